This is an optimization exercise on Yosys and OpenROAD, whose aim is small area, not a production implementation.
At most, simulation tests tie the RTL to the original design; equivalence was not proved.
Runs are listed by start time; runs that overlapped did not see each other's results, and the first one shown may already differ from the original design.
The series may have gaps, and a smaller design here may also do less where the tests do not look.
The RTL of run 13 was laid out without a check of its function.
Power is estimated from default activity; no workload was simulated.

[design/flow/run.sh]
#!/bin/bash
# synth_recipe.tcl (not shown) runs the flow's synth.tcl, then flattens the netlist and writes it again
# the make line also repeats each setting of config.mk as NAME=value (left out here)
make -C /OpenROAD-flow-scripts/flow DESIGN_CONFIG=/design/flow/config.mk WORK_HOME=/design/flow/orfs CLKGATE_MAP_FILE= SYNTH_SCRIPT=/design/flow/synth_recipe.tcl finish
[design/flow/config.mk]
export PLATFORM = sky130hd
export DESIGN_NAME = accelerate_matrix
export DESIGN_NICKNAME = accelerate_matrix
export VERILOG_FILES = /design/flow/design.v
export SDC_FILE = /design/flow/constraint.sdc
export NUM_CORES = 4
export LEC_CHECK = 0
export ABC_AREA = 1
export CAP_MARGIN = 20
export CORE_MARGIN = 2
export CORE_UTILIZATION = 40
export PLACE_DENSITY = 0.6
export SLEW_MARGIN = 20
export SYNTH_HIERARCHICAL = 1
export SYNTH_MINIMUM_KEEP_SIZE = 0
[design/flow/constraint.sdc]
create_clock -name core_clock -period 10.0 [get_ports {clk}]
set_input_delay 2.0000 -clock core_clock [delete_from_list [all_inputs] [get_ports {clk}]]
set_output_delay 2.0000 -clock core_clock [all_outputs]
set_load 0.01 [all_outputs]
[design/flow/design.v]
`timescale 1ns/10ps
module accelerate_matrix (
    input clk,
    input rst,
    input [31:0]wmatrix,
    input [31:0]xmatrix,
    input [31:0]bias,
    output reg [15:0]out1,
    output reg [15:0]out2,
    output reg [15:0]out3,
    output reg [15:0]out4
);
    reg [3:0] p;
    always @(posedge clk or posedge rst) begin
        if (rst)
            p <= 4'd0;
        else
            p <= (p == 4'd12) ? 4'd0 : p + 4'd1;
    end
    wire ld_p  = (p == 4'd1) || (p == 4'd2);           
    wire ld_q  = (p == 4'd3) || (p == 4'd4);           
    wire sh_w  = (p >= 4'd1 && p <= 4'd4) || (p == 4'd6) || (p == 4'd8) || (p == 4'd10);
    wire ld_b  = (p == 4'd1);
    reg [31:0] xp0, xp1, xq0, xq1;
    always @(posedge clk) begin
        xp0 <= xp1;
        xp1 <= ld_p ? xmatrix : xp0;
        xq0 <= xq1;
        xq1 <= ld_q ? xmatrix : xq0;
    end
    reg [31:0] w0, w1, w2, w3;
    always @(posedge clk) begin
        if (sh_w) begin
            w0 <= w1;
            w1 <= w2;
            w2 <= w3;
            w3 <= wmatrix;
        end
    end
    reg [31:0] bq;
    always @(posedge clk) begin
        if (ld_b)
            bq <= bias;
    end
    reg [7:0] bsel;
    always @(*) begin
        case (p)
            4'd7, 4'd8:   bsel = bq[23:16];
            4'd9, 4'd10:  bsel = bq[15:8];
            4'd11, 4'd12: bsel = bq[7:0];
            default:      bsel = bq[31:24];
        endcase
    end
    wire [14:0] ya, yb;
    dot_unit ua (.w(w0), .x(xp0), .b(bsel), .y(ya));
    dot_unit ub (.w(w0), .x(xq0), .b(bsel), .y(yb));
    reg [14:0] ra0, ra1, ra2, ra3, rb0, rb1, rb2, rb3;
    always @(posedge clk) begin
        ra0 <= ya; ra1 <= ra0; ra2 <= ra1; ra3 <= ra2;
        rb0 <= yb; rb1 <= rb0; rb2 <= rb1; rb3 <= rb2;
    end
    always @(*) begin
        case (p[1:0])
            2'b01: begin
                out1 = {1'b0, ra3}; out2 = {1'b0, ra2};
                out3 = {1'b0, rb3}; out4 = {1'b0, rb2};
            end
            2'b10: begin
                out1 = {1'b0, ra2}; out2 = {1'b0, ra1};
                out3 = {1'b0, rb2}; out4 = {1'b0, rb1};
            end
            2'b11: begin
                out1 = {1'b0, ra1}; out2 = {1'b0, ra0};
                out3 = {1'b0, rb1}; out4 = {1'b0, rb0};
            end
            default: begin
                out1 = {1'b0, ra0}; out2 = {1'b0, ya};
                out3 = {1'b0, rb0}; out4 = {1'b0, yb};
            end
        endcase
    end
endmodule
module dot_unit (
    input  [31:0] w,
    input  [31:0] x,
    input  [7:0]  b,
    output [14:0] y
);
  wire t1 = ~(w[0] & x[0]);
  wire t2 = ~(w[0] & x[1]);
  wire t3 = ~(w[0] & x[2]);
  wire t4 = ~(w[0] & x[3]);
  wire t5 = ~(w[0] & x[4]);
  wire t6 = ~(w[0] & x[5]);
  wire t7 = ~(w[0] & x[6]);
  wire t8 = ~(w[0] & x[7]);
  wire t9 = ~(w[1] & x[0]);
  wire t10 = ~(w[1] & x[1]);
  wire t11 = ~(w[1] & x[2]);
  wire t12 = ~(w[1] & x[3]);
  wire t13 = ~(w[1] & x[4]);
  wire t14 = ~(w[1] & x[5]);
  wire t15 = ~(w[1] & x[6]);
  wire t16 = ~(w[1] & x[7]);
  wire t17 = ~(w[2] & x[0]);
  wire t18 = ~(w[2] & x[1]);
  wire t19 = ~(w[2] & x[2]);
  wire t20 = ~(w[2] & x[3]);
  wire t21 = ~(w[2] & x[4]);
  wire t22 = ~(w[2] & x[5]);
  wire t23 = ~(w[2] & x[6]);
  wire t24 = ~(w[2] & x[7]);
  wire t25 = ~(w[3] & x[0]);
  wire t26 = ~(w[3] & x[1]);
  wire t27 = ~(w[3] & x[2]);
  wire t28 = ~(w[3] & x[3]);
  wire t29 = ~(w[3] & x[4]);
  wire t30 = ~(w[3] & x[5]);
  wire t31 = ~(w[3] & x[6]);
  wire t32 = ~(w[3] & x[7]);
  wire t33 = ~(w[4] & x[0]);
  wire t34 = ~(w[4] & x[1]);
  wire t35 = ~(w[4] & x[2]);
  wire t36 = ~(w[4] & x[3]);
  wire t37 = ~(w[4] & x[4]);
  wire t38 = ~(w[4] & x[5]);
  wire t39 = ~(w[4] & x[6]);
  wire t40 = ~(w[4] & x[7]);
  wire t41 = ~(w[5] & x[0]);
  wire t42 = ~(w[5] & x[1]);
  wire t43 = ~(w[5] & x[2]);
  wire t44 = ~(w[5] & x[3]);
  wire t45 = ~(w[5] & x[4]);
  wire t46 = ~(w[5] & x[5]);
  wire t47 = ~(w[5] & x[6]);
  wire t48 = ~(w[5] & x[7]);
  wire t49 = ~(w[6] & x[0]);
  wire t50 = ~(w[6] & x[1]);
  wire t51 = ~(w[6] & x[2]);
  wire t52 = ~(w[6] & x[3]);
  wire t53 = ~(w[6] & x[4]);
  wire t54 = ~(w[6] & x[5]);
  wire t55 = ~(w[6] & x[6]);
  wire t56 = ~(w[6] & x[7]);
  wire t57 = ~(w[7] & x[0]);
  wire t58 = ~(w[7] & x[1]);
  wire t59 = ~(w[7] & x[2]);
  wire t60 = ~(w[7] & x[3]);
  wire t61 = ~(w[7] & x[4]);
  wire t62 = ~(w[7] & x[5]);
  wire t63 = ~(w[7] & x[6]);
  wire t64 = ~(w[7] & x[7]);
  wire t65 = ~(w[8] & x[8]);
  wire t66 = ~(w[8] & x[9]);
  wire t67 = ~(w[8] & x[10]);
  wire t68 = ~(w[8] & x[11]);
  wire t69 = ~(w[8] & x[12]);
  wire t70 = ~(w[8] & x[13]);
  wire t71 = ~(w[8] & x[14]);
  wire t72 = ~(w[8] & x[15]);
  wire t73 = ~(w[9] & x[8]);
  wire t74 = ~(w[9] & x[9]);
  wire t75 = ~(w[9] & x[10]);
  wire t76 = ~(w[9] & x[11]);
  wire t77 = ~(w[9] & x[12]);
  wire t78 = ~(w[9] & x[13]);
  wire t79 = ~(w[9] & x[14]);
  wire t80 = ~(w[9] & x[15]);
  wire t81 = ~(w[10] & x[8]);
  wire t82 = ~(w[10] & x[9]);
  wire t83 = ~(w[10] & x[10]);
  wire t84 = ~(w[10] & x[11]);
  wire t85 = ~(w[10] & x[12]);
  wire t86 = ~(w[10] & x[13]);
  wire t87 = ~(w[10] & x[14]);
  wire t88 = ~(w[10] & x[15]);
  wire t89 = ~(w[11] & x[8]);
  wire t90 = ~(w[11] & x[9]);
  wire t91 = ~(w[11] & x[10]);
  wire t92 = ~(w[11] & x[11]);
  wire t93 = ~(w[11] & x[12]);
  wire t94 = ~(w[11] & x[13]);
  wire t95 = ~(w[11] & x[14]);
  wire t96 = ~(w[11] & x[15]);
  wire t97 = ~(w[12] & x[8]);
  wire t98 = ~(w[12] & x[9]);
  wire t99 = ~(w[12] & x[10]);
  wire t100 = ~(w[12] & x[11]);
  wire t101 = ~(w[12] & x[12]);
  wire t102 = ~(w[12] & x[13]);
  wire t103 = ~(w[12] & x[14]);
  wire t104 = ~(w[12] & x[15]);
  wire t105 = ~(w[13] & x[8]);
  wire t106 = ~(w[13] & x[9]);
  wire t107 = ~(w[13] & x[10]);
  wire t108 = ~(w[13] & x[11]);
  wire t109 = ~(w[13] & x[12]);
  wire t110 = ~(w[13] & x[13]);
  wire t111 = ~(w[13] & x[14]);
  wire t112 = ~(w[13] & x[15]);
  wire t113 = ~(w[14] & x[8]);
  wire t114 = ~(w[14] & x[9]);
  wire t115 = ~(w[14] & x[10]);
  wire t116 = ~(w[14] & x[11]);
  wire t117 = ~(w[14] & x[12]);
  wire t118 = ~(w[14] & x[13]);
  wire t119 = ~(w[14] & x[14]);
  wire t120 = ~(w[14] & x[15]);
  wire t121 = ~(w[15] & x[8]);
  wire t122 = ~(w[15] & x[9]);
  wire t123 = ~(w[15] & x[10]);
  wire t124 = ~(w[15] & x[11]);
  wire t125 = ~(w[15] & x[12]);
  wire t126 = ~(w[15] & x[13]);
  wire t127 = ~(w[15] & x[14]);
  wire t128 = ~(w[15] & x[15]);
  wire t129 = ~(w[16] & x[16]);
  wire t130 = ~(w[16] & x[17]);
  wire t131 = ~(w[16] & x[18]);
  wire t132 = ~(w[16] & x[19]);
  wire t133 = ~(w[16] & x[20]);
  wire t134 = ~(w[16] & x[21]);
  wire t135 = ~(w[16] & x[22]);
  wire t136 = ~(w[16] & x[23]);
  wire t137 = ~(w[17] & x[16]);
  wire t138 = ~(w[17] & x[17]);
  wire t139 = ~(w[17] & x[18]);
  wire t140 = ~(w[17] & x[19]);
  wire t141 = ~(w[17] & x[20]);
  wire t142 = ~(w[17] & x[21]);
  wire t143 = ~(w[17] & x[22]);
  wire t144 = ~(w[17] & x[23]);
  wire t145 = ~(w[18] & x[16]);
  wire t146 = ~(w[18] & x[17]);
  wire t147 = ~(w[18] & x[18]);
  wire t148 = ~(w[18] & x[19]);
  wire t149 = ~(w[18] & x[20]);
  wire t150 = ~(w[18] & x[21]);
  wire t151 = ~(w[18] & x[22]);
  wire t152 = ~(w[18] & x[23]);
  wire t153 = ~(w[19] & x[16]);
  wire t154 = ~(w[19] & x[17]);
  wire t155 = ~(w[19] & x[18]);
  wire t156 = ~(w[19] & x[19]);
  wire t157 = ~(w[19] & x[20]);
  wire t158 = ~(w[19] & x[21]);
  wire t159 = ~(w[19] & x[22]);
  wire t160 = ~(w[19] & x[23]);
  wire t161 = ~(w[20] & x[16]);
  wire t162 = ~(w[20] & x[17]);
  wire t163 = ~(w[20] & x[18]);
  wire t164 = ~(w[20] & x[19]);
  wire t165 = ~(w[20] & x[20]);
  wire t166 = ~(w[20] & x[21]);
  wire t167 = ~(w[20] & x[22]);
  wire t168 = ~(w[20] & x[23]);
  wire t169 = ~(w[21] & x[16]);
  wire t170 = ~(w[21] & x[17]);
  wire t171 = ~(w[21] & x[18]);
  wire t172 = ~(w[21] & x[19]);
  wire t173 = ~(w[21] & x[20]);
  wire t174 = ~(w[21] & x[21]);
  wire t175 = ~(w[21] & x[22]);
  wire t176 = ~(w[21] & x[23]);
  wire t177 = ~(w[22] & x[16]);
  wire t178 = ~(w[22] & x[17]);
  wire t179 = ~(w[22] & x[18]);
  wire t180 = ~(w[22] & x[19]);
  wire t181 = ~(w[22] & x[20]);
  wire t182 = ~(w[22] & x[21]);
  wire t183 = ~(w[22] & x[22]);
  wire t184 = ~(w[22] & x[23]);
  wire t185 = ~(w[23] & x[16]);
  wire t186 = ~(w[23] & x[17]);
  wire t187 = ~(w[23] & x[18]);
  wire t188 = ~(w[23] & x[19]);
  wire t189 = ~(w[23] & x[20]);
  wire t190 = ~(w[23] & x[21]);
  wire t191 = ~(w[23] & x[22]);
  wire t192 = ~(w[23] & x[23]);
  wire t193 = ~(w[24] & x[24]);
  wire t194 = ~(w[24] & x[25]);
  wire t195 = ~(w[24] & x[26]);
  wire t196 = ~(w[24] & x[27]);
  wire t197 = ~(w[24] & x[28]);
  wire t198 = ~(w[24] & x[29]);
  wire t199 = ~(w[24] & x[30]);
  wire t200 = ~(w[24] & x[31]);
  wire t201 = ~(w[25] & x[24]);
  wire t202 = ~(w[25] & x[25]);
  wire t203 = ~(w[25] & x[26]);
  wire t204 = ~(w[25] & x[27]);
  wire t205 = ~(w[25] & x[28]);
  wire t206 = ~(w[25] & x[29]);
  wire t207 = ~(w[25] & x[30]);
  wire t208 = ~(w[25] & x[31]);
  wire t209 = ~(w[26] & x[24]);
  wire t210 = ~(w[26] & x[25]);
  wire t211 = ~(w[26] & x[26]);
  wire t212 = ~(w[26] & x[27]);
  wire t213 = ~(w[26] & x[28]);
  wire t214 = ~(w[26] & x[29]);
  wire t215 = ~(w[26] & x[30]);
  wire t216 = ~(w[26] & x[31]);
  wire t217 = ~(w[27] & x[24]);
  wire t218 = ~(w[27] & x[25]);
  wire t219 = ~(w[27] & x[26]);
  wire t220 = ~(w[27] & x[27]);
  wire t221 = ~(w[27] & x[28]);
  wire t222 = ~(w[27] & x[29]);
  wire t223 = ~(w[27] & x[30]);
  wire t224 = ~(w[27] & x[31]);
  wire t225 = ~(w[28] & x[24]);
  wire t226 = ~(w[28] & x[25]);
  wire t227 = ~(w[28] & x[26]);
  wire t228 = ~(w[28] & x[27]);
  wire t229 = ~(w[28] & x[28]);
  wire t230 = ~(w[28] & x[29]);
  wire t231 = ~(w[28] & x[30]);
  wire t232 = ~(w[28] & x[31]);
  wire t233 = ~(w[29] & x[24]);
  wire t234 = ~(w[29] & x[25]);
  wire t235 = ~(w[29] & x[26]);
  wire t236 = ~(w[29] & x[27]);
  wire t237 = ~(w[29] & x[28]);
  wire t238 = ~(w[29] & x[29]);
  wire t239 = ~(w[29] & x[30]);
  wire t240 = ~(w[29] & x[31]);
  wire t241 = ~(w[30] & x[24]);
  wire t242 = ~(w[30] & x[25]);
  wire t243 = ~(w[30] & x[26]);
  wire t244 = ~(w[30] & x[27]);
  wire t245 = ~(w[30] & x[28]);
  wire t246 = ~(w[30] & x[29]);
  wire t247 = ~(w[30] & x[30]);
  wire t248 = ~(w[30] & x[31]);
  wire t249 = ~(w[31] & x[24]);
  wire t250 = ~(w[31] & x[25]);
  wire t251 = ~(w[31] & x[26]);
  wire t252 = ~(w[31] & x[27]);
  wire t253 = ~(w[31] & x[28]);
  wire t254 = ~(w[31] & x[29]);
  wire t255 = ~(w[31] & x[30]);
  wire t256 = ~(w[31] & x[31]);
  wire t257 = ~b[0];
  wire t258 = ~b[1];
  wire t259 = ~b[2];
  wire t260 = ~b[3];
  wire t261 = ~b[4];
  wire t262 = ~b[5];
  wire t263 = ~b[6];
  wire t264 = ~b[7];
  wire t265, t266;
  FA u_t265 (.a(t7), .b(t14), .c(1'b1), .s(t265), .co(t266));
  wire t267, t268;
  FA u_t267 (.a(t8), .b(t15), .c(t22), .s(t267), .co(t268));
  wire t269, t270;
  FA u_t269 (.a(t29), .b(t36), .c(t43), .s(t269), .co(t270));
  wire t271, t272;
  FA u_t271 (.a(t50), .b(t57), .c(t72), .s(t271), .co(t272));
  wire t273, t274;
  FA u_t273 (.a(t16), .b(t23), .c(t30), .s(t273), .co(t274));
  wire t275, t276;
  FA u_t275 (.a(t37), .b(t44), .c(1'b1), .s(t275), .co(t276));
  wire t277, t278;
  FA u_t277 (.a(t5), .b(t12), .c(t19), .s(t277), .co(t278));
  wire t279, t280;
  FA u_t279 (.a(t6), .b(t13), .c(t20), .s(t279), .co(t280));
  wire t281, t282;
  FA u_t281 (.a(t27), .b(t34), .c(t41), .s(t281), .co(t282));
  wire t283, t284;
  FA u_t283 (.a(t70), .b(t77), .c(t84), .s(t283), .co(t284));
  wire t285, t286;
  FA u_t285 (.a(t91), .b(t98), .c(1'b1), .s(t285), .co(t286));
  wire t287, t288;
  FA u_t287 (.a(t265), .b(t21), .c(t28), .s(t287), .co(t288));
  wire t289, t290;
  FA u_t289 (.a(t35), .b(t42), .c(t49), .s(t289), .co(t290));
  wire t291, t292;
  FA u_t291 (.a(t71), .b(t78), .c(t85), .s(t291), .co(t292));
  wire t293, t294;
  FA u_t293 (.a(t92), .b(t99), .c(t106), .s(t293), .co(t294));
  wire t295, t296;
  FA u_t295 (.a(t113), .b(t135), .c(t142), .s(t295), .co(t296));
  wire t297, t298;
  FA u_t297 (.a(t149), .b(t156), .c(t163), .s(t297), .co(t298));
  wire t299, t300;
  FA u_t299 (.a(t170), .b(t177), .c(1'b1), .s(t299), .co(t300));
  wire t301, t302;
  FA u_t301 (.a(t266), .b(t267), .c(t269), .s(t301), .co(t302));
  wire t303, t304;
  FA u_t303 (.a(t271), .b(t79), .c(t86), .s(t303), .co(t304));
  wire t305, t306;
  FA u_t305 (.a(t93), .b(t100), .c(t107), .s(t305), .co(t306));
  wire t307, t308;
  FA u_t307 (.a(t114), .b(t121), .c(t136), .s(t307), .co(t308));
  wire t309, t310;
  FA u_t309 (.a(t143), .b(t150), .c(t157), .s(t309), .co(t310));
  wire t311, t312;
  FA u_t311 (.a(t164), .b(t171), .c(t178), .s(t311), .co(t312));
  wire t313, t314;
  FA u_t313 (.a(t185), .b(t200), .c(t207), .s(t313), .co(t314));
  wire t315, t316;
  FA u_t315 (.a(t214), .b(t221), .c(t228), .s(t315), .co(t316));
  wire t317, t318;
  FA u_t317 (.a(t268), .b(t270), .c(t272), .s(t317), .co(t318));
  wire t319, t320;
  FA u_t319 (.a(t273), .b(t275), .c(t51), .s(t319), .co(t320));
  wire t321, t322;
  FA u_t321 (.a(t58), .b(t80), .c(t87), .s(t321), .co(t322));
  wire t323, t324;
  FA u_t323 (.a(t94), .b(t101), .c(t108), .s(t323), .co(t324));
  wire t325, t326;
  FA u_t325 (.a(t115), .b(t122), .c(t144), .s(t325), .co(t326));
  wire t327, t328;
  FA u_t327 (.a(t151), .b(t158), .c(t165), .s(t327), .co(t328));
  wire t329, t330;
  FA u_t329 (.a(t172), .b(t179), .c(t186), .s(t329), .co(t330));
  wire t331, t332;
  FA u_t331 (.a(t208), .b(t215), .c(t222), .s(t331), .co(t332));
  wire t333, t334;
  FA u_t333 (.a(t229), .b(t236), .c(1'b1), .s(t333), .co(t334));
  wire t335, t336;
  FA u_t335 (.a(t274), .b(t276), .c(t24), .s(t335), .co(t336));
  wire t337, t338;
  FA u_t337 (.a(t31), .b(t38), .c(t45), .s(t337), .co(t338));
  wire t339, t340;
  FA u_t339 (.a(t52), .b(t59), .c(t88), .s(t339), .co(t340));
  wire t341, t342;
  FA u_t341 (.a(t95), .b(t102), .c(t109), .s(t341), .co(t342));
  wire t343, t344;
  FA u_t343 (.a(t116), .b(t123), .c(t152), .s(t343), .co(t344));
  wire t345, t346;
  FA u_t345 (.a(t159), .b(t166), .c(t173), .s(t345), .co(t346));
  wire t347, t348;
  FA u_t347 (.a(t180), .b(t187), .c(t216), .s(t347), .co(t348));
  wire t349, t350;
  FA u_t349 (.a(t223), .b(t230), .c(t237), .s(t349), .co(t350));
  wire t351, t352;
  FA u_t351 (.a(t32), .b(t39), .c(t46), .s(t351), .co(t352));
  wire t353, t354;
  FA u_t353 (.a(t53), .b(t60), .c(t96), .s(t353), .co(t354));
  wire t355, t356;
  FA u_t355 (.a(t103), .b(t110), .c(t117), .s(t355), .co(t356));
  wire t357, t358;
  FA u_t357 (.a(t124), .b(t160), .c(t167), .s(t357), .co(t358));
  wire t359, t360;
  FA u_t359 (.a(t174), .b(t181), .c(1'b1), .s(t359), .co(t360));
  wire t361, t362;
  FA u_t361 (.a(t40), .b(t47), .c(t54), .s(t361), .co(t362));
  wire t363, t364;
  FA u_t363 (.a(t4), .b(t11), .c(t18), .s(t363), .co(t364));
  wire t365, t366;
  FA u_t365 (.a(t25), .b(t68), .c(t75), .s(t365), .co(t366));
  wire t367, t368;
  FA u_t367 (.a(t277), .b(t26), .c(t33), .s(t367), .co(t368));
  wire t369, t370;
  FA u_t369 (.a(t69), .b(t76), .c(t83), .s(t369), .co(t370));
  wire t371, t372;
  FA u_t371 (.a(t90), .b(t97), .c(t133), .s(t371), .co(t372));
  wire t373, t374;
  FA u_t373 (.a(t140), .b(t147), .c(t154), .s(t373), .co(t374));
  wire t375, t376;
  FA u_t375 (.a(t278), .b(t279), .c(t281), .s(t375), .co(t376));
  wire t377, t378;
  FA u_t377 (.a(t283), .b(t285), .c(t105), .s(t377), .co(t378));
  wire t379, t380;
  FA u_t379 (.a(t134), .b(t141), .c(t148), .s(t379), .co(t380));
  wire t381, t382;
  FA u_t381 (.a(t155), .b(t162), .c(t169), .s(t381), .co(t382));
  wire t383, t384;
  FA u_t383 (.a(t198), .b(t205), .c(t212), .s(t383), .co(t384));
  wire t385, t386;
  FA u_t385 (.a(t280), .b(t282), .c(t284), .s(t385), .co(t386));
  wire t387, t388;
  FA u_t387 (.a(t286), .b(t287), .c(t289), .s(t387), .co(t388));
  wire t389, t390;
  FA u_t389 (.a(t291), .b(t293), .c(t295), .s(t389), .co(t390));
  wire t391, t392;
  FA u_t391 (.a(t297), .b(t299), .c(t199), .s(t391), .co(t392));
  wire t393, t394;
  FA u_t393 (.a(t206), .b(t213), .c(t220), .s(t393), .co(t394));
  wire t395, t396;
  FA u_t395 (.a(t227), .b(t234), .c(1'b1), .s(t395), .co(t396));
  wire t397, t398;
  FA u_t397 (.a(t288), .b(t290), .c(t292), .s(t397), .co(t398));
  wire t399, t400;
  FA u_t399 (.a(t294), .b(t296), .c(t298), .s(t399), .co(t400));
  wire t401, t402;
  FA u_t401 (.a(t300), .b(t301), .c(t303), .s(t401), .co(t402));
  wire t403, t404;
  FA u_t403 (.a(t305), .b(t307), .c(t309), .s(t403), .co(t404));
  wire t405, t406;
  FA u_t405 (.a(t311), .b(t313), .c(t315), .s(t405), .co(t406));
  wire t407, t408;
  FA u_t407 (.a(t235), .b(t242), .c(t249), .s(t407), .co(t408));
  wire t409, t410;
  FA u_t409 (.a(t302), .b(t304), .c(t306), .s(t409), .co(t410));
  wire t411, t412;
  FA u_t411 (.a(t308), .b(t310), .c(t312), .s(t411), .co(t412));
  wire t413, t414;
  FA u_t413 (.a(t314), .b(t316), .c(t317), .s(t413), .co(t414));
  wire t415, t416;
  FA u_t415 (.a(t319), .b(t321), .c(t323), .s(t415), .co(t416));
  wire t417, t418;
  FA u_t417 (.a(t325), .b(t327), .c(t329), .s(t417), .co(t418));
  wire t419, t420;
  FA u_t419 (.a(t331), .b(t333), .c(t243), .s(t419), .co(t420));
  wire t421, t422;
  FA u_t421 (.a(t318), .b(t320), .c(t322), .s(t421), .co(t422));
  wire t423, t424;
  FA u_t423 (.a(t324), .b(t326), .c(t328), .s(t423), .co(t424));
  wire t425, t426;
  FA u_t425 (.a(t330), .b(t332), .c(t334), .s(t425), .co(t426));
  wire t427, t428;
  FA u_t427 (.a(t335), .b(t337), .c(t339), .s(t427), .co(t428));
  wire t429, t430;
  FA u_t429 (.a(t341), .b(t343), .c(t345), .s(t429), .co(t430));
  wire t431, t432;
  FA u_t431 (.a(t347), .b(t349), .c(t244), .s(t431), .co(t432));
  wire t433, t434;
  FA u_t433 (.a(t336), .b(t338), .c(t340), .s(t433), .co(t434));
  wire t435, t436;
  FA u_t435 (.a(t342), .b(t344), .c(t346), .s(t435), .co(t436));
  wire t437, t438;
  FA u_t437 (.a(t348), .b(t350), .c(t351), .s(t437), .co(t438));
  wire t439, t440;
  FA u_t439 (.a(t353), .b(t355), .c(t357), .s(t439), .co(t440));
  wire t441, t442;
  FA u_t441 (.a(t359), .b(t188), .c(t224), .s(t441), .co(t442));
  wire t443, t444;
  FA u_t443 (.a(t231), .b(t238), .c(t245), .s(t443), .co(t444));
  wire t445, t446;
  FA u_t445 (.a(t352), .b(t354), .c(t356), .s(t445), .co(t446));
  wire t447, t448;
  FA u_t447 (.a(t358), .b(t360), .c(t361), .s(t447), .co(t448));
  wire t449, t450;
  FA u_t449 (.a(t61), .b(t104), .c(t111), .s(t449), .co(t450));
  wire t451, t452;
  FA u_t451 (.a(t118), .b(t125), .c(t168), .s(t451), .co(t452));
  wire t453, t454;
  FA u_t453 (.a(t175), .b(t182), .c(t189), .s(t453), .co(t454));
  wire t455, t456;
  FA u_t455 (.a(t232), .b(t239), .c(t246), .s(t455), .co(t456));
  wire t457, t458;
  FA u_t457 (.a(t362), .b(t48), .c(t55), .s(t457), .co(t458));
  wire t459, t460;
  FA u_t459 (.a(t62), .b(t112), .c(t119), .s(t459), .co(t460));
  wire t461, t462;
  FA u_t461 (.a(t126), .b(t176), .c(t183), .s(t461), .co(t462));
  wire t463, t464;
  FA u_t463 (.a(t3), .b(t10), .c(t17), .s(t463), .co(t464));
  wire t465, t466;
  FA u_t465 (.a(t67), .b(t74), .c(t81), .s(t465), .co(t466));
  wire t467, t468;
  FA u_t467 (.a(t363), .b(t365), .c(t82), .s(t467), .co(t468));
  wire t469, t470;
  FA u_t469 (.a(t89), .b(t132), .c(t139), .s(t469), .co(t470));
  wire t471, t472;
  FA u_t471 (.a(t146), .b(t153), .c(t196), .s(t471), .co(t472));
  wire t473, t474;
  FA u_t473 (.a(t364), .b(t366), .c(t367), .s(t473), .co(t474));
  wire t475, t476;
  FA u_t475 (.a(t369), .b(t371), .c(t373), .s(t475), .co(t476));
  wire t477, t478;
  FA u_t477 (.a(t161), .b(t197), .c(t204), .s(t477), .co(t478));
  wire t479, t480;
  FA u_t479 (.a(t211), .b(t218), .c(1'b1), .s(t479), .co(t480));
  wire t481, t482;
  FA u_t481 (.a(t368), .b(t370), .c(t372), .s(t481), .co(t482));
  wire t483, t484;
  FA u_t483 (.a(t374), .b(t375), .c(t377), .s(t483), .co(t484));
  wire t485, t486;
  FA u_t485 (.a(t379), .b(t381), .c(t383), .s(t485), .co(t486));
  wire t487, t488;
  FA u_t487 (.a(t219), .b(t226), .c(t233), .s(t487), .co(t488));
  wire t489, t490;
  FA u_t489 (.a(t376), .b(t378), .c(t380), .s(t489), .co(t490));
  wire t491, t492;
  FA u_t491 (.a(t382), .b(t384), .c(t385), .s(t491), .co(t492));
  wire t493, t494;
  FA u_t493 (.a(t387), .b(t389), .c(t391), .s(t493), .co(t494));
  wire t495, t496;
  FA u_t495 (.a(t393), .b(t395), .c(t241), .s(t495), .co(t496));
  wire t497, t498;
  FA u_t497 (.a(t386), .b(t388), .c(t390), .s(t497), .co(t498));
  wire t499, t500;
  FA u_t499 (.a(t392), .b(t394), .c(t396), .s(t499), .co(t500));
  wire t501, t502;
  FA u_t501 (.a(t397), .b(t399), .c(t401), .s(t501), .co(t502));
  wire t503, t504;
  FA u_t503 (.a(t403), .b(t405), .c(t407), .s(t503), .co(t504));
  wire t505, t506;
  FA u_t505 (.a(t398), .b(t400), .c(t402), .s(t505), .co(t506));
  wire t507, t508;
  FA u_t507 (.a(t404), .b(t406), .c(t408), .s(t507), .co(t508));
  wire t509, t510;
  FA u_t509 (.a(t409), .b(t411), .c(t413), .s(t509), .co(t510));
  wire t511, t512;
  FA u_t511 (.a(t415), .b(t417), .c(t419), .s(t511), .co(t512));
  wire t513, t514;
  FA u_t513 (.a(t410), .b(t412), .c(t414), .s(t513), .co(t514));
  wire t515, t516;
  FA u_t515 (.a(t416), .b(t418), .c(t420), .s(t515), .co(t516));
  wire t517, t518;
  FA u_t517 (.a(t421), .b(t423), .c(t425), .s(t517), .co(t518));
  wire t519, t520;
  FA u_t519 (.a(t427), .b(t429), .c(t431), .s(t519), .co(t520));
  wire t521, t522;
  FA u_t521 (.a(t422), .b(t424), .c(t426), .s(t521), .co(t522));
  wire t523, t524;
  FA u_t523 (.a(t428), .b(t430), .c(t432), .s(t523), .co(t524));
  wire t525, t526;
  FA u_t525 (.a(t433), .b(t435), .c(t437), .s(t525), .co(t526));
  wire t527, t528;
  FA u_t527 (.a(t439), .b(t441), .c(t443), .s(t527), .co(t528));
  wire t529, t530;
  FA u_t529 (.a(t434), .b(t436), .c(t438), .s(t529), .co(t530));
  wire t531, t532;
  FA u_t531 (.a(t440), .b(t442), .c(t444), .s(t531), .co(t532));
  wire t533, t534;
  FA u_t533 (.a(t445), .b(t447), .c(t449), .s(t533), .co(t534));
  wire t535, t536;
  FA u_t535 (.a(t451), .b(t453), .c(t455), .s(t535), .co(t536));
  wire t537, t538;
  FA u_t537 (.a(t446), .b(t448), .c(t450), .s(t537), .co(t538));
  wire t539, t540;
  FA u_t539 (.a(t452), .b(t454), .c(t456), .s(t539), .co(t540));
  wire t541, t542;
  FA u_t541 (.a(t457), .b(t459), .c(t461), .s(t541), .co(t542));
  wire t543, t544;
  FA u_t543 (.a(t190), .b(t240), .c(t247), .s(t543), .co(t544));
  wire t545, t546;
  FA u_t545 (.a(t458), .b(t460), .c(t462), .s(t545), .co(t546));
  wire t547, t548;
  FA u_t547 (.a(t56), .b(t63), .c(t120), .s(t547), .co(t548));
  wire t549, t550;
  FA u_t549 (.a(t127), .b(t184), .c(t191), .s(t549), .co(t550));
  wire t551, t552;
  FA u_t551 (.a(t2), .b(t9), .c(t66), .s(t551), .co(t552));
  wire t553, t554;
  FA u_t553 (.a(t73), .b(t130), .c(1'b1), .s(t553), .co(t554));
  wire t555, t556;
  FA u_t555 (.a(t463), .b(t465), .c(t131), .s(t555), .co(t556));
  wire t557, t558;
  FA u_t557 (.a(t138), .b(t145), .c(t195), .s(t557), .co(t558));
  wire t559, t560;
  FA u_t559 (.a(t202), .b(t209), .c(1'b1), .s(t559), .co(t560));
  wire t561, t562;
  FA u_t561 (.a(t464), .b(t466), .c(t467), .s(t561), .co(t562));
  wire t563, t564;
  FA u_t563 (.a(t469), .b(t471), .c(t203), .s(t563), .co(t564));
  wire t565, t566;
  FA u_t565 (.a(t210), .b(t217), .c(t260), .s(t565), .co(t566));
  wire t567, t568;
  FA u_t567 (.a(t468), .b(t470), .c(t472), .s(t567), .co(t568));
  wire t569, t570;
  FA u_t569 (.a(t473), .b(t475), .c(t477), .s(t569), .co(t570));
  wire t571, t572;
  FA u_t571 (.a(t479), .b(t225), .c(t261), .s(t571), .co(t572));
  wire t573, t574;
  FA u_t573 (.a(t474), .b(t476), .c(t478), .s(t573), .co(t574));
  wire t575, t576;
  FA u_t575 (.a(t480), .b(t481), .c(t483), .s(t575), .co(t576));
  wire t577, t578;
  FA u_t577 (.a(t485), .b(t487), .c(t262), .s(t577), .co(t578));
  wire t579, t580;
  FA u_t579 (.a(t482), .b(t484), .c(t486), .s(t579), .co(t580));
  wire t581, t582;
  FA u_t581 (.a(t488), .b(t489), .c(t491), .s(t581), .co(t582));
  wire t583, t584;
  FA u_t583 (.a(t493), .b(t495), .c(t263), .s(t583), .co(t584));
  wire t585, t586;
  FA u_t585 (.a(t490), .b(t492), .c(t494), .s(t585), .co(t586));
  wire t587, t588;
  FA u_t587 (.a(t496), .b(t497), .c(t499), .s(t587), .co(t588));
  wire t589, t590;
  FA u_t589 (.a(t501), .b(t503), .c(t264), .s(t589), .co(t590));
  wire t591, t592;
  FA u_t591 (.a(t498), .b(t500), .c(t502), .s(t591), .co(t592));
  wire t593, t594;
  FA u_t593 (.a(t504), .b(t505), .c(t507), .s(t593), .co(t594));
  wire t595, t596;
  FA u_t595 (.a(t509), .b(t511), .c(t250), .s(t595), .co(t596));
  wire t597, t598;
  FA u_t597 (.a(t506), .b(t508), .c(t510), .s(t597), .co(t598));
  wire t599, t600;
  FA u_t599 (.a(t512), .b(t513), .c(t515), .s(t599), .co(t600));
  wire t601, t602;
  FA u_t601 (.a(t517), .b(t519), .c(t251), .s(t601), .co(t602));
  wire t603, t604;
  FA u_t603 (.a(t514), .b(t516), .c(t518), .s(t603), .co(t604));
  wire t605, t606;
  FA u_t605 (.a(t520), .b(t521), .c(t523), .s(t605), .co(t606));
  wire t607, t608;
  FA u_t607 (.a(t525), .b(t527), .c(t252), .s(t607), .co(t608));
  wire t609, t610;
  FA u_t609 (.a(t522), .b(t524), .c(t526), .s(t609), .co(t610));
  wire t611, t612;
  FA u_t611 (.a(t528), .b(t529), .c(t531), .s(t611), .co(t612));
  wire t613, t614;
  FA u_t613 (.a(t533), .b(t535), .c(t253), .s(t613), .co(t614));
  wire t615, t616;
  FA u_t615 (.a(t530), .b(t532), .c(t534), .s(t615), .co(t616));
  wire t617, t618;
  FA u_t617 (.a(t536), .b(t537), .c(t539), .s(t617), .co(t618));
  wire t619, t620;
  FA u_t619 (.a(t541), .b(t543), .c(t254), .s(t619), .co(t620));
  wire t621, t622;
  FA u_t621 (.a(t538), .b(t540), .c(t542), .s(t621), .co(t622));
  wire t623, t624;
  FA u_t623 (.a(t544), .b(t545), .c(t547), .s(t623), .co(t624));
  wire t625, t626;
  FA u_t625 (.a(t549), .b(t248), .c(t255), .s(t625), .co(t626));
  wire t627, t628;
  FA u_t627 (.a(t546), .b(t548), .c(t550), .s(t627), .co(t628));
  wire t629, t630;
  FA u_t629 (.a(t64), .b(t128), .c(t192), .s(t629), .co(t630));
  wire t631, t632;
  FA u_t631 (.a(t1), .b(t65), .c(1'b1), .s(t631), .co(t632));
  wire t633, t634;
  FA u_t633 (.a(t551), .b(t553), .c(t137), .s(t633), .co(t634));
  wire t635, t636;
  FA u_t635 (.a(t194), .b(t201), .c(1'b1), .s(t635), .co(t636));
  wire t637, t638;
  FA u_t637 (.a(t552), .b(t554), .c(t555), .s(t637), .co(t638));
  wire t639, t640;
  FA u_t639 (.a(t557), .b(t559), .c(t259), .s(t639), .co(t640));
  wire t641, t642;
  FA u_t641 (.a(t556), .b(t558), .c(t560), .s(t641), .co(t642));
  wire t643, t644;
  FA u_t643 (.a(t561), .b(t563), .c(t565), .s(t643), .co(t644));
  wire t645, t646;
  FA u_t645 (.a(t562), .b(t564), .c(t566), .s(t645), .co(t646));
  wire t647, t648;
  FA u_t647 (.a(t567), .b(t569), .c(t571), .s(t647), .co(t648));
  wire t649, t650;
  FA u_t649 (.a(t568), .b(t570), .c(t572), .s(t649), .co(t650));
  wire t651, t652;
  FA u_t651 (.a(t573), .b(t575), .c(t577), .s(t651), .co(t652));
  wire t653, t654;
  FA u_t653 (.a(t574), .b(t576), .c(t578), .s(t653), .co(t654));
  wire t655, t656;
  FA u_t655 (.a(t579), .b(t581), .c(t583), .s(t655), .co(t656));
  wire t657, t658;
  FA u_t657 (.a(t580), .b(t582), .c(t584), .s(t657), .co(t658));
  wire t659, t660;
  FA u_t659 (.a(t585), .b(t587), .c(t589), .s(t659), .co(t660));
  wire t661, t662;
  FA u_t661 (.a(t586), .b(t588), .c(t590), .s(t661), .co(t662));
  wire t663, t664;
  FA u_t663 (.a(t591), .b(t593), .c(t595), .s(t663), .co(t664));
  wire t665, t666;
  FA u_t665 (.a(t592), .b(t594), .c(t596), .s(t665), .co(t666));
  wire t667, t668;
  FA u_t667 (.a(t597), .b(t599), .c(t601), .s(t667), .co(t668));
  wire t669, t670;
  FA u_t669 (.a(t598), .b(t600), .c(t602), .s(t669), .co(t670));
  wire t671, t672;
  FA u_t671 (.a(t603), .b(t605), .c(t607), .s(t671), .co(t672));
  wire t673, t674;
  FA u_t673 (.a(t604), .b(t606), .c(t608), .s(t673), .co(t674));
  wire t675, t676;
  FA u_t675 (.a(t609), .b(t611), .c(t613), .s(t675), .co(t676));
  wire t677, t678;
  FA u_t677 (.a(t610), .b(t612), .c(t614), .s(t677), .co(t678));
  wire t679, t680;
  FA u_t679 (.a(t615), .b(t617), .c(t619), .s(t679), .co(t680));
  wire t681, t682;
  FA u_t681 (.a(t616), .b(t618), .c(t620), .s(t681), .co(t682));
  wire t683, t684;
  FA u_t683 (.a(t621), .b(t623), .c(t625), .s(t683), .co(t684));
  wire t685, t686;
  FA u_t685 (.a(t622), .b(t624), .c(t626), .s(t685), .co(t686));
  wire t687, t688;
  FA u_t687 (.a(t627), .b(t629), .c(t256), .s(t687), .co(t688));
  wire t689, t690;
  FA u_t689 (.a(t631), .b(t129), .c(1'b1), .s(t689), .co(t690));
  wire t691, t692;
  FA u_t691 (.a(t632), .b(t633), .c(t635), .s(t691), .co(t692));
  wire t693, t694;
  FA u_t693 (.a(t634), .b(t636), .c(t637), .s(t693), .co(t694));
  wire t695, t696;
  FA u_t695 (.a(t638), .b(t640), .c(t641), .s(t695), .co(t696));
  wire t697, t698;
  FA u_t697 (.a(t642), .b(t644), .c(t645), .s(t697), .co(t698));
  wire t699, t700;
  FA u_t699 (.a(t646), .b(t648), .c(t649), .s(t699), .co(t700));
  wire t701, t702;
  FA u_t701 (.a(t650), .b(t652), .c(t653), .s(t701), .co(t702));
  wire t703, t704;
  FA u_t703 (.a(t654), .b(t656), .c(t657), .s(t703), .co(t704));
  wire t705, t706;
  FA u_t705 (.a(t658), .b(t660), .c(t661), .s(t705), .co(t706));
  wire t707, t708;
  FA u_t707 (.a(t662), .b(t664), .c(t665), .s(t707), .co(t708));
  wire t709, t710;
  FA u_t709 (.a(t666), .b(t668), .c(t669), .s(t709), .co(t710));
  wire t711, t712;
  FA u_t711 (.a(t670), .b(t672), .c(t673), .s(t711), .co(t712));
  wire t713, t714;
  FA u_t713 (.a(t674), .b(t676), .c(t677), .s(t713), .co(t714));
  wire t715, t716;
  FA u_t715 (.a(t678), .b(t680), .c(t681), .s(t715), .co(t716));
  wire t717, t718;
  FA u_t717 (.a(t682), .b(t684), .c(t685), .s(t717), .co(t718));
  wire t719, t720;
  FA u_t719 (.a(t686), .b(t688), .c(t628), .s(t719), .co(t720));
  wire t721, t722;
  FA u_t721 (.a(t689), .b(t193), .c(1'b1), .s(t721), .co(t722));
  wire t723, t724;
  FA u_t723 (.a(t690), .b(t691), .c(t258), .s(t723), .co(t724));
  wire t725, t726;
  FA u_t725 (.a(t692), .b(t693), .c(t639), .s(t725), .co(t726));
  wire t727, t728;
  FA u_t727 (.a(t694), .b(t695), .c(t643), .s(t727), .co(t728));
  wire t729, t730;
  FA u_t729 (.a(t696), .b(t697), .c(t647), .s(t729), .co(t730));
  wire t731, t732;
  FA u_t731 (.a(t698), .b(t699), .c(t651), .s(t731), .co(t732));
  wire t733, t734;
  FA u_t733 (.a(t700), .b(t701), .c(t655), .s(t733), .co(t734));
  wire t735, t736;
  FA u_t735 (.a(t702), .b(t703), .c(t659), .s(t735), .co(t736));
  wire t737, t738;
  FA u_t737 (.a(t704), .b(t705), .c(t663), .s(t737), .co(t738));
  wire t739, t740;
  FA u_t739 (.a(t706), .b(t707), .c(t667), .s(t739), .co(t740));
  wire t741, t742;
  FA u_t741 (.a(t708), .b(t709), .c(t671), .s(t741), .co(t742));
  wire t743, t744;
  FA u_t743 (.a(t710), .b(t711), .c(t675), .s(t743), .co(t744));
  wire t745, t746;
  FA u_t745 (.a(t712), .b(t713), .c(t679), .s(t745), .co(t746));
  wire t747, t748;
  FA u_t747 (.a(t714), .b(t715), .c(t683), .s(t747), .co(t748));
  wire t749, t750;
  FA u_t749 (.a(t716), .b(t717), .c(t687), .s(t749), .co(t750));
  wire t751, t752;
  FA u_t751 (.a(t718), .b(t719), .c(t630), .s(t751), .co(t752));
  wire t753, t754;
  FA u_t753 (.a(t721), .b(t257), .c(1'b1), .s(t753), .co(t754));
  wire t755, t756;
  FA u_t755 (.a(t722), .b(t723), .c(t754), .s(t755), .co(t756));
  wire t757, t758;
  FA u_t757 (.a(t724), .b(t725), .c(t756), .s(t757), .co(t758));
  wire t759, t760;
  FA u_t759 (.a(t726), .b(t727), .c(t758), .s(t759), .co(t760));
  wire t761, t762;
  FA u_t761 (.a(t728), .b(t729), .c(t760), .s(t761), .co(t762));
  wire t763, t764;
  FA u_t763 (.a(t730), .b(t731), .c(t762), .s(t763), .co(t764));
  wire t765, t766;
  FA u_t765 (.a(t732), .b(t733), .c(t764), .s(t765), .co(t766));
  wire t767, t768;
  FA u_t767 (.a(t734), .b(t735), .c(t766), .s(t767), .co(t768));
  wire t769, t770;
  FA u_t769 (.a(t736), .b(t737), .c(t768), .s(t769), .co(t770));
  wire t771, t772;
  FA u_t771 (.a(t738), .b(t739), .c(t770), .s(t771), .co(t772));
  wire t773, t774;
  FA u_t773 (.a(t740), .b(t741), .c(t772), .s(t773), .co(t774));
  wire t775, t776;
  FA u_t775 (.a(t742), .b(t743), .c(t774), .s(t775), .co(t776));
  wire t777, t778;
  FA u_t777 (.a(t744), .b(t745), .c(t776), .s(t777), .co(t778));
  wire t779, t780;
  FA u_t779 (.a(t746), .b(t747), .c(t778), .s(t779), .co(t780));
  wire t781, t782;
  FA u_t781 (.a(t748), .b(t749), .c(t780), .s(t781), .co(t782));
  wire t783 = t750 ^ t751 ^ t782;
  wire [15:0] sn;   
  assign sn[0] = t753;
  assign sn[1] = t755;
  assign sn[2] = t757;
  assign sn[3] = t759;
  assign sn[4] = t761;
  assign sn[5] = t763;
  assign sn[6] = t765;
  assign sn[7] = t767;
  assign sn[8] = t769;
  assign sn[9] = t771;
  assign sn[10] = t773;
  assign sn[11] = t775;
  assign sn[12] = t777;
  assign sn[13] = t779;
  assign sn[14] = t781;
  assign sn[15] = t783;
  assign y = sn[15] ? ~sn[14:0] : 15'd0;
endmodule
module FA (input a, input b, input c, output s, output co);
  assign s  = a ^ b ^ c;
  assign co = (a & b) | (a & c) | (b & c);
endmodule
==> impl_metrics.tcl, run 1 <==
set metrics [dict create \
    outcome "finished with violations" \
    violations "negative setup slack" \
    crit_arrival_ps 9200 \
    routedWlPerCell_microns 21.4 \
    yosysTopAreaCell "fa_1" \
    clk_latency_ps 600 \
    crit_buf_inv 5 \
    finish.utilization 0.500 \
    htree_num_levels 2 \
    dieWidth_microns 259 \
    cts-hold-fix-buffers 0 \
    max-clock-path-buffers 3 \
    setup_slack_ps -1200 \
    p_per_area_nw_per_um2 335 \
    final_nets 3205 \
    power_mw 10.8 \
    synth_area_leaders "fa_1 (40%), dfxtp_1 (19%), edfxtp_1 (18%), nand2_1 (11%), clkbuf_1 (2.3%)" \
    postSynth.asyncResetShare 0.00971 \
    grt_max_degree 67 \
    ios 162 \
    rows 93 \
    crit_family "adder cells" \
    syn_avg_cell_area_sq_um 11.4 \
    synth_edf_count 160 \
    hold_violations 0 \
    clk_pin_slew_ps 60 \
    cts_tree "yes" \
    cts.sinks 412 \
    die_h_microns 259 \
    dpl.hpwl_microns 59000 \
    layout-drive-gt1-share 0.193 \
    fin_crit_sh 1.12 \
    drv_cap 0 \
    fmax_ghz 0.0893 \
    hold_class "reg2reg" \
    max_slew_margin 0.379 \
    required_ps 8000 \
    dieArea_sq_um 67100 \
    antenna_left 0 \
    finalWirelength_microns 74500 \
    crit_path_max_fanout 13 \
    slowest_stage "fa_2" \
    path_common_cell "fa_2" \
    cts-buffers-inserted 47 \
    cpPeakStageDelay_ps 600 \
    drv_slew 0 \
    drc 0 \
    endpoint_kind "primary output" \
    synth_seq_area_share 0.379 \
    via_count 17680 \
    netlist_area_sq_um 26000 \
    io_buffers 157 \
    grt_pass1_vias 19159 \
    grt_pass1_wl_microns 114000 \
    crit_type "reg2out" \
    synth-seq-cells 412 \
    rsz0062_at_grt "true" \
    dpl_cell_area_sq_um 30400 \
    setup_viol 30 \
    setup_tns_ps -33860 \
    yosysWarningCount 7 \
    grt_use_total 0.226 \
    grt_remaining_overflow 0 \
    synth_top_cell_area_share 0.398 \
    firstDrtPassIters 8 \
    core_area_sq_um 64300 \
    p_leak_nw 12.3 \
    place_congestion 0.944 \
    via_per_inst 5.08 \
    tightest_slew_ps 932 \
    antenna_found_initial 2 \
    syn_inst 2284 \
    vdd_drop_max_mv 0.549 \
    crit_path_start_kind "flip-flop" \
    area_growth_pct 23.5 \
    ys_types 29 \
    final_area_sq_um 32100 \
    clockRootBuffer "clkbuf_16" \
    synth_top_flop_cell "dfxtp_1" \
    initial_core_util 0.405 \
    period_needed_ps 11200 \
    clock_skew_ps 38.3 \
    drtIter0Drc 1490 \
]
## metal layers
layer  part of all wire  up-vias  wire length (microns)  track usage
li1                   -     7654                      -            -
met1               0.43     9187                  31700        0.322
met2               0.47      734                  34700        0.359
met3              0.077      105                   5740       0.0389
met4              0.031        0                   2290       0.0629
met5                  0        -                      0            0
## cell type report
class / instances / area, sq um
inverters: 96 / 365
flip-flops and latches: 412 / 9870
fillers: 5594 / 32200
repair buffers: 402 / 3610
clock buffers: 65 / 1360
diodes: 1 / 2.50
well taps: 855 / 1070
multi-input cells: 1625 / 15600
clock inverters: 22 / 255
## cell usage after synthesis, types with 2 or more instances
| master | count |
|---|---|
| buf_6 | 9 |
| nor2_1 | 82 |
| buf_2 | 5 |
| clkbuf_1 | 159 |
| nor2_4 | 2 |
| buf_1 | 3 |
| o21ai_1 | 5 |
| buf_4 | 6 |
| nand2_1 | 745 |
| nand3_1 | 14 |
| a21oi_1 | 62 |
| conb_1 | 3 |
| o21ai_0 | 34 |
| dfrtp_1 | 4 |
| nand2_2 | 2 |
| edfxtp_1 | 160 |
| o21ai_2 | 28 |
| inv_1 | 94 |
| ha_1 | 5 |
| nor2_2 | 22 |
| nor3_1 | 2 |
| dfxtp_1 | 248 |
| a21boi_0 | 8 |
| fa_1 | 518 |
| a31oi_1 | 60 |
## stage by stage
step / std cells / worst slack [ps] / hold WS, ps
2_1_floorplan: 2315 / -98.1 / 310
3_3_place_gp: 3379 / -965 / 310
3_5_place_dp: 3379 / -1040 / 312
4_1_cts: 3477 / -1210 / 296
5_1_grt: 3477 / -1480 / 312
6_report: 3478 / -1200 / 297
## worst paths after layout
check | start | cells after the start | slack (ps) | endpoint
max | w0[0]$_DFFE_PP_ | 29 | -1200 | out4[5]
min | xp1[23]$_DFF_P_ | 0 | 300 | xp0[23]$_DFF_P_
max reg2reg | w0[0]$_DFFE_PP_ | 26 | 1620 | rb0[2]$_DFF_P_
min reg2reg | xp1[23]$_DFF_P_ | 0 | 300 | xp0[23]$_DFF_P_
max in group asynchronous | rst | 2 | 8210 | p[3]$_DFF_PP0_
min in group asynchronous | rst | 2 | 1630 | p[1]$_DFF_PP0_
## state kept, by name, summed over array words and instances (netlist names), 32 cells and up
name and cells:
xq1 32, xp0 32, w3 32, bq 32, xq0 32, w2 32
w0 32, w1 32, xp1 32
## logic make-up (layout without fill, tap and decap cells)
family                   Yosys count  count (layout)  share of synthesized area
flip-flops                       412             412                      0.379
buffers and inverters            278             585                     0.0439
adder cells (fa/ha/maj)          523             523                      0.401
AO/OA/AOI/OAI                    197             197                     0.0456
AND/OR/NAND/NOR                  871             871                      0.130
other                              3              35                   0.000432
## power breakdown
part	internal, mW	switching (mW)
registers	2.06	0.156
clock network	1.04	0.734
logic	3.24	3.55
total	6.34	4.44
## per-module statistics from Yosys (local to each module, per instance)
| module | cells inside | times used |
|---|---|---|
| FA | 1 | 518 |
| dot_unit | 354 | 2 |
| accelerate_matrix | 1058 | 1 |
## cells in the final DEF (no fill, tap or decap), types with 6 or more instances in the layout
master / Yosys / routed
a21boi_0: 8 / 8
a21oi_1: 62 / 62
a31oi_1: 60 / 30
a31oi_2: 0 / 30
buf_12: 0 / 25
buf_2: 5 / 29
buf_4: 6 / 217
clkbuf_1: 159 / 6
clkbuf_16: 0 / 48
clkbuf_8: 0 / 9
clkdlybuf4s50_1: 0 / 127
conb_1: 3 / 34
dfxtp_1: 248 / 248
edfxtp_1: 160 / 160
fa_1: 518 / 485
fa_2: 0 / 33
inv_1: 94 / 93
nand2_1: 745 / 735
nand2_2: 2 / 9
nand3_1: 14 / 13
nor2_1: 82 / 70
nor2_2: 22 / 15
nor2_4: 2 / 21
o21ai_0: 34 / 33
o21ai_2: 28 / 28
## timing repair
item / in CTS / in global routing
endpoints found under the setup margin: 30 / 30
pin swaps: 6 / 3
setup buffers: 10 / 0
gates resized for setup: 170 / 3
gates cloned: 1 / 0
==> inputs of run 2 (changes only) <==
--- a/design/flow/design.v
+++ b/design/flow/design.v
@@ -18,65 +18,55 @@
             p <= (p == 4'd12) ? 4'd0 : p + 4'd1;
     end
-    wire ld_p  = (p == 4'd1) || (p == 4'd2);           
-    wire ld_q  = (p == 4'd3) || (p == 4'd4);           
-    wire sh_w  = (p >= 4'd1 && p <= 4'd4) || (p == 4'd6) || (p == 4'd8) || (p == 4'd10);
-    wire ld_b  = (p == 4'd1);
-    reg [31:0] xp0, xp1, xq0, xq1;
+    wire ld_w = (p >= 4'd1) && (p <= 4'd4);            
+    wire ld_b = (p == 4'd1);                           
+    wire ld_p = (p == 4'd1) || (p == 4'd2);            
+    wire ld_q = (p == 4'd3) || (p == 4'd4);            
+    wire hi   = (p >= 4'd8) && (p <= 4'd11);           
+    reg [31:0] r0, r1, r2, r3;
     always @(posedge clk) begin
-        xp0 <= xp1;
-        xp1 <= ld_p ? xmatrix : xp0;
-        xq0 <= xq1;
-        xq1 <= ld_q ? xmatrix : xq0;
+        r0 <= r1;
+        r1 <= r2;
+        r2 <= r3;
+        r3 <= ld_w ? wmatrix : r0;
     end
-    reg [31:0] w0, w1, w2, w3;
+    reg [7:0] s0, s1, s2, s3;
     always @(posedge clk) begin
-        if (sh_w) begin
-            w0 <= w1;
-            w1 <= w2;
-            w2 <= w3;
-            w3 <= wmatrix;
+        if (ld_b) begin
+            s0 <= bias[31:24];
+            s1 <= bias[23:16];
+            s2 <= bias[15:8];
+            s3 <= bias[7:0];
+        end else begin
+            s0 <= s1;
+            s1 <= s2;
+            s2 <= s3;
+            s3 <= s0;
         end
     end
-    reg [31:0] bq;
+    reg [31:0] xp0, xp1, xq0, xq1;
     always @(posedge clk) begin
-        if (ld_b)
-            bq <= bias;
-    end
-    reg [7:0] bsel;
-    always @(*) begin
-        case (p)
-            4'd7, 4'd8:   bsel = bq[23:16];
-            4'd9, 4'd10:  bsel = bq[15:8];
-            4'd11, 4'd12: bsel = bq[7:0];
-            default:      bsel = bq[31:24];
-        endcase
+        xp0 <= xp1;
+        xp1 <= ld_p ? xmatrix : xp0;
+        xq0 <= xq1;
+        xq1 <= ld_q ? xmatrix : xq0;
     end
+    wire [31:0] xa = hi ? xq1 : xp1;
+    wire [31:0] xb = hi ? xq0 : xp0;
     wire [14:0] ya, yb;
-    dot_unit ua (.w(w0), .x(xp0), .b(bsel), .y(ya));
-    dot_unit ub (.w(w0), .x(xq0), .b(bsel), .y(yb));
-    reg [14:0] ra0, ra1, ra2, ra3, rb0, rb1, rb2, rb3;
+    dot_unit ua (.w(r1), .x(xa), .b(s2), .y(ya));
+    dot_unit ub (.w(r1), .x(xb), .b(s2), .y(yb));
+    reg [14:0] ra0, ra1, ra2, ra3, ra4, rb0, rb1, rb2, rb3, rb4;
     always @(posedge clk) begin
-        ra0 <= ya; ra1 <= ra0; ra2 <= ra1; ra3 <= ra2;
-        rb0 <= yb; rb1 <= rb0; rb2 <= rb1; rb3 <= rb2;
+        ra0 <= ya; ra1 <= ra0; ra2 <= ra1; ra3 <= ra2; ra4 <= ra3;
+        rb0 <= yb; rb1 <= rb0; rb2 <= rb1; rb3 <= rb2; rb4 <= rb3;
     end
     always @(*) begin
-        case (p[1:0])
-            2'b01: begin
-                out1 = {1'b0, ra3}; out2 = {1'b0, ra2};
-                out3 = {1'b0, rb3}; out4 = {1'b0, rb2};
-            end
-            2'b10: begin
-                out1 = {1'b0, ra2}; out2 = {1'b0, ra1};
-                out3 = {1'b0, rb2}; out4 = {1'b0, rb1};
-            end
-            2'b11: begin
-                out1 = {1'b0, ra1}; out2 = {1'b0, ra0};
-                out3 = {1'b0, rb1}; out4 = {1'b0, rb0};
-            end
-            default: begin
-                out1 = {1'b0, ra0}; out2 = {1'b0, ya};
-                out3 = {1'b0, rb0}; out4 = {1'b0, yb};
-            end
-        endcase
+        if (p[0]) begin
+            out1 = {1'b0, ra4}; out2 = {1'b0, rb4};
+            out3 = {1'b0, ra0}; out4 = {1'b0, rb0};
+        end else begin
+            out1 = {1'b0, rb4}; out2 = {1'b0, ra4};
+            out3 = {1'b0, rb0}; out4 = {1'b0, ra0};
+        end
     end
 endmodule
==> run 2 against run 1 <==
  * Now clean on timing, DRC and antenna
  * Synthesized area down 1.9%
  * Critical path depth unchanged
  * Count of clock-buffer cells in the layout fell by 10
  * Hold slack better by 19 ps
  * Sequential share of layout area decreased by 0.87 points
  * Routed wire length about the same
  * Non-clock buffer count shrank 159
  * Sequential cell count rose by 30
  * Synthesized cell count grew 9.7%
  * Worst setup slack improved by 1600 ps
  * Maximum frequency increased by 16%
  * Register-to-register slack got worse by 1300 ps
  * Critical path type is now reg2reg
  * Largest cell class unchanged
==> impl_metrics.tcl, run 2 <==
set metrics [dict create \
    syn_inst 2506 \
    dpl.hpwl_microns 59300 \
    grt_pass1_vias 19562 \
    layout-drive-gt1-share 0.0749 \
    crit_arrival_ps 10100 \
    endpoint_kind "flip-flop" \
    crit_path_start_kind "flip-flop" \
    reg2reg_to "ra0[0]$_DFF_P_" \
    grt_max_degree 66 \
    core_area_sq_um 63100 \
    antenna_left 0 \
    fmax_ghz 0.104 \
    min_from "ra1[6]$_DFF_P_" \
    ys_types 21 \
    period_needed_ps 9650 \
    seqCellArea_sq_um 8870 \
    synth_common_cells "nand2_1 (973), fa_1 (518), dfxtp_1 (438), nand3_1 (198), clkbuf_1 (164)" \
    htree_num_levels 2 \
    hold_violations 0 \
    ios 162 \
    slowest_stage "fa_1" \
    post_cts_buffers 0 \
    synth_top_flop_cell "dfxtp_1" \
    synth_area_leaders "fa_1 (41%), dfxtp_1 (34%), nand2_1 (14%), nand3_1 (3.9%), clkbuf_1 (2.4%)" \
    clk_latency_ps 590 \
    drtIter0Drc 1551 \
    rr_startpoint "p[2]$_DFF_PP0_" \
    synth_top_cell_area_share 0.406 \
    fin_crit_sh 0.965 \
    multi_input_area_sq_um 15700 \
    grt_remaining_overflow 0 \
    cpPeakStageDelay_ps 600 \
    synth_edf_count 0 \
    setup_tns_ps 0 \
    max-clock-path-buffers 3 \
    crit_path_max_fanout 65 \
    tightest_slew_ps 1170 \
    required_ps 10450 \
    via_count 17854 \
    synth_seq_area_share 0.347 \
    grt_use_total 0.230 \
    dieArea_sq_um 65900 \
    dieWidth_microns 257 \
    layout_commonest_cell "nand2_1" \
    final_nets 3240 \
    min_path_cells 0 \
    drc 0 \
    cts-buffers-inserted 46 \
    crit_type "reg2reg" \
    netlist_area_sq_um 25500 \
    finalWirelength_microns 74400 \
    yosysWarningCount 7 \
    synth-seq-cells 442 \
    outcome "complete, no violations" \
    yosysTopAreaCell "fa_1" \
    firstDrtPassIters 7 \
    cts.sinks 442 \
    fillers 5857 \
    rows 92 \
    postSynth.asyncResetShare 0.00905 \
    grt_pass1_wl_microns 115000 \
    rsz0062_at_grt "false" \
    worst-r2r-setup-slack_ps 350 \
    drv_cap 0 \
    antenna_found_initial 0 \
    via_per_inst 5.10 \
    final_cell_mix "nand2_1 (970), fa_1 (518), dfxtp_1 (438)" \
    clockRootBuffer "clkbuf_16" \
    initial_core_util 0.405 \
    holdPathEnd "ra2[6]$_DFF_P_" \
    area_growth_pct 16.4 \
    path_common_cell "fa_1" \
    synthMostInstantiatedCell "nand2_1" \
    clk_pin_slew_ps 60 \
    syn_avg_cell_area_sq_um 10.2 \
    cts_tree "yes" \
    routedWlPerCell_microns 21.2 \
    clock_skew_ps 24.7 \
    hold_class "reg2reg" \
    max_slew_margin 0.219 \
    io_buffers 157 \
    setup_viol 0 \
    drv_slew 0 \
    die_h_microns 257 \
    place_congestion 0.997 \
    r2r_cells 29 \
]
## run 2: Yosys stat by module (local to each module, per instance)
module	times used	area, sq um	cells
FA	518	20.0	1
accelerate_matrix	1	12400	1280
dot_unit	2	1370	354
## run 2: kinds of logic (layout without fill, tap and decap cells)
logic type,after synthesis,in the layout,share of synthesized area
simple gates,1208,1208,0.190
fa+ha+maj,522,522,0.408
flops,442,442,0.347
buf+inv,269,388,0.0421
compound gates,62,62,0.0121
other cells,3,35,0.000441
## run 2: how the worst max path moves through the flow
stage	slack (ps)	to	startpoint
after floorplan	540	rb0[10]$_DFF_P_	p[2]$_DFF_PP0_
after global placement	390	ra0[1]$_DFF_P_	p[3]$_DFF_PP0_
after detailed placement	290	ra0[0]$_DFF_P_	p[3]$_DFF_PP0_
after CTS	260	ra0[0]$_DFF_P_	p[3]$_DFF_PP0_
after global routing	30	ra0[0]$_DFF_P_	p[2]$_DFF_PP0_
final	350	ra0[0]$_DFF_P_	p[2]$_DFF_PP0_
## run 2: final cells by class
class                   count  share of cell area
repair buffers            243              0.0755
inverters                  61             0.00770
well taps                 846              0.0356
multi-input cells        1826               0.530
flip-flops and latches    442               0.298
clock inverters            29              0.0114
clock buffers              55              0.0419
diodes                      1           0.0000842
## run 2: routing by layer
metal,GRT usage,up-vias,share of wire
met5,0,-,0
met1,0.293,9005,0.40
met3,0.0420,188,0.079
li1,-,7770,-
met2,0.389,891,0.48
met4,0.0862,0,0.040
## run 2: repair_timing
item	CTS	global route
resized for setup	0	4
endpoints found under the setup margin	0	30
hold buffers	0	0
## run 2: through the flow
step / setup slack [ps] / utilization / cells / area (sq um) / hold slack [ps]
4_1_cts: 264 / 0.471 / 3502 / 29700 / 314
3_3_place_gp: 390 / 0.446 / 3418 / 28100 / 310
3_5_place_dp: 293 / 0.446 / 3418 / 28100 / 312
6_report: 355 / 0.471 / 3503 / 29700 / 316
5_1_grt: 28.6 / 0.471 / 3502 / 29700 / 322
2_1_floorplan: 542 / - / 2537 / 25700 / 310
## run 2: critical path, delay by kind of cell (launching register included)
family | cells | cell delay (ps)
and+or+nand+nor | 8 | 1040
adders and majority gates | 18 | 7630
buffers and inverters | 3 | 440
DFF | 1 | 390
Power of run 2 is not shown: the default activity estimate is doubtful for this run.
==> inputs of run 3 (changes only) <==
--- a/design/flow/design.v
+++ b/design/flow/design.v
@@ -56,17 +56,15 @@
     dot_unit ua (.w(r1), .x(xa), .b(s2), .y(ya));
     dot_unit ub (.w(r1), .x(xb), .b(s2), .y(yb));
-    reg [14:0] ra0, ra1, ra2, ra3, ra4, rb0, rb1, rb2, rb3, rb4;
+    wire ev = ~p[0];
+    reg [14:0] e0, e1, e2, e3, e4, o0, o1, o2, o3, o4;
     always @(posedge clk) begin
-        ra0 <= ya; ra1 <= ra0; ra2 <= ra1; ra3 <= ra2; ra4 <= ra3;
-        rb0 <= yb; rb1 <= rb0; rb2 <= rb1; rb3 <= rb2; rb4 <= rb3;
+        e0 <= ev ? ya : yb; e1 <= e0; e2 <= e1; e3 <= e2; e4 <= e3;
+        o0 <= ev ? yb : ya; o1 <= o0; o2 <= o1; o3 <= o2; o4 <= o3;
     end
     always @(*) begin
-        if (p[0]) begin
-            out1 = {1'b0, ra4}; out2 = {1'b0, rb4};
-            out3 = {1'b0, ra0}; out4 = {1'b0, rb0};
-        end else begin
-            out1 = {1'b0, rb4}; out2 = {1'b0, ra4};
-            out3 = {1'b0, rb0}; out4 = {1'b0, ra0};
-        end
+        out1 = {1'b0, e4};
+        out2 = {1'b0, o4};
+        out3 = {1'b0, e0};
+        out4 = {1'b0, o0};
     end
 endmodule
--- a/design/flow/config.mk
+++ b/design/flow/config.mk
@@ -10,4 +10,7 @@
 export CORE_MARGIN = 2
 export CORE_UTILIZATION = 40
+export CTS_BUF_LIST = sky130_fd_sc_hd__clkbuf_16 sky130_fd_sc_hd__clkbuf_8
+export CTS_CLUSTER_DIAMETER = 60
+export CTS_CLUSTER_SIZE = 20
 export PLACE_DENSITY = 0.6
 export SLEW_MARGIN = 20
==> run 3 against run 2 <==
  * Largest cell class unchanged
  * Clock skew is 25 ps higher
  * First-iteration DRC count is 28% lower
  * Utilization is 0.65 points lower
  * Synthesized cell count is 3.3% lower
  * Global-route usage is 0.52 points lower
  * Die area is 1.3% lower
  * Highest routed layer unchanged
  * Cell count is 2.6% lower
  * Hold slack better by 6.5 ps
  * Count of clock-buffer cells in the layout is 21 lower
  * Still clean
  * Critical path depth is 3 higher
  * Worst setup slack better by 50 ps
==> impl_metrics.tcl, run 3 <==
set metrics [dict create \
    finalWirelength_microns 71300 \
    initial_core_util 0.402 \
    worst-r2r-setup-slack_ps 410 \
    yosysTopAreaCell "fa_1" \
    clk_pin_slew_ps 80 \
    multi_input_area_sq_um 15500 \
    via_per_inst 5.01 \
    hold_class "reg2reg" \
    clk_latency_ps 620 \
    cts.sinks 442 \
    drv_cap 0 \
    outcome "complete, no violations" \
    endpoint_kind "flip-flop" \
    drv_slew 0 \
    final_nets 3169 \
    path_common_cell "fa_1" \
    rows 92 \
    seqCellArea_sq_um 8870 \
    crit_path_max_fanout 17 \
    synth_area_leaders "fa_1 (41%), dfxtp_1 (35%), nand2_1 (14%), nand3_1 (3.9%), clkbuf_1 (2.3%)" \
    min_path_cells 0 \
    grt_remaining_overflow 0 \
    cts_tree "yes" \
    synth_seq_area_share 0.352 \
    antenna_found_initial 1 \
    hold_violations 0 \
    postSynth.asyncResetShare 0.00905 \
    fillers 5798 \
    slowest_stage "fa_1" \
    setup_tns_ps 0 \
    htree_num_levels 1 \
    die_h_microns 255 \
    netlist_area_sq_um 25200 \
    grt_use_total 0.225 \
    firstDrtPassIters 6 \
    grt_pass1_vias 18710 \
    ys_types 20 \
    synthMostInstantiatedCell "nand2_1" \
    crit_path_start_kind "flip-flop" \
    synth_top_flop_cell "dfxtp_1" \
    fmax_ghz 0.104 \
    clockRootBuffer "clkbuf_16" \
    core_area_sq_um 62600 \
    synth_edf_count 0 \
    rsz0062_at_grt "false" \
    syn_inst 2424 \
    grt_pass1_wl_microns 109000 \
    crit_buf_inv 4 \
    setup_viol 0 \
    crit_family "adder cells" \
    max-clock-path-buffers 3 \
    final_cell_mix "nand2_1 (936), fa_1 (515), dfxtp_1 (438)" \
    ios 162 \
    drc 0 \
    synth_top_cell_area_share 0.412 \
    rr_startpoint "p[2]$_DFF_PP0_" \
    max_slew_margin 0.316 \
    synth_common_cells "nand2_1 (943), fa_1 (518), dfxtp_1 (438), nand3_1 (198), clkbuf_1 (156)" \
    holdPathEnd "e2[2]$_DFF_P_" \
    tightest_slew_ps 1030 \
    min_from "e1[2]$_DFF_P_" \
    grt_max_degree 70 \
    required_ps 10430 \
    crit_arrival_ps 10030 \
    period_needed_ps 9590 \
    area_growth_pct 15.5 \
    place_congestion 0.929 \
    cts-buffers-inserted 31 \
    fin_crit_sh 0.959 \
    syn_avg_cell_area_sq_um 10.4 \
    layout_commonest_cell "nand2_1" \
    dpl.hpwl_microns 57800 \
    antenna_left 0 \
    drtIter0Drc 1121 \
    routedWlPerCell_microns 20.9 \
    via_count 17093 \
    dieArea_sq_um 65000 \
    synth-seq-cells 442 \
    reg2reg_to "o0[2]$_DFF_P_" \
    cpPeakStageDelay_ps 590 \
    layout-drive-gt1-share 0.0749 \
    yosysWarningCount 7 \
    clock_skew_ps 49.9 \
    crit_type "reg2reg" \
    r2r_cells 32 \
    dieWidth_microns 255 \
    io_buffers 157 \
]
run 3: repair_timing:
action                     in CTS  in global routing
resized for setup               0                 17
buffers inserted                0                  4
hold buffers                    0                  0
setup endpoints to repair       0                 30
run 3: kinds of logic after synthesis:
kind of cell             after synthesis  synth area share
AO/OA/AOI/OAI                         32           0.00636
AND/OR/NAND/NOR                     1178             0.188
flip-flops                           442             0.352
adder cells (fa/ha/maj)              522             0.414
other                                  3          0.000447
buffers and inverters                247            0.0394
run 3: cell type report:
class	count	share of cell area
diodes	1	0.0000860
repair buffers	261	0.0837
well taps	846	0.0364
clock buffers	34	0.0281
inverters	46	0.00610
clock inverters	15	0.00765
flip-flops and latches	442	0.305
multi-input cells	1767	0.533
run 3: how the worst max path moves through the flow:
stage                              start             end  slack, ps  cells after the start
final                     p[2]$_DFF_PP0_   o0[2]$_DFF_P_        410                     32
after global routing      p[2]$_DFF_PP0_   e0[3]$_DFF_P_         10                     32
after CTS                 p[3]$_DFF_PP0_   o0[2]$_DFF_P_        130                     30
after detailed placement  p[2]$_DFF_PP0_   o0[2]$_DFF_P_        170                     31
after global placement    p[3]$_DFF_PP0_   e0[3]$_DFF_P_        240                     30
after floorplan           p[2]$_DFF_PP0_  o0[13]$_DFF_P_        400                     34
run 3: per-stage QoR:
| step | cell area (sq um) | setup slack, ps | cells | hold WS [ps] | utilization |
|---|---|---|---|---|---|
| finish | 29100 | 405 | 3412 | 323 | 0.465 |
| CTS | 29000 | 129 | 3404 | 323 | 0.462 |
| floorplan | 25300 | 403 | 2455 | 310 | - |
| detailed placement | 27900 | 167 | 3355 | 312 | 0.446 |
| global route | 29100 | 12.0 | 3411 | 326 | 0.465 |
| global placement | 27900 | 237 | 3355 | 310 | 0.446 |
run 3: Yosys stat by module, one instance, submodules excluded:
module             area (sq um)  copies in the design  flip-flops and latches  cells
accelerate_matrix         12100                     1                     442   1198
dot_unit                   1370                     2                       0    354
FA                         20.0                   518                       0      1
run 3: per-layer routing:
metal | vias to the layer above | wire (microns) | GRT usage
met4 | 0 | 3170 | 0.0959
met1 | 8736 | 29100 | 0.285
met5 | - | 0 | 0
li1 | 7517 | - | -
met3 | 165 | 4420 | 0.0318
met2 | 675 | 34600 | 0.384
Power of run 3 is left out: the tool's default activity adds up to more than one toggle a clock period on the data nets, which glitch-free logic cannot reach.
==> inputs of run 4 (changes only) <==
--- a/design/flow/config.mk
+++ b/design/flow/config.mk
@@ -10,7 +10,4 @@
 export CORE_MARGIN = 2
 export CORE_UTILIZATION = 40
-export CTS_BUF_LIST = sky130_fd_sc_hd__clkbuf_16 sky130_fd_sc_hd__clkbuf_8
-export CTS_CLUSTER_DIAMETER = 60
-export CTS_CLUSTER_SIZE = 20
 export PLACE_DENSITY = 0.6
 export SLEW_MARGIN = 20
==> run 4 against run 3 <==
  * Count of clock-buffer cells in the layout increased by 27
  * Cell count grew 1.0%
  * Utilization grew 0.80 points
  * Worst setup slack got worse by 43 ps
  * Synthesized cell count stayed put
  * Routed wire length rose by 1.0%
  * Register-to-register slack got worse by 40 ps
  * Global-route usage increased by 0.31 points
  * Die area did not move
  * Clock skew shrank 23 ps
  * Hold slack worse by 1.1 ps
==> impl_metrics.tcl, run 4 <==
set metrics [dict create \
    outcome "complete, no violations" \
    io_buffers 157 \
    synth-seq-cells 442 \
    drc 0 \
    grt_remaining_overflow 0 \
    syn_inst 2424 \
    antenna_found_initial 1 \
    firstDrtPassIters 5 \
    via_count 17179 \
    grt_max_degree 70 \
    endpoint_kind "flip-flop" \
    cts_tree "yes" \
    ios 162 \
    rows 92 \
    cts-buffers-inserted 45 \
    place_congestion 0.929 \
    cts.sinks 442 \
    crit_arrival_ps 10050 \
    whs_ps 321 \
    layout-drive-gt1-share 0.0835 \
    die_h_microns 255 \
    fmax_ghz 0.104 \
    dieWidth_microns 255 \
    area_growth_pct 17.5 \
    drtIter0Drc 1055 \
    synth_edf_count 0 \
    hold_violations 0 \
    max_slew_margin 0.318 \
    initial_core_util 0.402 \
    ys_types 20 \
    dieArea_sq_um 65000 \
    cpPeakStageDelay_ps 580 \
    clockRootBuffer "clkbuf_16" \
    via_per_inst 4.99 \
    final_nets 3183 \
    required_ps 10410 \
    grt_use_total 0.228 \
    crit_type "reg2reg" \
    setup_viol 0 \
    clk_latency_ps 590 \
    yosysWarningCount 7 \
    tightest_slew_ps 1020 \
    core_area_sq_um 62600 \
    synth_seq_area_share 0.352 \
    synthMostInstantiatedCell "nand2_1" \
    synth_top_flop_cell "dfxtp_1" \
    grt_pass1_wl_microns 110000 \
    drv_cap 0 \
    drv_slew 0 \
    setup_tns_ps 0 \
    synth_area_leaders "fa_1 (41%), dfxtp_1 (35%), nand2_1 (14%), nand3_1 (3.9%), clkbuf_1 (2.3%)" \
    netlist_area_sq_um 25200 \
    synth_common_cells "nand2_1 (943), fa_1 (518), dfxtp_1 (438), nand3_1 (198), clkbuf_1 (156)" \
    final_cell_mix "nand2_1 (937), fa_1 (516), dfxtp_1 (438)" \
    fin_crit_sh 0.964 \
    yosysTopAreaCell "fa_1" \
    crit_path_max_fanout 17 \
    layout_commonest_cell "nand2_1" \
    dpl.hpwl_microns 57800 \
    max-clock-path-buffers 3 \
    clk_pin_slew_ps 60 \
    finalWirelength_microns 72000 \
    slowest_stage "fa_1" \
    routedWlPerCell_microns 20.9 \
    rsz0062_at_grt "false" \
    final_area_sq_um 29600 \
    postSynth.asyncResetShare 0.00905 \
    synth_top_cell_area_share 0.412 \
    grt_pass1_vias 18968 \
    path_common_cell "fa_1" \
    htree_num_levels 2 \
    period_needed_ps 9640 \
    dpl_cell_area_sq_um 27900 \
    antenna_left 0 \
    crit_path_start_kind "flip-flop" \
    hold_class "reg2reg" \
    clock_skew_ps 27.2 \
    syn_avg_cell_area_sq_um 10.4 \
]
## run 4: cell count changes in the layout (fill, tap and decap cells not counted), sizes merged
cell	delta
clkinvlp	+3
inv	-5
clkbuf	+27
clkinv	+8
bufinv	+1
## run 4: final timing paths
check                          startpoint  slack (ps)        endpoint  depth (start not counted)
max                        p[2]$_DFF_PP0_         360   o0[2]$_DFF_P_                         32
min                         r2[3]$_DFF_P_         320   r1[3]$_DFF_P_                          0
max reg2reg                p[2]$_DFF_PP0_         360   o0[2]$_DFF_P_                         32
min reg2reg                 r2[3]$_DFF_P_         320   r1[3]$_DFF_P_                          0
max in group asynchronous             rst        8140  p[3]$_DFF_PP0_                          2
min in group asynchronous             rst        1660  p[1]$_DFF_PP0_                          2
## run 4: worst max-delay path, delay by kind of cell, from the launching register on
| family | cells | cell delay [ps] |
|---|---|---|
| flip-flops | 1 | 410 |
| buffers and inverters | 4 | 420 |
| AO/OA/AOI/OAI | 1 | 100 |
| adder cells (fa/ha/maj) | 18 | 7690 |
| AND/OR/NAND/NOR | 9 | 870 |
## run 4: Yosys stat by module (local to each module, per instance)
module | flip-flops and latches | times used | cells | cell area [sq um]
accelerate_matrix | 442 | 1 | 1198 | 12100
dot_unit | 0 | 2 | 354 | 1370
FA | 0 | 518 | 1 | 20.0
## run 4: cells by family (layout without fill, tap and decap cells)
logic type      Yosys count  after routing  synth area share
buf+inv                 247            390            0.0394
simple gates           1178           1179             0.188
compound gates           32             32           0.00636
fa+ha+maj               522            522             0.414
flops                   442            442             0.352
other cells               3             35          0.000447
## run 4: final cells by class
class                      instances  area [sq um]
clock buffer                      61          1280
antenna                            1          2.50
sequential                       442          8870
multi-input combinational       1767         15500
clock inverter                    22           265
inverter                          46           178
timing repair buffer             261          2440
fill                            5760         33000
tap                              846          1060
## run 4: stage by stage
stage	setup slack, ps	utilization	std cells
6_report	362	0.473	3446
5_1_grt	3.68	0.473	3445
4_1_cts	150	0.471	3438
2_1_floorplan	403	-	2455
3_3_place_gp	237	0.446	3355
3_5_place_dp	167	0.446	3355
## run 4: timing repair
action	in CTS	in global routing
hold buffers	0	0
gates resized for setup	0	15
buffers inserted	0	4
endpoints found under the setup margin	0	30
## run 4: layer usage
| layer | part of all wire | track usage |
|---|---|---|
| met5 | 0 | 0 |
| met4 | 0.049 | 0.110 |
| met3 | 0.062 | 0.0376 |
| met2 | 0.48 | 0.385 |
| met1 | 0.41 | 0.284 |
Power of run 4 is left out for the same reason.
==> inputs of run 5 (changes only) <==
--- a/design/flow/config.mk
+++ b/design/flow/config.mk
@@ -10,4 +10,7 @@
 export CORE_MARGIN = 2
 export CORE_UTILIZATION = 40
+export CTS_BUF_LIST = sky130_fd_sc_hd__clkbuf_16
+export CTS_CLUSTER_DIAMETER = 80
+export CTS_CLUSTER_SIZE = 30
 export PLACE_DENSITY = 0.6
 export SLEW_MARGIN = 20
==> run 5 against run 4 <==
  * Global-route usage is 0.32 points lower
  * Maximum frequency is 0.22% higher
  * Routed wire length is 1.2% lower
  * First-iteration DRC count is 15% higher
  * Die area stayed put
  * Highest routed layer is now met5
  * Synthesized area stayed put
  * Non-clock buffer count is 2 lower
  * Clock skew is 3.9 ps higher
  * Still clean
  * Critical path depth stayed put
  * Sequential share of layout area is 0.76 points higher
  * Synthesized cell count stayed put
==> impl_metrics.tcl, run 5 <==
set metrics [dict create \
    outcome "complete, no violations" \
    crit_path_max_fanout 17 \
    layout_commonest_cell "nand2_1" \
    yosysWarningCount 7 \
    htree_num_levels 1 \
    hold_violations 0 \
    final_cell_mix "nand2_1 (937), fa_1 (516), dfxtp_1 (438)" \
    yosysTopAreaCell "fa_1" \
    finalWirelength_microns 71100 \
    syn_inst 2424 \
    syn_avg_cell_area_sq_um 10.4 \
    path_common_cell "fa_1" \
    slowest_stage "fa_1" \
    grt_use_total 0.224 \
    fin_crit_sh 0.962 \
    setup_viol 0 \
    synth_area_leaders "fa_1 (41%), dfxtp_1 (35%), nand2_1 (14%), nand3_1 (3.9%), clkbuf_1 (2.3%)" \
    grt_pass1_vias 18549 \
    synth_top_flop_cell "dfxtp_1" \
    synth_top_cell_area_share 0.412 \
    core_area_sq_um 62600 \
    synth-seq-cells 442 \
    crit_type "reg2reg" \
    grt_util_met2 0.383 \
    synth_common_cells "nand2_1 (943), fa_1 (518), dfxtp_1 (438), nand3_1 (198), clkbuf_1 (156)" \
    io_buffers 157 \
    dieWidth_microns 255 \
    initial_core_util 0.402 \
    required_ps 10430 \
    ios 162 \
    drtIter0Drc 1210 \
    grt_max_degree 70 \
    clockRootBuffer "clkbuf_16" \
    period_needed_ps 9620 \
    drc 0 \
    ys_types 20 \
    crit_buf_inv 4 \
    clk_pin_slew_ps 100 \
    area_growth_pct 14.6 \
    netlist_area_sq_um 25200 \
    cts_tree "yes" \
    grt_remaining_overflow 0 \
    pre_cts_ws_ps 167 \
    antenna_left 0 \
    via_count 17004 \
    antenna_found_initial 1 \
    die_h_microns 255 \
    cpPeakStageDelay_ps 580 \
    crit_family "adder cells" \
    setup_slack_ps 383 \
    grt_pass1_wl_microns 109000 \
    cts-buffers-inserted 23 \
    clock_skew_ps 31.2 \
    use_met1 0.284 \
    final_nets 3159 \
    fillers 5828 \
    top_usage_layer "met2" \
    synthMostInstantiatedCell "nand2_1" \
    synth_seq_area_share 0.352 \
    dieArea_sq_um 65000 \
    multi_input_area_sq_um 15500 \
    layout-drive-gt1-share 0.0690 \
    endpoint_kind "flip-flop" \
    tightest_slew_ps 1030 \
    antennaDiodeCount 0 \
    via_per_inst 5.01 \
    max_slew_margin 0.315 \
    dpl.hpwl_microns 57800 \
    hold_class "reg2reg" \
    firstDrtPassIters 5 \
    drv_slew 0 \
    rows 92 \
    max-clock-path-buffers 3 \
    crit_arrival_ps 10050 \
    seqCellArea_sq_um 8870 \
    cts.sinks 442 \
    routedWlPerCell_microns 20.9 \
    drv_cap 0 \
    synth_edf_count 0 \
    met3_usage 0.0370 \
    clk_latency_ps 580 \
    place_congestion 0.929 \
    fmax_ghz 0.104 \
    crit_path_start_kind "flip-flop" \
    postSynth.asyncResetShare 0.00905 \
]
==> run 5: worst paths after layout <==
| path | start | to | slack (ps) | depth (start not counted) |
|---|---|---|---|---|
| worst max-delay path | p[2]$_DFF_PP0_ | o0[2]$_DFF_P_ | 380 | 32 |
| worst min-delay path | e3[1]$_DFF_P_ | e4[1]$_DFF_P_ | 300 | 0 |
| worst max register to register | p[2]$_DFF_PP0_ | o0[2]$_DFF_P_ | 380 | 32 |
| worst min register to register | e3[1]$_DFF_P_ | e4[1]$_DFF_P_ | 300 | 0 |
| max in group asynchronous | rst | p[3]$_DFF_PP0_ | 8130 | 2 |
| min in group asynchronous | rst | p[3]$_DFF_PP0_ | 1660 | 2 |
==> run 5: cell families (layout without fill, tap and decap cells) <==
group / count (synthesis) / count (layout) / synth area share
compound gates: 32 / 32 / 0.00636
fa+ha+maj: 522 / 522 / 0.414
buf+inv: 247 / 341 / 0.0394
flops: 442 / 442 / 0.352
other cells: 3 / 34 / 0.000447
simple gates: 1178 / 1179 / 0.188
==> run 5: stage by stage <==
stage | std cells | hold WS, ps | instance area (sq um) | util | TNS, ps
floorplan | 2455 | 310 | 25300 | - | 0
global placement | 3355 | 310 | 27900 | 0.446 | 0
detailed placement | 3355 | 312 | 27900 | 0.446 | 0
CTS | 3391 | 296 | 28700 | 0.459 | 0
global route | 3396 | 301 | 28900 | 0.461 | -13.2
finish | 3396 | 302 | 28900 | 0.461 | 0
==> run 5: layout make-up <==
| cell class | instances | area share |
|---|---|---|
| Inverter | 46 | 0.00615 |
| Multi-Input combinational cell | 1767 | 0.538 |
| Clock buffer | 23 | 0.0199 |
| Sequential cell | 442 | 0.307 |
| Timing Repair Buffer | 259 | 0.0843 |
| Tap cell | 846 | 0.0367 |
| Clock inverter | 13 | 0.00810 |
==> run 5: repair_timing <==
action | CTS | global route
hold buffers | 0 | 0
endpoints found under the hold margin | 0 | 0
resized for setup | 0 | 15
setup buffers | 0 | 2
setup endpoints to repair | 0 | 30
==> run 5: Yosys stat by module (local to each module, per instance) <==
module	area (sq um)	flops+latches	cells inside	copies in the design
accelerate_matrix	12100	442	1198	1
dot_unit	1370	0	354	2
FA	20.0	0	1	518
==> run 5: routing by layer <==
layer,vias up,wire [microns]
met3,162,4670
met5,-,13
met1,8713,28800
li1,7484,-
met4,2,3300
met2,643,34300
Power of run 5 is left out for the same reason.
==> inputs of run 6 (changes only) <==
==> design/flow/flow/run.sh (new file) <==
#!/bin/bash
# The standard layout (standard.sh: the ORFS flow and synthesis, unchanged),
# with the port buffers made from the smallest buffer cell instead of
# clkdlybuf4s50_1. Every port still gets its own buffer.
set -euo pipefail
export BUFFER_PORTS_ARGS="-buffer_cell sky130_fd_sc_hd__buf_1"
bash standard.sh finish > standard_flow.log 2>&1
==> design/flow/standard.sh (new file) <==
#!/bin/bash
# synth_recipe.tcl (not shown) runs the flow's synth.tcl, then flattens the netlist and writes it again
# the make line also repeats each setting of config.mk as NAME=value (left out here)
make -C /OpenROAD-flow-scripts/flow DESIGN_CONFIG=/design/flow/config.mk WORK_HOME=/design/flow/orfs CLKGATE_MAP_FILE= SYNTH_SCRIPT=/design/flow/synth_recipe.tcl "${@:-finish}"
--- a/design/flow/config.mk
+++ b/design/flow/config.mk
@@ -10,7 +10,7 @@
 export CORE_MARGIN = 2
 export CORE_UTILIZATION = 40
-export CTS_BUF_LIST = sky130_fd_sc_hd__clkbuf_16
-export CTS_CLUSTER_DIAMETER = 80
-export CTS_CLUSTER_SIZE = 30
+export CTS_BUF_LIST = sky130_fd_sc_hd__clkbuf_16 sky130_fd_sc_hd__clkbuf_8
+export CTS_CLUSTER_DIAMETER = 60
+export CTS_CLUSTER_SIZE = 20
 export PLACE_DENSITY = 0.6
 export SLEW_MARGIN = 20
removed: design/flow/run.sh
==> run 6 against run 5 <==
  * Worst setup slack worse by 32 ps
  * Sequential share of layout area is 0.71 points higher
  * Critical endpoint is now e0[6]$_DFF_P_
  * Global-route usage is 0.14 points higher
==> impl_metrics.tcl, run 6 <==
set metrics [dict create \
    synth_seq_area_share 0.352 \
    drv_cap 0 \
    crit_arrival_ps 10020 \
    antenna_left 0 \
    ys_types 20 \
    grt_remaining_overflow 0 \
    syn_avg_cell_area_sq_um 10.4 \
    finish.utilization 0.451 \
    drv_slew 0 \
    cts.sinks 442 \
    synth-seq-cells 442 \
    grt_max_degree 70 \
    drc 0 \
    whs_ps 318 \
    cts-buffers-inserted 34 \
    layout_commonest_cell "nand2_1" \
    synth_top_cell_area_share 0.412 \
    grt_pass1_wl_microns 110000 \
    fin_crit_sh 0.965 \
    io_buffers 157 \
    via_count 17102 \
    clockRootBuffer "clkbuf_16" \
    crit_buf_inv 6 \
    yosysTopAreaCell "fa_1" \
    synthMostInstantiatedCell "nand2_1" \
    dpl.hpwl_microns 57100 \
    die_h_microns 255 \
    fin_cells 3413 \
    core_area_sq_um 62600 \
    synth_edf_count 0 \
    antenna_found_initial 1 \
    crit_type "reg2reg" \
    max_slew_margin 0.283 \
    endpoint_kind "flip-flop" \
    clk_latency_ps 570 \
    final_nets 3170 \
    crit_path_start_kind "flip-flop" \
    clock_skew_ps 42.9 \
    place_congestion 0.938 \
    grt_use_total 0.226 \
    hold_class "reg2reg" \
    synth_area_leaders "fa_1 (41%), dfxtp_1 (35%), nand2_1 (14%), nand3_1 (3.9%), clkbuf_1 (2.3%)" \
    syn_inst 2424 \
    ios 162 \
    finalWirelength_microns 71400 \
    dieArea_sq_um 65000 \
    outcome "complete, no violations" \
    htree_num_levels 2 \
    final_cell_mix "nand2_1 (932), fa_1 (515), dfxtp_1 (438)" \
    synth_top_flop_cell "dfxtp_1" \
    placedCellCount 3351 \
    rows 92 \
    crit_path_max_fanout 16 \
    crit_family "adder cells" \
    tightest_slew_ps 1080 \
    firstDrtPassIters 5 \
    period_needed_ps 9650 \
    slowest_stage "fa_1" \
    dieWidth_microns 255 \
    hold_violations 0 \
    grt_pass1_vias 18663 \
    path_common_cell "fa_1" \
    synth_common_cells "nand2_1 (943), fa_1 (518), dfxtp_1 (438), nand3_1 (198), clkbuf_1 (156)" \
    cts-hold-fix-buffers 0 \
    fillers 5981 \
    max-clock-path-buffers 3 \
    area_growth_pct 12.0 \
    initial_core_util 0.402 \
    antennaDiodeCount 0 \
    yosysWarningCount 7 \
    setup_viol 0 \
    cpPeakStageDelay_ps 570 \
    fmax_ghz 0.104 \
    cts_tree "yes" \
    layout-drive-gt1-share 0.0775 \
    netlist_area_sq_um 25200 \
    drtIter0Drc 1293 \
    postSynth.asyncResetShare 0.00905 \
    routedWlPerCell_microns 20.9 \
    seqCellArea_sq_um 8870 \
    multi_input_area_sq_um 15600 \
    required_ps 10370 \
    via_per_inst 5.01 \
    clk_pin_slew_ps 80 \
]
[run 6: cell counts after synthesis]
No cell type changed its count.
[run 6: repair_timing]
item                                    in CTS  in global routing
endpoints found under the hold margin        0                  0
setup buffers                                0                  5
gates resized for setup                      0                 23
endpoints found under the setup margin       0                 30
[run 6: stage by stage]
| step | area, sq um | setup WS, ps | TNS, ps |
|---|---|---|---|
| after global routing | 28200 | -4.27 | -6.84 |
| final | 28200 | 351 | 0 |
| after CTS | 28000 | 133 | 0 |
| after floorplan | 25300 | 403 | 0 |
| after global placement | 26900 | 191 | 0 |
| after detailed placement | 26900 | 172 | 0 |
[run 6: cells by family after synthesis]
family                   Yosys count  share of synthesized area
AND/OR/NAND/NOR                 1178                      0.188
adder cells (fa/ha/maj)          522                      0.414
flip-flops                       442                      0.352
buffers and inverters            247                     0.0394
AO/OA/AOI/OAI                     32                    0.00636
other                              3                   0.000447
[run 6: area by class of cell]
cell class	count	area share
well taps	846	0.0375
flip-flops and latches	442	0.314
clock inverters	18	0.00913
multi-input cells	1768	0.551
repair buffers	258	0.0506
clock buffers	35	0.0310
inverters	46	0.00630
[run 6: final timing paths]
kind                       cells past startpoint  slack [ps]      startpoint              to
min in group asynchronous                      2        1320             rst  p[1]$_DFF_PP0_
hold reg to reg                                0         320  e1[13]$_DFF_P_  e2[13]$_DFF_P_
max in group asynchronous                      2        8470             rst  p[3]$_DFF_PP0_
setup / recovery                              32         350  p[2]$_DFF_PP0_   e0[6]$_DFF_P_
setup reg to reg                              32         350  p[2]$_DFF_PP0_   e0[6]$_DFF_P_
hold / removal                                 0         320  e1[13]$_DFF_P_  e2[13]$_DFF_P_
[run 6: routing by layer]
layer / share of wire / global-route usage
met1: 0.41 / 0.287
met4: 0.042 / 0.0932
met3: 0.066 / 0.0410
met5: 0.00022 / 0
met2: 0.48 / 0.381
[run 6: modules after synthesis (local to each module, per instance)]
module / copies in the design / flip-flops and latches
FA: 518 / 0
accelerate_matrix: 1 / 442
dot_unit: 2 / 0
[run 6: worst reg2reg max path, delay by kind of cell (launching register included)]
| kind | cells | cell delay, ps |
|---|---|---|
| flops | 1 | 420 |
| fa+ha+maj | 17 | 7510 |
| compound gates | 1 | 90 |
| simple gates | 8 | 690 |
| buf+inv | 6 | 770 |
Power of run 6 is left out for the same reason.
==> inputs of run 7 (changes only) <==
==> design/flow/flow/run.sh (replaced) <==
#!/bin/bash
# The standard layout (standard.sh: the ORFS flow and synthesis, unchanged),
# with three changes that only affect buffering and sizing:
#  - the port buffers are the smallest buffer cell instead of clkdlybuf4s50_1
#    (every port still gets its own buffer);
#  - the buffers Yosys/ABC put in are removed at floorplan, as the
#    timing-driven placement would otherwise do;
#  - after global routing, gates on paths with slack are downsized.
set -euo pipefail
export BUFFER_PORTS_ARGS="-buffer_cell sky130_fd_sc_hd__buf_1"
export REMOVE_ABC_BUFFERS=1
export RECOVER_POWER=100
bash standard.sh finish > standard_flow.log 2>&1
--- a/design/flow/config.mk
+++ b/design/flow/config.mk
@@ -13,4 +13,5 @@
 export CTS_CLUSTER_DIAMETER = 60
 export CTS_CLUSTER_SIZE = 20
+export GPL_TIMING_DRIVEN = 0
 export PLACE_DENSITY = 0.6
 export SLEW_MARGIN = 20
==> run 7 against run 6 <==
  * Now fails the layout checks on max-capacitance violations, max-slew violations
  * Highest routed layer unchanged
  * Via count down 0.95%
  * Cell count down 2.0%
  * Critical endpoint is now o0[14]$_DFF_P_
  * Sequential cell count unchanged
  * Die area unchanged
  * Synthesized area unchanged
  * Critical path type unchanged
==> impl_metrics.tcl, run 7 <==
set metrics [dict create \
    grt_max_degree 41 \
    cts.sinks 442 \
    routedWlPerCell_microns 20.5 \
    synth_xor_area_frac 0 \
    yosysTopAreaCell "fa_1" \
    fmax_ghz 0.102 \
    hold_class "reg2reg" \
    fin_crit_sh 0.976 \
    tightest_slew_ps 2450 \
    synth_area_leaders "fa_1 (41%), dfxtp_1 (35%), nand2_1 (14%), nand3_1 (3.9%), clkbuf_1 (2.3%)" \
    violations "max-capacitance violations, max-slew violations" \
    clk_pin_slew_ps 80 \
    dieWidth_microns 255 \
    drtIter0Drc 1473 \
    drv_cap 2 \
    synth_compound_gate_area_share 0.00636 \
    synth-seq-cells 442 \
    fillers 5911 \
    met3_usage 0.0407 \
    antenna_left 0 \
    die_h_microns 255 \
    via_per_inst 5.06 \
    setup_viol 0 \
    yosysWarningCount 7 \
    synth_seq_area_share 0.352 \
    grt_remaining_overflow 0 \
    finalWirelength_microns 68600 \
    min_path_cells 0 \
    core_area_sq_um 62600 \
    firstDrtPassIters 8 \
    ios 162 \
    syn_avg_cell_area_sq_um 10.4 \
    area_growth_pct 11.0 \
    synthMuxAreaShare 0 \
    required_ps 10470 \
    synth_top_cell_area_share 0.412 \
    io_buffers 157 \
    syn_inst 2424 \
    rows 92 \
    via_count 16939 \
    grt_use_total 0.219 \
    synth_top_flop_cell "dfxtp_1" \
    period_needed_ps 9760 \
    ys_types 20 \
    layout-drive-gt1-share 0.0600 \
    use_met1 0.281 \
    grt_pass1_wl_microns 106000 \
    whs_ps 315 \
    clockRootBuffer "clkbuf_16" \
    dieArea_sq_um 65000 \
    cts-hold-fix-buffers 0 \
    final_nets 3094 \
    synth_common_cells "nand2_1 (943), fa_1 (518), dfxtp_1 (438), nand3_1 (198), clkbuf_1 (156)" \
    synth_top_family_by_area "adder cells" \
    cts_tree "yes" \
    crit_path_max_fanout 17 \
    crit_type "reg2reg" \
    grt_util_met2 0.363 \
    antenna_found_initial 3 \
    crit_path_start_kind "flip-flop" \
    synth_edf_count 0 \
    max-clock-path-buffers 3 \
    final_cell_mix "nand2_1 (917), fa_1 (505), dfxtp_1 (438)" \
    clock_skew_ps 25.1 \
    dpl.hpwl_microns 49700 \
    r2r_cells 26 \
    netlist_area_sq_um 25200 \
    synthSimpleGateAreaFrac 0.188 \
    drc 0 \
    drv_slew 71 \
    synthMostInstantiatedCell "nand2_1" \
    htree_num_levels 2 \
    max_slew_margin -0.633 \
    postSynth.asyncResetShare 0.00905 \
    cts-buffers-inserted 36 \
    top_usage_layer "met2" \
    place_congestion 0.898 \
    endpoint_kind "flip-flop" \
    initial_core_util 0.402 \
    hold_violations 0 \
    grt_pass1_vias 18619 \
    synth-adder-area-share 0.414 \
    layout_commonest_cell "nand2_1" \
    crit_arrival_ps 10230 \
    clk_latency_ps 580 \
    outcome "finished with violations" \
]
[run 7: cell counts after synthesis]
No cell type changed its count.
[run 7: through the flow]
step	util	std cells	instance area, sq um	TNS, ps	setup slack, ps
2_1_floorplan	-	2254	24500	-37260	-1270
3_3_place_gp	0.417	3257	26100	-117610	-4070
3_5_place_dp	0.421	3264	26300	-39660	-1540
4_1_cts	0.446	3337	27900	-3.35	-3.35
5_1_grt	0.446	3345	28000	-44.1	-19.7
6_report	0.446	3346	28000	0	239
[run 7: metal layers]
metal	wire length (microns)	up-vias
met5	12	-
met4	2990	2
met3	5130	141
met2	32400	753
met1	28000	8660
li1	-	7383
[run 7: Yosys stat by module (local to each module, per instance)]
module             flops+latches  times used
accelerate_matrix            442           1
dot_unit                       0           2
FA                             0         518
[run 7: layout make-up]
cell class,instances,area [sq um],share of cell area
well taps,846,1060,0.0379
repair inverters,2,17.5,0.000627
flip-flops and latches,442,8880,0.317
clock inverters,25,313,0.0112
clock buffers,37,915,0.0327
inverters,46,189,0.00676
repair buffers,175,796,0.0285
multi-input cells,1771,15800,0.565
diodes,2,5.00,0.000179
[run 7: path summary, 6_finish.rpt]
check	startpoint	end	slack (ps)
max in group asynchronous	rst	p[2]$_DFF_PP0_	8540
min in group asynchronous	rst	p[3]$_DFF_PP0_	1280
hold / removal	r2[21]$_DFF_P_	r1[21]$_DFF_P_	320
hold reg to reg	r2[21]$_DFF_P_	r1[21]$_DFF_P_	320
setup reg to reg	r1[0]$_DFF_P_	o0[14]$_DFF_P_	240
setup / recovery	r1[0]$_DFF_P_	o0[14]$_DFF_P_	240
[run 7: worst max-delay path, stage by stage, from the launching register on]
cell and delay, ps:
dfxtp_1 1040, nand2_1 200, fa_1 550, fa_1 580, fa_1 450, fa_1 560, fa_1 440, fa_1 410
fa_1 390, fa_1 390, fa_2 360, fa_2 350, fa_1 380, fa_1 380, fa_1 400, fa_2 350
fa_2 370, fa_2 360, fa_2 350, fa_2 360, nand2_2 110, nand2_1 90, nand2_4 170, nand2_8 130
nor2_4 200, nand2_1 80, o21ai_1 160
[run 7: cell families after synthesis]
logic type | Yosys count
and+or+nand+nor | 1178
adders and majority gates | 522
AOI/OAI and AO/OA | 32
buffers and inverters | 247
DFF | 442
other | 3
[run 7: what timing repair did]
action | in CTS | in global routing
resized for setup | 59 | 24
setup buffers | 4 | 6
pin swaps | 6 | 12
setup endpoints to repair | 30 | 30
cloned | 7 | 1
Power of run 7 is left out for the same reason.
==> inputs of run 8 (changes only) <==
==> design/flow/flow/run.sh (replaced) <==
#!/bin/bash
# The standard layout (standard.sh: the ORFS flow and synthesis, unchanged),
# with two changes that only affect buffering and sizing:
#  - the port buffers are the smallest buffer cell instead of clkdlybuf4s50_1
#    (every port still gets its own buffer);
#  - the buffers Yosys/ABC put in are removed at floorplan, as the
#    timing-driven placement would otherwise do;

set -euo pipefail
export BUFFER_PORTS_ARGS="-buffer_cell sky130_fd_sc_hd__buf_1"
export REMOVE_ABC_BUFFERS=1
bash standard.sh finish > standard_flow.log 2>&1
==> run 8 against run 7 <==
  * The run now finishes clean
  * Non-clock buffer count unchanged
  * Count of clock-buffer cells in the layout unchanged
  * Hold slack about the same
  * Maximum frequency up 0.16%
  * Synthesized area unchanged
  * Highest routed layer unchanged
  * Largest cell class unchanged
  * Via count up 0.24%
  * Sequential cell count unchanged
  * Routed wire length about the same
==> impl_metrics.tcl, run 8 <==
set metrics [dict create \
    synth_edf_count 0 \
    synth_seq_area_share 0.352 \
    final_nets 3094 \
    antenna_left 0 \
    routedWlPerCell_microns 20.5 \
    fin_cells 3346 \
    endpoint_kind "flip-flop" \
    via_per_inst 5.07 \
    cts.sinks 442 \
    crit_type "reg2reg" \
    hold_class "reg2reg" \
    yosysWarningCount 7 \
    clockRootBuffer "clkbuf_16" \
    crit_family "adder cells" \
    yosysTopAreaCell "fa_1" \
    grt_max_degree 41 \
    crit_path_start_kind "flip-flop" \
    synth_compound_gate_area_share 0.00636 \
    synth_top_family_by_area "adder cells" \
    required_ps 10470 \
    setup_tns_ps 0 \
    period_needed_ps 9750 \
    finalWirelength_microns 68600 \
    synth_top_flop_cell "dfxtp_1" \
    tightest_slew_ps 1100 \
    dieWidth_microns 255 \
    netlist_area_sq_um 25200 \
    cpPeakStageDelay_ps 580 \
    htree_num_levels 2 \
    synthMostInstantiatedCell "nand2_1" \
    clk_pin_slew_ps 80 \
    fillers 5890 \
    crit_buf_inv 1 \
    clock_skew_ps 25.7 \
    slowest_stage "fa_1" \
    area_growth_pct 11.4 \
    firstDrtPassIters 5 \
    syn_avg_cell_area_sq_um 10.4 \
    grt_use_total 0.219 \
    drtIter0Drc 1550 \
    layout-drive-gt1-share 0.0641 \
    synthMuxAreaShare 0 \
    synthSimpleGateAreaFrac 0.188 \
    syn_inst 2424 \
    layout_commonest_cell "nand2_1" \
    initial_core_util 0.402 \
    crit_arrival_ps 10220 \
    dpl.hpwl_microns 49700 \
    max-clock-path-buffers 3 \
    cts-buffers-inserted 36 \
    postSynth.asyncResetShare 0.00905 \
    placedCellCount 3264 \
    synth-adder-area-share 0.414 \
    cts_tree "yes" \
    ys_types 20 \
    setup_slack_ps 255 \
    drv_slew 0 \
    outcome "complete, no violations" \
    setup_viol 0 \
    synth-seq-cells 442 \
    max_slew_margin 0.264 \
    antenna_found_initial 3 \
    core_area_sq_um 62600 \
    die_h_microns 255 \
    path_common_cell "fa_1" \
    synth_area_leaders "fa_1 (41%), dfxtp_1 (35%), nand2_1 (14%), nand3_1 (3.9%), clkbuf_1 (2.3%)" \
    rows 92 \
    synth_common_cells "nand2_1 (943), fa_1 (518), dfxtp_1 (438), nand3_1 (198), clkbuf_1 (156)" \
    grt_pass1_wl_microns 106000 \
    fin_crit_sh 0.975 \
    synth_xor_area_frac 0 \
    pre_cts_ws_ps -1540 \
    drc 0 \
    ios 162 \
    finish.utilization 0.448 \
    multi_input_area_sq_um 15800 \
    fmax_ghz 0.103 \
    drv_cap 0 \
    grt_pass1_vias 18619 \
    via_count 16979 \
    seqCellArea_sq_um 8880 \
    dieArea_sq_um 65000 \
    synth_top_cell_area_share 0.412 \
    final_cell_mix "nand2_1 (914), fa_1 (505), dfxtp_1 (437)" \
    clk_latency_ps 580 \
    io_buffers 157 \
    grt_remaining_overflow 0 \
    place_congestion 0.898 \
    hold_violations 0 \
    crit_path_max_fanout 34 \
]
run 8: path summary, 6_finish.rpt:
check,startpoint,to,slack (ps),depth (start not counted)
hold reg to reg,r2[21]$_DFF_P_,r1[21]$_DFF_P_,320,0
max in group asynchronous,rst,p[2]$_DFF_PP0_,8550,2
min in group asynchronous,rst,p[3]$_DFF_PP0_,1270,2
setup reg to reg,p[3]$_DFF_PP0_,o0[14]$_DFF_P_,250,30
setup / recovery,p[3]$_DFF_PP0_,o0[14]$_DFF_P_,250,30
hold / removal,r2[21]$_DFF_P_,r1[21]$_DFF_P_,320,0
run 8: modules after synthesis (local to each module, per instance):
module,cells inside,flip-flops and latches
accelerate_matrix,1198,442
dot_unit,354,0
FA,1,0
run 8: cell families after synthesis:
family,after synthesis
simple gates,1178
fa+ha+maj,522
flops,442
buf+inv,247
compound gates,32
other cells,3
run 8: routing by layer:
layer  routed length (microns)  GRT usage  share of wire
met4                      2970     0.0981          0.043
met2                     32500      0.363           0.47
met3                      5320     0.0407          0.078
met5                        12          0        0.00018
met1                     27800      0.281           0.41
run 8: through the flow:
| stage | instance area, sq um | hold slack [ps] |
|---|---|---|
| after floorplan | 24500 | 310 |
| after global placement | 26100 | 310 |
| after detailed placement | 26300 | 312 |
| after CTS | 27900 | 318 |
| after global routing | 28100 | 325 |
| final | 28100 | 315 |
run 8: timing repair:
action                     CTS  global route
gates resized for setup     59            24
gates cloned                 7             1
buffers inserted             4             6
pin swaps                    6            12
setup endpoints to repair   30            30
hold buffers                 0             0
run 8: cell type report:
| class | instances | area share |
|---|---|---|
| Timing Repair Buffer | 175 | 0.0306 |
| Multi-Input combinational cell | 1771 | 0.564 |
| Clock inverter | 25 | 0.0111 |
| Antenna cell | 2 | 0.000178 |
| Timing Repair inverter | 2 | 0.000624 |
| Sequential cell | 442 | 0.316 |
| Tap cell | 846 | 0.0377 |
| Clock buffer | 37 | 0.0326 |
| Inverter | 46 | 0.00673 |
run 8: worst reg2reg max path, delay by kind of cell, from the launching register on:
family                   cells  cell delay (ps)
AO/OA/AOI/OAI                1              170
adder cells (fa/ha/maj)     18             7420
buffers and inverters        1              190
flip-flops                   1              500
AND/OR/NAND/NOR             10             1360
Power of run 8 is left out for the same reason.
==> inputs of run 9 (changes only) <==
--- a/design/flow/config.mk
+++ b/design/flow/config.mk
@@ -10,7 +10,7 @@
 export CORE_MARGIN = 2
 export CORE_UTILIZATION = 40
-export CTS_BUF_LIST = sky130_fd_sc_hd__clkbuf_16 sky130_fd_sc_hd__clkbuf_8
-export CTS_CLUSTER_DIAMETER = 60
-export CTS_CLUSTER_SIZE = 20
+export CTS_BUF_LIST = sky130_fd_sc_hd__clkbuf_16
+export CTS_CLUSTER_DIAMETER = 80
+export CTS_CLUSTER_SIZE = 30
 export GPL_TIMING_DRIVEN = 0
 export PLACE_DENSITY = 0.6
==> run 9 against run 8 <==
  * Die area is the same
  * Synthesized area did not move
  * Count of clock-buffer cells in the layout down 13
  * Critical path type unchanged
  * Cell count decreased by 0.72%
  * Routed wire length fell by 1.1%
  * Still clean
  * Clock skew up 3.8 ps
  * Utilization fell by 0.53 points
  * Highest routed layer is now met4
  * Sequential cell count unchanged
==> impl_metrics.tcl, run 9 <==
set metrics [dict create \
    netlist_area_sq_um 25200 \
    grt_max_degree 41 \
    place_congestion 0.898 \
    synth_edf_count 0 \
    crit_type "reg2reg" \
    hold_class "reg2reg" \
    rr_startpoint "p[3]$_DFF_PP0_" \
    reg2reg_to "o0[14]$_DFF_P_" \
    holdPathEnd "r1[16]$_DFF_P_" \
    dieArea_sq_um 65000 \
    required_ps 10510 \
    htree_num_levels 1 \
    synth_area_leaders "fa_1 (41%), dfxtp_1 (35%), nand2_1 (14%), nand3_1 (3.9%), clkbuf_1 (2.3%)" \
    slowest_stage "fa_1" \
    area_growth_pct 10.0 \
    routedWlPerCell_microns 20.4 \
    yosysWarningCount 7 \
    initial_core_util 0.402 \
    synthMostInstantiatedCell "nand2_1" \
    via_per_inst 5.04 \
    min_path_cells 0 \
    worst-r2r-setup-slack_ps 300 \
    core_area_sq_um 62600 \
    final_nets 3081 \
    io_buffers 157 \
    ys_types 20 \
    syn_avg_cell_area_sq_um 10.4 \
    max-clock-path-buffers 3 \
    pre_cts_ws_ps -1540 \
    finish.utilization 0.443 \
    antenna_found_initial 2 \
    fillers 5927 \
    setup_viol 0 \
    seqCellArea_sq_um 8880 \
    synth_top_cell_area_share 0.412 \
    min_from "r2[16]$_DFF_P_" \
    drc 0 \
    crit_path_start_kind "flip-flop" \
    setup_tns_ps 0 \
    clk_latency_ps 580 \
    yosysTopAreaCell "fa_1" \
    layout-drive-gt1-share 0.0578 \
    cts-buffers-inserted 24 \
    clk_pin_slew_ps 100 \
    max_slew_margin 0.263 \
    fin_crit_sh 0.970 \
    r2r_cells 30 \
    dpl.hpwl_microns 49700 \
    crit_path_max_fanout 34 \
    cpPeakStageDelay_ps 580 \
    rows 92 \
    tightest_slew_ps 1100 \
    hold_violations 0 \
    ios 162 \
    grt_remaining_overflow 0 \
    grt_pass1_vias 18355 \
    layout_commonest_cell "nand2_1" \
    path_common_cell "fa_1" \
    period_needed_ps 9700 \
    dieWidth_microns 255 \
    postSynth.asyncResetShare 0.00905 \
    fmax_ghz 0.103 \
    final_cell_mix "nand2_1 (914), fa_1 (505), dfxtp_1 (437)" \
    drv_slew 0 \
    grt_use_total 0.216 \
    finalWirelength_microns 67800 \
    setup_slack_ps 302 \
    drv_cap 0 \
    synth-seq-cells 442 \
    endpoint_kind "flip-flop" \
    die_h_microns 255 \
    clockRootBuffer "clkbuf_16" \
    outcome "complete, no violations" \
    syn_inst 2424 \
    synth_seq_area_share 0.352 \
    multi_input_area_sq_um 15900 \
    clock_skew_ps 29.5 \
    grt_pass1_wl_microns 105000 \
    antenna_left 0 \
    firstDrtPassIters 5 \
    synth_common_cells "nand2_1 (943), fa_1 (518), dfxtp_1 (438), nand3_1 (198), clkbuf_1 (156)" \
    crit_arrival_ps 10210 \
    cts.sinks 442 \
    via_count 16749 \
    drtIter0Drc 1361 \
    synth_top_flop_cell "dfxtp_1" \
    cts_tree "yes" \
]
-- run 9: cell count changes in the layout (fill, tap and decap cells not counted), moves of 3 or more --
cell / delta
inv_6: -4
o21ai_2: +3
clkbuf_16: -12
inv_16: -3
inv_1: -4
clkinv_16: +4
-- run 9: cell type report --
class                      count  share of cell area
clock buffer                  24              0.0217
clock inverter                15             0.00988
inverter                      46             0.00681
antenna                        2            0.000181
multi-input combinational   1771               0.572
tap                          846              0.0382
sequential                   442               0.320
timing repair buffer         175              0.0310
timing repair inverter         1            0.000316
-- run 9: Yosys stat by module (local to each module, per instance) --
module	times used	flip-flops and latches	cells	area, sq um
FA	518	0	1	20.0
accelerate_matrix	1	442	1198	12100
dot_unit	2	0	354	1370
-- run 9: worst max path at each step --
stage | from | to | slack, ps
after floorplan | p[3]$_DFF_PP0_ | e0[0]$_DFF_P_ | -1270
after global placement | p[3]$_DFF_PP0_ | o0[14]$_DFF_P_ | -4070
after detailed placement | p[2]$_DFF_PP0_ | e0[14]$_DFF_P_ | -1540
after CTS | p[3]$_DFF_PP0_ | o0[14]$_DFF_P_ | 10
after global routing | p[3]$_DFF_PP0_ | o0[3]$_DFF_P_ | -10
final | p[3]$_DFF_PP0_ | o0[14]$_DFF_P_ | 300
-- run 9: critical path, delay by kind of cell (launching register included) --
family / cells / cell delay [ps]
AOI/OAI and AO/OA: 1 / 120
and+or+nand+nor: 10 / 1310
DFF: 1 / 510
buffers and inverters: 1 / 190
adders and majority gates: 18 / 7420
-- run 9: repair_timing --
item                                    in CTS  in global routing
buffers inserted                             2                  8
gates cloned                                 6                  1
pin swaps                                    4                 17
resized for setup                           58                 32
endpoints found under the setup margin      30                 30
hold buffers                                 0                  0
-- run 9: cells by family after synthesis --
kind of cell / share of synthesized area
and+or+nand+nor: 0.188
adders and majority gates: 0.414
DFF: 0.352
buffers and inverters: 0.0394
AOI/OAI and AO/OA: 0.00636
other: 0.000447
-- run 9: through the flow --
| step | hold slack, ps | std cells | instance area [sq um] |
|---|---|---|---|
| finish | 319 | 3322 | 27700 |
| CTS | 305 | 3311 | 27500 |
| global placement | 310 | 3257 | 26100 |
| detailed placement | 312 | 3264 | 26300 |
| global route | 310 | 3321 | 27700 |
| floorplan | 310 | 2254 | 24500 |
-- run 9: metal layers --
layer,global-route usage,routed length (microns),up-vias
met3,0.0371,5200,122
met5,0,0,-
met4,0.0957,3080,0
met1,0.278,27700,8598
met2,0.357,31900,693
li1,-,-,7336
Power of run 9 is left out for the same reason.
==> inputs of run 10 (changes only) <==
--- a/design/flow/config.mk
+++ b/design/flow/config.mk
@@ -9,10 +9,10 @@
 export CAP_MARGIN = 20
 export CORE_MARGIN = 2
-export CORE_UTILIZATION = 40
+export CORE_UTILIZATION = 60
 export CTS_BUF_LIST = sky130_fd_sc_hd__clkbuf_16
 export CTS_CLUSTER_DIAMETER = 80
 export CTS_CLUSTER_SIZE = 30
 export GPL_TIMING_DRIVEN = 0
-export PLACE_DENSITY = 0.6
+export PLACE_DENSITY = 0.75
 export SLEW_MARGIN = 20
 export SYNTH_HIERARCHICAL = 1
==> run 10 against run 9 <==
  * Sequential share of layout area increased by 0.80 points
  * Highest routed layer unchanged
  * Utilization rose by 21 points
  * Cell area shrank 2.5%
  * Worst setup slack lost 24 ps
  * Sequential cell count unchanged
  * Via count grew 2.6%
  * Routed wire length shrank 5.3%
  * Clock skew decreased by 12 ps
  * Die area down 33%
  * Critical path type unchanged
==> impl_metrics.tcl, run 10 <==
set metrics [dict create \
    rr_startpoint "p[3]$_DFF_PP0_" \
    fin_crit_sh 0.972 \
    place_congestion 0.948 \
    rows 75 \
    grt_remaining_overflow 0 \
    pre_cts_ws_ps -1650 \
    cts-buffers-inserted 20 \
    drc 0 \
    fmax_ghz 0.103 \
    via_count 17182 \
    yosysWarningCount 7 \
    drtIter0Drc 1603 \
    synth_seq_area_share 0.352 \
    crit_type "reg2reg" \
    finalWirelength_microns 64200 \
    cts.sinks 442 \
    slowest_stage "fa_1" \
    clk_latency_ps 560 \
    dieWidth_microns 209 \
    antenna_found_initial 0 \
    initial_core_util 0.605 \
    die_h_microns 209 \
    grt_pass1_vias 18575 \
    dpl.hpwl_microns 46600 \
    holdPathEnd "e3[3]$_DFF_P_" \
    drv_slew 0 \
    finish.utilization 0.649 \
    syn_inst 2424 \
    crit_buf_inv 3 \
    via_per_inst 5.73 \
    dieArea_sq_um 43600 \
    cts_tree "yes" \
    drv_cap 0 \
    clock_skew_ps 17.2 \
    ios 162 \
    synthMostInstantiatedCell "nand2_1" \
    crit_family "adder cells" \
    antenna_left 0 \
    required_ps 10470 \
    max-clock-path-buffers 3 \
    crit_path_start_kind "flip-flop" \
    io_buffers 157 \
    cts-hold-fix-buffers 0 \
    synth_top_cell_area_share 0.412 \
    r2r_cells 30 \
    whs_ps 329 \
    final_cell_mix "nand2_1 (910), fa_1 (510), dfxtp_1 (438)" \
    hold_violations 0 \
    min_path_cells 0 \
    area_growth_pct 7.31 \
    htree_num_levels 1 \
    routedWlPerCell_microns 21.4 \
    synth_top_flop_cell "dfxtp_1" \
    syn_avg_cell_area_sq_um 10.4 \
    reg2reg_to "o0[13]$_DFF_P_" \
    max_slew_margin 0.255 \
    final_nets 3073 \
    tightest_slew_ps 1120 \
    synth-seq-cells 442 \
    path_common_cell "fa_1" \
    hold_class "reg2reg" \
    setup_slack_ps 278 \
    postSynth.asyncResetShare 0.00905 \
    grt_pass1_wl_microns 101000 \
    outcome "complete, no violations" \
    worst-r2r-setup-slack_ps 280 \
    netlist_area_sq_um 25200 \
    period_needed_ps 9720 \
    endpoint_kind "flip-flop" \
    cpPeakStageDelay_ps 570 \
    grt_use_total 0.305 \
    ys_types 20 \
    clk_pin_slew_ps 110 \
    layout_commonest_cell "nand2_1" \
    min_from "e2[3]$_DFF_P_" \
    grt_max_degree 53 \
    synth_edf_count 0 \
    core_area_sq_um 41700 \
    firstDrtPassIters 5 \
    clockRootBuffer "clkbuf_16" \
    layout-drive-gt1-share 0.0508 \
    crit_path_max_fanout 16 \
    synth_common_cells "nand2_1 (943), fa_1 (518), dfxtp_1 (438), nand3_1 (198), clkbuf_1 (156)" \
    antennaDiodeCount 0 \
    setup_tns_ps 0 \
    yosysTopAreaCell "fa_1" \
    synth_area_leaders "fa_1 (41%), dfxtp_1 (35%), nand2_1 (14%), nand3_1 (3.9%), clkbuf_1 (2.3%)" \
    setup_viol 0 \
    crit_arrival_ps 10190 \
]
## run 10: cell counts after synthesis
No cell type changed its count.
## run 10: worst register-to-register path: cells and delay by family, from the launching register on
kind / cells / cell delay (ps)
adders and majority gates: 18 / 7520
and+or+nand+nor: 8 / 1160
buffers and inverters: 3 / 310
DFF: 1 / 520
AOI/OAI and AO/OA: 1 / 160
## run 10: worst max-delay path by stage
stage / startpoint / depth (start not counted) / to
3_3_place_gp: p[3]$_DFF_PP0_ / 30 / o0[0]$_DFF_P_
3_5_place_dp: p[2]$_DFF_PP0_ / 30 / e0[14]$_DFF_P_
2_1_floorplan: p[3]$_DFF_PP0_ / 30 / e0[0]$_DFF_P_
4_1_cts: p[3]$_DFF_PP0_ / 29 / o0[14]$_DFF_P_
5_1_grt: p[3]$_DFF_PP0_ / 29 / o0[13]$_DFF_P_
6_report: p[3]$_DFF_PP0_ / 30 / o0[13]$_DFF_P_
## run 10: metrics by stage
| stage | instance area [sq um] | cells |
|---|---|---|
| 6_report | 27000 | 3001 |
| 5_1_grt | 27000 | 3001 |
| 4_1_cts | 26800 | 2996 |
| 3_5_place_dp | 25900 | 2954 |
| 3_3_place_gp | 25800 | 2950 |
| 2_1_floorplan | 24500 | 2254 |
## run 10: routing by layer
metal  wire length, microns  part of all wire  GRT usage
met5                      0                 0          0
met4                   4440             0.069      0.176
met3                   6400              0.10     0.0588
met2                  29900              0.47      0.487
met1                  23500              0.37      0.393
## run 10: modules after synthesis, one instance, submodules excluded
module / times used / flops+latches
FA: 518 / 0
accelerate_matrix: 1 / 442
dot_unit: 2 / 0
## run 10: cells by family (layout without fill, tap and decap cells)
group,after synthesis,in the layout,share of synthesized area
and+or+nand+nor,1178,1182,0.188
adders and majority gates,522,522,0.414
DFF,442,442,0.352
buffers and inverters,247,250,0.0394
AOI/OAI and AO/OA,32,32,0.00636
other,3,34,0.000447
## run 10: layout make-up
type	instances	area [sq um]
sequential	442	8870
tap	539	674
clock inverter	10	144
timing repair inverter	1	8.76
multi-input combinational	1770	15800
inverter	46	189
clock buffer	21	526
fill	3276	14600
timing repair buffer	172	807
## run 10: repair_timing
item | in CTS | in global routing
setup endpoints to repair | 30 | 30
hold endpoints to repair | 0 | 0
pin swaps | 1 | 14
cloned | 3 | 2
buffers inserted | 8 | 3
resized for setup | 30 | 55
Power of run 10 is left out for the same reason.
==> inputs of run 11 (changes only) <==
==> design/flow/flow/run.sh (replaced) <==
#!/bin/bash
# The standard layout (standard.sh: the ORFS flow and synthesis, unchanged),
# with changes that only affect buffering and sizing:
#  - the port buffers are the smallest buffer cell instead of clkdlybuf4s50_1
#    (every port still gets its own buffer);
#  - the buffers Yosys/ABC put in are removed at floorplan, as the
#    timing-driven placement would otherwise do;
#  - clock tree synthesis gets the same settings as config.mk gives it, and
#    inserts no dummy loads.
set -euo pipefail
export BUFFER_PORTS_ARGS="-buffer_cell sky130_fd_sc_hd__buf_1"
export REMOVE_ABC_BUFFERS=1
export CTS_ARGS="-sink_clustering_enable -repair_clock_nets -sink_clustering_size 30 -sink_clustering_max_diameter 80 -buf_list sky130_fd_sc_hd__clkbuf_16 -dont_use_dummy_load"
bash standard.sh finish > standard_flow.log 2>&1
==> run 11 against run 10 <==
  * Sequential cell count is the same
  * Die area did not move
  * Hold slack lost 24 ps
  * Critical path depth decreased by 1
  * Global-route usage fell by 0.077 points
  * Utilization decreased by 0.39 points
  * Clock skew is 23 ps higher
  * Sequential share of layout area increased by 0.21 points
  * Non-clock buffer count unchanged
  * Routed wire length decreased by 0.14%
  * Cell count fell by 0.33%
  * Still clean on timing, DRC and antenna
  * Synthesized cell count is the same
==> impl_metrics.tcl, run 11 <==
set metrics [dict create \
    syn_avg_cell_area_sq_um 10.4 \
    yosysTopAreaCell "fa_1" \
    cts-hold-fix-buffers 0 \
    crit_type "reg2reg" \
    endpoint_kind "flip-flop" \
    crit_path_start_kind "flip-flop" \
    synth-seq-cells 442 \
    period_needed_ps 9730 \
    cpPeakStageDelay_ps 600 \
    antennaDiodeCount 0 \
    tightest_slew_ps 1100 \
    dieWidth_microns 209 \
    fin_crit_sh 0.973 \
    finalWirelength_microns 64100 \
    ys_types 20 \
    area_growth_pct 6.66 \
    crit_arrival_ps 10210 \
    synth_top_flop_cell "dfxtp_1" \
    drv_cap 0 \
    crit_family "adder cells" \
    firstDrtPassIters 7 \
    grt_pass1_wl_microns 101000 \
    antenna_left 0 \
    via_per_inst 5.77 \
    max-clock-path-buffers 3 \
    rows 75 \
    setup_viol 0 \
    outcome "complete, no violations" \
    die_h_microns 209 \
    synth_top_cell_area_share 0.412 \
    layout_commonest_cell "nand2_1" \
    grt_max_degree 53 \
    placedCellCount 2954 \
    cts-buffers-inserted 20 \
    clockRootBuffer "clkbuf_16" \
    clock_skew_ps 40.7 \
    crit_path_max_fanout 36 \
    use_met1 0.390 \
    synthSimpleGateAreaFrac 0.188 \
    clk_pin_slew_ps 100 \
    slowest_stage "fa_1" \
    ios 162 \
    cts.sinks 442 \
    grt_remaining_overflow 0 \
    max_slew_margin 0.263 \
    syn_inst 2424 \
    synth_common_cells "nand2_1 (943), fa_1 (518), dfxtp_1 (438), nand3_1 (198), clkbuf_1 (156)" \
    place_congestion 0.948 \
    hold_class "reg2reg" \
    routedWlPerCell_microns 21.4 \
    cts_tree "yes" \
    path_common_cell "fa_1" \
    synth_xor_area_frac 0 \
    dieArea_sq_um 43600 \
    drtIter0Drc 1724 \
    htree_num_levels 1 \
    synth-adder-area-share 0.414 \
    synth_edf_count 0 \
    final_nets 3074 \
    synthMostInstantiatedCell "nand2_1" \
    fin_cells 2991 \
    antenna_found_initial 0 \
    required_ps 10470 \
    drc 0 \
    grt_use_total 0.304 \
    met3_usage 0.0630 \
    dpl.hpwl_microns 46600 \
    layout-drive-gt1-share 0.0473 \
    synth_top_family_by_area "adder cells" \
    grt_util_met2 0.484 \
    crit_buf_inv 3 \
    yosysWarningCount 7 \
    netlist_area_sq_um 25200 \
    grt_pass1_vias 18565 \
    clk_latency_ps 560 \
    postSynth.asyncResetShare 0.00905 \
    drv_slew 0 \
    synthMuxAreaShare 0 \
    top_usage_layer "met2" \
    via_count 17251 \
    setup_tns_ps 0 \
    initial_core_util 0.605 \
    synth_area_leaders "fa_1 (41%), dfxtp_1 (35%), nand2_1 (14%), nand3_1 (3.9%), clkbuf_1 (2.3%)" \
    synth_compound_gate_area_share 0.00636 \
    final_cell_mix "nand2_1 (910), fa_1 (512), dfxtp_1 (437)" \
    core_area_sq_um 41700 \
    fmax_ghz 0.103 \
    io_buffers 157 \
    synth_seq_area_share 0.352 \
    hold_violations 0 \
]
-- run 11: cells by family (layout without fill, tap and decap cells) --
group,after synthesis,in the layout
compound gates,32,32
buf+inv,247,239
fa+ha+maj,522,522
simple gates,1178,1183
flops,442,442
other cells,3,34
-- run 11: per-stage QoR --
stage	hold slack [ps]	area, sq um	setup slack, ps	util
finish	305	26900	266	0.645
CTS	308	26600	2.79	0.638
detailed placement	312	25900	-1650	0.622
floorplan	310	24500	-1270	-
global placement	310	25800	-3610	0.618
global route	302	26900	-29.4	0.645
-- run 11: per-layer routing --
layer / wire length, microns / vias to the layer above
li1: - / 7308
met1: 23800 / 8734
met2: 29800 / 991
met3: 6180 / 218
met4: 4320 / 0
met5: 0 / -
-- run 11: worst paths after layout --
kind                                  end           start  slack [ps]  cells past startpoint
min reg2reg                 e3[3]$_DFF_P_   e2[3]$_DFF_P_         310                      0
max in group asynchronous  p[0]$_DFF_PP0_             rst        8500                      2
max reg2reg                 e0[9]$_DFF_P_  p[2]$_DFF_PP0_         270                     29
min                         e3[3]$_DFF_P_   e2[3]$_DFF_P_         310                      0
max                         e0[9]$_DFF_P_  p[2]$_DFF_PP0_         270                     29
min in group asynchronous  p[3]$_DFF_PP0_             rst        1310                      2
-- run 11: repair_timing --
| action | 4_1_cts | 5_1_grt |
|---|---|---|
| setup endpoints to repair | 30 | 30 |
| hold endpoints to repair | 0 | 0 |
| gates resized for setup | 25 | 56 |
| gates cloned | 3 | 3 |
| setup buffers | 6 | 5 |
| pin swaps | 1 | 14 |
-- run 11: worst reg2reg max path: cells and delay by family (launching register included) --
kind	cells	cell delay, ps
simple gates	7	1110
flops	1	540
fa+ha+maj	18	7530
compound gates	1	160
buf+inv	3	330
-- run 11: modules after synthesis, one instance, submodules excluded --
module / cells inside / cell area (sq um) / copies in the design
dot_unit: 354 / 1370 / 2
FA: 1 / 20.0 / 518
accelerate_matrix: 1198 / 12100 / 1
-- run 11: layout make-up --
type / count / area [sq um]
Sequential cell: 442 / 8880
Tap cell: 539 / 674
Fill cell: 3297 / 14800
Timing Repair inverter: 1 / 8.76
Inverter: 46 / 185
Multi-Input combinational cell: 1771 / 15800
Timing Repair Buffer: 172 / 820
Clock buffer: 20 / 500
Power of run 11 is left out for the same reason.
==> inputs of run 12 (changes only) <==
==> design/flow/flow/run.sh (replaced) <==
#!/bin/bash
# The standard layout (standard.sh: the ORFS flow and synthesis, unchanged),
# with two changes that only affect buffering and sizing:
#  - the port buffers are the smallest buffer cell instead of clkdlybuf4s50_1
#    (every port still gets its own buffer);
#  - the buffers Yosys/ABC put in are removed at floorplan, as the
#    timing-driven placement would otherwise do;

set -euo pipefail
export BUFFER_PORTS_ARGS="-buffer_cell sky130_fd_sc_hd__buf_1"
export REMOVE_ABC_BUFFERS=1
bash standard.sh finish > standard_flow.log 2>&1
--- a/design/flow/config.mk
+++ b/design/flow/config.mk
@@ -9,10 +9,10 @@
 export CAP_MARGIN = 20
 export CORE_MARGIN = 2
-export CORE_UTILIZATION = 60
+export CORE_UTILIZATION = 75
 export CTS_BUF_LIST = sky130_fd_sc_hd__clkbuf_16
 export CTS_CLUSTER_DIAMETER = 80
 export CTS_CLUSTER_SIZE = 30
 export GPL_TIMING_DRIVEN = 0
-export PLACE_DENSITY = 0.75
+export PLACE_DENSITY = 0.85
 export SLEW_MARGIN = 20
 export SYNTH_HIERARCHICAL = 1
==> run 12 against run 11 <==
  * Count of clock-buffer cells in the layout shrank 1
  * Routed wire length grew 1.9%
  * Largest cell class unchanged
  * Die area shrank 20%
  * Critical endpoint is now o0[10]$_DFF_P_
  * Cell area grew 0.28%
  * Synthesized cell count is the same
  * Sequential share of layout area shrank 0.097 points
  * Register-to-register slack lost 60 ps
  * Non-clock buffer count grew 12
  * Global-route usage grew 7.7 points
  * Sequential cell count is the same
  * Still clean on timing, DRC and antenna
  * Maximum frequency shrank 0.65%
==> impl_metrics.tcl, run 12 <==
set metrics [dict create \
    outcome "complete, no violations" \
    fin_crit_sh 0.980 \
    fillers 1961 \
    routedWlPerCell_microns 22.4 \
    cts.sinks 442 \
    clockRootBuffer "clkbuf_16" \
    firstDrtPassIters 5 \
    required_ps 10450 \
    synth-adder-area-share 0.414 \
    finish.utilization 0.810 \
    drc 0 \
    syn_avg_cell_area_sq_um 10.4 \
    final_cell_mix "nand2_1 (909), fa_1 (512), dfxtp_1 (436)" \
    grt_pass1_wl_microns 101000 \
    dieArea_sq_um 35100 \
    synth-seq-cells 442 \
    place_congestion 0.976 \
    synth_area_leaders "fa_1 (41%), dfxtp_1 (35%), nand2_1 (14%), nand3_1 (3.9%), clkbuf_1 (2.3%)" \
    synth_edf_count 0 \
    synth_top_flop_cell "dfxtp_1" \
    postSynth.asyncResetShare 0.00905 \
    clk_pin_slew_ps 100 \
    path_common_cell "fa_1" \
    antenna_left 0 \
    hold_violations 0 \
    synth_common_cells "nand2_1 (943), fa_1 (518), dfxtp_1 (438), nand3_1 (198), clkbuf_1 (156)" \
    grt_remaining_overflow 0 \
    endpoint_kind "flip-flop" \
    grt_max_degree 55 \
    crit_path_max_fanout 17 \
    slowest_stage "dfxtp_1" \
    syn_inst 2424 \
    synth_top_cell_area_share 0.412 \
    drv_cap 0 \
    synthMostInstantiatedCell "nand2_1" \
    io_buffers 157 \
    final_area_sq_um 26900 \
    drv_slew 0 \
    antennaDiodeCount 0 \
    cpPeakStageDelay_ps 970 \
    finalWirelength_microns 65300 \
    crit_arrival_ps 10250 \
    synth_top_family_by_area "adder cells" \
    via_count 17756 \
    dieWidth_microns 187 \
    setup_viol 0 \
    fmax_ghz 0.102 \
    max-clock-path-buffers 3 \
    period_needed_ps 9800 \
    core_area_sq_um 33300 \
    synth_seq_area_share 0.352 \
    initial_core_util 0.757 \
    synth_compound_gate_area_share 0.00636 \
    grt_use_total 0.381 \
    crit_type "reg2reg" \
    cts-buffers-inserted 19 \
    tightest_slew_ps 1140 \
    hold_class "reg2reg" \
    yosysTopAreaCell "fa_1" \
    clk_latency_ps 550 \
    rows 67 \
    synthMuxAreaShare 0 \
    crit_path_start_kind "flip-flop" \
    area_growth_pct 6.96 \
    antenna_found_initial 1 \
    netlist_area_sq_um 25200 \
    yosysWarningCount 7 \
    clock_skew_ps 22.3 \
    dpl_cell_area_sq_um 25800 \
    ys_types 20 \
    synthSimpleGateAreaFrac 0.188 \
    drtIter0Drc 1887 \
    max_slew_margin 0.236 \
    grt_pass1_vias 19099 \
    layout_commonest_cell "nand2_1" \
    ios 162 \
    layout-drive-gt1-share 0.0559 \
    via_per_inst 6.09 \
    dpl.hpwl_microns 45600 \
    synth_xor_area_frac 0 \
    htree_num_levels 1 \
    cts_tree "yes" \
    final_nets 3085 \
    die_h_microns 187 \
]
## run 12: cell counts after synthesis
Identical to the previous run, type by type.
## run 12: cell type report
type | count | area [sq um] | share of cell area
tap | 448 | 561 | 0.0208
timing repair inverter | 1 | 8.76 | 0.000325
clock inverter | 5 | 73.8 | 0.00274
clock buffer | 19 | 475 | 0.0176
timing repair buffer | 184 | 902 | 0.0335
sequential | 442 | 8880 | 0.329
inverter | 46 | 185 | 0.00687
multi-input combinational | 1771 | 15900 | 0.589
## run 12: critical path: cells and delay by family, from the launching register on
family	cells	cell delay [ps]
AO/OA/AOI/OAI	1	150
adder cells (fa/ha/maj)	18	7590
buffers and inverters	1	70
flip-flops	1	970
AND/OR/NAND/NOR	6	890
## run 12: per-module statistics from Yosys (local to each module, per instance)
module             cells inside  cell area, sq um
accelerate_matrix          1198             12100
dot_unit                    354              1370
FA                            1              20.0
## run 12: logic make-up after synthesis
| kind of cell | count (synthesis) |
|---|---|
| DFF | 442 |
| buffers and inverters | 247 |
| and+or+nand+nor | 1178 |
| adders and majority gates | 522 |
| other | 3 |
| AOI/OAI and AO/OA | 32 |
## run 12: routing by layer
layer	vias to the layer above	share of wire	track usage
met2	1368	0.47	0.607
met5	-	0.0011	0
met1	8728	0.33	0.467
met3	330	0.11	0.0837
li1	7328	-	-
met4	2	0.085	0.274
## run 12: stage by stage
step	setup TNS (ps)	worst slack, ps	instances	hold slack, ps
after global routing	-368	-119	2916	334
after CTS	0	0.738	2897	331
after floorplan	-37260	-1270	2254	310
after global placement	-100230	-3410	2859	310
final	0	203	2916	330
after detailed placement	-48780	-1710	2863	312
## run 12: final timing paths
kind	end	startpoint	slack, ps	depth (start not counted)
worst min register to register	r2[0]$_DFF_P_	r3[0]$_DFF_P_	330	0
max in group asynchronous	p[3]$_DFF_PP0_	rst	8500	2
worst max-delay path	o0[10]$_DFF_P_	r1[1]$_DFF_P_	200	26
min in group asynchronous	p[2]$_DFF_PP0_	rst	1330	2
worst min-delay path	r2[0]$_DFF_P_	r3[0]$_DFF_P_	330	0
worst max register to register	o0[10]$_DFF_P_	r1[1]$_DFF_P_	200	26
## run 12: what timing repair did
| action | CTS | global route |
|---|---|---|
| gates resized for setup | 32 | 61 |
| pin swaps | 1 | 19 |
| setup endpoints to repair | 30 | 30 |
| hold buffers | 0 | 0 |
| buffers inserted | 7 | 16 |
| gates cloned | 3 | 3 |
Power of run 12 is left out for the same reason.
==> inputs of run 13 (changes only) <==
==> design/flow/design.v (replaced) <==
`timescale 1ns/10ps
module accelerate_matrix (
    input clk,
    input rst,
    input [31:0]wmatrix,
    input [31:0]xmatrix,
    input [31:0]bias,
    output reg [15:0]out1,
    output reg [15:0]out2,
    output reg [15:0]out3,
    output reg [15:0]out4
);
    reg [3:0] p;
    always @(posedge clk or posedge rst) begin
        if (rst)
            p <= 4'd0;
        else
            p <= (p == 4'd12) ? 4'd0 : p + 4'd1;
    end
    wire ld_w = (p >= 4'd1) && (p <= 4'd4);            
    wire ld_b = (p == 4'd1);                           
    wire ld_p = (p == 4'd1) || (p == 4'd2);            
    wire ld_q = (p == 4'd3) || (p == 4'd4);            
    wire hi   = (p >= 4'd8) && (p <= 4'd11);           
    reg [31:0] r0, r1, r2, r3;
    always @(posedge clk) begin
        r0 <= r1;
        r1 <= r2;
        r2 <= r3;
        r3 <= ld_w ? wmatrix : r0;
    end
    reg [7:0] s0, s1, s2, s3;
    always @(posedge clk) begin
        if (ld_b) begin
            s0 <= bias[31:24];
            s1 <= bias[23:16];
            s2 <= bias[15:8];
            s3 <= bias[7:0];
        end else begin
            s0 <= s1;
            s1 <= s2;
            s2 <= s3;
            s3 <= s0;
        end
    end
    reg [31:0] xp0, xp1, xq0, xq1;
    always @(posedge clk) begin
        xp0 <= xp1;
        xp1 <= ld_p ? xmatrix : xp0;
        xq0 <= xq1;
        xq1 <= ld_q ? xmatrix : xq0;
    end
    wire [31:0] xa = hi ? xq1 : xp1;
    wire [31:0] xb = hi ? xq0 : xp0;
    wire [14:0] ya, yb;
    dot_unit ua (.w(r1), .x(xa), .b(s2), .y(ya));
    dot_unit ub (.w(r1), .x(xb), .b(s2), .y(yb));
    wire ev = ~p[0];
    reg [14:0] e0, e1, e2, e3, e4, o0, o1, o2, o3, o4;
    always @(posedge clk) begin
        e0 <= ev ? ya : yb; e1 <= e0; e2 <= e1; e3 <= e2; e4 <= e3;
        o0 <= ev ? yb : ya; o1 <= o0; o2 <= o1; o3 <= o2; o4 <= o3;
    end
    always @(*) begin
        out1 = {1'b0, e4};
        out2 = {1'b0, o4};
        out3 = {1'b0, e0};
        out4 = {1'b0, o0};
    end
endmodule
module dot_unit (
    input  [31:0] w,
    input  [31:0] x,
    input  [7:0]  b,
    output [14:0] y
);
  wire t1 = ~(w[0] & x[0]);
  wire t2 = ~(w[0] & x[1]);
  wire t3 = ~(w[0] & x[2]);
  wire t4 = ~(w[0] & x[3]);
  wire t5 = ~(w[0] & x[4]);
  wire t6 = ~(w[0] & x[5]);
  wire t7 = ~(w[0] & x[6]);
  wire t8 = ~(w[0] & x[7]);
  wire t9 = ~(w[1] & x[0]);
  wire t10 = ~(w[1] & x[1]);
  wire t11 = ~(w[1] & x[2]);
  wire t12 = ~(w[1] & x[3]);
  wire t13 = ~(w[1] & x[4]);
  wire t14 = ~(w[1] & x[5]);
  wire t15 = ~(w[1] & x[6]);
  wire t16 = ~(w[1] & x[7]);
  wire t17 = ~(w[2] & x[0]);
  wire t18 = ~(w[2] & x[1]);
  wire t19 = ~(w[2] & x[2]);
  wire t20 = ~(w[2] & x[3]);
  wire t21 = ~(w[2] & x[4]);
  wire t22 = ~(w[2] & x[5]);
  wire t23 = ~(w[2] & x[6]);
  wire t24 = ~(w[2] & x[7]);
  wire t25 = ~(w[3] & x[0]);
  wire t26 = ~(w[3] & x[1]);
  wire t27 = ~(w[3] & x[2]);
  wire t28 = ~(w[3] & x[3]);
  wire t29 = ~(w[3] & x[4]);
  wire t30 = ~(w[3] & x[5]);
  wire t31 = ~(w[3] & x[6]);
  wire t32 = ~(w[3] & x[7]);
  wire t33 = ~(w[4] & x[0]);
  wire t34 = ~(w[4] & x[1]);
  wire t35 = ~(w[4] & x[2]);
  wire t36 = ~(w[4] & x[3]);
  wire t37 = ~(w[4] & x[4]);
  wire t38 = ~(w[4] & x[5]);
  wire t39 = ~(w[4] & x[6]);
  wire t40 = ~(w[4] & x[7]);
  wire t41 = ~(w[5] & x[0]);
  wire t42 = ~(w[5] & x[1]);
  wire t43 = ~(w[5] & x[2]);
  wire t44 = ~(w[5] & x[3]);
  wire t45 = ~(w[5] & x[4]);
  wire t46 = ~(w[5] & x[5]);
  wire t47 = ~(w[5] & x[6]);
  wire t48 = ~(w[5] & x[7]);
  wire t49 = ~(w[6] & x[0]);
  wire t50 = ~(w[6] & x[1]);
  wire t51 = ~(w[6] & x[2]);
  wire t52 = ~(w[6] & x[3]);
  wire t53 = ~(w[6] & x[4]);
  wire t54 = ~(w[6] & x[5]);
  wire t55 = ~(w[6] & x[6]);
  wire t56 = ~(w[6] & x[7]);
  wire t57 = ~(w[7] & x[0]);
  wire t58 = ~(w[7] & x[1]);
  wire t59 = ~(w[7] & x[2]);
  wire t60 = ~(w[7] & x[3]);
  wire t61 = ~(w[7] & x[4]);
  wire t62 = ~(w[7] & x[5]);
  wire t63 = ~(w[7] & x[6]);
  wire t64 = ~(w[7] & x[7]);
  wire t65 = ~(w[8] & x[8]);
  wire t66 = ~(w[8] & x[9]);
  wire t67 = ~(w[8] & x[10]);
  wire t68 = ~(w[8] & x[11]);
  wire t69 = ~(w[8] & x[12]);
  wire t70 = ~(w[8] & x[13]);
  wire t71 = ~(w[8] & x[14]);
  wire t72 = ~(w[8] & x[15]);
  wire t73 = ~(w[9] & x[8]);
  wire t74 = ~(w[9] & x[9]);
  wire t75 = ~(w[9] & x[10]);
  wire t76 = ~(w[9] & x[11]);
  wire t77 = ~(w[9] & x[12]);
  wire t78 = ~(w[9] & x[13]);
  wire t79 = ~(w[9] & x[14]);
  wire t80 = ~(w[9] & x[15]);
  wire t81 = ~(w[10] & x[8]);
  wire t82 = ~(w[10] & x[9]);
  wire t83 = ~(w[10] & x[10]);
  wire t84 = ~(w[10] & x[11]);
  wire t85 = ~(w[10] & x[12]);
  wire t86 = ~(w[10] & x[13]);
  wire t87 = ~(w[10] & x[14]);
  wire t88 = ~(w[10] & x[15]);
  wire t89 = ~(w[11] & x[8]);
  wire t90 = ~(w[11] & x[9]);
  wire t91 = ~(w[11] & x[10]);
  wire t92 = ~(w[11] & x[11]);
  wire t93 = ~(w[11] & x[12]);
  wire t94 = ~(w[11] & x[13]);
  wire t95 = ~(w[11] & x[14]);
  wire t96 = ~(w[11] & x[15]);
  wire t97 = ~(w[12] & x[8]);
  wire t98 = ~(w[12] & x[9]);
  wire t99 = ~(w[12] & x[10]);
  wire t100 = ~(w[12] & x[11]);
  wire t101 = ~(w[12] & x[12]);
  wire t102 = ~(w[12] & x[13]);
  wire t103 = ~(w[12] & x[14]);
  wire t104 = ~(w[12] & x[15]);
  wire t105 = ~(w[13] & x[8]);
  wire t106 = ~(w[13] & x[9]);
  wire t107 = ~(w[13] & x[10]);
  wire t108 = ~(w[13] & x[11]);
  wire t109 = ~(w[13] & x[12]);
  wire t110 = ~(w[13] & x[13]);
  wire t111 = ~(w[13] & x[14]);
  wire t112 = ~(w[13] & x[15]);
  wire t113 = ~(w[14] & x[8]);
  wire t114 = ~(w[14] & x[9]);
  wire t115 = ~(w[14] & x[10]);
  wire t116 = ~(w[14] & x[11]);
  wire t117 = ~(w[14] & x[12]);
  wire t118 = ~(w[14] & x[13]);
  wire t119 = ~(w[14] & x[14]);
  wire t120 = ~(w[14] & x[15]);
  wire t121 = ~(w[15] & x[8]);
  wire t122 = ~(w[15] & x[9]);
  wire t123 = ~(w[15] & x[10]);
  wire t124 = ~(w[15] & x[11]);
  wire t125 = ~(w[15] & x[12]);
  wire t126 = ~(w[15] & x[13]);
  wire t127 = ~(w[15] & x[14]);
  wire t128 = ~(w[15] & x[15]);
  wire t129 = ~(w[16] & x[16]);
  wire t130 = ~(w[16] & x[17]);
  wire t131 = ~(w[16] & x[18]);
  wire t132 = ~(w[16] & x[19]);
  wire t133 = ~(w[16] & x[20]);
  wire t134 = ~(w[16] & x[21]);
  wire t135 = ~(w[16] & x[22]);
  wire t136 = ~(w[16] & x[23]);
  wire t137 = ~(w[17] & x[16]);
  wire t138 = ~(w[17] & x[17]);
  wire t139 = ~(w[17] & x[18]);
  wire t140 = ~(w[17] & x[19]);
  wire t141 = ~(w[17] & x[20]);
  wire t142 = ~(w[17] & x[21]);
  wire t143 = ~(w[17] & x[22]);
  wire t144 = ~(w[17] & x[23]);
  wire t145 = ~(w[18] & x[16]);
  wire t146 = ~(w[18] & x[17]);
  wire t147 = ~(w[18] & x[18]);
  wire t148 = ~(w[18] & x[19]);
  wire t149 = ~(w[18] & x[20]);
  wire t150 = ~(w[18] & x[21]);
  wire t151 = ~(w[18] & x[22]);
  wire t152 = ~(w[18] & x[23]);
  wire t153 = ~(w[19] & x[16]);
  wire t154 = ~(w[19] & x[17]);
  wire t155 = ~(w[19] & x[18]);
  wire t156 = ~(w[19] & x[19]);
  wire t157 = ~(w[19] & x[20]);
  wire t158 = ~(w[19] & x[21]);
  wire t159 = ~(w[19] & x[22]);
  wire t160 = ~(w[19] & x[23]);
  wire t161 = ~(w[20] & x[16]);
  wire t162 = ~(w[20] & x[17]);
  wire t163 = ~(w[20] & x[18]);
  wire t164 = ~(w[20] & x[19]);
  wire t165 = ~(w[20] & x[20]);
  wire t166 = ~(w[20] & x[21]);
  wire t167 = ~(w[20] & x[22]);
  wire t168 = ~(w[20] & x[23]);
  wire t169 = ~(w[21] & x[16]);
  wire t170 = ~(w[21] & x[17]);
  wire t171 = ~(w[21] & x[18]);
  wire t172 = ~(w[21] & x[19]);
  wire t173 = ~(w[21] & x[20]);
  wire t174 = ~(w[21] & x[21]);
  wire t175 = ~(w[21] & x[22]);
  wire t176 = ~(w[21] & x[23]);
  wire t177 = ~(w[22] & x[16]);
  wire t178 = ~(w[22] & x[17]);
  wire t179 = ~(w[22] & x[18]);
  wire t180 = ~(w[22] & x[19]);
  wire t181 = ~(w[22] & x[20]);
  wire t182 = ~(w[22] & x[21]);
  wire t183 = ~(w[22] & x[22]);
  wire t184 = ~(w[22] & x[23]);
  wire t185 = ~(w[23] & x[16]);
  wire t186 = ~(w[23] & x[17]);
  wire t187 = ~(w[23] & x[18]);
  wire t188 = ~(w[23] & x[19]);
  wire t189 = ~(w[23] & x[20]);
  wire t190 = ~(w[23] & x[21]);
  wire t191 = ~(w[23] & x[22]);
  wire t192 = ~(w[23] & x[23]);
  wire t193 = ~(w[24] & x[24]);
  wire t194 = ~(w[24] & x[25]);
  wire t195 = ~(w[24] & x[26]);
  wire t196 = ~(w[24] & x[27]);
  wire t197 = ~(w[24] & x[28]);
  wire t198 = ~(w[24] & x[29]);
  wire t199 = ~(w[24] & x[30]);
  wire t200 = ~(w[24] & x[31]);
  wire t201 = ~(w[25] & x[24]);
  wire t202 = ~(w[25] & x[25]);
  wire t203 = ~(w[25] & x[26]);
  wire t204 = ~(w[25] & x[27]);
  wire t205 = ~(w[25] & x[28]);
  wire t206 = ~(w[25] & x[29]);
  wire t207 = ~(w[25] & x[30]);
  wire t208 = ~(w[25] & x[31]);
  wire t209 = ~(w[26] & x[24]);
  wire t210 = ~(w[26] & x[25]);
  wire t211 = ~(w[26] & x[26]);
  wire t212 = ~(w[26] & x[27]);
  wire t213 = ~(w[26] & x[28]);
  wire t214 = ~(w[26] & x[29]);
  wire t215 = ~(w[26] & x[30]);
  wire t216 = ~(w[26] & x[31]);
  wire t217 = ~(w[27] & x[24]);
  wire t218 = ~(w[27] & x[25]);
  wire t219 = ~(w[27] & x[26]);
  wire t220 = ~(w[27] & x[27]);
  wire t221 = ~(w[27] & x[28]);
  wire t222 = ~(w[27] & x[29]);
  wire t223 = ~(w[27] & x[30]);
  wire t224 = ~(w[27] & x[31]);
  wire t225 = ~(w[28] & x[24]);
  wire t226 = ~(w[28] & x[25]);
  wire t227 = ~(w[28] & x[26]);
  wire t228 = ~(w[28] & x[27]);
  wire t229 = ~(w[28] & x[28]);
  wire t230 = ~(w[28] & x[29]);
  wire t231 = ~(w[28] & x[30]);
  wire t232 = ~(w[28] & x[31]);
  wire t233 = ~(w[29] & x[24]);
  wire t234 = ~(w[29] & x[25]);
  wire t235 = ~(w[29] & x[26]);
  wire t236 = ~(w[29] & x[27]);
  wire t237 = ~(w[29] & x[28]);
  wire t238 = ~(w[29] & x[29]);
  wire t239 = ~(w[29] & x[30]);
  wire t240 = ~(w[29] & x[31]);
  wire t241 = ~(w[30] & x[24]);
  wire t242 = ~(w[30] & x[25]);
  wire t243 = ~(w[30] & x[26]);
  wire t244 = ~(w[30] & x[27]);
  wire t245 = ~(w[30] & x[28]);
  wire t246 = ~(w[30] & x[29]);
  wire t247 = ~(w[30] & x[30]);
  wire t248 = ~(w[30] & x[31]);
  wire t249 = ~(w[31] & x[24]);
  wire t250 = ~(w[31] & x[25]);
  wire t251 = ~(w[31] & x[26]);
  wire t252 = ~(w[31] & x[27]);
  wire t253 = ~(w[31] & x[28]);
  wire t254 = ~(w[31] & x[29]);
  wire t255 = ~(w[31] & x[30]);
  wire t256 = ~(w[31] & x[31]);
  wire t257 = ~b[0];
  wire t258 = ~b[1];
  wire t259 = ~b[2];
  wire t260 = ~b[3];
  wire t261 = ~b[4];
  wire t262 = ~b[5];
  wire t263 = ~b[6];
  wire t264 = ~b[7];
  wire t265, t266;
  FA u_t265 (.a(t7), .b(t14), .c(t21), .s(t265), .co(t266));
  wire t267, t268;
  FA u_t267 (.a(t8), .b(t15), .c(t22), .s(t267), .co(t268));
  wire t269, t270;
  FA u_t269 (.a(t29), .b(t36), .c(t43), .s(t269), .co(t270));
  wire t271, t272;
  FA u_t271 (.a(t50), .b(t57), .c(t72), .s(t271), .co(t272));
  wire t273, t274;
  FA u_t273 (.a(t16), .b(t23), .c(t30), .s(t273), .co(t274));
  wire t275, t276;
  FA u_t275 (.a(t37), .b(t44), .c(t51), .s(t275), .co(t276));
  wire t277, t278;
  FA u_t277 (.a(t5), .b(t12), .c(t19), .s(t277), .co(t278));
  wire t279, t280;
  FA u_t279 (.a(t6), .b(t13), .c(t20), .s(t279), .co(t280));
  wire t281, t282;
  FA u_t281 (.a(t27), .b(t34), .c(t41), .s(t281), .co(t282));
  wire t283, t284;
  FA u_t283 (.a(t70), .b(t77), .c(t84), .s(t283), .co(t284));
  wire t285, t286;
  FA u_t285 (.a(t91), .b(t98), .c(t105), .s(t285), .co(t286));
  wire t287, t288;
  FA u_t287 (.a(t28), .b(t35), .c(t42), .s(t287), .co(t288));
  wire t289, t290;
  FA u_t289 (.a(t49), .b(t71), .c(t78), .s(t289), .co(t290));
  wire t291, t292;
  FA u_t291 (.a(t85), .b(t92), .c(t99), .s(t291), .co(t292));
  wire t293, t294;
  FA u_t293 (.a(t106), .b(t113), .c(t135), .s(t293), .co(t294));
  wire t295, t296;
  FA u_t295 (.a(t142), .b(t149), .c(t156), .s(t295), .co(t296));
  wire t297, t298;
  FA u_t297 (.a(t163), .b(t170), .c(t177), .s(t297), .co(t298));
  wire t299, t300;
  FA u_t299 (.a(t79), .b(t86), .c(t93), .s(t299), .co(t300));
  wire t301, t302;
  FA u_t301 (.a(t100), .b(t107), .c(t114), .s(t301), .co(t302));
  wire t303, t304;
  FA u_t303 (.a(t121), .b(t136), .c(t143), .s(t303), .co(t304));
  wire t305, t306;
  FA u_t305 (.a(t150), .b(t157), .c(t164), .s(t305), .co(t306));
  wire t307, t308;
  FA u_t307 (.a(t171), .b(t178), .c(t185), .s(t307), .co(t308));
  wire t309, t310;
  FA u_t309 (.a(t200), .b(t207), .c(t214), .s(t309), .co(t310));
  wire t311, t312;
  FA u_t311 (.a(t221), .b(t228), .c(t235), .s(t311), .co(t312));
  wire t313, t314;
  FA u_t313 (.a(t242), .b(t249), .c(t264), .s(t313), .co(t314));
  wire t315, t316;
  FA u_t315 (.a(t58), .b(t80), .c(t87), .s(t315), .co(t316));
  wire t317, t318;
  FA u_t317 (.a(t94), .b(t101), .c(t108), .s(t317), .co(t318));
  wire t319, t320;
  FA u_t319 (.a(t115), .b(t122), .c(t144), .s(t319), .co(t320));
  wire t321, t322;
  FA u_t321 (.a(t151), .b(t158), .c(t165), .s(t321), .co(t322));
  wire t323, t324;
  FA u_t323 (.a(t172), .b(t179), .c(t186), .s(t323), .co(t324));
  wire t325, t326;
  FA u_t325 (.a(t208), .b(t215), .c(t222), .s(t325), .co(t326));
  wire t327, t328;
  FA u_t327 (.a(t229), .b(t236), .c(t243), .s(t327), .co(t328));
  wire t329, t330;
  FA u_t329 (.a(t250), .b(t268), .c(t270), .s(t329), .co(t330));
  wire t331, t332;
  FA u_t331 (.a(t24), .b(t31), .c(t38), .s(t331), .co(t332));
  wire t333, t334;
  FA u_t333 (.a(t45), .b(t52), .c(t59), .s(t333), .co(t334));
  wire t335, t336;
  FA u_t335 (.a(t88), .b(t95), .c(t102), .s(t335), .co(t336));
  wire t337, t338;
  FA u_t337 (.a(t109), .b(t116), .c(t123), .s(t337), .co(t338));
  wire t339, t340;
  FA u_t339 (.a(t152), .b(t159), .c(t166), .s(t339), .co(t340));
  wire t341, t342;
  FA u_t341 (.a(t173), .b(t180), .c(t187), .s(t341), .co(t342));
  wire t343, t344;
  FA u_t343 (.a(t216), .b(t223), .c(t230), .s(t343), .co(t344));
  wire t345, t346;
  FA u_t345 (.a(t237), .b(t244), .c(t251), .s(t345), .co(t346));
  wire t347, t348;
  FA u_t347 (.a(t32), .b(t39), .c(t46), .s(t347), .co(t348));
  wire t349, t350;
  FA u_t349 (.a(t53), .b(t60), .c(t96), .s(t349), .co(t350));
  wire t351, t352;
  FA u_t351 (.a(t103), .b(t110), .c(t117), .s(t351), .co(t352));
  wire t353, t354;
  FA u_t353 (.a(t124), .b(t160), .c(t167), .s(t353), .co(t354));
  wire t355, t356;
  FA u_t355 (.a(t174), .b(t181), .c(t188), .s(t355), .co(t356));
  wire t357, t358;
  FA u_t357 (.a(t40), .b(t47), .c(t54), .s(t357), .co(t358));
  wire t359, t360;
  FA u_t359 (.a(t4), .b(t11), .c(t18), .s(t359), .co(t360));
  wire t361, t362;
  FA u_t361 (.a(t25), .b(t68), .c(t75), .s(t361), .co(t362));
  wire t363, t364;
  FA u_t363 (.a(t26), .b(t33), .c(t69), .s(t363), .co(t364));
  wire t365, t366;
  FA u_t365 (.a(t76), .b(t83), .c(t90), .s(t365), .co(t366));
  wire t367, t368;
  FA u_t367 (.a(t97), .b(t133), .c(t140), .s(t367), .co(t368));
  wire t369, t370;
  FA u_t369 (.a(t147), .b(t154), .c(t161), .s(t369), .co(t370));
  wire t371, t372;
  FA u_t371 (.a(t134), .b(t141), .c(t148), .s(t371), .co(t372));
  wire t373, t374;
  FA u_t373 (.a(t155), .b(t162), .c(t169), .s(t373), .co(t374));
  wire t375, t376;
  FA u_t375 (.a(t198), .b(t205), .c(t212), .s(t375), .co(t376));
  wire t377, t378;
  FA u_t377 (.a(t219), .b(t226), .c(t233), .s(t377), .co(t378));
  wire t379, t380;
  FA u_t379 (.a(t262), .b(t278), .c(t279), .s(t379), .co(t380));
  wire t381, t382;
  FA u_t381 (.a(t199), .b(t206), .c(t213), .s(t381), .co(t382));
  wire t383, t384;
  FA u_t383 (.a(t220), .b(t227), .c(t234), .s(t383), .co(t384));
  wire t385, t386;
  FA u_t385 (.a(t241), .b(t263), .c(t265), .s(t385), .co(t386));
  wire t387, t388;
  FA u_t387 (.a(t280), .b(t282), .c(t284), .s(t387), .co(t388));
  wire t389, t390;
  FA u_t389 (.a(t286), .b(t287), .c(t289), .s(t389), .co(t390));
  wire t391, t392;
  FA u_t391 (.a(t291), .b(t293), .c(t295), .s(t391), .co(t392));
  wire t393, t394;
  FA u_t393 (.a(t266), .b(t267), .c(t269), .s(t393), .co(t394));
  wire t395, t396;
  FA u_t395 (.a(t271), .b(t288), .c(t290), .s(t395), .co(t396));
  wire t397, t398;
  FA u_t397 (.a(t292), .b(t294), .c(t296), .s(t397), .co(t398));
  wire t399, t400;
  FA u_t399 (.a(t298), .b(t299), .c(t301), .s(t399), .co(t400));
  wire t401, t402;
  FA u_t401 (.a(t303), .b(t305), .c(t307), .s(t401), .co(t402));
  wire t403, t404;
  FA u_t403 (.a(t309), .b(t311), .c(t313), .s(t403), .co(t404));
  wire t405, t406;
  FA u_t405 (.a(t272), .b(t273), .c(t275), .s(t405), .co(t406));
  wire t407, t408;
  FA u_t407 (.a(t300), .b(t302), .c(t304), .s(t407), .co(t408));
  wire t409, t410;
  FA u_t409 (.a(t306), .b(t308), .c(t310), .s(t409), .co(t410));
  wire t411, t412;
  FA u_t411 (.a(t312), .b(t314), .c(t315), .s(t411), .co(t412));
  wire t413, t414;
  FA u_t413 (.a(t317), .b(t319), .c(t321), .s(t413), .co(t414));
  wire t415, t416;
  FA u_t415 (.a(t323), .b(t325), .c(t327), .s(t415), .co(t416));
  wire t417, t418;
  FA u_t417 (.a(t274), .b(t276), .c(t316), .s(t417), .co(t418));
  wire t419, t420;
  FA u_t419 (.a(t318), .b(t320), .c(t322), .s(t419), .co(t420));
  wire t421, t422;
  FA u_t421 (.a(t324), .b(t326), .c(t328), .s(t421), .co(t422));
  wire t423, t424;
  FA u_t423 (.a(t330), .b(t331), .c(t333), .s(t423), .co(t424));
  wire t425, t426;
  FA u_t425 (.a(t335), .b(t337), .c(t339), .s(t425), .co(t426));
  wire t427, t428;
  FA u_t427 (.a(t341), .b(t343), .c(t345), .s(t427), .co(t428));
  wire t429, t430;
  FA u_t429 (.a(t224), .b(t231), .c(t238), .s(t429), .co(t430));
  wire t431, t432;
  FA u_t431 (.a(t245), .b(t252), .c(t332), .s(t431), .co(t432));
  wire t433, t434;
  FA u_t433 (.a(t334), .b(t336), .c(t338), .s(t433), .co(t434));
  wire t435, t436;
  FA u_t435 (.a(t340), .b(t342), .c(t344), .s(t435), .co(t436));
  wire t437, t438;
  FA u_t437 (.a(t346), .b(t347), .c(t349), .s(t437), .co(t438));
  wire t439, t440;
  FA u_t439 (.a(t351), .b(t353), .c(t355), .s(t439), .co(t440));
  wire t441, t442;
  FA u_t441 (.a(t61), .b(t104), .c(t111), .s(t441), .co(t442));
  wire t443, t444;
  FA u_t443 (.a(t118), .b(t125), .c(t168), .s(t443), .co(t444));
  wire t445, t446;
  FA u_t445 (.a(t175), .b(t182), .c(t189), .s(t445), .co(t446));
  wire t447, t448;
  FA u_t447 (.a(t232), .b(t239), .c(t246), .s(t447), .co(t448));
  wire t449, t450;
  FA u_t449 (.a(t253), .b(t348), .c(t350), .s(t449), .co(t450));
  wire t451, t452;
  FA u_t451 (.a(t352), .b(t354), .c(t356), .s(t451), .co(t452));
  wire t453, t454;
  FA u_t453 (.a(t48), .b(t55), .c(t62), .s(t453), .co(t454));
  wire t455, t456;
  FA u_t455 (.a(t112), .b(t119), .c(t126), .s(t455), .co(t456));
  wire t457, t458;
  FA u_t457 (.a(t176), .b(t183), .c(t190), .s(t457), .co(t458));
  wire t459, t460;
  FA u_t459 (.a(t3), .b(t10), .c(t17), .s(t459), .co(t460));
  wire t461, t462;
  FA u_t461 (.a(t67), .b(t74), .c(t81), .s(t461), .co(t462));
  wire t463, t464;
  FA u_t463 (.a(t82), .b(t89), .c(t132), .s(t463), .co(t464));
  wire t465, t466;
  FA u_t465 (.a(t139), .b(t146), .c(t153), .s(t465), .co(t466));
  wire t467, t468;
  FA u_t467 (.a(t196), .b(t203), .c(t210), .s(t467), .co(t468));
  wire t469, t470;
  FA u_t469 (.a(t197), .b(t204), .c(t211), .s(t469), .co(t470));
  wire t471, t472;
  FA u_t471 (.a(t218), .b(t225), .c(t261), .s(t471), .co(t472));
  wire t473, t474;
  FA u_t473 (.a(t277), .b(t360), .c(t362), .s(t473), .co(t474));
  wire t475, t476;
  FA u_t475 (.a(t363), .b(t365), .c(t367), .s(t475), .co(t476));
  wire t477, t478;
  FA u_t477 (.a(t281), .b(t283), .c(t285), .s(t477), .co(t478));
  wire t479, t480;
  FA u_t479 (.a(t364), .b(t366), .c(t368), .s(t479), .co(t480));
  wire t481, t482;
  FA u_t481 (.a(t370), .b(t371), .c(t373), .s(t481), .co(t482));
  wire t483, t484;
  FA u_t483 (.a(t375), .b(t377), .c(t379), .s(t483), .co(t484));
  wire t485, t486;
  FA u_t485 (.a(t297), .b(t372), .c(t374), .s(t485), .co(t486));
  wire t487, t488;
  FA u_t487 (.a(t376), .b(t378), .c(t380), .s(t487), .co(t488));
  wire t489, t490;
  FA u_t489 (.a(t381), .b(t383), .c(t385), .s(t489), .co(t490));
  wire t491, t492;
  FA u_t491 (.a(t387), .b(t389), .c(t391), .s(t491), .co(t492));
  wire t493, t494;
  FA u_t493 (.a(t382), .b(t384), .c(t386), .s(t493), .co(t494));
  wire t495, t496;
  FA u_t495 (.a(t388), .b(t390), .c(t392), .s(t495), .co(t496));
  wire t497, t498;
  FA u_t497 (.a(t393), .b(t395), .c(t397), .s(t497), .co(t498));
  wire t499, t500;
  FA u_t499 (.a(t399), .b(t401), .c(t403), .s(t499), .co(t500));
  wire t501, t502;
  FA u_t501 (.a(t329), .b(t394), .c(t396), .s(t501), .co(t502));
  wire t503, t504;
  FA u_t503 (.a(t398), .b(t400), .c(t402), .s(t503), .co(t504));
  wire t505, t506;
  FA u_t505 (.a(t404), .b(t405), .c(t407), .s(t505), .co(t506));
  wire t507, t508;
  FA u_t507 (.a(t409), .b(t411), .c(t413), .s(t507), .co(t508));
  wire t509, t510;
  FA u_t509 (.a(t406), .b(t408), .c(t410), .s(t509), .co(t510));
  wire t511, t512;
  FA u_t511 (.a(t412), .b(t414), .c(t416), .s(t511), .co(t512));
  wire t513, t514;
  FA u_t513 (.a(t417), .b(t419), .c(t421), .s(t513), .co(t514));
  wire t515, t516;
  FA u_t515 (.a(t423), .b(t425), .c(t427), .s(t515), .co(t516));
  wire t517, t518;
  FA u_t517 (.a(t418), .b(t420), .c(t422), .s(t517), .co(t518));
  wire t519, t520;
  FA u_t519 (.a(t424), .b(t426), .c(t428), .s(t519), .co(t520));
  wire t521, t522;
  FA u_t521 (.a(t429), .b(t431), .c(t433), .s(t521), .co(t522));
  wire t523, t524;
  FA u_t523 (.a(t435), .b(t437), .c(t439), .s(t523), .co(t524));
  wire t525, t526;
  FA u_t525 (.a(t357), .b(t430), .c(t432), .s(t525), .co(t526));
  wire t527, t528;
  FA u_t527 (.a(t434), .b(t436), .c(t438), .s(t527), .co(t528));
  wire t529, t530;
  FA u_t529 (.a(t440), .b(t441), .c(t443), .s(t529), .co(t530));
  wire t531, t532;
  FA u_t531 (.a(t445), .b(t447), .c(t449), .s(t531), .co(t532));
  wire t533, t534;
  FA u_t533 (.a(t240), .b(t247), .c(t254), .s(t533), .co(t534));
  wire t535, t536;
  FA u_t535 (.a(t358), .b(t442), .c(t444), .s(t535), .co(t536));
  wire t537, t538;
  FA u_t537 (.a(t446), .b(t448), .c(t450), .s(t537), .co(t538));
  wire t539, t540;
  FA u_t539 (.a(t452), .b(t453), .c(t455), .s(t539), .co(t540));
  wire t541, t542;
  FA u_t541 (.a(t56), .b(t63), .c(t120), .s(t541), .co(t542));
  wire t543, t544;
  FA u_t543 (.a(t127), .b(t184), .c(t191), .s(t543), .co(t544));
  wire t545, t546;
  FA u_t545 (.a(t248), .b(t255), .c(t454), .s(t545), .co(t546));
  wire t547, t548;
  FA u_t547 (.a(t2), .b(t9), .c(t66), .s(t547), .co(t548));
  wire t549, t550;
  FA u_t549 (.a(t73), .b(t130), .c(t137), .s(t549), .co(t550));
  wire t551, t552;
  FA u_t551 (.a(t131), .b(t138), .c(t145), .s(t551), .co(t552));
  wire t553, t554;
  FA u_t553 (.a(t195), .b(t202), .c(t209), .s(t553), .co(t554));
  wire t555, t556;
  FA u_t555 (.a(t259), .b(t459), .c(t461), .s(t555), .co(t556));
  wire t557, t558;
  FA u_t557 (.a(t217), .b(t260), .c(t359), .s(t557), .co(t558));
  wire t559, t560;
  FA u_t559 (.a(t361), .b(t460), .c(t462), .s(t559), .co(t560));
  wire t561, t562;
  FA u_t561 (.a(t463), .b(t465), .c(t467), .s(t561), .co(t562));
  wire t563, t564;
  FA u_t563 (.a(t369), .b(t464), .c(t466), .s(t563), .co(t564));
  wire t565, t566;
  FA u_t565 (.a(t468), .b(t469), .c(t471), .s(t565), .co(t566));
  wire t567, t568;
  FA u_t567 (.a(t473), .b(t475), .c(1'b1), .s(t567), .co(t568));
  wire t569, t570;
  FA u_t569 (.a(t470), .b(t472), .c(t474), .s(t569), .co(t570));
  wire t571, t572;
  FA u_t571 (.a(t476), .b(t477), .c(t479), .s(t571), .co(t572));
  wire t573, t574;
  FA u_t573 (.a(t481), .b(t483), .c(1'b1), .s(t573), .co(t574));
  wire t575, t576;
  FA u_t575 (.a(t478), .b(t480), .c(t482), .s(t575), .co(t576));
  wire t577, t578;
  FA u_t577 (.a(t484), .b(t485), .c(t487), .s(t577), .co(t578));
  wire t579, t580;
  FA u_t579 (.a(t489), .b(t491), .c(1'b1), .s(t579), .co(t580));
  wire t581, t582;
  FA u_t581 (.a(t486), .b(t488), .c(t490), .s(t581), .co(t582));
  wire t583, t584;
  FA u_t583 (.a(t492), .b(t493), .c(t495), .s(t583), .co(t584));
  wire t585, t586;
  FA u_t585 (.a(t497), .b(t499), .c(1'b1), .s(t585), .co(t586));
  wire t587, t588;
  FA u_t587 (.a(t415), .b(t494), .c(t496), .s(t587), .co(t588));
  wire t589, t590;
  FA u_t589 (.a(t498), .b(t500), .c(t501), .s(t589), .co(t590));
  wire t591, t592;
  FA u_t591 (.a(t503), .b(t505), .c(t507), .s(t591), .co(t592));
  wire t593, t594;
  FA u_t593 (.a(t502), .b(t504), .c(t506), .s(t593), .co(t594));
  wire t595, t596;
  FA u_t595 (.a(t508), .b(t509), .c(t511), .s(t595), .co(t596));
  wire t597, t598;
  FA u_t597 (.a(t513), .b(t515), .c(1'b1), .s(t597), .co(t598));
  wire t599, t600;
  FA u_t599 (.a(t510), .b(t512), .c(t514), .s(t599), .co(t600));
  wire t601, t602;
  FA u_t601 (.a(t516), .b(t517), .c(t519), .s(t601), .co(t602));
  wire t603, t604;
  FA u_t603 (.a(t521), .b(t523), .c(1'b1), .s(t603), .co(t604));
  wire t605, t606;
  FA u_t605 (.a(t451), .b(t518), .c(t520), .s(t605), .co(t606));
  wire t607, t608;
  FA u_t607 (.a(t522), .b(t524), .c(t525), .s(t607), .co(t608));
  wire t609, t610;
  FA u_t609 (.a(t527), .b(t529), .c(t531), .s(t609), .co(t610));
  wire t611, t612;
  FA u_t611 (.a(t457), .b(t526), .c(t528), .s(t611), .co(t612));
  wire t613, t614;
  FA u_t613 (.a(t530), .b(t532), .c(t533), .s(t613), .co(t614));
  wire t615, t616;
  FA u_t615 (.a(t535), .b(t537), .c(t539), .s(t615), .co(t616));
  wire t617, t618;
  FA u_t617 (.a(t456), .b(t458), .c(t534), .s(t617), .co(t618));
  wire t619, t620;
  FA u_t619 (.a(t536), .b(t538), .c(t540), .s(t619), .co(t620));
  wire t621, t622;
  FA u_t621 (.a(t541), .b(t543), .c(t545), .s(t621), .co(t622));
  wire t623, t624;
  FA u_t623 (.a(t64), .b(t128), .c(t192), .s(t623), .co(t624));
  wire t625, t626;
  FA u_t625 (.a(t256), .b(t542), .c(t544), .s(t625), .co(t626));
  wire t627, t628;
  FA u_t627 (.a(t1), .b(t65), .c(t129), .s(t627), .co(t628));
  wire t629, t630;
  FA u_t629 (.a(t194), .b(t201), .c(t258), .s(t629), .co(t630));
  wire t631, t632;
  FA u_t631 (.a(t548), .b(t550), .c(t551), .s(t631), .co(t632));
  wire t633, t634;
  FA u_t633 (.a(t552), .b(t554), .c(t556), .s(t633), .co(t634));
  wire t635, t636;
  FA u_t635 (.a(t557), .b(t559), .c(t561), .s(t635), .co(t636));
  wire t637, t638;
  FA u_t637 (.a(t558), .b(t560), .c(t562), .s(t637), .co(t638));
  wire t639, t640;
  FA u_t639 (.a(t563), .b(t565), .c(t567), .s(t639), .co(t640));
  wire t641, t642;
  FA u_t641 (.a(t564), .b(t566), .c(t568), .s(t641), .co(t642));
  wire t643, t644;
  FA u_t643 (.a(t569), .b(t571), .c(t573), .s(t643), .co(t644));
  wire t645, t646;
  FA u_t645 (.a(t570), .b(t572), .c(t574), .s(t645), .co(t646));
  wire t647, t648;
  FA u_t647 (.a(t575), .b(t577), .c(t579), .s(t647), .co(t648));
  wire t649, t650;
  FA u_t649 (.a(t576), .b(t578), .c(t580), .s(t649), .co(t650));
  wire t651, t652;
  FA u_t651 (.a(t581), .b(t583), .c(t585), .s(t651), .co(t652));
  wire t653, t654;
  FA u_t653 (.a(t582), .b(t584), .c(t586), .s(t653), .co(t654));
  wire t655, t656;
  FA u_t655 (.a(t587), .b(t589), .c(t591), .s(t655), .co(t656));
  wire t657, t658;
  FA u_t657 (.a(t588), .b(t590), .c(t592), .s(t657), .co(t658));
  wire t659, t660;
  FA u_t659 (.a(t593), .b(t595), .c(t597), .s(t659), .co(t660));
  wire t661, t662;
  FA u_t661 (.a(t594), .b(t596), .c(t598), .s(t661), .co(t662));
  wire t663, t664;
  FA u_t663 (.a(t599), .b(t601), .c(t603), .s(t663), .co(t664));
  wire t665, t666;
  FA u_t665 (.a(t600), .b(t602), .c(t604), .s(t665), .co(t666));
  wire t667, t668;
  FA u_t667 (.a(t605), .b(t607), .c(t609), .s(t667), .co(t668));
  wire t669, t670;
  FA u_t669 (.a(t606), .b(t608), .c(t610), .s(t669), .co(t670));
  wire t671, t672;
  FA u_t671 (.a(t611), .b(t613), .c(t615), .s(t671), .co(t672));
  wire t673, t674;
  FA u_t673 (.a(t612), .b(t614), .c(t616), .s(t673), .co(t674));
  wire t675, t676;
  FA u_t675 (.a(t617), .b(t619), .c(t621), .s(t675), .co(t676));
  wire t677, t678;
  FA u_t677 (.a(t546), .b(t618), .c(t620), .s(t677), .co(t678));
  wire t679, t680;
  FA u_t679 (.a(t622), .b(t623), .c(t625), .s(t679), .co(t680));
  wire t681, t682;
  FA u_t681 (.a(t547), .b(t549), .c(t628), .s(t681), .co(t682));
  wire t683, t684;
  FA u_t683 (.a(t553), .b(t555), .c(t630), .s(t683), .co(t684));
  wire t685, t686;
  FA u_t685 (.a(t632), .b(t633), .c(t635), .s(t685), .co(t686));
  wire t687, t688;
  FA u_t687 (.a(t634), .b(t636), .c(t637), .s(t687), .co(t688));
  wire t689, t690;
  FA u_t689 (.a(t638), .b(t640), .c(t641), .s(t689), .co(t690));
  wire t691, t692;
  FA u_t691 (.a(t642), .b(t644), .c(t645), .s(t691), .co(t692));
  wire t693, t694;
  FA u_t693 (.a(t646), .b(t648), .c(t649), .s(t693), .co(t694));
  wire t695, t696;
  FA u_t695 (.a(t650), .b(t652), .c(t653), .s(t695), .co(t696));
  wire t697, t698;
  FA u_t697 (.a(t654), .b(t656), .c(t657), .s(t697), .co(t698));
  wire t699, t700;
  FA u_t699 (.a(t658), .b(t660), .c(t661), .s(t699), .co(t700));
  wire t701, t702;
  FA u_t701 (.a(t662), .b(t664), .c(t665), .s(t701), .co(t702));
  wire t703, t704;
  FA u_t703 (.a(t666), .b(t668), .c(t669), .s(t703), .co(t704));
  wire t705, t706;
  FA u_t705 (.a(t670), .b(t672), .c(t673), .s(t705), .co(t706));
  wire t707, t708;
  FA u_t707 (.a(t674), .b(t676), .c(t677), .s(t707), .co(t708));
  wire t709, t710;
  FA u_t709 (.a(t624), .b(t626), .c(t678), .s(t709), .co(t710));
  wire t711, t712;
  FA u_t711 (.a(t193), .b(t257), .c(t627), .s(t711), .co(t712));
  wire t713, t714;
  FA u_t713 (.a(t629), .b(t681), .c(1'b1), .s(t713), .co(t714));
  wire t715, t716;
  FA u_t715 (.a(t631), .b(t682), .c(t683), .s(t715), .co(t716));
  wire t717, t718;
  FA u_t717 (.a(t684), .b(t685), .c(1'b1), .s(t717), .co(t718));
  wire t719, t720;
  FA u_t719 (.a(t639), .b(t686), .c(t687), .s(t719), .co(t720));
  wire t721, t722;
  FA u_t721 (.a(t643), .b(t688), .c(t689), .s(t721), .co(t722));
  wire t723, t724;
  FA u_t723 (.a(t647), .b(t690), .c(t691), .s(t723), .co(t724));
  wire t725, t726;
  FA u_t725 (.a(t651), .b(t692), .c(t693), .s(t725), .co(t726));
  wire t727, t728;
  FA u_t727 (.a(t655), .b(t694), .c(t695), .s(t727), .co(t728));
  wire t729, t730;
  FA u_t729 (.a(t659), .b(t696), .c(t697), .s(t729), .co(t730));
  wire t731, t732;
  FA u_t731 (.a(t663), .b(t698), .c(t699), .s(t731), .co(t732));
  wire t733, t734;
  FA u_t733 (.a(t667), .b(t700), .c(t701), .s(t733), .co(t734));
  wire t735, t736;
  FA u_t735 (.a(t671), .b(t702), .c(t703), .s(t735), .co(t736));
  wire t737, t738;
  FA u_t737 (.a(t675), .b(t704), .c(t705), .s(t737), .co(t738));
  wire t739, t740;
  FA u_t739 (.a(t679), .b(t706), .c(t707), .s(t739), .co(t740));
  wire t741, t742;
  FA u_t741 (.a(t680), .b(t708), .c(t709), .s(t741), .co(t742));
  wire t743, t744;
  FA u_t743 (.a(t712), .b(t713), .c(1'b1), .s(t743), .co(t744));
  wire t745, t746;
  FA u_t745 (.a(t714), .b(t715), .c(t744), .s(t745), .co(t746));
  wire t747, t748;
  FA u_t747 (.a(t716), .b(t717), .c(t746), .s(t747), .co(t748));
  wire t749, t750;
  FA u_t749 (.a(t718), .b(t719), .c(t748), .s(t749), .co(t750));
  wire t751, t752;
  FA u_t751 (.a(t720), .b(t721), .c(t750), .s(t751), .co(t752));
  wire t753, t754;
  FA u_t753 (.a(t722), .b(t723), .c(t752), .s(t753), .co(t754));
  wire t755, t756;
  FA u_t755 (.a(t724), .b(t725), .c(t754), .s(t755), .co(t756));
  wire t757, t758;
  FA u_t757 (.a(t726), .b(t727), .c(t756), .s(t757), .co(t758));
  wire t759, t760;
  FA u_t759 (.a(t728), .b(t729), .c(t758), .s(t759), .co(t760));
  wire t761, t762;
  FA u_t761 (.a(t730), .b(t731), .c(t760), .s(t761), .co(t762));
  wire t763, t764;
  FA u_t763 (.a(t732), .b(t733), .c(t762), .s(t763), .co(t764));
  wire t765, t766;
  FA u_t765 (.a(t734), .b(t735), .c(t764), .s(t765), .co(t766));
  wire t767, t768;
  FA u_t767 (.a(t736), .b(t737), .c(t766), .s(t767), .co(t768));
  wire t769, t770;
  FA u_t769 (.a(t738), .b(t739), .c(t768), .s(t769), .co(t770));
  wire t771 = t740 ^ t741 ^ t770;
  wire [15:0] sn;   
  assign sn[0] = t711;
  assign sn[1] = t743;
  assign sn[2] = t745;
  assign sn[3] = t747;
  assign sn[4] = t749;
  assign sn[5] = t751;
  assign sn[6] = t753;
  assign sn[7] = t755;
  assign sn[8] = t757;
  assign sn[9] = t759;
  assign sn[10] = t761;
  assign sn[11] = t763;
  assign sn[12] = t765;
  assign sn[13] = t767;
  assign sn[14] = t769;
  assign sn[15] = t771;
  assign y = sn[15] ? ~sn[14:0] : 15'd0;
endmodule
module FA (input a, input b, input c, output s, output co);
  assign s  = a ^ b ^ c;
  assign co = (a & b) | (a & c) | (b & c);
endmodule
==> design/flow/flow/run.sh (replaced) <==
#!/bin/bash
# The standard layout (standard.sh: the ORFS flow and synthesis, unchanged),
# with changes that only affect buffering and sizing:
#  - the port buffers are the smallest buffer cell instead of clkdlybuf4s50_1
#    (every port still gets its own buffer);
#  - the buffers Yosys/ABC put in are removed at floorplan, as the
#    timing-driven placement would otherwise do;
#  - clock tree synthesis gets the same settings as config.mk gives it, and
#    inserts no dummy loads.
set -euo pipefail
export BUFFER_PORTS_ARGS="-buffer_cell sky130_fd_sc_hd__buf_1"
export REMOVE_ABC_BUFFERS=1
export CTS_ARGS="-sink_clustering_enable -repair_clock_nets -sink_clustering_size 30 -sink_clustering_max_diameter 80 -buf_list sky130_fd_sc_hd__clkbuf_16 -dont_use_dummy_load"
bash standard.sh finish > standard_flow.log 2>&1
--- a/design/flow/config.mk
+++ b/design/flow/config.mk
@@ -9,10 +9,10 @@
 export CAP_MARGIN = 20
 export CORE_MARGIN = 2
-export CORE_UTILIZATION = 75
+export CORE_UTILIZATION = 60
 export CTS_BUF_LIST = sky130_fd_sc_hd__clkbuf_16
 export CTS_CLUSTER_DIAMETER = 80
 export CTS_CLUSTER_SIZE = 30
 export GPL_TIMING_DRIVEN = 0
-export PLACE_DENSITY = 0.85
+export PLACE_DENSITY = 0.75
 export SLEW_MARGIN = 20
 export SYNTH_HIERARCHICAL = 1
==> run 13 against run 12 <==
  * Sequential share of layout area increased by 0.66 points
  * Cell count increased by 1.2%
  * Cell area decreased by 2.0%
  * Synthesized cell count decreased by 0.50%
  * Critical path depth increased by 3
  * Via count decreased by 5.4%
  * Register-to-register slack improved by 110 ps
  * Routed wire length decreased by 3.8%
  * Worst setup slack improved by 110 ps
  * Utilization decreased by 16 points
  * Critical path type unchanged
  * Critical endpoint is now o0[14]$_DFF_P_
  * Largest cell class unchanged
==> impl_metrics.tcl, run 13 <==
set metrics [dict create \
    outcome "complete, no violations" \
    drc 0 \
    syn_inst 2412 \
    antenna_left 0 \
    slowest_stage "fa_1" \
    final_cell_mix "nand2_1 (904), fa_1 (506), dfxtp_1 (438)" \
    cts.sinks 442 \
    core_area_sq_um 40900 \
    crit_path_max_fanout 34 \
    synthMostInstantiatedCell "nand2_1" \
    synth_top_cell_area_share 0.406 \
    antenna_found_initial 0 \
    dpl.hpwl_microns 45800 \
    cts-buffers-inserted 19 \
    rsz0062_at_grt "false" \
    dieArea_sq_um 43200 \
    crit_arrival_ps 10160 \
    yosysTopAreaCell "fa_1" \
    drtIter0Drc 1539 \
    clock_skew_ps 64.2 \
    syn_avg_cell_area_sq_um 10.3 \
    ys_types 20 \
    postSynth.asyncResetShare 0.00905 \
    crit_type "reg2reg" \
    rows 74 \
    ios 162 \
    synth_top_flop_cell "dfxtp_1" \
    synth_seq_area_share 0.355 \
    dieWidth_microns 208 \
    grt_remaining_overflow 0 \
    hold_violations 0 \
    routedWlPerCell_microns 21.3 \
    endpoint_kind "flip-flop" \
    antennaDiodeCount 0 \
    synth_edf_count 0 \
    drv_slew 0 \
    clk_latency_ps 570 \
    tightest_slew_ps 1190 \
    clk_pin_slew_ps 110 \
    place_congestion 0.949 \
    setup_viol 0 \
    required_ps 10470 \
    layout-drive-gt1-share 0.0434 \
    yosysWarningCount 7 \
    grt_pass1_wl_microns 100000 \
    grt_max_degree 68 \
    synth-seq-cells 442 \
    grt_use_total 0.301 \
    cpPeakStageDelay_ps 620 \
    max-clock-path-buffers 3 \
    io_buffers 157 \
    fillers 3215 \
    max_slew_margin 0.204 \
    area_growth_pct 5.88 \
    period_needed_ps 9680 \
    finalWirelength_microns 62900 \
    firstDrtPassIters 6 \
    final_nets 3029 \
    fmax_ghz 0.103 \
    drv_cap 0 \
    cts_tree "yes" \
    htree_num_levels 1 \
    die_h_microns 208 \
    via_per_inst 5.69 \
    grt_pass1_vias 18199 \
    initial_core_util 0.610 \
    layout_commonest_cell "nand2_1" \
    clockRootBuffer "clkbuf_16" \
    path_common_cell "fa_1" \
    fin_crit_sh 0.968 \
    synth_area_leaders "fa_1 (41%), dfxtp_1 (35%), nand2_1 (14%), nand3_1 (4.0%), clkbuf_1 (2.3%)" \
    crit_path_start_kind "flip-flop" \
    placedCellCount 2922 \
    fin_cells 2951 \
    netlist_area_sq_um 25000 \
    synth_common_cells "nand2_1 (943), fa_1 (506), dfxtp_1 (438), nand3_1 (198), clkbuf_1 (156)" \
    via_count 16803 \
    hold_class "reg2reg" \
]
-- run 13: modules after synthesis (local to each module, per instance) --
module,flip-flops and latches,copies in the design,cells inside,cell area [sq um]
dot_unit,0,2,354,1370
accelerate_matrix,442,1,1198,12100
FA,0,506,1,20.0
-- run 13: critical path, delay by kind of cell (launching register included) --
kind,cells,cell delay [ps]
compound gates,1,150
simple gates,10,1350
flops,1,550
buf+inv,1,150
fa+ha+maj,17,7380
-- run 13: final timing paths --
path / from / endpoint / slack [ps] / cells past startpoint
setup / recovery: p[2]$_DFF_PP0_ / o0[14]$_DFF_P_ / 320 / 29
hold / removal: r3[24]$_DFF_P_ / r2[24]$_DFF_P_ / 300 / 0
hold reg to reg: r3[24]$_DFF_P_ / r2[24]$_DFF_P_ / 300 / 0
setup reg to reg: p[2]$_DFF_PP0_ / o0[14]$_DFF_P_ / 320 / 29
min in group asynchronous: rst / p[2]$_DFF_PP0_ / 1310 / 2
max in group asynchronous: rst / p[3]$_DFF_PP0_ / 8520 / 2
-- run 13: cells by family (layout without fill, tap and decap cells) --
logic type,after synthesis,after routing,synth area share
AO/OA/AOI/OAI,32,32,0.00642
adder cells (fa/ha/maj),510,510,0.408
buffers and inverters,247,233,0.0398
flip-flops,442,442,0.355
other,3,22,0.000451
AND/OR/NAND/NOR,1178,1180,0.190
-- run 13: cell type report --
cell class / instances / area (sq um) / share of cell area
sequential: 442 / 8880 / 0.336
clock buffer: 19 / 475 / 0.0180
tap: 532 / 666 / 0.0252
multi-input combinational: 1744 / 15400 / 0.583
timing repair buffer: 167 / 777 / 0.0294
timing repair inverter: 1 / 11.3 / 0.000426
inverter: 46 / 199 / 0.00753
-- run 13: per-stage QoR --
stage	setup slack (ps)	area, sq um	hold slack, ps	TNS, ps	util
detailed placement	-1350	25600	312	-37380	0.625
floorplan	-917	24200	310	-26760	-
global route	19.5	26400	315	0	0.646
finish	317	26400	304	0	0.646
global placement	-3250	25500	310	-95490	0.622
CTS	0.550	26200	309	0	0.639
-- run 13: repair_timing --
item	in CTS	in global routing
setup buffers	2	4
gates cloned	1	2
setup endpoints to repair	30	30
pin swaps	1	1
gates resized for setup	18	48
hold buffers	0	0
-- run 13: routing by layer --
metal	routed length, microns	share of wire	up-vias	global-route usage
met1	23200	0.37	8394	0.389
li1	-	-	7223	-
met5	0	0	-	0
met2	29000	0.46	957	0.478
met3	6170	0.098	229	0.0629
met4	4500	0.072	0	0.173
Power of run 13 is not shown: the default activity estimate is doubtful for this run.
==> inputs of run 14 (changes only) <==
--- a/design/flow/design.v
+++ b/design/flow/design.v
@@ -23,4 +23,5 @@
     wire ld_q = (p == 4'd3) || (p == 4'd4);            
     wire hi   = (p >= 4'd8) && (p <= 4'd11);           
+    wire mv   = (p >= 4'd7) && (p <= 4'd10);           
     reg [31:0] r0, r1, r2, r3;
     always @(posedge clk) begin
@@ -45,6 +46,8 @@
     end
     reg [31:0] xp0, xp1, xq0, xq1;
+    reg [14:0] e0, e1, e2, o0, o1, o2;
     always @(posedge clk) begin
-        xp0 <= xp1;
+        xp0[29:0] <= mv ? {o2, e2} : xp1[29:0];
+        xp0[31:30] <= xp1[31:30];
         xp1 <= ld_p ? xmatrix : xp0;
         xq0 <= xq1;
@@ -57,12 +60,11 @@
     dot_unit ub (.w(r1), .x(xb), .b(s2), .y(yb));
     wire ev = ~p[0];
-    reg [14:0] e0, e1, e2, e3, e4, o0, o1, o2, o3, o4;
     always @(posedge clk) begin
-        e0 <= ev ? ya : yb; e1 <= e0; e2 <= e1; e3 <= e2; e4 <= e3;
-        o0 <= ev ? yb : ya; o1 <= o0; o2 <= o1; o3 <= o2; o4 <= o3;
+        e0 <= ev ? ya : yb; e1 <= e0; e2 <= e1;
+        o0 <= ev ? yb : ya; o1 <= o0; o2 <= o1;
     end
     always @(*) begin
-        out1 = {1'b0, e4};
-        out2 = {1'b0, o4};
+        out1 = {1'b0, xp1[14:0]};
+        out2 = {1'b0, xp1[29:15]};
         out3 = {1'b0, e0};
         out4 = {1'b0, o0};
==> run 14 against run 13 <==
  * Cell count increased by 1.4%
  * Cell area decreased by 2.4%
  * Utilization fell by 0.95 points
  * Synthesized area down 1.7%
  * Critical path type unchanged
  * Register-to-register slack got worse by 110 ps
  * Critical path depth stayed put
  * Count of clock-buffer cells in the layout is the same
  * Via count up 4.0%
==> impl_metrics.tcl, run 14 <==
set metrics [dict create \
    outcome "complete, no violations" \
    initial_core_util 0.605 \
    synth-adder-area-share 0.415 \
    yosysWarningCount 7 \
    seqCellArea_sq_um 7680 \
    synth_xor_area_frac 0.000357 \
    postSynth.asyncResetShare 0.0105 \
    clk_latency_ps 560 \
    final_cell_mix "nand2_1 (935), fa_1 (506), dfxtp_1 (378)" \
    yosysTopAreaCell "fa_1" \
    drv_slew 0 \
    required_ps 10460 \
    synth_common_cells "nand2_1 (972), fa_1 (506), dfxtp_1 (378), nand3_1 (196), clkbuf_1 (136)" \
    max-clock-path-buffers 3 \
    drc 0 \
    ys_types 24 \
    htree_num_levels 1 \
    antenna_left 0 \
    setup_viol 0 \
    layout-drive-gt1-share 0.0484 \
    drtIter0Drc 1787 \
    via_per_inst 5.84 \
    holdPathEnd "e2[1]$_DFF_P_" \
    cts-buffers-inserted 19 \
    ios 162 \
    synth_seq_area_share 0.312 \
    synth_top_flop_cell "dfxtp_1" \
    hold_class "reg2reg" \
    grt_pass1_wl_microns 104000 \
    synth_edf_count 0 \
    clk_pin_slew_ps 100 \
    dieWidth_microns 206 \
    antennaDiodeCount 0 \
    syn_avg_cell_area_sq_um 9.89 \
    area_growth_pct 5.12 \
    rr_startpoint "p[3]$_DFF_PP0_" \
    io_buffers 157 \
    grt_remaining_overflow 0 \
    endpoint_kind "flip-flop" \
    core_area_sq_um 40600 \
    crit_type "reg2reg" \
    dpl.hpwl_microns 49700 \
    tightest_slew_ps 1070 \
    clock_skew_ps 39.9 \
    firstDrtPassIters 6 \
    die_h_microns 206 \
    min_from "e1[1]$_DFF_P_" \
    rsz0062_at_grt "true" \
    grt_pass1_vias 18446 \
    fin_crit_sh 0.980 \
    rows 74 \
    slowest_stage "fa_1" \
    period_needed_ps 9800 \
    pre_cts_ws_ps -1400 \
    crit_path_start_kind "flip-flop" \
    grt_use_total 0.328 \
    synth-seq-cells 382 \
    drv_cap 0 \
    place_congestion 0.949 \
    worst-r2r-setup-slack_ps 200 \
    path_common_cell "fa_1" \
    finalWirelength_microns 67400 \
    netlist_area_sq_um 24500 \
    synthMostInstantiatedCell "nand2_1" \
    cts_tree "yes" \
    cpPeakStageDelay_ps 550 \
    antenna_found_initial 1 \
    synth_compound_gate_area_share 0.0133 \
    fmax_ghz 0.102 \
    layout_commonest_cell "nand2_1" \
    crit_path_max_fanout 36 \
    syn_inst 2482 \
    synth_area_leaders "fa_1 (41%), dfxtp_1 (31%), nand2_1 (15%), nand3_1 (4.0%), clkbuf_1 (2.1%)" \
    multi_input_area_sq_um 15800 \
    synthSimpleGateAreaFrac 0.199 \
    synth_top_cell_area_share 0.413 \
    min_path_cells 0 \
    dieArea_sq_um 42500 \
    reg2reg_to "o0[8]$_DFF_P_" \
    fillers 3301 \
    hold_violations 0 \
    final_nets 3070 \
    routedWlPerCell_microns 22.5 \
    synth_top_family_by_area "adder cells" \
    max_slew_margin 0.285 \
    clockRootBuffer "clkbuf_16" \
    grt_max_degree 69 \
    cts.sinks 382 \
    r2r_cells 29 \
    setup_slack_ps 204 \
    synthMuxAreaShare 0 \
    via_count 17469 \
    crit_arrival_ps 10250 \
]
## run 14: cell count changes in the layout (fill, tap and decap cells not counted), moves of 4 or more
cell and delta:
dfxtp_1 -60, inv_1 +31, nand2_1 +31, o21ai_1 +31
o21ai_0 -4, o21ai_4 +4
## run 14: cell type report
class                   instances  area share
repair inverters                1    0.000437
repair buffers                173      0.0333
multi-input cells            1806       0.612
inverters                      79      0.0125
flip-flops and latches        382       0.298
clock buffers                  19      0.0184
well taps                     532      0.0258
## run 14: layer usage
metal | global-route usage | vias to the layer above | part of all wire
met3 | 0.0717 | 275 | 0.10
met2 | 0.531 | 1082 | 0.47
met1 | 0.416 | 8753 | 0.36
met4 | 0.172 | 0 | 0.067
met5 | 0 | - | 0
li1 | - | 7359 | -
## run 14: how the worst max path moves through the flow
stage	from	to	slack, ps	cells after the start
2_1_floorplan	p[3]$_DFF_PP0_	e0[0]$_DFF_P_	-1050	29
3_3_place_gp	p[3]$_DFF_PP0_	o0[8]$_DFF_P_	-4080	28
3_5_place_dp	p[2]$_DFF_PP0_	o0[7]$_DFF_P_	-1400	29
4_1_cts	p[2]$_DFF_PP0_	e0[14]$_DFF_P_	10	28
5_1_grt	p[2]$_DFF_PP0_	o0[14]$_DFF_P_	-40	29
6_report	p[3]$_DFF_PP0_	o0[8]$_DFF_P_	200	29
## run 14: worst max-delay path: cells and delay by family, from the launching register on
kind,cells,cell delay [ps]
and+or+nand+nor,9,1250
AOI/OAI and AO/OA,1,240
adders and majority gates,17,7320
buffers and inverters,2,320
DFF,1,520
## run 14: per-module statistics from Yosys, one instance, submodules excluded
module,flip-flops and latches,copies in the design,area [sq um],cells inside
accelerate_matrix,382,1,11700,1268
FA,0,506,20.0,1
dot_unit,0,2,1370,354
## run 14: stage by stage
stage / instance area [sq um] / util / cells / TNS, ps / hold slack, ps
after global placement: 24700 / 0.609 / 2953 / -111000 / 310
after CTS: 25500 / 0.628 / 2982 / 0 / 299
after floorplan: 23400 / - / 2264 / -30780 / 310
after detailed placement: 24900 / 0.613 / 2959 / -32590 / 312
after global routing: 25800 / 0.636 / 2992 / -114 / 303
final: 25800 / 0.636 / 2992 / 0 / 293
## run 14: cell families (layout without fill, tap and decap cells)
group	after synthesis	in the layout
compound gates	63	63
xor+xnor	1	1
fa+ha+maj	510	510
buf+inv	316	272
flops	382	382
other cells	3	22
simple gates	1207	1210
## run 14: repair_timing
| action | in CTS | in global routing |
|---|---|---|
| gates cloned | 2 | 2 |
| setup buffers | 2 | 7 |
| endpoints found under the setup margin | 30 | 30 |
| pin swaps | 1 | 3 |
| gates resized for setup | 32 | 46 |
| hold buffers | 0 | 0 |
Power of run 14 is left out: the tool's default activity adds up to more than one toggle a clock period on the data nets, which glitch-free logic cannot reach.
==> inputs of run 15 (changes only) <==
--- a/design/flow/design.v
+++ b/design/flow/design.v
@@ -22,5 +22,4 @@
     wire ld_p = (p == 4'd1) || (p == 4'd2);            
     wire ld_q = (p == 4'd3) || (p == 4'd4);            
-    wire hi   = (p >= 4'd8) && (p <= 4'd11);           
     wire mv   = (p >= 4'd7) && (p <= 4'd10);           
     reg [31:0] r0, r1, r2, r3;
@@ -54,4 +53,7 @@
         xq1 <= ld_q ? xmatrix : xq0;
     end
+    reg hi;
+    always @(posedge clk)
+        hi <= (p >= 4'd7) && (p <= 4'd10);
     wire [31:0] xa = hi ? xq1 : xp1;
     wire [31:0] xb = hi ? xq0 : xp0;
==> run 15 against run 14 <==
  * Worst setup slack better by 74 ps
  * Critical endpoint is now o0[6]$_DFF_P_
  * Cell area is 1.8% lower
  * Register-to-register slack better by 70 ps
  * Still clean
  * Sequential cell count is 1 higher
  * Synthesized area is 0.98% lower
  * First-iteration DRC count is 25% lower
==> impl_metrics.tcl, run 15 <==
set metrics [dict create \
    outcome "complete, no violations" \
    setup_viol 0 \
    hold_class "reg2reg" \
    cpPeakStageDelay_ps 580 \
    ios 162 \
    clk_pin_slew_ps 100 \
    cp.depth 27 \
    fin_crit_sh 0.972 \
    syn_inst 2337 \
    place_congestion 0.929 \
    clk_latency_ps 550 \
    routedWlPerCell_microns 22.3 \
    tightest_slew_ps 1060 \
    synth_edf_count 0 \
    drtIter0Drc 1338 \
    synth-seq-cells 383 \
    rows 73 \
    drv_cap 0 \
    setup_slack_ps 278 \
    pre_cts_ws_ps -273 \
    min_path_cells 0 \
    dieWidth_microns 205 \
    endpoint_kind "flip-flop" \
    final_cell_mix "nand2_1 (840), fa_1 (506), dfxtp_1 (378)" \
    antenna_found_initial 0 \
    fin_cells 2844 \
    synth_top_flop_cell "dfxtp_1" \
    cts_tree "yes" \
    area_growth_pct 4.26 \
    cts-buffers-inserted 18 \
    grt_use_total 0.316 \
    io_buffers 157 \
    placedCellCount 2824 \
    core_area_sq_um 39800 \
    layout-drive-gt1-share 0.0569 \
    layout_commonest_cell "nand2_1" \
    rsz0062_at_grt "false" \
    synth_area_leaders "fa_1 (42%), dfxtp_1 (31%), nand2_1 (13%), mux2_2 (3.0%), nand3_1 (2.7%)" \
    firstDrtPassIters 5 \
    r2r_cells 27 \
    yosysTopAreaCell "fa_1" \
    required_ps 10420 \
    clock_skew_ps 46.7 \
    slowest_stage "fa_1" \
    drv_slew 0 \
    crit_path_max_fanout 15 \
    drc 0 \
    dpl.hpwl_microns 48700 \
    htree_num_levels 1 \
    postSynth.asyncResetShare 0.0104 \
    finalWirelength_microns 63400 \
    max-clock-path-buffers 3 \
    crit_arrival_ps 10140 \
    initial_core_util 0.610 \
    finish.utilization 0.636 \
    crit_family "adder cells" \
    die_h_microns 205 \
    grt_max_degree 43 \
    grt_pass1_vias 17725 \
    path_common_cell "fa_1" \
    final_nets 2929 \
    clockRootBuffer "clkbuf_16" \
    synth_top_cell_area_share 0.417 \
    crit_type "reg2reg" \
    period_needed_ps 9720 \
    crit_path_start_kind "flip-flop" \
    ys_types 26 \
    whs_ps 287 \
    antenna_left 0 \
    netlist_area_sq_um 24300 \
    max_slew_margin 0.295 \
    grt_remaining_overflow 0 \
    dieArea_sq_um 42100 \
    crit_buf_inv 2 \
    synth_seq_area_share 0.316 \
    antennaDiodeCount 0 \
    via_per_inst 5.76 \
    grt_pass1_wl_microns 99400 \
    synth_common_cells "nand2_1 (843), fa_1 (506), dfxtp_1 (379), clkbuf_1 (146), nand3_1 (131)" \
    synthMostInstantiatedCell "nand2_1" \
    yosysWarningCount 7 \
    cts.sinks 383 \
    fmax_ghz 0.103 \
    cts-hold-fix-buffers 0 \
    via_count 16392 \
    syn_avg_cell_area_sq_um 10.4 \
    hold_violations 0 \
    fillers 3201 \
]
## run 15: changes by cell type after synthesis, moves of 2 or more
cell	change
buf_1	+8
a21oi_1	+2
nand3_1	-65
buf_6	-7
clkbuf_1	+10
nand2_2	-2
buf_4	-4
buf_2	-23
nand2_1	-129
o21ai_1	-6
inv_1	-2
mux2_2	+64
o21ai_0	+7
## run 15: worst reg2reg max path: cells and delay by family, from the launching register on
| kind | cells | cell delay [ps] |
|---|---|---|
| buf+inv | 2 | 320 |
| mux | 1 | 520 |
| flops | 1 | 400 |
| simple gates | 6 | 850 |
| compound gates | 1 | 250 |
| fa+ha+maj | 17 | 7290 |
## run 15: area by class of cell
class                      count  area (sq um)  area share
timing repair buffer         167           817      0.0323
clock buffer                  18           450      0.0178
tap                          525           657      0.0259
inverter                      77           289      0.0114
sequential                   383          7690       0.304
multi-input combinational   1674         15400       0.609
## run 15: worst paths after layout
| kind | from | to | slack, ps |
|---|---|---|---|
| max | hi$_DFF_P_ | o0[6]$_DFF_P_ | 280 |
| min | r2[29]$_DFF_P_ | r1[29]$_DFF_P_ | 290 |
| max reg2reg | hi$_DFF_P_ | o0[6]$_DFF_P_ | 280 |
| min reg2reg | r2[29]$_DFF_P_ | r1[29]$_DFF_P_ | 290 |
| max in group asynchronous | rst | p[3]$_DFF_PP0_ | 8510 |
| min in group asynchronous | rst | p[0]$_DFF_PP0_ | 1310 |
## run 15: per-stage QoR
| stage | TNS, ps | instance area (sq um) |
|---|---|---|
| 2_1_floorplan | -2800 | 23300 |
| 3_3_place_gp | -52580 | 24600 |
| 3_5_place_dp | -1300 | 24800 |
| 4_1_cts | 0 | 25300 |
| 5_1_grt | 0 | 25300 |
| 6_report | 0 | 25300 |
## run 15: Yosys stat by module, one instance, submodules excluded
module             flops+latches  cells  area (sq um)  copies in the design
dot_unit                       0    354          1370                     2
accelerate_matrix            383   1123         11400                     1
FA                             0      1          20.0                   506
## run 15: cells by family after synthesis
group	count (synthesis)	synth area share
AND/OR/NAND/NOR	1010	0.166
adder cells (fa/ha/maj)	510	0.419
flip-flops	383	0.316
buffers and inverters	299	0.0541
AO/OA/AOI/OAI	67	0.0142
multiplexers	64	0.0297
other	3	0.000463
XOR/XNOR	1	0.000361
## run 15: routing by layer
metal / GRT usage / share of wire / vias to the layer above
met1: 0.410 / 0.37 / 8308
met3: 0.0755 / 0.10 / 187
met4: 0.152 / 0.058 / 0
li1: - / - / 6938
met2: 0.506 / 0.47 / 959
met5: 0 / 0 / -
## run 15: what timing repair did
item / in CTS / in global routing
gates resized for setup: 8 / 5
endpoints found under the setup margin: 15 / 30
pin swaps: 0 / 0
cloned: 0 / 0
setup buffers: 1 / 1
Power of run 15 is left out for the same reason.
==> inputs of run 16 (changes only) <==
--- a/design/flow/design.v
+++ b/design/flow/design.v
@@ -58,11 +58,17 @@
     wire [31:0] xa = hi ? xq1 : xp1;
     wire [31:0] xb = hi ? xq0 : xp0;
-    wire [14:0] ya, yb;
-    dot_unit ua (.w(r1), .x(xa), .b(s2), .y(ya));
-    dot_unit ub (.w(r1), .x(xb), .b(s2), .y(yb));
+    wire [15:0] sa, sb;
+    dot_unit ua (.w(r1), .x(xa), .b(s2), .sn(sa));
+    dot_unit ub (.w(r1), .x(xb), .b(s2), .sn(sb));
     wire ev = ~p[0];
+    wire na_e = ~(ev & sa[15]);
+    wire nb_e = ~(~ev & sb[15]);
+    wire na_o = ~(~ev & sa[15]);
+    wire nb_o = ~(ev & sb[15]);
+    wire [14:0] e_d = ~(({15{na_e}} | sa[14:0]) & ({15{nb_e}} | sb[14:0]));
+    wire [14:0] o_d = ~(({15{na_o}} | sa[14:0]) & ({15{nb_o}} | sb[14:0]));
     always @(posedge clk) begin
-        e0 <= ev ? ya : yb; e1 <= e0; e2 <= e1;
-        o0 <= ev ? yb : ya; o1 <= o0; o2 <= o1;
+        e0 <= e_d; e1 <= e0; e2 <= e1;
+        o0 <= o_d; o1 <= o0; o2 <= o1;
     end
     always @(*) begin
@@ -77,5 +83,5 @@
     input  [31:0] x,
     input  [7:0]  b,
-    output [14:0] y
+    output [15:0] sn
 );
   wire t1 = ~(w[0] & x[0]);
@@ -850,5 +856,4 @@
   FA u_t769 (.a(t738), .b(t739), .c(t768), .s(t769), .co(t770));
   wire t771 = t740 ^ t741 ^ t770;
-  wire [15:0] sn;   
   assign sn[0] = t711;
   assign sn[1] = t743;
@@ -867,5 +872,4 @@
   assign sn[14] = t769;
   assign sn[15] = t771;
-  assign y = sn[15] ? ~sn[14:0] : 15'd0;
 endmodule
 module FA (input a, input b, input c, output s, output co);
==> run 16 against run 15 <==
  * Synthesized cell count shrank 1.7%
  * Synthesized area grew 0.30%
  * Die area increased by 0.29%
  * Sequential share of layout area rose by 0.26 points
  * Sequential cell count is the same
  * First-iteration DRC count grew 5.5%
  * Critical path depth shrank 4
  * Worst setup slack better by 56 ps
  * Utilization is 0.70 points lower
==> impl_metrics.tcl, run 16 <==
set metrics [dict create \
    dpl.hpwl_microns 48200 \
    final_nets 2862 \
    synth_seq_area_share 0.315 \
    initial_core_util 0.611 \
    grt_pass1_vias 17441 \
    r2r_cells 23 \
    drtIter0Drc 1411 \
    syn_inst 2297 \
    postSynth.asyncResetShare 0.0104 \
    cts.sinks 383 \
    antenna_found_initial 0 \
    synth_area_leaders "fa_1 (42%), dfxtp_1 (31%), nand2_1 (13%), buf_2 (3.2%), mux2_2 (3.0%)" \
    max_slew_margin 0.282 \
    clock_skew_ps 50.5 \
    clockRootBuffer "clkbuf_16" \
    rows 73 \
    rsz0062_at_grt "false" \
    cts-buffers-inserted 20 \
    tightest_slew_ps 1080 \
    htree_num_levels 1 \
    dpl_cell_area_sq_um 24500 \
    placedCellCount 2755 \
    max-clock-path-buffers 3 \
    place_congestion 0.940 \
    rr_startpoint "r1[10]$_DFF_P_" \
    outcome "complete, no violations" \
    crit_arrival_ps 10110 \
    period_needed_ps 9670 \
    synth_top_cell_area_share 0.416 \
    grt_max_degree 47 \
    endpoint_kind "flip-flop" \
    worst-r2r-setup-slack_ps 330 \
    ios 162 \
    synth-seq-cells 383 \
    antenna_left 0 \
    io_buffers 157 \
    drv_slew 0 \
    reg2reg_to "e0[11]$_DFF_P_" \
    finalWirelength_microns 62200 \
    via_count 16097 \
    whs_ps 288 \
    area_growth_pct 3.04 \
    final_cell_mix "nand2_1 (812), fa_1 (506), dfxtp_1 (378)" \
    syn_avg_cell_area_sq_um 10.6 \
    hold_class "reg2reg" \
    fin_crit_sh 0.967 \
    layout_commonest_cell "nand2_1" \
    required_ps 10440 \
    endpoint "e0[11]$_DFF_P_" \
    cts_tree "yes" \
    min_path_cells 0 \
    netlist_area_sq_um 24400 \
    layout-drive-gt1-share 0.0551 \
    grt_remaining_overflow 0 \
    yosysTopAreaCell "fa_1" \
    clk_latency_ps 550 \
    dieArea_sq_um 42200 \
    drv_cap 0 \
    yosysWarningCount 7 \
    dieWidth_microns 206 \
    via_per_inst 5.80 \
    ys_types 22 \
    crit_path_max_fanout 17 \
    final_area_sq_um 25100 \
    firstDrtPassIters 7 \
    hold_violations 0 \
    synth_top_flop_cell "dfxtp_1" \
    grt_pass1_wl_microns 96500 \
    fin_cells 2776 \
    drc 0 \
    crit_type "reg2reg" \
    grt_use_total 0.305 \
    crit_path_start_kind "flip-flop" \
    cts-hold-fix-buffers 0 \
    antennaDiodeCount 0 \
    routedWlPerCell_microns 22.4 \
    die_h_microns 206 \
    synth_edf_count 0 \
    fmax_ghz 0.103 \
    clk_pin_slew_ps 110 \
    setup.worst_path.start "r1[10]$_DFF_P_" \
    setup_viol 0 \
    synth_common_cells "nand2_1 (823), fa_1 (506), dfxtp_1 (379), buf_2 (158), nand3_1 (129)" \
    core_area_sq_um 39900 \
    synthMostInstantiatedCell "nand2_1" \
]
[run 16: area by class of cell]
type / count / area, sq um
well taps: 525 / 657
multi-input cells: 1622 / 15300
fillers: 3161 / 14800
repair buffers: 164 / 739
flip-flops and latches: 383 / 7690
clock buffers: 20 / 500
inverters: 62 / 233
[run 16: cell families (layout without fill, tap and decap cells)]
logic type | after synthesis | in the layout | synth area share
AOI/OAI and AO/OA | 67 | 67 | 0.0157
adders and majority gates | 511 | 511 | 0.418
muxes | 64 | 64 | 0.0296
other | 3 | 22 | 0.000462
and+or+nand+nor | 958 | 958 | 0.154
DFF | 383 | 383 | 0.315
buffers and inverters | 311 | 246 | 0.0662
[run 16: per-stage QoR]
stage | setup slack, ps | setup TNS [ps] | utilization
floorplan | 70.4 | 0 | -
global placement | -1820 | -49910 | 0.609
detailed placement | -176 | -1810 | 0.614
CTS | 89.3 | 0 | 0.628
global route | 121 | 0 | 0.629
finish | 334 | 0 | 0.629
[run 16: metal layers]
| layer | GRT usage | share of wire | wire (microns) | vias to the layer above |
|---|---|---|---|---|
| met5 | 0 | 0 | 0 | - |
| met4 | 0.168 | 0.063 | 3900 | 0 |
| met3 | 0.0751 | 0.10 | 6200 | 198 |
| met2 | 0.493 | 0.48 | 29700 | 963 |
| met1 | 0.381 | 0.36 | 22400 | 8152 |
| li1 | - | - | - | 6784 |
[run 16: critical path, stage by stage (launching register included)]
cell,delay [ps]
dfxtp_1,1020
nand2_1,200
fa_1,570
fa_1,570
fa_1,420
fa_1,540
fa_1,460
fa_1,420
fa_1,380
fa_1,390
fa_1,390
fa_1,390
fa_1,400
fa_1,390
fa_1,390
fa_1,430
fa_1,410
fa_1,390
fa_1,410
inv_1,80
nand2_1,50
nand2_1,150
nand2_2,350
o22ai_2,340
[run 16: timing repair]
item	in CTS	in global routing
setup buffers	0	1
endpoints found under the hold margin	0	0
resized for setup	11	10
setup endpoints to repair	16	30
[run 16: how the worst min path moves through the flow]
| stage | start | end | slack, ps |
|---|---|---|---|
| 3_5_place_dp | o1[14]$_DFF_P_ | o2[14]$_DFF_P_ | 310 |
| 6_report | e1[3]$_DFF_P_ | e2[3]$_DFF_P_ | 290 |
| 5_1_grt | o1[11]$_DFF_P_ | o2[11]$_DFF_P_ | 310 |
| 2_1_floorplan | e1[0]$_DFF_P_ | e2[0]$_DFF_P_ | 310 |
| 4_1_cts | e1[3]$_DFF_P_ | e2[3]$_DFF_P_ | 290 |
| 3_3_place_gp | r3[30]$_DFF_P_ | r2[30]$_DFF_P_ | 310 |
[run 16: per-module statistics from Yosys, one instance, submodules excluded]
| module | flip-flops and latches | copies in the design | cells | cell area (sq um) |
|---|---|---|---|---|
| FA | 0 | 506 | 1 | 20.0 |
| accelerate_matrix | 383 | 1 | 1083 | 11300 |
| dot_unit | 0 | 2 | 354 | 1470 |
Power of run 16 is left out for the same reason.
==> inputs of run 17 (changes only) <==
--- a/design/flow/config.mk
+++ b/design/flow/config.mk
@@ -9,10 +9,10 @@
 export CAP_MARGIN = 20
 export CORE_MARGIN = 2
-export CORE_UTILIZATION = 60
+export CORE_UTILIZATION = 50
 export CTS_BUF_LIST = sky130_fd_sc_hd__clkbuf_16
 export CTS_CLUSTER_DIAMETER = 80
 export CTS_CLUSTER_SIZE = 30
 export GPL_TIMING_DRIVEN = 0
-export PLACE_DENSITY = 0.75
+export PLACE_DENSITY = 0.7
 export SLEW_MARGIN = 20
 export SYNTH_HIERARCHICAL = 1
==> run 17 against run 16 <==
  * Highest routed layer unchanged
  * Utilization shrank 10 points
  * Global-route usage shrank 4.1 points
  * Clock skew grew 20 ps
==> impl_metrics.tcl, run 17 <==
set metrics [dict create \
    syn_avg_cell_area_sq_um 10.6 \
    final_nets 2865 \
    crit_arrival_ps 10040 \
    hold_violations 0 \
    crit_chain "nand2_1 -> fa_1 -> fa_1 -> fa_1 -> fa_1 -> fa_1 -> fa_1 -> fa_1 -> fa_1 -> fa_1 -> fa_1 -> fa_1 -> fa_1 -> fa_1 -> fa_1 -> fa_1 -> fa_1 -> fa_1 -> inv_1 -> nand2_1 -> nand2_1 -> nand2_4 -> o22ai_1" \
    wl_met1_microns 23600 \
    synth_common_cells "nand2_1 (823), fa_1 (506), dfxtp_1 (379), buf_2 (158), nand3_1 (129)" \
    tightest_slew_ps 1140 \
    endpoint_kind "flip-flop" \
    clk_pin_slew_ps 110 \
    layout-drive-gt1-share 0.0563 \
    hold_class "reg2reg" \
    drv_slew 0 \
    clock_skew_ps 70.1 \
    grt_use_total 0.264 \
    synth_area_leaders "fa_1 (42%), dfxtp_1 (31%), nand2_1 (13%), buf_2 (3.2%), mux2_2 (3.0%)" \
    cts.sinks 383 \
    route.top_layer_used "met4" \
    cts-buffers-inserted 20 \
    synth_top_cell_area_share 0.416 \
    cts_tree "yes" \
    antenna_found_initial 0 \
    htree_num_levels 1 \
    rsz0062_at_grt "false" \
    die_h_microns 225 \
    io_buffers 157 \
    setup_viol 0 \
    drc 0 \
    yosysTopAreaCell "fa_1" \
    rows 80 \
    finalWirelength_microns 63900 \
    wl_met3_microns 6070 \
    max-clock-path-buffers 3 \
    via_per_inst 5.58 \
    core_area_sq_um 47900 \
    max_slew_margin 0.241 \
    slowest_stage "dfxtp_1" \
    cpPeakStageDelay_ps 1070 \
    drv_cap 0 \
    drtIter0Drc 1623 \
    fmax_ghz 0.104 \
    synthMostInstantiatedCell "nand2_1" \
    ys_types 22 \
    final_cell_mix "nand2_1 (812), fa_1 (506), dfxtp_1 (378)" \
    dieWidth_microns 225 \
    syn_inst 2297 \
    synth-seq-cells 383 \
    grt_pass1_wl_microns 100000 \
    dieArea_sq_um 50500 \
    clk_latency_ps 570 \
    routedWlPerCell_microns 22.3 \
    outcome "complete, no violations" \
    firstDrtPassIters 6 \
    initial_core_util 0.508 \
    antennaDiodeCount 0 \
    yosysWarningCount 7 \
    whs_ps 247 \
    crit_path_max_fanout 17 \
    synth_edf_count 0 \
    clockRootBuffer "clkbuf_16" \
    wl_met2_microns 30100 \
    grt_remaining_overflow 0 \
    area_growth_pct 3.85 \
    ios 162 \
    grt_max_degree 49 \
    place_congestion 0.947 \
    crit_family "adder cells" \
    crit_path_start_kind "flip-flop" \
    synth_seq_area_share 0.315 \
    crit_buf_inv 1 \
    via_count 15995 \
    crit_type "reg2reg" \
    dpl.hpwl_microns 49700 \
    synth_top_flop_cell "dfxtp_1" \
    netlist_area_sq_um 24400 \
    cts-hold-fix-buffers 0 \
    antenna_left 0 \
    fin_crit_sh 0.963 \
    path_common_cell "fa_1" \
    layout_commonest_cell "nand2_1" \
    required_ps 10410 \
    grt_pass1_vias 17567 \
    postSynth.asyncResetShare 0.0104 \
    period_needed_ps 9630 \
]
[run 17: cell type report]
class	instances	area, sq um
Multi-Input combinational cell	1622	15300
Sequential cell	383	7690
Fill cell	4223	22600
Clock buffer	20	500
Inverter	62	233
Timing Repair Buffer	167	815
Tap cell	615	769
[run 17: repair_timing]
item	CTS	global route
resized for setup	0	23
setup buffers	0	1
setup endpoints to repair	11	30
cloned	0	0
[run 17: worst paths after layout]
check | cells after the start | to | startpoint | slack [ps]
setup / recovery | 23 | o0[0]$_DFF_P_ | r1[24]$_DFF_P_ | 370
hold / removal | 0 | e2[10]$_DFF_P_ | e1[10]$_DFF_P_ | 250
setup reg to reg | 23 | o0[0]$_DFF_P_ | r1[24]$_DFF_P_ | 370
hold reg to reg | 0 | e2[10]$_DFF_P_ | e1[10]$_DFF_P_ | 250
max in group asynchronous | 2 | p[1]$_DFF_PP0_ | rst | 8570
min in group asynchronous | 2 | p[3]$_DFF_PP0_ | rst | 1290
[run 17: per-module statistics from Yosys, one instance, submodules excluded]
module,cells inside,copies in the design,area [sq um],flip-flops and latches
FA,1,506,20.0,0
accelerate_matrix,1083,1,11300,383
dot_unit,354,2,1470,0
[run 17: kinds of logic after synthesis]
logic type	share of synthesized area
AOI/OAI and AO/OA	0.0157
adders and majority gates	0.418
buffers and inverters	0.0662
DFF	0.315
muxes	0.0296
other	0.000462
and+or+nand+nor	0.154
[run 17: worst reg2reg max path: cells and delay by family, from the launching register on]
kind / cells / cell delay (ps)
fa+ha+maj: 17 / 7350
flops: 1 / 1070
simple gates: 4 / 720
buf+inv: 1 / 60
compound gates: 1 / 330
[run 17: metal layers]
layer	up-vias	GRT usage
li1	6788	-
met1	8101	0.332
met2	893	0.433
met3	213	0.0598
met4	0	0.133
met5	-	0.00587
[run 17: metrics by stage]
step	instance area [sq um]	setup TNS [ps]	worst slack, ps	cells	utilization
2_1_floorplan	23100	0	70.4	2067	-
5_1_grt	25300	0	106	2869	0.528
3_3_place_gp	24400	-48020	-1720	2839	0.509
4_1_cts	25200	-596	-85.3	2868	0.525
3_5_place_dp	24700	0	14.1	2848	0.515
6_report	25300	0	370	2869	0.528
Power of run 17 is left out for the same reason.
==> inputs of run 18 (changes only) <==
--- a/design/flow/config.mk
+++ b/design/flow/config.mk
@@ -9,10 +9,10 @@
 export CAP_MARGIN = 20
 export CORE_MARGIN = 2
-export CORE_UTILIZATION = 50
+export CORE_UTILIZATION = 65
 export CTS_BUF_LIST = sky130_fd_sc_hd__clkbuf_16
 export CTS_CLUSTER_DIAMETER = 80
 export CTS_CLUSTER_SIZE = 30
 export GPL_TIMING_DRIVEN = 0
-export PLACE_DENSITY = 0.7
+export PLACE_DENSITY = 0.8
 export SLEW_MARGIN = 20
 export SYNTH_HIERARCHICAL = 1
==> run 18 against run 17 <==
  * Routed wire length fell by 2.7%
  * Utilization rose by 15 points
  * Die area fell by 23%
==> impl_metrics.tcl, run 18 <==
set metrics [dict create \
    outcome "complete, no violations" \
    final_cell_mix "nand2_1 (812), fa_1 (506), dfxtp_1 (378)" \
    via_count 16306 \
    cts.sinks 383 \
    setup_slack_ps 230 \
    cts_tree "yes" \
    drc 0 \
    initial_core_util 0.663 \
    drv_slew 0 \
    final_nets 2859 \
    synth_top_cell_area_share 0.416 \
    slowest_stage "fa_1" \
    crit_type "reg2reg" \
    clk_pin_slew_ps 90 \
    crit_buf_inv 2 \
    synth_area_leaders "fa_1 (42%), dfxtp_1 (31%), nand2_1 (13%), buf_2 (3.2%), mux2_2 (3.0%)" \
    hold_violations 0 \
    place_congestion 0.960 \
    drv_cap 0 \
    antenna_left 0 \
    synth-seq-cells 383 \
    antennaDiodeCount 0 \
    grt_remaining_overflow 0 \
    cts-hold-fix-buffers 0 \
    antenna_found_initial 0 \
    yosysWarningCount 7 \
    routedWlPerCell_microns 22.9 \
    core_area_sq_um 36800 \
    cp.depth 25 \
    syn_avg_cell_area_sq_um 10.6 \
    synthMostInstantiatedCell "nand2_1" \
    holdPathEnd "r2[26]$_DFF_P_" \
    grt_max_degree 45 \
    dieWidth_microns 198 \
    htree_num_levels 1 \
    synth_top_flop_cell "dfxtp_1" \
    period_needed_ps 9770 \
    clock_skew_ps 28.0 \
    die_h_microns 198 \
    finalWirelength_microns 62200 \
    reg2reg_to "o0[12]$_DFF_P_" \
    max-clock-path-buffers 3 \
    ios 162 \
    postSynth.asyncResetShare 0.0104 \
    min_from "r3[26]$_DFF_P_" \
    grt_pass1_wl_microns 97100 \
    fmax_ghz 0.102 \
    drtIter0Drc 1976 \
    synth_common_cells "nand2_1 (823), fa_1 (506), dfxtp_1 (379), buf_2 (158), nand3_1 (129)" \
    netlist_area_sq_um 24400 \
    crit_family "adder cells" \
    area_growth_pct 2.33 \
    layout_commonest_cell "nand2_1" \
    tightest_slew_ps 1060 \
    finish.utilization 0.678 \
    setup_viol 0 \
    firstDrtPassIters 13 \
    cpPeakStageDelay_ps 630 \
    crit_path_start_kind "flip-flop" \
    fillers 2730 \
    grt_use_total 0.332 \
    fin_crit_sh 0.977 \
    synth_seq_area_share 0.315 \
    clk_latency_ps 530 \
    required_ps 10420 \
    min_path_cells 0 \
    ys_types 22 \
    multi_input_area_sq_um 15300 \
    crit_arrival_ps 10190 \
    max_slew_margin 0.294 \
    synth_edf_count 0 \
    io_buffers 157 \
    dpl.hpwl_microns 47100 \
    worst-r2r-setup-slack_ps 230 \
    path_common_cell "fa_1" \
    rsz0062_at_grt "false" \
    crit_path_max_fanout 44 \
    clockRootBuffer "clkbuf_16" \
    syn_inst 2297 \
    seqCellArea_sq_um 7690 \
    layout-drive-gt1-share 0.0525 \
    hold_class "reg2reg" \
    cts-buffers-inserted 17 \
    pre_cts_ws_ps -166 \
    setup_tns_ps 0 \
    r2r_cells 25 \
    dieArea_sq_um 39100 \
    yosysTopAreaCell "fa_1" \
    rows 70 \
    via_per_inst 6.00 \
    rr_startpoint "hi$_DFF_P_" \
    endpoint_kind "flip-flop" \
    grt_pass1_vias 17588 \
]
[run 18: modules after synthesis (local to each module, per instance)]
| module | flops+latches | cells inside |
|---|---|---|
| dot_unit | 0 | 354 |
| FA | 0 | 1 |
| accelerate_matrix | 383 | 1083 |
[run 18: area by class of cell]
cell class | instances | share of cell area
multi-input combinational | 1622 | 0.612
sequential | 383 | 0.308
timing repair buffer | 164 | 0.0295
tap | 468 | 0.0235
clock buffer | 17 | 0.0171
inverter | 62 | 0.00933
[run 18: kinds of logic after synthesis]
logic type	Yosys count	synth area share
flops	383	0.315
mux	64	0.0296
buf+inv	311	0.0662
simple gates	958	0.154
compound gates	67	0.0157
fa+ha+maj	511	0.418
other cells	3	0.000462
[run 18: per-stage QoR]
step,instance area [sq um],hold slack [ps],std cells
finish,24900,311,2716
global route,24900,323,2716
CTS,24900,309,2715
detailed placement,24400,312,2698
global placement,24200,310,2692
floorplan,23100,310,2067
[run 18: repair_timing]
item / 4_1_cts / 5_1_grt
resized for setup: 10 / 7
cloned: 0 / 0
buffers inserted: 0 / 1
endpoints found under the setup margin: 14 / 24
[run 18: routing by layer]
| layer | GRT usage | vias up | share of wire |
|---|---|---|---|
| li1 | - | 6782 | - |
| met1 | 0.409 | 8185 | 0.34 |
| met2 | 0.536 | 1107 | 0.47 |
| met3 | 0.0864 | 232 | 0.11 |
| met4 | 0.190 | 0 | 0.068 |
| met5 | 0.00383 | - | 0 |
[run 18: worst max-delay path by stage]
stage               start              to
2_1_floorplan  hi$_DFF_P_   e0[0]$_DFF_P_
3_3_place_gp   hi$_DFF_P_   o0[6]$_DFF_P_
3_5_place_dp   hi$_DFF_P_  e0[10]$_DFF_P_
4_1_cts        hi$_DFF_P_  o0[11]$_DFF_P_
5_1_grt        hi$_DFF_P_  o0[12]$_DFF_P_
6_report       hi$_DFF_P_  o0[12]$_DFF_P_
Power of run 18 is left out for the same reason.
==> inputs of run 19 (changes only) <==
--- a/design/flow/config.mk
+++ b/design/flow/config.mk
@@ -14,5 +14,5 @@
 export CTS_CLUSTER_SIZE = 30
 export GPL_TIMING_DRIVEN = 0
-export PLACE_DENSITY = 0.8
+export PLACE_DENSITY = 0.85
 export SLEW_MARGIN = 20
 export SYNTH_HIERARCHICAL = 1
==> run 19 against run 18 <==
  * Now fails the layout checks on negative setup slack
  * Maximum frequency down 2.4%
  * Routed wire length up 1.3%
  * First-iteration DRC count shrank 9.6%
  * Count of clock-buffer cells in the layout did not move
  * Cell area did not move
  * Non-clock buffer count unchanged
  * Cell count unchanged
  * Hold slack better by 2.1 ps
  * Highest routed layer unchanged
==> impl_metrics.tcl, run 19 <==
set metrics [dict create \
    grt_use_total 0.335 \
    yosysTopAreaCell "fa_1" \
    clock_skew_ps 25.1 \
    violations "negative setup slack" \
    final_nets 2859 \
    setup_viol 2 \
    dieWidth_microns 198 \
    endpoint_kind "flip-flop" \
    outcome "finished with violations" \
    cts-buffers-inserted 17 \
    syn_avg_cell_area_sq_um 10.6 \
    grt_pass1_vias 17906 \
    fmax_ghz 0.0999 \
    pre_cts_ws_ps -221 \
    synth_top_cell_area_share 0.416 \
    syn_inst 2297 \
    initial_core_util 0.663 \
    drtIter0Drc 1787 \
    io_buffers 157 \
    grt_remaining_overflow 0 \
    firstDrtPassIters 8 \
    cts.sinks 383 \
    via_count 16500 \
    drv_slew 0 \
    area_growth_pct 2.33 \
    synthMostInstantiatedCell "nand2_1" \
    hold_class "reg2reg" \
    max-clock-path-buffers 3 \
    yosysWarningCount 7 \
    antennaDiodeCount 0 \
    period_needed_ps 10010 \
    required_ps 10390 \
    die_h_microns 198 \
    htree_num_levels 1 \
    clockRootBuffer "clkbuf_16" \
    routedWlPerCell_microns 23.2 \
    crit_arrival_ps 10410 \
    max_slew_margin 0.300 \
    setup_slack_ps -11.9 \
    worst-r2r-setup-slack_ps -10 \
    fin_cells 2716 \
    drv_cap 0 \
    postSynth.asyncResetShare 0.0104 \
    ys_types 22 \
    final_cell_mix "nand2_1 (812), fa_1 (506), dfxtp_1 (378)" \
    antenna_left 0 \
    synth_common_cells "nand2_1 (823), fa_1 (506), dfxtp_1 (379), buf_2 (158), nand3_1 (129)" \
    rsz0062_at_grt "true" \
    synth_edf_count 0 \
    dpl.hpwl_microns 47800 \
    layout-drive-gt1-share 0.0512 \
    netlist_area_sq_um 24400 \
    antenna_found_initial 1 \
    dieArea_sq_um 39100 \
    rows 70 \
    hold_violations 0 \
    tightest_slew_ps 1050 \
    placedCellCount 2699 \
    synth_seq_area_share 0.315 \
    place_congestion 0.950 \
    post_cts_buffers 0 \
    finalWirelength_microns 63000 \
    synth-seq-cells 383 \
    layout_commonest_cell "nand2_1" \
    fin_crit_sh 1.00 \
    clk_latency_ps 530 \
    grt_max_degree 49 \
    crit_type "reg2reg" \
    cts_tree "yes" \
    ios 162 \
    grt_pass1_wl_microns 97900 \
    clk_pin_slew_ps 110 \
    synth_top_flop_cell "dfxtp_1" \
    via_per_inst 6.08 \
    synth_area_leaders "fa_1 (42%), dfxtp_1 (31%), nand2_1 (13%), buf_2 (3.2%), mux2_2 (3.0%)" \
    crit_path_max_fanout 48 \
    crit_path_start_kind "flip-flop" \
    drc 0 \
    core_area_sq_um 36800 \
]
==> run 19: logic make-up after synthesis <==
logic type / Yosys count / synth area share
buffers and inverters: 311 / 0.0662
flip-flops: 383 / 0.315
multiplexers: 64 / 0.0296
AO/OA/AOI/OAI: 67 / 0.0157
other: 3 / 0.000462
adder cells (fa/ha/maj): 511 / 0.418
AND/OR/NAND/NOR: 958 / 0.154
==> run 19: path summary, 6_finish.rpt <==
| check | start | to | cells past startpoint |
|---|---|---|---|
| worst max-delay path | hi$_DFF_P_ | e0[10]$_DFF_P_ | 25 |
| worst min-delay path | e1[9]$_DFF_P_ | e2[9]$_DFF_P_ | 0 |
| worst max register to register | hi$_DFF_P_ | e0[10]$_DFF_P_ | 25 |
| worst min register to register | e1[9]$_DFF_P_ | e2[9]$_DFF_P_ | 0 |
| max in group asynchronous | rst | p[3]$_DFF_PP0_ | 2 |
| min in group asynchronous | rst | p[2]$_DFF_PP0_ | 2 |
==> run 19: cell type report <==
type                    count  area, sq um
multi-input cells        1622        15300
fillers                  2639        11800
flip-flops and latches    383         7690
repair buffers            164          752
well taps                 468          586
clock buffers              17          425
inverters                  62          233
==> run 19: per-layer routing <==
| layer | vias up | GRT usage | routed length, microns |
|---|---|---|---|
| li1 | 6783 | - | - |
| met1 | 8186 | 0.412 | 21600 |
| met2 | 1208 | 0.533 | 29200 |
| met3 | 323 | 0.0886 | 7240 |
| met4 | 0 | 0.206 | 4930 |
| met5 | - | 0 | 0 |
==> run 19: per-module statistics from Yosys, one instance, submodules excluded <==
module / cells / copies in the design
FA: 1 / 506
dot_unit: 354 / 2
accelerate_matrix: 1083 / 1
==> run 19: what timing repair did <==
item	CTS	global route
endpoints found under the setup margin	18	18
gates resized for setup	4	11
hold buffers	0	0
==> run 19: per-stage QoR <==
step	setup TNS [ps]	cell area, sq um	hold WS (ps)	utilization
floorplan	0	23100	310	-
finish	-22.7	24900	313	0.678
detailed placement	-1960	24400	312	0.664
global placement	-49690	24200	310	0.659
global route	-750	24900	322	0.678
CTS	0	24900	316	0.676
==> run 19: worst max-delay path, stage by stage (launching register included) <==
cell and delay, ps:
dfxtp_4 540, buf_16 280, mux2_2 410, nand2_1 130, fa_1 650, fa_1 450, fa_1 510, fa_1 450
fa_1 510, fa_1 420, fa_1 390, fa_1 390, fa_1 390, fa_1 390, fa_1 390, fa_1 390
fa_1 390, fa_1 420, fa_1 410, fa_1 390, fa_1 400, inv_1 70, nand2_1 50, nand2_1 190
nand2_2 340, o22ai_1 470
Power of run 19 is left out for the same reason.
==> inputs of run 20 (changes only) <==
--- a/design/flow/flow/run.sh
+++ b/design/flow/flow/run.sh
@@ -11,4 +11,4 @@
 export BUFFER_PORTS_ARGS="-buffer_cell sky130_fd_sc_hd__buf_1"
 export REMOVE_ABC_BUFFERS=1
-export CTS_ARGS="-sink_clustering_enable -repair_clock_nets -sink_clustering_size 30 -sink_clustering_max_diameter 80 -buf_list sky130_fd_sc_hd__clkbuf_16 -dont_use_dummy_load"
+export CTS_ARGS="-sink_clustering_enable -repair_clock_nets -sink_clustering_size 16 -sink_clustering_max_diameter 60 -buf_list sky130_fd_sc_hd__clkbuf_8 -dont_use_dummy_load"
 bash standard.sh finish > standard_flow.log 2>&1
--- a/design/flow/config.mk
+++ b/design/flow/config.mk
@@ -10,9 +10,9 @@
 export CORE_MARGIN = 2
 export CORE_UTILIZATION = 65
-export CTS_BUF_LIST = sky130_fd_sc_hd__clkbuf_16
-export CTS_CLUSTER_DIAMETER = 80
-export CTS_CLUSTER_SIZE = 30
+export CTS_BUF_LIST = sky130_fd_sc_hd__clkbuf_8
+export CTS_CLUSTER_DIAMETER = 60
+export CTS_CLUSTER_SIZE = 16
 export GPL_TIMING_DRIVEN = 0
-export PLACE_DENSITY = 0.85
+export PLACE_DENSITY = 0.8
 export SLEW_MARGIN = 20
 export SYNTH_HIERARCHICAL = 1
==> run 20 against run 19 <==
  * The run now finishes clean
  * Non-clock buffer count fell by 1
  * First-iteration DRC count fell by 0.90%
  * Worst setup slack improved by 250 ps
  * Critical endpoint is now e0[12]$_DFF_P_
  * Largest cell class unchanged
==> impl_metrics.tcl, run 20 <==
set metrics [dict create \
    outcome "complete, no violations" \
    rr_startpoint "hi$_DFF_P_" \
    cts_tree "yes" \
    core_area_sq_um 36800 \
    r2r_cells 25 \
    fin_crit_sh 0.976 \
    max-clock-path-buffers 3 \
    drtIter0Drc 1771 \
    clk_latency_ps 610 \
    period_needed_ps 9760 \
    syn_inst 2297 \
    synth-seq-cells 383 \
    grt_pass1_wl_microns 96700 \
    reg2reg_to "e0[12]$_DFF_P_" \
    endpoint "e0[12]$_DFF_P_" \
    grt_max_degree 45 \
    netlist_area_sq_um 24400 \
    hold_violations 0 \
    grt_use_total 0.332 \
    hold_class "reg2reg" \
    routedWlPerCell_microns 22.7 \
    via_per_inst 5.96 \
    multi_input_area_sq_um 15300 \
    htree_num_levels 1 \
    placedCellCount 2698 \
    setup_slack_ps 238 \
    post_cts_buffers 0 \
    setup_viol 0 \
    final_nets 2870 \
    synth_seq_area_share 0.315 \
    use_met1 0.413 \
    clk_pin_slew_ps 90 \
    setup.worst_path.start "hi$_DFF_P_" \
    crit_path_max_fanout 44 \
    drv_cap 0 \
    grt_util_met2 0.535 \
    seqCellArea_sq_um 7690 \
    required_ps 10490 \
    syn_avg_cell_area_sq_um 10.6 \
    synth_top_cell_area_share 0.416 \
    dieWidth_microns 198 \
    antenna_found_initial 0 \
    via_count 16260 \
    setup_tns_ps 0 \
    dpl.hpwl_microns 47100 \
    top_usage_layer "met2" \
    fillers 2751 \
    clock_skew_ps 39.3 \
    cts.sinks 383 \
    max_slew_margin 0.239 \
    synth_common_cells "nand2_1 (823), fa_1 (506), dfxtp_1 (379), buf_2 (158), nand3_1 (129)" \
    pre_cts_ws_ps -166 \
    met3_usage 0.0816 \
    yosysWarningCount 7 \
    crit_type "reg2reg" \
    dieArea_sq_um 39100 \
    initial_core_util 0.663 \
    final_cell_mix "nand2_1 (812), fa_1 (506), dfxtp_1 (378)" \
    cts-buffers-inserted 29 \
    finalWirelength_microns 61800 \
    antennaDiodeCount 0 \
    synth_area_leaders "fa_1 (42%), dfxtp_1 (31%), nand2_1 (13%), buf_2 (3.2%), mux2_2 (3.0%)" \
    fin_cells 2727 \
    crit_path_start_kind "flip-flop" \
    area_growth_pct 2.27 \
    tightest_slew_ps 1140 \
    grt_remaining_overflow 0 \
    endpoint_kind "flip-flop" \
    worst-r2r-setup-slack_ps 240 \
    die_h_microns 198 \
    grt_pass1_vias 17599 \
    rsz0062_at_grt "false" \
    synthMostInstantiatedCell "nand2_1" \
    antenna_left 0 \
    drv_slew 0 \
    ios 162 \
    synth_edf_count 0 \
    rows 70 \
    finish.utilization 0.678 \
    ys_types 22 \
    yosysTopAreaCell "fa_1" \
    synth_top_flop_cell "dfxtp_1" \
    min_from "r3[22]$_DFF_P_" \
    io_buffers 157 \
    place_congestion 0.960 \
    clockRootBuffer "clkbuf_8" \
    layout_commonest_cell "nand2_1" \
    firstDrtPassIters 8 \
    drc 0 \
    fmax_ghz 0.102 \
    postSynth.asyncResetShare 0.0104 \
    crit_arrival_ps 10250 \
    layout-drive-gt1-share 0.0580 \
]
==> run 20: cell counts after synthesis <==
Identical to the previous run, type by type.
==> run 20: final cells by class <==
| type | count | area share |
|---|---|---|
| multi-input cells | 1622 | 0.614 |
| flip-flops and latches | 383 | 0.309 |
| repair buffers | 163 | 0.0291 |
| well taps | 468 | 0.0235 |
| clock buffers | 29 | 0.0160 |
| inverters | 62 | 0.00934 |
==> run 20: cell families after synthesis <==
logic type                 after synthesis  synth area share
muxes                                   64            0.0296
AOI/OAI and AO/OA                       67            0.0157
other                                    3          0.000462
buffers and inverters                  311            0.0662
DFF                                    383             0.315
and+or+nand+nor                        958             0.154
adders and majority gates              511             0.418
==> run 20: layer usage <==
metal	share of wire	routed length [microns]	up-vias
met3	0.11	6870	244
met5	0	0	-
met1	0.35	21400	8102
li1	-	-	6796
met4	0.069	4240	0
met2	0.47	29400	1118
==> run 20: stage by stage <==
| step | hold slack, ps | instance area (sq um) |
|---|---|---|
| after floorplan | 310 | 23100 |
| after global placement | 310 | 24200 |
| after detailed placement | 312 | 24400 |
| after CTS | 318 | 24900 |
| after global routing | 327 | 24900 |
| final | 323 | 24900 |
==> run 20: critical path, cell delays in order (launching register included) <==
cell and delay (ps):
dfxtp_4 550, buf_12 280, mux2_2 420, nand2_1 130, fa_1 640, fa_1 440, fa_1 510, fa_1 450
fa_1 510, fa_1 420, fa_1 390, fa_1 380, fa_1 390, fa_1 390, fa_1 390, fa_1 380
fa_1 400, fa_1 430, fa_1 410, fa_1 390, fa_1 390, inv_1 60, nand2_1 50, nand2_1 230
nand2_4 240, o22ai_2 350
==> run 20: repair_timing <==
item | CTS | global route
endpoints found under the hold margin | 0 | 0
cloned | 0 | 0
setup endpoints to repair | 13 | 15
gates resized for setup | 9 | 12
hold buffers | 0 | 0
==> run 20: worst min path at each step <==
stage | cells past startpoint | endpoint
6_report | 0 | r2[22]$_DFF_P_
3_5_place_dp | 0 | r1[7]$_DFF_P_
4_1_cts | 0 | e1[4]$_DFF_P_
3_3_place_gp | 0 | r2[24]$_DFF_P_
2_1_floorplan | 0 | e2[0]$_DFF_P_
5_1_grt | 0 | e1[4]$_DFF_P_
==> run 20: per-module statistics from Yosys (local to each module, per instance) <==
module             cells inside  cell area, sq um
dot_unit                    354              1470
accelerate_matrix          1083             11300
FA                            1              20.0
Power of run 20 is left out for the same reason.

separate check: timing with driven ports:
The results above use ideal ports. As a check the final layouts listed here were re-extracted and re-timed, cells and wires unchanged.
Step 1 (the two cells are an assumption about what drives the block):
set clk [get_ports {clk}]
set_driving_cell -lib_cell sky130_fd_sc_hd__clkbuf_16 $clk
set_driving_cell -lib_cell sky130_fd_sc_hd__buf_2 [delete_from_list [all_inputs] $clk]
Step 2 adds t to the input delays and takes it off the output delays; t is the mean of the earliest and latest rising clock arrival at the registers after step 1. Input paths then give back, and output paths get back, about the clock's delay inside the block.
Three values: no drivers, after step 1, after step 2; two values: the first two.
run | t (ns) | slack for setup (ns) | worst hold slack (ns) | worst slew at a driven data input, ns | pins driven straight from the clock port
run 1 | 0.639 | -1.197 / -1.256 / -0.616 | 0.297 / 0.297 / 0.297 | 0.09 | 1
run 2 | 0.637 | 0.355 / 0.355 / 0.355 | 0.316 / 0.316 / 0.316 | 0.06 | 1
run 3 | 0.653 | 0.405 / 0.405 / 0.405 | 0.323 / 0.323 / 0.323 | 0.05 | 1
run 4 | 0.631 | 0.362 / 0.362 / 0.362 | 0.321 / 0.321 / 0.321 | 0.05 | 1
run 5 | 0.625 | 0.383 / 0.383 / 0.383 | 0.302 / 0.302 / 0.302 | 0.05 | 1
run 6 | 0.607 | 0.351 / 0.351 / 0.351 | 0.318 / 0.318 / 0.318 | 0.07 | 1
run 7 | 0.625 | 0.239 / 0.239 / 0.239 | 0.315 / 0.315 / 0.315 | 0.13 | 1
run 8 | 0.626 | 0.255 / 0.255 / 0.255 | 0.315 / 0.315 / 0.315 | 0.13 | 1
run 9 | 0.631 | 0.302 / 0.302 / 0.302 | 0.319 / 0.319 / 0.319 | 0.11 | 1
run 10 | 0.607 | 0.278 / 0.278 / 0.278 | 0.329 / 0.329 / 0.329 | 0.06 | 1
run 11 | 0.597 | 0.266 / 0.266 / 0.266 | 0.305 / 0.305 / 0.305 | 0.06 | 1
run 12 | 0.595 | 0.203 / 0.203 / 0.203 | 0.330 / 0.330 / 0.330 | 0.04 | 1
run 13 | 0.597 | 0.317 / 0.317 / 0.317 | 0.304 / 0.304 / 0.304 | 0.04 | 1
run 14 | 0.597 | 0.204 / 0.204 / 0.204 | 0.293 / 0.293 / 0.293 | 0.06 | 1
run 15 | 0.583 | 0.278 / 0.278 / 0.278 | 0.287 / 0.287 / 0.287 | 0.05 | 1
run 16 | 0.580 | 0.334 / 0.334 / 0.334 | 0.288 / 0.288 / 0.288 | 0.05 | 1
run 17 | 0.594 | 0.370 / 0.370 / 0.370 | 0.247 / 0.247 / 0.247 | 0.06 | 1
run 18 | 0.575 | 0.230 / 0.230 / 0.230 | 0.311 / 0.311 / 0.311 | 0.04 | 1
run 19 | 0.571 | -0.012 / -0.012 / -0.012 | 0.313 / 0.313 / 0.313 | 0.05 | 1
run 20 | 0.641 | 0.238 / 0.238 / 0.238 | 0.323 / 0.323 / 0.323 | 0.05 | 1
